Context: an optimization exercise on an open-source flow, tuned for a short achievable clock period and few clock cycles. The choices shown serve that exercise and are no tape-out recipe.
RTL that was checked went through simulation tests only; none was proved equivalent to the original.
The runs stand in the order in which they began. Some may have run side by side, so a run need not build on the results above it, and the first need not be the original design.
The series may have gaps, and a smaller design here may also do less where the tests do not look.
Function not checked in run 1: the RTL went through the layout flow alone.

==> flow/design.v <==
module Adder (
    in1,
    in2,
    out
);
  parameter width = 32;
  input [width - 1:0] in1, in2;
  output [width - 1:0] out;
  assign out = in1 + in2;
endmodule
module MUX (
    in0,
    in1,
    sel,
    out
);
  parameter width = 32;
  input [width - 1:0] in0, in1;
  input sel;
  output [width - 1:0] out;
  assign out = sel ? in1 : in0;
endmodule
module register (
    clk,
    rst,
    en,
    in,
    out
);
  parameter width = 32;
  input clk, rst, en;
  input [width - 1:0] in;
  output reg [width - 1:0] out;
  always @(posedge clk) begin
    if (rst) out <= 0;
    else if (en) out <= in;
  end
endmodule
module status_reg (
    clk,
    rst,
    en,
    in,
    out
);
  input clk, rst, en;
  input [3:0] in;
  output reg [3:0] out;
  always @(negedge clk) begin
    if (rst) out <= 0;
    else if (en) out <= in;
  end
endmodule
module RegisterFile (
    input clk,
    rst,
    input [3:0] src1,
    src2,
    Dest_wb,
    input [31:0] Result_WB,
    input writeBackEn,
    output [31:0] reg1,
    reg2
);
  reg [31:0] reg_file[0:15];
  integer i;
  always @(negedge clk) begin
    if (rst) begin
      for (i = 0; i < 16; i = i + 1) begin
        reg_file[i] <= i;
      end
    end else if (writeBackEn) begin
      reg_file[Dest_wb] <= Result_WB;
    end
  end
  assign reg1 = reg_file[src1];
  assign reg2 = reg_file[src2];
endmodule
module Condition_Check (
    input [3:0] cond,
    SR,
    output reg flag
);
  wire N, Z, C, V;
  assign N = SR[3];
  assign Z = SR[2];
  assign C = SR[1];
  assign V = SR[0];
  parameter [3:0] EQ = 4'd0, NE = 4'd1, CS_HS = 4'd2, CC_LO = 4'd3, MI = 4'd4, 
                PL = 4'd5, VS = 4'd6, VC = 4'd7, HI = 4'd8, LS = 4'd9, 
                GE = 4'd10, LT = 4'd11, GT = 4'd12, LE = 4'd13, AL = 4'd14;
  always @(cond, SR, N, Z, C, V) begin
    flag = 1;
    case (cond)
      EQ: flag = Z;
      NE: flag = ~Z;
      CS_HS: flag = C;
      CC_LO: flag = ~C;
      MI: flag = N;
      PL: flag = ~N;
      VS: flag = V;
      VC: flag = ~V;
      HI: flag = C & (~Z);
      LS: flag = (~C) & Z;
      GE: flag = N == V;
      LT: flag = N != V;
      GT: flag = (~Z) & (N == V);
      LE: flag = Z | (N != V);
      AL: flag = 1;
      default: flag = 1;
    endcase
  end
endmodule
module ControlUnit (
    input [3:0] OP_Code,
    input [1:0] Mode,
    input S_in,
    I_in,
    output reg [3:0] EXE_CMD,
    output reg WB_EN,
    MEM_R_EN,
    MEM_W_EN,
    B_out,
    S_out
);
  parameter [3:0] NOP = 4'd0, MOV = 4'd1, MVN = 4'd2, ADD = 4'd3, ADC = 4'd4, SUB = 4'd5, SBC = 4'd6,
                    AND = 4'd7, ORR = 4'd8, EOR = 4'd9, CMP = 4'd10, TST = 4'd11, LDR = 4'd12, STR = 4'd13, B = 4'd14;
  reg [3:0] operation;
  always @(Mode, OP_Code, S_in, I_in) begin
    operation = NOP;
    S_out = 1'b0;
    case (Mode)
      2'b00: begin
        S_out = S_in;
        case (OP_Code)
          4'b1101: operation = MOV;
          4'b1111: operation = MVN;
          4'b0100: operation = ADD;
          4'b0101: operation = ADC;
          4'b0010: operation = SUB;
          4'b0110: operation = SBC;
          4'b0000: operation = AND;
          4'b1100: operation = ORR;
          4'b0001: operation = EOR;
          4'b1010: operation = CMP;
          4'b1000: operation = TST;
          default: operation = NOP;
        endcase
      end
      2'b01: begin
        case (OP_Code)
          4'b0100: begin
            if (S_in) operation = LDR;
            else operation = STR;
          end
          default: operation = NOP;
        endcase
      end
      2'b10: begin
        if (I_in) operation = B;
        else operation = NOP;
      end
      default: operation = NOP;
    endcase
  end
  always @(operation, S_in) begin
    EXE_CMD = 4'd0;
    WB_EN = 1'b0;
    MEM_R_EN = 1'b0;
    MEM_W_EN = 1'b0;
    B_out = 1'b0;
    case (operation)
      NOP: begin
        EXE_CMD = 4'b0110;
      end
      MOV: begin
        EXE_CMD = 4'b0001;
        WB_EN   = 1'b1;
      end
      MVN: begin
        EXE_CMD = 4'b1001;
        WB_EN   = 1'b1;
      end
      ADD: begin
        EXE_CMD = 4'b0010;
        WB_EN   = 1'b1;
      end
      ADC: begin
        EXE_CMD = 4'b0011;
        WB_EN   = 1'b1;
      end
      SUB: begin
        EXE_CMD = 4'b0100;
        WB_EN   = 1'b1;
      end
      SBC: begin
        EXE_CMD = 4'b0101;
        WB_EN   = 1'b1;
      end
      AND: begin
        EXE_CMD = 4'b0110;
        WB_EN   = 1'b1;
      end
      ORR: begin
        EXE_CMD = 4'b0111;
        WB_EN   = 1'b1;
      end
      EOR: begin
        EXE_CMD = 4'b1000;
        WB_EN   = 1'b1;
      end
      CMP: begin
        EXE_CMD = 4'b0100;
      end
      TST: begin
        EXE_CMD = 4'b0110;
      end
      LDR: begin
        EXE_CMD = 4'b0010;
        MEM_R_EN = 1'b1;
        WB_EN = 1'b1;
      end
      STR: begin
        EXE_CMD  = 4'b0010;
        MEM_W_EN = 1'b1;
      end
      B: begin
        B_out = 1'b1;
      end
    endcase
  end
endmodule
module IF_Stage (
    input clk,
    rst,
    freeze,
    Branch_Taken,
    input [31:0] Branch_Address,
    output [31:0] PC,
    Instruction,
    output [31:0] imem_addr,
    input [31:0] imem_data
);
  wire en;
  assign en = ~freeze;
  wire [31:0] mux_out, pc_out, adder_out, instruction_memory_out;
  register pc (
      clk,
      rst,
      en,
      mux_out,
      pc_out
  );
  MUX mux (
      adder_out,
      Branch_Address,
      Branch_Taken,
      mux_out
  );
  Adder adder (
      32'd4,
      pc_out,
      adder_out
  );
  assign PC = adder_out;
  assign imem_addr = pc_out;
  assign Instruction = imem_data;
endmodule
module IF_Stage_Reg (
    input clk,
    rst,
    freeze,
    flush,
    input [31:0] PC_in,
    Instruction_in,
    output reg [31:0] PC,
    instructions
);
  wire en;
  assign en = ~freeze;
  always @(posedge clk) begin
    if (flush) begin
      PC <= 0;
      instructions <= 0;
    end else if (rst) begin
      PC <= 0;
      instructions <= 0;
    end else if (en) begin
      PC <= PC_in;
      instructions <= Instruction_in;
    end
  end
endmodule
module ID_Stage (
    input clk,
    rst,
    input [31:0] Instruction,
    input [31:0] Result_WB,
    input writeBackEN,
    input [3:0] Dest_wb,
    input hazard,
    input [3:0] SR,
    output WB_EN,
    MEM_R_EN,
    MEM_W_EN,
    B,
    S,
    output [3:0] EXE_CMD,
    output [31:0] Val_Rn,
    Val_Rm,
    output imm,
    output [11:0] Shift_operand,
    output [23:0] Signed_imm_24,
    output [3:0] Dest,
    output [3:0] src1,
    src2,
    output Two_src
);
  wire [3:0] cond, OPCode, Rn, Rm, Rd, rotate_imm, immed_8, CU_EXE_CMD;
  wire [1:0] OPC_mode;
  wire OPC_S, CU_B, CU_S, CU_WB_EN, CU_MEM_R_EN, CU_MEM_W_EN, cond_flag, zero_sel, not_cond_flag;
  assign cond = Instruction[31:28];
  assign OPC_mode = Instruction[27:26];
  assign imm = Instruction[25];
  assign OPCode = Instruction[24:21];
  assign OPC_S = Instruction[20];
  assign Rn = Instruction[19:16];
  assign Rd = Instruction[15:12];
  assign not_cond_flag = ~cond_flag;
  assign zero_sel = not_cond_flag | hazard;
  assign Two_src = (~imm) | MEM_W_EN;
  assign src1 = Rn;
  assign src2 = Rm;
  assign Dest = Instruction[15:12];
  assign Signed_imm_24 = Instruction[23:0];
  assign Shift_operand = Instruction[11:0];
  assign Rm = MEM_W_EN ? Rd : Instruction[3:0];
  assign {EXE_CMD, WB_EN, MEM_R_EN, MEM_W_EN, B, S} = zero_sel ? 9'b0: 
         {CU_EXE_CMD, CU_WB_EN, CU_MEM_R_EN, CU_MEM_W_EN, CU_B, CU_S};
  Condition_Check condition_check (
      cond,
      SR,
      cond_flag
  );
  RegisterFile register_file (
      clk,
      rst,
      Rn,
      Rm,
      Dest_wb,
      Result_WB,
      writeBackEN,
      Val_Rn,
      Val_Rm
  );
  ControlUnit control_unit (
      OPCode,
      OPC_mode,
      OPC_S,
      imm,
      CU_EXE_CMD,
      CU_WB_EN,
      CU_MEM_R_EN,
      CU_MEM_W_EN,
      CU_B,
      CU_S
  );
endmodule
module ID_Stage_Reg (
    input clk,
    rst, freeze,
    flush,
    WB_EN_IN,
    MEM_R_EN_IN,
    MEM_W_EN_IN,
    B_IN,
    S_IN,
    input [3:0] EXE_CMD_IN,
    SR_IN,   
    input [31:0] PC_IN,
    Val_Rn_IN,
    Val_Rm_IN,
    input imm_IN,
    input [11:0] Shift_operand_IN,
    input [23:0] Signed_imm_24_IN,
    input [3:0] Dest_IN,
    Src1_IN,
    Src2_IN,
    output reg WB_EN,
    MEM_R_EN,
    MEM_W_EN,
    B,
    S,
    output reg [3:0] EXE_CMD,
    output reg [31:0] PC,
    Val_Rn,
    Val_Rm,
    output reg imm,
    output reg [11:0] Shift_operand,
    output reg [23:0] Signed_imm_24,
    output reg [3:0] Dest,
    Src1,
    Src2,
    SR_OUT   
);
  always @(posedge clk) begin
    if (flush) begin
      WB_EN <= 0;
      MEM_R_EN <= 0;
      MEM_W_EN <= 0;
      B <= 0;
      S <= 0;
      EXE_CMD <= 0;
      PC <= 0;
      Val_Rn <= 0;
      Val_Rm <= 0;
      imm <= 0;
      Shift_operand <= 0;
      Signed_imm_24 <= 0;
      Dest <= 0;
      Src1 <= 0;
      Src2 <= 0;
      SR_OUT <= 0;
    end else if (rst | flush) begin
      WB_EN <= 0;
      MEM_R_EN <= 0;
      MEM_W_EN <= 0;
      B <= 0;
      S <= 0;
      EXE_CMD <= 0;
      PC <= 0;
      Val_Rn <= 0;
      Val_Rm <= 0;
      imm <= 0;
      Shift_operand <= 0;
      Signed_imm_24 <= 0;
      Dest <= 0;
      Src1 <= 0;
      Src2 <= 0;
      SR_OUT <= 0;
    end else if (~freeze) begin
      WB_EN <= WB_EN_IN;
      MEM_R_EN <= MEM_R_EN_IN;
      MEM_W_EN <= MEM_W_EN_IN;
      B <= B_IN;
      S <= S_IN;
      EXE_CMD <= EXE_CMD_IN;
      PC <= PC_IN;
      Val_Rn <= Val_Rn_IN;
      Val_Rm <= Val_Rm_IN;
      imm <= imm_IN;
      Shift_operand <= Shift_operand_IN;
      Signed_imm_24 <= Signed_imm_24_IN;
      Dest <= Dest_IN;
      Src1 <= Src1_IN;
      Src2 <= Src2_IN;
      SR_OUT <= SR_IN;
    end
  end
endmodule
module Val2Generator (
    input I,
    bypass_rm,
    input [31:0] Val_Rm,
    input [11:0] Shift_operand,
    output reg [31:0] out
);
  parameter [1:0] LSL = 2'b00, LSR = 2'b01, ASR = 2'b10, ROR = 2'b11;
  wire [ 4:0] shift_imm;
  wire [ 1:0] shift;
  wire [ 3:0] rotate_imm;
  wire [ 7:0] immed_8;
  reg  [31:0] shift_buffer;
  assign immed_8 = Shift_operand[7:0];
  assign rotate_imm = Shift_operand[11:8];
  assign shift_imm = Shift_operand[11:7];
  assign shift = Shift_operand[6:5];
  always @(bypass_rm, I, shift, Val_Rm, shift_imm, immed_8, Shift_operand, rotate_imm) begin
    shift_buffer = 0;
    case (bypass_rm)   
      1'b0:
      case (I)
        1'b0: begin
          case (shift)
            LSL: out = Val_Rm << shift_imm;
            LSR: out = Val_Rm >> shift_imm;
            ASR: out = Val_Rm >>> shift_imm;
            ROR: out = Val_Rm << shift_imm | Val_Rm >> 5 - shift_imm;   
          endcase
        end
        1'b1: begin
          shift_buffer = {24'd0, immed_8};
          out = shift_buffer >> (rotate_imm << 1) | shift_buffer << (32 - (rotate_imm << 1));
        end
        default: out = 32'b0;
      endcase
      1'b1: out = {20'b0, Shift_operand};
    endcase
  end
endmodule
module ALU (
    input signed [31:0] in1,
    in2,
    input [3:0] EXE_CMD,
    input C,
    output [3:0] Status_bit,
    output reg signed [31:0] result
);
  parameter [3:0] MOV = 4'b001, MVN = 4'b1001, ADD_LDR_STR = 4'b0010, ADC = 4'b0011, SUB_CMP = 4'b0100, SBC = 4'b0101,
                    AND_TST = 4'b0110, ORR = 4'b0111, EOR = 4'b1000, TST = 4'b0110;
  reg N, Z, Co, V;
  assign Status_bit = {N, Z, Co, V};
  always @(in1, in2, C, EXE_CMD) begin
    N  = 1'b0;
    Z  = 1'b0;
    Co = 1'b0;
    V  = 1'b0;
    case (EXE_CMD)
      MOV:    result = in2;
      MVN:    result = ~in2;
      ADD_LDR_STR:    begin
                {Co,result} = in1 + in2;
                if(in1 > 0 & in2 > 0 & result < 0)
                    V = 1'b1;
                else if(in1 < 0 & in2 < 0 & result > 0)
                    V = 1'b1;
                else if(in1 > 0 & in2 < 0 & result > in1)
                    V = 1'b1;
                else if(in1 < 0 & in2 > 0 & result < in1)
                    V = 1'b1;
            end
      ADC:    begin
                {Co,result} = in1 + in2 + C;
                if(in1 > 0 & in2 > 0 & result < 0)
                    V = 1'b1;
                else if(in1 < 0 & in2 < 0 & result > 0)
                    V = 1'b1;
                else if(in1 > 0 & in2 < 0 & result > in1)
                    V = 1'b1;
                else if(in1 < 0 & in2 > 0 & result < in1)
                    V = 1'b1;
            end
      SUB_CMP:    begin
                result = in1 - in2;
                if(in1 > 0 & in2 < 0 & result < 0)
                    V = 1'b1;
                else if(in1 < 0 & in2 > 0 & result > 0)
                    V = 1'b1;
                else if(in1 > 0 & in2 > 0 & result > in1)
                    V = 1'b1;
                else if (in1 < 0 & in2 < 0 & result < in1)
                    V = 1'b1;
            end
      SBC:    begin
                result = in1 - in2 - (C);
                if(in1 > 0 & in2 < 0 & result < 0)
                    V = 1'b1;
                else if(in1 < 0 & in2 > 0 & result > 0)
                    V = 1'b1;
                else if(in1 > 0 & in2 > 0 & result > in1)
                    V = 1'b1;
                else if (in1 < 0 & in2 < 0 & result < in1)
                    V = 1'b1;
            end
      AND_TST:    result = in1 & in2;
      ORR:    result = in1 | in2;
      EOR:    result = in1 ^ in2;
      default: result = 32'b0;
    endcase
    if (result == 0) Z = 1'b1;
    if (result < 0) N = 1'b1;
  end
endmodule
module EXE_Stage (
    input         clk,
    input  [ 3:0] EXE_CMD,
    input         MEM_R_EN,
    MEM_W_EN,
    input  [31:0] PC,
    Val_Rn,
    Val_Rm,
    ALU_res_in,
    WB_data,   
    input         imm,
    input  [11:0] Shift_operand,
    input  [23:0] Signed_imm_24,
    input  [ 3:0] SR,
    input  [ 1:0] sel_src1,
    sel_src2,   
    output [31:0] ALU_result,
    mux2_out,   
    Br_addr,
    output [ 3:0] status
);
  wire bypass_rm;
  wire [31:0] val2, extended_imm, shifted_imm, mux1_out;
  assign extended_imm = {
    Signed_imm_24[23],
    Signed_imm_24[23],
    Signed_imm_24[23],
    Signed_imm_24[23],
    Signed_imm_24[23],
    Signed_imm_24[23],
    Signed_imm_24[23],
    Signed_imm_24[23],
    Signed_imm_24
  };
  assign shifted_imm = extended_imm << 2;
  assign bypass_rm = MEM_W_EN | MEM_R_EN;
  assign mux1_out = (sel_src1 == 2'b00) ? Val_Rn :   
      (sel_src1 == 2'b01) ? ALU_res_in : (sel_src1 == 2'b10) ? WB_data : Val_Rn;
  assign mux2_out = (sel_src2 == 2'b00) ? Val_Rm :
                    (sel_src2 == 2'b01) ? ALU_res_in :
                    (sel_src2 == 2'b10) ? WB_data :
                    Val_Rm;
  Val2Generator v2gen (
      imm,
      bypass_rm,
      mux2_out,
      Shift_operand,
      val2
  );
  ALU alu (
      mux1_out,
      val2,
      EXE_CMD,
      SR[1],
      status,
      ALU_result
  );
  Adder pc_adder (
      PC,
      shifted_imm,
      Br_addr
  );
endmodule
module EXE_Stage_Reg (
    input clk,
    rst,
    freeze,
    WB_EN_IN,
    MEM_R_EN_IN,
    MEM_W_EN_IN,
    input [31:0] ALU_result_inp,
    ST_val_in,
    input [3:0] Dest_in,
    output reg WB_EN,
    MEM_R_EN,
    MEM_W_EN,
    output reg [31:0] ALU_result,
    Val_Rm,
    output reg [3:0] Dest
);
  always @(posedge clk) begin
    if (rst) {WB_EN, MEM_R_EN, MEM_W_EN, ALU_result, Val_Rm, Dest} <= 71'b0;
    else if (~freeze) begin
      WB_EN <= WB_EN_IN;
      MEM_R_EN <= MEM_R_EN_IN;
      MEM_W_EN <= MEM_W_EN_IN;
      ALU_result <= ALU_result_inp;
      Val_Rm <= ST_val_in;
      Dest <= Dest_in;
    end
  end
endmodule
module Sram_Controller (
    input clk,
    rst,
    wr_en,
    rd_en,
    input [31:0] address,
    writeData,
    output [31:0] readData,
    output ready,
    input [15:0] SRAM_DQ_I,
    output [15:0] SRAM_DQ_O,
    output reg [17:0] SRAM_ADDR,
    output reg SRAM_WE_N
);
  parameter [3:0] idle = 0, writeState0 = 1, writeState1 = 2, readState0 = 3, readState1 = 4, readState2 = 5, readState3 = 6, readState4 = 7;
  reg [3:0] ns, ps;
  reg [15:0] readLSB;
  reg [31:0] res;
  always @* begin
    ns = idle;
    case (ps)
      idle: begin
        if (~wr_en & ~rd_en) ns = idle;
        else if (wr_en) ns = writeState0;
        else ns = readState0;
      end
      writeState0: ns = writeState1;
      writeState1: ns = idle;
      readState0: ns = readState1;
      readState1: ns = readState2;
      readState2: ns = readState3;
      readState3: ns = readState4;
      readState4: ns = idle;
      default: ns = idle;
    endcase
  end
  always @(ps, address) begin
    SRAM_ADDR = 18'b0;
    SRAM_WE_N = 1'b1;
    case (ps)
      writeState0: begin
        SRAM_ADDR = {address[18:2], 1'b0};
        SRAM_WE_N = 1'b0;
      end
      writeState1: begin
        SRAM_ADDR = {address[18:2], 1'b1};
        SRAM_WE_N = 1'b0;
      end
      readState0: begin
        SRAM_ADDR = {address[18:2], 1'b0};
      end
      readState1: begin
        SRAM_ADDR = {address[18:2], 1'b0};
      end
      readState2: begin
        SRAM_ADDR = {address[18:2], 1'b1};
      end
      readState3: begin
        SRAM_ADDR = {address[18:2], 1'b1};
      end
      default: begin
      end
    endcase
  end
  always @(posedge clk) begin
    if (ps == readState1) readLSB <= SRAM_DQ_I;
    if (ps == readState3) res <= {SRAM_DQ_I, readLSB};
  end
  always @(posedge clk) begin
    if (rst) ps <= idle;
    else ps <= ns;
  end
  assign ready = (ns == idle) ? 1'b1 : 1'b0;
  assign readData = res;
  assign SRAM_DQ_O = (ps == writeState1) ? writeData[31:16] : writeData[15:0];
endmodule
module MEM_reg (
    input clk,
    rst,
    freeze,
    WB_en_in,
    MEM_R_en_in,
    input [31:0] ALU_result_in,
    Mem_read_value_in,
    input [3:0] Dest_in,
    output reg WB_en,
    MEM_R_en,
    output reg [31:0] ALU_result,
    Mem_read_value,
    output reg [3:0] Dest
);
  always @(posedge clk) begin
    if (rst) {WB_en, MEM_R_en, ALU_result, Mem_read_value, Dest} <= 70'b0;
    else if (~freeze) begin
      Dest <= Dest_in;
      Mem_read_value <= Mem_read_value_in;
      ALU_result <= ALU_result_in;
      MEM_R_en <= MEM_R_en_in;
      WB_en <= WB_en_in;
    end
  end
endmodule
module WB_Stage (
    input [31:0] ALU_result,
    MEM_result,
    input MEM_R_en,
    output [31:0] out
);
  assign out = MEM_R_en ? MEM_result : ALU_result;
endmodule
module Hazard_Detection_Unit (
    input [3:0] src1,
    src2,
    Exe_Dest,
    input Exe_WB_EN,
    processor_mode,
    input [3:0] Mem_Dest,
    input Mem_WB_EN,
    output reg Hazard_Detected
);
  always @(src1, src2, Exe_WB_EN, Mem_Dest, Mem_WB_EN, Exe_Dest, processor_mode) begin
    Hazard_Detected = 1'b0;
    if (~processor_mode) begin
      if ((Exe_WB_EN & (src1 == Exe_Dest))|
          (Mem_WB_EN & (src1 == Mem_Dest))|
          (Exe_WB_EN & (src2 == Exe_Dest))|
          (Mem_WB_EN & (src2 == Mem_Dest)))
        Hazard_Detected = 1'b1;
    end
  end
endmodule
module Forwarding_Unit (
    input [3:0] WB_dest,
    Mem_Dest,
    src1,
    src2,
    input WB_en,
    Mem_WB_en,
    processor_mode,
    output reg [1:0] sel_src1,
    sel_src2
);
  always @(*) begin
    sel_src1 = 2'd0;
    sel_src2 = 2'd0;
    if (processor_mode) begin
      if (Mem_WB_en) begin
        if (src1 == Mem_Dest) sel_src1 = 2'd1;
        if (src2 == Mem_Dest) sel_src2 = 2'd1;
      end
      if (WB_en) begin
        if (src1 == WB_dest) sel_src1 = 2'd2;
        if (src2 == WB_dest) sel_src2 = 2'd2;
      end
    end
  end
endmodule
module ARM (
    input clk,
    input rst,
    output [31:0] imem_addr,
    input [31:0] imem_data,
    output [17:0] SRAM_ADDR,
    output [15:0] SRAM_DQ_O,
    input [15:0] SRAM_DQ_I,
    output SRAM_WE_N
);
  wire [17:0] SW;
  assign SW = {16'b0, 1'b1, rst};
  wire freeze, flush;
  wire writeBackEN_ID, hazard, WB_EN_ID_Stage,MEM_R_EN_ID_Stage, 
		MEM_W_EN_ID_Stage,B_ID_Stage,S_ID_Stage,imm_ID_Stage, 
		Two_src_ID_Stage, imm_ID_Reg, WB_EN_ID_Reg, MEM_W_EN_ID_Reg,
		MEM_R_EN_ID_Reg, B_ID_Reg, S_ID_Reg;
  wire [31:0] PC_IF_Stage, Inst_IF_Stage, Inst_IF_Reg, 
				Val_Rn_ID_Stage, Val_Rm_ID_Stage, PC_IF_Reg, 
			    PC_ID_Reg, Val_Rn_ID_Reg, Val_Rm_ID_Reg;
  wire [31:0] Result_WB, Mem_res_feedback;
  wire [3:0] Des_wb;
  wire [3:0] EXE_CMD_ID_Stage,EXE_CMD_ID_Reg, Dest_ID_Stage, src1_ID_Stage, src2_ID_Stage, dest_ID_Reg;
  wire [23:0] Signed_imm_24_ID_Stage, Signed_imm_24_ID_Reg;
  wire [11:0] Shift_operand, Shift_operand_ID_Reg;
  wire [3:0] SR, Status_bit;
  wire [31:0] ALU_result_EXE_Reg, Val_Rm_EXE_Reg;
  wire [31:0] MEM_result_MEM_Stage;
  wire [3:0] dest_EXE_Reg, src1_ID_Reg, src2_ID_Reg;
  wire WB_EN_EXE_Reg, MEM_R_EN_EXE_Reg, MEM_W_EN_EXE_Reg, processor_mode;
  wire [31:0] ALU_result_EXE_Stage, Br_addr, Val_Rm_EXE_Stage;
  wire [3:0] status, SR_ID_Reg;
  wire [1:0] fw_sel_src1, fw_sel_src2;
  assign processor_mode = SW[1];
  assign hazard = freeze;
  assign flush = 1'b0;
  assign Mem_res_feedback = MEM_R_EN_EXE_Reg ? MEM_result_MEM_Stage : ALU_result_EXE_Reg;
  wire slow_clk;
  wire Sram_Busy;
  assign slow_clk = clk;
  IF_Stage fetch (
      slow_clk,
      SW[0],
      (freeze | ~Sram_Busy),
      B_ID_Reg,
      Br_addr,
      PC_IF_Stage,
      Inst_IF_Stage,
      imem_addr,
      imem_data
  );
  IF_Stage_Reg if_reg (
      slow_clk,
      SW[0],
      (freeze | ~Sram_Busy),
      flush,
      PC_IF_Stage,
      Inst_IF_Stage,
      PC_IF_Reg,
      Inst_IF_Reg
  );
  ID_Stage decode (
      slow_clk,
      SW[0],
      Inst_IF_Reg,
      Result_WB,
      writeBackEN_ID,
      Des_wb,
      hazard,
      SR,
      WB_EN_ID_Stage,
      MEM_R_EN_ID_Stage,
      MEM_W_EN_ID_Stage,
      B_ID_Stage,
      S_ID_Stage,
      EXE_CMD_ID_Stage,
      Val_Rn_ID_Stage,
      Val_Rm_ID_Stage,
      imm_ID_Stage,
      Shift_operand,
      Signed_imm_24_ID_Stage,
      Dest_ID_Stage,
      src1_ID_Stage,
      src2_ID_Stage,
      Two_src_ID_Stage
  );
  ID_Stage_Reg id_reg (
      slow_clk,
      SW[0],
      (~Sram_Busy),
      flush,
      WB_EN_ID_Stage,
      MEM_R_EN_ID_Stage,
      MEM_W_EN_ID_Stage,
      B_ID_Stage,
      S_ID_Stage,
      EXE_CMD_ID_Stage,
      SR,
      PC_IF_Reg,
      Val_Rn_ID_Stage,
      Val_Rm_ID_Stage,
      imm_ID_Stage,
      Shift_operand,
      Signed_imm_24_ID_Stage,
      Dest_ID_Stage,
      src1_ID_Stage,
      src2_ID_Stage,
      WB_EN_ID_Reg,
      MEM_R_EN_ID_Reg,
      MEM_W_EN_ID_Reg,
      B_ID_Reg,
      S_ID_Reg,
      EXE_CMD_ID_Reg,
      PC_ID_Reg,
      Val_Rn_ID_Reg,
      Val_Rm_ID_Reg,
      imm_ID_Reg,
      Shift_operand_ID_Reg,
      Signed_imm_24_ID_Reg,
      dest_ID_Reg,
      src1_ID_Reg,
      src2_ID_Reg,
      SR_ID_Reg
  );
  status_reg Status_Register (
      slow_clk,
      SW[0],
      S_ID_Reg,
      Status_bit,
      SR
  );
  EXE_Stage execute (
      slow_clk,
      EXE_CMD_ID_Reg,
      MEM_R_EN_ID_Reg,
      MEM_W_EN_ID_Reg,
      PC_ID_Reg,
      Val_Rn_ID_Reg,
      Val_Rm_ID_Reg,
      Mem_res_feedback,
      Result_WB,
      imm_ID_Reg,
      Shift_operand_ID_Reg,
      Signed_imm_24_ID_Reg,
      SR_ID_Reg,
      fw_sel_src1,
      fw_sel_src2,
      ALU_result_EXE_Stage,
      Val_Rm_EXE_Stage,
      Br_addr,
      Status_bit
  );
  EXE_Stage_Reg EX_Reg (
      slow_clk,
      SW[0],
      (~Sram_Busy),
      WB_EN_ID_Reg,
      MEM_R_EN_ID_Reg,
      MEM_W_EN_ID_Reg,
      ALU_result_EXE_Stage,
      Val_Rm_EXE_Stage,
      dest_ID_Reg,
      WB_EN_EXE_Reg,
      MEM_R_EN_EXE_Reg,
      MEM_W_EN_EXE_Reg,
      ALU_result_EXE_Reg,
      Val_Rm_EXE_Reg,
      dest_EXE_Reg
  );
  wire MEM_R_en_MEM_Reg;
  wire [31:0] ALU_result_MEM_Reg, Mem_read_value_MEM_Reg;
  MEM_reg mem_reg (
      slow_clk,
      SW[0],
      (~Sram_Busy),
      (~Sram_Busy) ? (1'b0) : (WB_EN_EXE_Reg),
      MEM_R_EN_EXE_Reg,
      ALU_result_EXE_Reg,
      MEM_result_MEM_Stage,
      dest_EXE_Reg,
      writeBackEN_ID,
      MEM_R_en_MEM_Reg,
      ALU_result_MEM_Reg,
      Mem_read_value_MEM_Reg,
      Des_wb
  );
  WB_Stage wb_stage (
      ALU_result_MEM_Reg,
      Mem_read_value_MEM_Reg,
      MEM_R_en_MEM_Reg,
      Result_WB
  );
  Hazard_Detection_Unit hdu (
      src1_ID_Stage,
      src2_ID_Stage,
      dest_ID_Reg,
      WB_EN_ID_Reg,
      processor_mode,
      dest_EXE_Reg,
      WB_EN_EXE_Reg,
      freeze
  );
  Forwarding_Unit fwu (
      Des_wb,
      dest_EXE_Reg,
      src1_ID_Reg,
      src2_ID_Reg,
      writeBackEN_ID,
      WB_EN_EXE_Reg,
      processor_mode,
      fw_sel_src1,
      fw_sel_src2
  );
  Sram_Controller SC (
      slow_clk,
      SW[0],
      MEM_W_EN_EXE_Reg,
      MEM_R_EN_EXE_Reg,
      ALU_result_EXE_Reg,
      Val_Rm_EXE_Reg,
      MEM_result_MEM_Stage,
      Sram_Busy,
      SRAM_DQ_I,
      SRAM_DQ_O,
      SRAM_ADDR,
      SRAM_WE_N
  );
endmodule
==> flow/run.sh <==
#!/bin/bash
# synth_recipe.tcl (not shown) runs the flow's synth.tcl, then flattens the netlist and writes it again
# the make line also repeats each setting of config.mk as NAME=value (left out here)
make -C /OpenROAD-flow-scripts/flow DESIGN_CONFIG=/design/flow/config.mk WORK_HOME=/design/flow/orfs CLKGATE_MAP_FILE= SYNTH_SCRIPT=/design/flow/synth_recipe.tcl finish
==> flow/config.mk <==
export PLATFORM = sky130hd
export DESIGN_NAME = ARM
export DESIGN_NICKNAME = ARM
export VERILOG_FILES = /design/flow/design.v
export SDC_FILE = /design/flow/constraint.sdc
export NUM_CORES = 4
export LEC_CHECK = 0
export CAP_MARGIN = 20
export CORE_MARGIN = 2
export CORE_UTILIZATION = 40
export PLACE_DENSITY = 0.6
export SETUP_SLACK_MARGIN = 0.4
export SLEW_MARGIN = 20
==> flow/constraint.sdc <==
create_clock -name core_clock -period 21.0 [get_ports {clk}]
set_input_delay 4.2000 -clock core_clock [delete_from_list [all_inputs] [get_ports {clk}]]
set_output_delay 4.2000 -clock core_clock [all_outputs]
set_load 0.01 [all_outputs]
==> summary.txt, run 1 <==
worst setup path class reg -> reg; Final Hold Vio Count 0; Seq/Total Area, Yosys 0.373; std cell rows 148; Max-slew headroom 0.160; largest net degree at the start of global routing 183; R2R Path Start id_reg.Signed_imm_24[6]; Core Area 163000 um2; post-synthesis cell area 65700 um2; Clock Skew a little under 0.06 ns; cell taking the most area after synthesis edfxtp_1; Critical Path AT 10.58 ns; average vias per placed instance 6.49; commonest non-fill, non-tap cells in the layout nor2_1, nand2_1, buf_4; Post-synth top flop edfxtp_1; routed length per instance 33.9 um; Yosys top cell area share 0.256; most common cell after layout, fill and taps aside nor2_1; CTS sink cnt 943; syn nets 7463; total grt overflow 0; Most common cell on crit path buf_4; CTS tree done; vias in the first global route 64000; Tot GR Track Use 0.406; total CTS buffers about 100; Syn Inst Count slightly above 7000; Placement Setup Slack 0.557 ns; worst-case reg-to-reg path depth 34; reg-to-reg slack, setup 0.50 ns; Syn. warnings 14; DIE AREA 167000 um2; worst r2r dst Status_Register.out[0]; synth top area cells edfxtp_1, dfxtp_1, mux4_2, ha_1, nor2_1; IO Count 117; first-pass GRT wire length between 400000 and 500000 um; slowest stage delay, CP between 1 and 1.5 ns; CP Launch Type flip-flop; worst-margin pin slew 1.26 ns; starting DRC count in detailed routing between 9000 and 10000; CTS clk-pin slew, worst paths around 0.070 ns; # hold bufs at CTS 0; worst hold path type reg -> reg; Clock Path Buffers 3; dpl hpwl between 200000 and 300000 um; EDFF count, synth 560; RSZ-0062 raised after global routing no; WL final 350000 um; worst hold endpoint SC.res[5]; status no timing/DRC/antenna violations; final setup vio count 0; Max Slew Vio Count 0; FFs w/ async S/R, synth 0; hold path depth 0; synth unique cells about 110; setup slack after layout roughly 0.5 ns; Die Wd 409 um; gpl congestion 1.10; hold path start SC.readLSB[5]; antenna violations before repair 16; Pre-Repair DR Iteration Count 8; Post-route DRC 0; CP max-delay cell dfxtp_1; Starting Density 0.403; area grow syn2layout 20.7%; DRT antenna net count 0; required time worst endpoint between 10 and 15 ns; Synth Area per Inst 9.27 um2; FF+latch count, synth 943; Worst-Skew Late Latency 0.76 ns; Clock Root Buffer clkbuf_16; Max Cap Viol 0; setup TNS 0 ns; htree depth 3; DR vias 67000; ratio of cells with drive above 1 in the final layout 0.184; Die H ~410 um; crit-path max FO 14; fillcell total 15500; IO buf count 116; CP endpoint kind flip-flop; Layout Nets 8428
==> timing repair <==
item | in CTS | in global routing
buffers inserted | 0 | 4
resized for setup | 0 | 27
endpoints found under the hold margin | 0 | 0
setup endpoints to repair | 0 | 2
==> layout make-up <==
type	count	area, um2	area share
multi-input combinational	5396	38800	0.489
sequential	943	24500	0.309
timing repair buffer	892	7150	0.0902
clock buffer	124	2800	0.0353
tap	2175	2720	0.0343
clock inverter	582	2550	0.0322
inverter	200	751	0.00947
antenna	6	15.0	0.000189
==> routing by layer <==
layer,up-vias,global-route usage,share of wire
met5,-,0,0.00016
met3,931,0.116,0.12
met2,4685,0.594,0.42
li1,28300,-,-
met1,33100,0.536,0.39
met4,8,0.232,0.067
==> state kept, by name, indices dropped and copies added (netlist names), 3 cells and up, named ones only <==
signal and flops:
decode.register_file.reg_file 512, mem_reg.ALU_result 32, id_reg.Val_Rn 32, if_reg.PC 32, fetch.pc.out 32, id_reg.Val_Rm 32
id_reg.EXE_CMD 4, EX_Reg.Dest 4, if_reg.instructions 32, id_reg.Signed_imm_24 21, SC.readLSB 16, id_reg.Src2 4
SC.res 32, EX_Reg.ALU_result 32, mem_reg.Mem_read_value 32, Status_Register.out 4, id_reg.PC 32, id_reg.Src1 3
SC.ps 3, EX_Reg.Val_Rm 32, mem_reg.Dest 4
==> cells in the mapped netlist (all sizes together) (27+ instances only) <==
master and count:
a21oi 585, xnor2 147, a22oi 51, o31ai 44
ha 319, nand4 73, inv 187, mux4 334
edfxtp 560, and3 53, o21ai 217, buf 106
clkbuf 441, a211oi 175, o22ai 76, mux2 32
nand2b 58, nor4 60, a311oi 58, nand2 849
and2 75, nor2 1041, dfxtp 383, or4 30
mux2i 138, o221ai 30, xor2 40, a31o 27
o211ai 31, o21a 29, a221oi 54, o21bai 31
a21o 77, a31oi 65, nand3 130, nor2b 48
nor3 119
==> stage by stage <==
| stage | util | std cells | cell area, um2 | hold WS (ns) |
|---|---|---|---|---|
| floorplan | - | 7087 | 65700 | 0.400 |
| global placement | 0.453 | 9602 | 73700 | 0.403 |
| detailed placement | 0.453 | 9602 | 73700 | 0.405 |
| CTS | 0.485 | 10300 | 79100 | 0.423 |
| global route | 0.487 | 10300 | 79300 | 0.428 |
| finish | 0.487 | 10300 | 79300 | 0.422 |
==> how the worst max path moves through the flow <==
stage | cells past startpoint | end | start
floorplan | 39 | Status_Register.out[0] | id_reg.Signed_imm_24[8]
global placement | 40 | Status_Register.out[0] | mem_reg.Dest[0]
detailed placement | 37 | Status_Register.out[0] | mem_reg.Dest[0]
CTS | 37 | Status_Register.out[0] | mem_reg.Dest[0]
global route | 37 | Status_Register.out[0] | mem_reg.Dest[0]
finish | 34 | Status_Register.out[0] | id_reg.Signed_imm_24[6]
==> cells by family after synthesis <==
| group | share of synthesized area |
|---|---|
| AND/OR/NAND/NOR | 0.174 |
| buffers and inverters | 0.0442 |
| multiplexers | 0.141 |
| AO/OA/AOI/OAI | 0.179 |
| adder cells (fa/ha/maj) | 0.0629 |
| flip-flops | 0.373 |
| XOR/XNOR | 0.0252 |
==> critical path: cells and delay by family (launching register included) <==
| family | cells | cell delay, ns |
|---|---|---|
| buffers and inverters | 7 | 1.37 |
| flip-flops | 1 | 1.16 |
| AND/OR/NAND/NOR | 12 | 3.50 |
| XOR/XNOR | 1 | 0.17 |
| adder cells (fa/ha/maj) | 2 | 0.61 |
| AO/OA/AOI/OAI | 10 | 2.45 |
| multiplexers | 2 | 0.53 |
Power of run 1 is not shown: the default activity estimate is doubtful for this run.
==> run 2, diff against run 1 <==
==> flow/design.v (replaced) <==
module ARM (
    input clk,
    input rst,
    output [31:0] imem_addr,
    input [31:0] imem_data,
    output [17:0] SRAM_ADDR,
    output [15:0] SRAM_DQ_O,
    input [15:0] SRAM_DQ_I,
    output SRAM_WE_N
);
  wire adv;   
  reg  [31:0] pc;
  wire [31:0] pc4 = pc + 32'd4;
  wire        br_taken;
  reg  [31:0] e_target;
  always @(posedge clk)
    if (rst) pc <= 32'd0;
    else if (adv) pc <= br_taken ? e_target : pc4;
  assign imem_addr = pc;
  reg [31:0] d_inst, d_pc4;
  reg        d_valid;
  always @(posedge clk)
    if (rst) begin
      d_valid <= 1'b0;
      d_inst  <= 32'd0;
      d_pc4   <= 32'd0;
    end else if (adv) begin
      d_valid <= 1'b1;
      d_inst  <= imem_data;
      d_pc4   <= pc4;
    end
  wire [3:0] d_cond = d_inst[31:28];
  wire [1:0] d_mode = d_inst[27:26];
  wire d_I = d_inst[25];
  wire [3:0] d_opc = d_inst[24:21];
  wire d_Sb = d_inst[20];
  wire [3:0] d_rn = d_inst[19:16];
  wire [3:0] d_rd = d_inst[15:12];
  wire [11:0] d_sh = d_inst[11:0];
  wire d_dp = d_valid & (d_mode == 2'b00);
  wire d_mem = d_valid & (d_mode == 2'b01) & (d_opc == 4'b0100);
  wire d_ldr = d_mem & d_Sb;
  wire d_str = d_mem & ~d_Sb;
  wire d_b = d_valid & (d_mode == 2'b10) & d_I;
  wire o_mov = d_opc == 4'b1101, o_mvn = d_opc == 4'b1111, o_add = d_opc == 4'b0100,
       o_adc = d_opc == 4'b0101, o_sub = d_opc == 4'b0010, o_sbc = d_opc == 4'b0110,
       o_and = d_opc == 4'b0000, o_orr = d_opc == 4'b1100, o_eor = d_opc == 4'b0001,
       o_cmp = d_opc == 4'b1010;
  wire d_wb = (d_dp & (o_mov | o_mvn | o_add | o_adc | o_sub | o_sbc | o_and | o_orr | o_eor)) | d_ldr;
  wire d_S = d_dp & d_Sb;
  wire a_mov = d_dp & o_mov;
  wire a_mvn = d_dp & o_mvn;
  wire a_add = (d_dp & o_add) | d_mem;
  wire a_adc = d_dp & o_adc;
  wire a_sub = d_dp & (o_sub | o_cmp);
  wire a_sbc = d_dp & o_sbc;
  wire a_orr = d_dp & o_orr;
  wire a_eor = d_dp & o_eor;
  wire a_and = d_dp & ~(o_mov | o_mvn | o_add | o_adc | o_sub | o_cmp | o_sbc | o_orr | o_eor);
  wire [3:0] d_src1 = d_rn;
  wire [3:0] d_src2 = d_str ? d_rd : d_sh[3:0];
  wire d_use1 = d_mem | (d_dp & ~(o_mov | o_mvn));
  wire d_use2 = d_str | (d_dp & ~d_I);
  wire [3:0] rotate_imm = d_sh[11:8];
  wire [7:0] immed_8 = d_sh[7:0];
  reg [31:0] shift_buffer, rot_imm;
  always @* begin
    shift_buffer = {24'd0, immed_8};
    rot_imm = shift_buffer >> (rotate_imm << 1) | shift_buffer << (32 - (rotate_imm << 1));
  end
  wire d_selimm = d_mem | d_I;
  wire [31:0] d_imm = d_mem ? {20'b0, d_sh} : rot_imm;
  wire [4:0] shift_imm = d_sh[11:7];
  wire [1:0] shift = d_sh[6:5];
  wire d_len = (shift == 2'b00) | (shift == 2'b11);
  wire [4:0] d_lamt = shift_imm;
  wire d_ren = (shift == 2'b01) | (shift == 2'b10) | ((shift == 2'b11) & (shift_imm <= 5'd5));
  wire [4:0] d_ramt = (shift == 2'b11) ? (5'd5 - shift_imm) : shift_imm;
  wire [31:0] d_target = d_pc4 + {{6{d_inst[23]}}, d_inst[23:0], 2'b00};
  reg [31:0] rf[0:15];
  reg w2_wb_en, w2_pend, w2_tag;
  reg [3:0] w2_dest;
  reg [31:0] w2_res;
  reg ld_now, ld_now_tag;
  reg [15:0] ld_lo;
  wire w2_arrive = w2_pend & ld_now & (w2_tag == ld_now_tag);
  wire [31:0] w2_val = w2_pend ? {SRAM_DQ_I, ld_lo} : w2_res;
  integer i;
  always @(posedge clk)
    if (rst) begin
      for (i = 0; i < 16; i = i + 1) rf[i] <= i;
    end else if (adv & w2_wb_en) rf[w2_dest] <= w2_val;
  wire [31:0] d_val1 = (w2_wb_en && w2_dest == d_src1) ? w2_val : rf[d_src1];
  wire [31:0] d_val2 = (w2_wb_en && w2_dest == d_src2) ? w2_val : rf[d_src2];
  reg [3:0] e_cond, e_dest;
  reg e_wb, e_S, e_ldr, e_str, e_b, e_use1, e_use2;
  reg e_mov, e_mvn, e_add, e_adc, e_sub, e_sbc, e_and, e_orr, e_eor;
  reg [31:0] e_val1, e_val2, e_imm;
  reg e_selimm, e_len, e_ren;
  reg [4:0] e_lamt, e_ramt;
  reg [2:0] e_m1, e_m2;
  reg m_wb_en, m_pend, m_tag;
  reg [3:0] m_dest;
  reg [31:0] m_res;
  reg w_wb_en, w_pend, w_tag;
  reg [3:0] w_dest;
  reg [31:0] w_res;
  always @(posedge clk)
    if (rst) begin
      {e_wb, e_S, e_ldr, e_str, e_b, e_use1, e_use2} <= 7'b0;
      {e_mov, e_mvn, e_add, e_adc, e_sub, e_sbc, e_and, e_orr, e_eor} <= 9'b0;
      e_cond <= 4'd0;
      e_dest <= 4'd0;
      e_val1 <= 32'd0;
      e_val2 <= 32'd0;
      e_imm <= 32'd0;
      e_selimm <= 1'b0;
      e_len <= 1'b0;
      e_ren <= 1'b0;
      e_lamt <= 5'd0;
      e_ramt <= 5'd0;
      e_target <= 32'd0;
      e_m1 <= 3'd0;
      e_m2 <= 3'd0;
    end else if (adv) begin
      e_cond <= d_cond;
      e_dest <= d_rd;
      e_wb <= d_wb;
      e_S <= d_S;
      e_ldr <= d_ldr;
      e_str <= d_str;
      e_b <= d_b;
      e_use1 <= d_use1;
      e_use2 <= d_use2;
      {e_mov, e_mvn, e_add, e_adc, e_sub, e_sbc, e_and, e_orr, e_eor} <=
          {a_mov, a_mvn, a_add, a_adc, a_sub, a_sbc, a_and, a_orr, a_eor};
      e_val1 <= d_val1;
      e_val2 <= d_val2;
      e_imm <= d_imm;
      e_selimm <= d_selimm;
      e_len <= d_len;
      e_ren <= d_ren;
      e_lamt <= d_lamt;
      e_ramt <= d_ramt;
      e_target <= d_target;
      e_m1 <= {d_src1 == w_dest, d_src1 == m_dest, d_src1 == e_dest};
      e_m2 <= {d_src2 == w_dest, d_src2 == m_dest, d_src2 == e_dest};
    end
  reg [3:0] flags;   
  wire fN = flags[3], fZ = flags[2], fC = flags[1], fV = flags[0];
  reg pass;
  always @* begin
    case (e_cond)
      4'd0: pass = fZ;
      4'd1: pass = ~fZ;
      4'd2: pass = fC;
      4'd3: pass = ~fC;
      4'd4: pass = fN;
      4'd5: pass = ~fN;
      4'd6: pass = fV;
      4'd7: pass = ~fV;
      4'd8: pass = fC & ~fZ;
      4'd9: pass = ~fC & fZ;
      4'd10: pass = fN == fV;
      4'd11: pass = fN != fV;
      4'd12: pass = ~fZ & (fN == fV);
      4'd13: pass = fZ | (fN != fV);
      default: pass = 1'b1;
    endcase
  end
  wire s1_w = e_m1[1] & w_wb_en;
  wire s1_m = ~s1_w & e_m1[0] & m_wb_en;
  wire s1_2 = ~s1_w & ~s1_m & e_m1[2] & w2_wb_en;
  wire s2_w = e_m2[1] & w_wb_en;
  wire s2_m = ~s2_w & e_m2[0] & m_wb_en;
  wire s2_2 = ~s2_w & ~s2_m & e_m2[2] & w2_wb_en;
  wire [31:0] op1 = s1_w ? w_res : s1_m ? m_res : s1_2 ? w2_res : e_val1;
  wire [31:0] op2 = s2_w ? w_res : s2_m ? m_res : s2_2 ? w2_res : e_val2;
  wire pend1 = (s1_w & w_pend) | (s1_m & m_pend) | (s1_2 & w2_pend);
  wire pend2 = (s2_w & w_pend) | (s2_m & m_pend) | (s2_2 & w2_pend);
  wire [31:0] shl = e_len ? (op2 << e_lamt) : 32'd0;
  wire [31:0] shr = e_ren ? (op2 >> e_ramt) : 32'd0;
  wire [31:0] a = op1;
  wire [31:0] b = e_selimm ? e_imm : (shl | shr);
  wire inv = e_sub | e_sbc;
  wire [31:0] bb = inv ? ~b : b;
  wire cin = (e_adc & fC) | e_sub | (e_sbc & ~fC);
  wire [32:0] sum = {1'b0, a} + {1'b0, bb} + {32'd0, cin};
  wire arith = e_add | e_adc | e_sub | e_sbc;
  wire [31:0] res = ({32{arith}} & sum[31:0]) | ({32{e_mov}} & b) | ({32{e_mvn}} & ~b) |
                    ({32{e_and}} & (a & b)) | ({32{e_orr}} & (a | b)) | ({32{e_eor}} & (a ^ b));
  wire rN = res[31];
  wire rZ = res == 32'd0;
  wire a_pos = ~a[31] & (a != 32'd0);
  wire b_pos = ~b[31] & (b != 32'd0);
  wire r_pos = ~res[31] & ~rZ;
  wire rC = (e_add & (a[31] ^ b[31] ^ sum[32])) | (e_adc & sum[32]);
  wire rV = ((e_add | e_adc) & ((a_pos & b_pos & res[31]) | (a[31] & b[31] & r_pos))) |
            ((e_sub | e_sbc) & ((a_pos & b[31] & res[31]) | (a[31] & b_pos & r_pos)));
  wire e_memop = (e_ldr | e_str) & pass;
  assign br_taken = e_b & pass;
  localparam [1:0] S_IDLE = 2'd0, S_STLO = 2'd1, S_LDLO = 2'd2, S_HI = 2'd3;
  reg [1:0] sst;
  reg hi_ld, ld_tag;
  reg [17:0] sa;
  reg swe_n;
  reg [15:0] sdo, st_hi;
  wire port_busy = (sst == S_STLO) | (sst == S_LDLO);
  wire stall = (e_memop & port_busy) | (pass & ((e_use1 & pend1) | (e_use2 & pend2)));
  assign adv = ~stall;
  wire issue = adv & e_memop;
  always @(posedge clk) begin
    if ((sst == S_HI) & hi_ld) ld_lo <= SRAM_DQ_I;
    if (rst) begin
      sst <= S_IDLE;
      swe_n <= 1'b1;
      ld_now <= 1'b0;
      ld_now_tag <= 1'b0;
      ld_tag <= 1'b0;
      hi_ld <= 1'b0;
      sa <= 18'd0;
      sdo <= 16'd0;
      st_hi <= 16'd0;
    end else begin
      ld_now <= (sst == S_HI) & hi_ld;
      ld_now_tag <= ld_tag;
      if (issue) begin
        sa <= {sum[18:2], 1'b0};
        swe_n <= ~e_str;
        sdo <= op2[15:0];
        st_hi <= op2[31:16];
        sst <= e_str ? S_STLO : S_LDLO;
        if (e_ldr) ld_tag <= ~ld_tag;
      end else begin
        case (sst)
          S_STLO: begin
            sa[0] <= 1'b1;
            sdo <= st_hi;
            swe_n <= 1'b0;
            sst <= S_HI;
            hi_ld <= 1'b0;
          end
          S_LDLO: begin
            sa[0] <= 1'b1;
            swe_n <= 1'b1;
            sst <= S_HI;
            hi_ld <= 1'b1;
          end
          default: begin
            swe_n <= 1'b1;
            sst <= S_IDLE;
          end
        endcase
      end
    end
  end
  assign SRAM_ADDR = sa;
  assign SRAM_WE_N = swe_n;
  assign SRAM_DQ_O = sdo;
  always @(posedge clk)
    if (rst) flags <= 4'd0;
    else if (adv & e_S & pass) flags <= {rN, rZ, rC, rV};
  wire [31:0] ld_word = {SRAM_DQ_I, ld_lo};
  wire nm_wb_en = adv ? (e_wb & pass) : m_wb_en;
  wire nm_pend = adv ? (e_ldr & pass) : m_pend;
  wire nm_tag = adv ? ~ld_tag : m_tag;
  wire [3:0] nm_dest = adv ? e_dest : m_dest;
  wire [31:0] nm_res = adv ? res : m_res;
  wire nw_wb_en = adv ? m_wb_en : w_wb_en;
  wire nw_pend = adv ? m_pend : w_pend;
  wire nw_tag = adv ? m_tag : w_tag;
  wire [3:0] nw_dest = adv ? m_dest : w_dest;
  wire [31:0] nw_res = adv ? m_res : w_res;
  wire n2_wb_en = adv ? w_wb_en : w2_wb_en;
  wire n2_pend = adv ? w_pend : w2_pend;
  wire n2_tag = adv ? w_tag : w2_tag;
  wire [3:0] n2_dest = adv ? w_dest : w2_dest;
  wire [31:0] n2_res = adv ? w_res : w2_res;
  wire am = ld_now & nm_pend & (nm_tag == ld_now_tag);
  wire aw = ld_now & nw_pend & (nw_tag == ld_now_tag);
  wire a2 = ld_now & n2_pend & (n2_tag == ld_now_tag);
  always @(posedge clk)
    if (rst) begin
      {m_wb_en, m_pend, m_tag, w_wb_en, w_pend, w_tag, w2_wb_en, w2_pend, w2_tag} <= 9'd0;
      m_dest <= 4'd0;
      w_dest <= 4'd0;
      w2_dest <= 4'd0;
      m_res <= 32'd0;
      w_res <= 32'd0;
      w2_res <= 32'd0;
    end else begin
      m_wb_en <= nm_wb_en;
      m_tag <= nm_tag;
      m_dest <= nm_dest;
      m_pend <= nm_pend & ~am;
      m_res <= am ? ld_word : nm_res;
      w_wb_en <= nw_wb_en;
      w_tag <= nw_tag;
      w_dest <= nw_dest;
      w_pend <= nw_pend & ~aw;
      w_res <= aw ? ld_word : nw_res;
      w2_wb_en <= n2_wb_en;
      w2_tag <= n2_tag;
      w2_dest <= n2_dest;
      w2_pend <= n2_pend & ~a2;
      w2_res <= a2 ? ld_word : n2_res;
    end
endmodule
==> flow/config.mk (replaced) <==
export PLATFORM = sky130hd
export DESIGN_NAME = ARM
export DESIGN_NICKNAME = ARM
export VERILOG_FILES = /design/flow/design.v
export SDC_FILE = /design/flow/constraint.sdc
export NUM_CORES = 4
export LEC_CHECK = 0
export CAP_MARGIN = 70
export CORE_MARGIN = 2
export CORE_UTILIZATION = 55
export PLACE_DENSITY = 0.7
export SETUP_SLACK_MARGIN = 0.4
export SLEW_MARGIN = 70
==> summary.txt, run 2 <==
std cell rows roughly 120; Max Cap Viol 0; Clock Root Buffer clkbuf_16; Placement Setup Slack 13.10 ns; largest net degree at the start of global routing 78; average vias per placed instance 7.02; FFs w/ async S/R, synth 0; worst-margin pin slew 0.503 ns; Yosys top cell area share 0.270; Die Wd 331 um; Die H 331 um; synth top area cells edfxtp_1, dfxtp_1, mux4_2, nor2_1, nand2_1; Worst-Skew Late Latency about 0.74 ns; CP Launch Type flip-flop; post-synthesis cell area about 59000 um2; CTS tree done; Clock Skew 0.102 ns; Syn. warnings 1; Layout Nets roughly 6300; Setup Fix Bufs, Post-CTS 0; starting DRC count in detailed routing 7667; ratio of cells with drive above 1 in the final layout 0.182; required time worst endpoint 21.63 ns; Syn Inst Count 6129; DR vias 53200; dpl hpwl ~170000 um; # hold bufs at CTS 0; Post-CTS Resized 0; crit-path max FO 21; max reg flops a little over 500; htree depth 3; status no timing/DRC/antenna violations; worst hold path type reg -> reg; routed length per instance 31.7 um; syn nets about 6300; Max Slew Vio Count 0; worst setup path class reg -> reg; crit path buf inv count 7; commonest non-fill, non-tap cells in the layout nor2_1, nand2_1, edfxtp_1; gpl congestion 1.10; fmax 0.121 GHz; Critical Path AT a little under 9 ns; Most common cell on crit path buf_16; Top delay family on crit path simple AND/OR/NAND/NOR gates; DRT antenna net count 0; CP endpoint kind flip-flop; IO Count 117; FF+latch count, synth between 900 and 1000; DIE AREA 110000 um2; setup slack after layout between 10 and 15 ns; total CTS buffers around 100; IO buf count 116; cell taking the most area after synthesis edfxtp_1; Post-synth top flop edfxtp_1; Synth Area per Inst 9.59 um2; WL final 241000 um; CP max-delay cell clkdlybuf4s50_1; top cells by count, synth nor2_1, nand2_1, edfxtp_1, dfxtp_1, clkbuf_1; CTS sink cnt 973; Pre-Repair DR Iteration Count 7; first-pass GRT wire length 345000 um; Clock Path Buffers 3; Starting Density 0.556; antenna violations before repair 7; CTS clk-pin slew, worst paths 0.07 ns; period utilization 0.394; Core Area 106000 um2; setup TNS 0 ns; area grow syn2layout 16.6%; Tot GR Track Use 0.433; EDFF count, synth 528; RSZ-0062 raised after global routing no; Post-route DRC 0; final setup vio count 0; Most flops, register rf; top-count cell post-synth nor2_1; Final Hold Vio Count 0; vias in the first global route 49500; Seq/Total Area, Yosys 0.421; slowest stage delay, CP 0.59 ns; Max-slew headroom 0.663; most common cell after layout, fill and taps aside nor2_1; final worst path period need 8.26 ns; total grt overflow 0; synth unique cells 101
==> run 2: cell types whose count changed in the layout (fill, tap and decap cells not counted), moves of 57 or more <==
cell     previous run  this run
buf_4             762       108
inv_1             698       101
a21oi_1           577       335
ha_1              319       131
nand2_1           831       754
o21ai_0           209       140
o22ai_1            76        18
a21o_1             77        20
==> run 2: logic make-up (layout without fill, tap and decap cells) <==
logic type,after synthesis,after routing,share of synthesized area
other,0,6,0
adders and majority gates,135,135,0.0291
AOI/OAI and AO/OA,1255,1255,0.146
xor gates and xnor gates,141,141,0.0210
DFF,973,973,0.421
muxes,500,500,0.155
and+or+nand+nor,2479,2479,0.184
buffers and inverters,646,704,0.0434
==> run 2: worst min-delay path: cells and delay by family, from the launching register on <==
| family | cells | cell delay, ns |
|---|---|---|
| flip-flops | 1 | 0.31 |
| AO/OA/AOI/OAI | 1 | 0.05 |
| AND/OR/NAND/NOR | 1 | 0.05 |
==> run 2: final timing paths <==
check | startpoint | end | slack [ns] | cells past startpoint
min reg2reg | d_pc4[1] | e_target[1] | 0.45 | 2
max | w_wb_en | flags[0] | 12.74 | 29
max reg2reg | w_wb_en | flags[0] | 12.74 | 29
min | d_pc4[1] | e_target[1] | 0.45 | 2
==> run 2: cell type report <==
cell class                      instances  area (um2)
Multi-Input combinational cell       4510       33400
Clock buffer                          140        2870
Tap cell                             1391        1740
Antenna cell                            6        15.0
Timing Repair Buffer                  399        4530
Inverter                              109         419
Clock inverter                         56         732
Fill cell                            8350       37200
Sequential cell                       973       24800
==> run 2: routing by layer <==
metal	GRT usage	vias up	part of all wire	wire (um)
li1	-	22700	-	-
met1	0.559	25900	0.36	87300
met4	0.290	2	0.082	19700
met3	0.105	838	0.12	28300
met5	0.00348	-	0.00017	42
met2	0.650	3846	0.44	105000
==> run 2: through the flow <==
stage          cell area [um2]  hold slack, ns  utilization  instances
6_report                 68500           0.449        0.648       7584
5_1_grt                  68500           0.459        0.648       7580
4_1_cts                  67900           0.440        0.642       7561
3_5_place_dp             64300           0.442        0.608       7365
3_3_place_gp             61100           0.438        0.578       7270
2_1_floorplan            58800           0.427            -       6129
Testbench counts for the RTL of run 2, summed over its fixed seeds: cycles 43,177.
Power of run 2 is not shown: the default activity estimate is doubtful for this run.
==> run 3, diff against run 2 <==
==> flow/config.mk (replaced) <==
export PLATFORM = sky130hd
export DESIGN_NAME = ARM
export DESIGN_NICKNAME = ARM
export VERILOG_FILES = /design/flow/design.v
export SDC_FILE = /design/flow/constraint.sdc
export NUM_CORES = 4
export LEC_CHECK = 0
export CAP_MARGIN = 20
export CORE_MARGIN = 2
export CORE_UTILIZATION = 40
export PLACE_DENSITY = 0.6
export SETUP_SLACK_MARGIN = 0.4
export SLEW_MARGIN = 20
==> summary.txt, run 3 <==
setup slack after layout ~12 ns; Worst-Skew Late Latency ~0.77 ns; largest net degree at the start of global routing 195; post-synthesis cell area between 50000 and 60000 um2; slowest stage delay, CP 0.84 ns; DRT antenna net count 0; Tot GR Track Use 0.318; routed length per instance 30.7 um; Clock Root Buffer clkbuf_16; Yosys top cell area share 0.270; Syn. warnings 1; EDFF count, synth ~530; max reg flops 512; std cell rows between 100 and 150; IO buf count roughly 120; IO Count 117; FF+latch count, synth 973; placed cell count between 7000 and 8000; Setup Fix Bufs, Post-CTS 0; Die Wd 387 um; worst setup path class reg -> reg; CTS clk-pin slew, worst paths 0.07 ns; commonest non-fill, non-tap cells in the layout nor2_1, nand2_1, edfxtp_1; Final Util 0.449; Most flops, register rf; syn nets 6314; period utilization 0.414; setup TNS 0 ns; Starting Density 0.403; first-pass GRT wire length 351000 um; DR vias 51400; cell taking the most area after synthesis edfxtp_1; worst-case reg-to-reg path depth 22; area grow syn2layout 11.2%; fmax 0.115 GHz; hold path depth 2; RSZ-0062 raised after global routing no; Max Slew Vio Count 0; Post-synth top flop edfxtp_1; htree depth 3; average vias per placed instance 6.42; total grt overflow 0; top-count cell post-synth nor2_1; required time worst endpoint 21.63 ns; fin cells roughly 8000; Post-CTS Resized 0; gpl congestion 1.02; Post-route DRC 0; CP cell instances and2_4, nor4_1, or3_1, mux4_2, a222oi_1, a32oi_1, a2bb2oi_1, xnor2_1, ha_1, a211oi_1, o21ai_0, a2111o_1, nand2_1, o21ai_0, xor2_1, a221oi_1, nand4_1, nor4_1, nand4_1, nor4_1, nand4_1, and3b_1; Max Cap Viol 0; CP endpoint kind flip-flop; WL final 246000 um; synth top area cells edfxtp_1, dfxtp_1, mux4_2, nor2_1, nand2_1; Max-slew headroom 0.141; Core Area ~150000 um2; Layout Nets between 6000 and 7000; CP max-delay cell and2_4; vias in the first global route just under 50000; worst hold path type reg -> reg; synth unique cells 101; Die H 387 um; crit-path max FO between 70 and 80; Placement Setup Slack 12.26 ns; dpl hpwl around 170000 um; status no timing/DRC/antenna violations; final setup vio count 0; top cells by count, synth nor2_1, nand2_1, edfxtp_1, dfxtp_1, clkbuf_1; fillcell total 13900; FFs w/ async S/R, synth 0; Syn Inst Count roughly 6100; antenna violations before repair 8; starting DRC count in detailed routing 6404; CTS sink cnt just under 1000; ratio of cells with drive above 1 in the final layout 0.128; Final Hold Vio Count 0; # hold bufs at CTS 0; Synth Area per Inst roughly 9.6 um2; Clock Skew 0.0768 ns; worst-margin pin slew 1.28 ns; Clock Path Buffers 3; CP Launch Type flip-flop; DIE AREA 150000 um2; total CTS buffers 106; Critical Path AT 9.31 ns; Pre-Repair DR Iteration Count 6; most common cell after layout, fill and taps aside nor2_1; Seq/Total Area, Yosys 0.421; final worst path period need 8.69 ns; CTS tree done
## run 3: cell counts after synthesis
Identical to the previous run, type by type.
## run 3: routing by layer
| metal | global-route usage | up-vias | part of all wire |
|---|---|---|---|
| li1 | - | 22500 | - |
| met1 | 0.418 | 25700 | 0.40 |
| met2 | 0.488 | 2685 | 0.45 |
| met3 | 0.0573 | 621 | 0.085 |
| met4 | 0.192 | 12 | 0.071 |
| met5 | 0 | - | 0.00028 |
## run 3: worst paths after layout
path	endpoint	slack [ns]	start
setup / recovery	flags[0]	12.31	w_wb_en
setup reg to reg	flags[0]	12.31	w_wb_en
hold reg to reg	d_inst[30]	0.45	d_inst[30]
hold / removal	d_inst[30]	0.45	d_inst[30]
## run 3: cells by family after synthesis
logic type | after synthesis | synth area share
XOR/XNOR | 141 | 0.0210
buffers and inverters | 646 | 0.0434
flip-flops | 973 | 0.421
multiplexers | 500 | 0.155
AO/OA/AOI/OAI | 1255 | 0.146
adder cells (fa/ha/maj) | 135 | 0.0291
AND/OR/NAND/NOR | 2479 | 0.184
## run 3: metrics by stage
| stage | instance area [um2] | hold WS [ns] |
|---|---|---|
| 2_1_floorplan | 58800 | 0.427 |
| 5_1_grt | 65400 | 0.466 |
| 6_report | 65400 | 0.453 |
| 3_5_place_dp | 61800 | 0.445 |
| 3_3_place_gp | 61800 | 0.438 |
| 4_1_cts | 65400 | 0.455 |
## run 3: final cells by class
class,count,area (um2),share of cell area
Inverter,109,409,0.00626
Clock buffer,132,2820,0.0431
Multi-Input combinational cell,4510,31700,0.485
Timing Repair Buffer,298,2570,0.0393
Antenna cell,5,12.5,0.000191
Tap cell,1917,2400,0.0367
Sequential cell,973,24800,0.379
Clock inverter,67,707,0.0108
## run 3: critical path: cells and delay by family (launching register included)
family / cells / cell delay [ns]
XOR/XNOR: 2 / 0.34
flip-flops: 1 / 0.83
AND/OR/NAND/NOR: 10 / 3.26
AO/OA/AOI/OAI: 8 / 3.18
adder cells (fa/ha/maj): 1 / 0.40
multiplexers: 1 / 0.56
Power of run 3 is not shown: the default activity estimate is doubtful for this run.
==> run 4, diff against run 3 <==
--- a/flow/design.v
+++ b/flow/design.v
@@ -20,14 +20,12 @@
   reg [31:0] d_inst, d_pc4;
   reg        d_valid;
   always @(posedge clk)
-    if (rst) begin
-      d_valid <= 1'b0;
-      d_inst  <= 32'd0;
-      d_pc4   <= 32'd0;
-    end else if (adv) begin
-      d_valid <= 1'b1;
-      d_inst  <= imem_data;
-      d_pc4   <= pc4;
+    if (rst) d_valid <= 1'b0;
+    else if (adv) d_valid <= 1'b1;
+  always @(posedge clk)
+    if (adv) begin
+      d_inst <= imem_data;
+      d_pc4  <= pc4;
     end
   wire [3:0] d_cond = d_inst[31:28];
   wire [1:0] d_mode = d_inst[27:26];
@@ -85,46 +83,40 @@
   reg [15:0] ld_lo;
   wire w2_arrive = w2_pend & ld_now & (w2_tag == ld_now_tag);
   wire [31:0] w2_val = w2_pend ? {SRAM_DQ_I, ld_lo} : w2_res;
-  integer i;
+  reg [15:0] rf_wr;
   always @(posedge clk)
-    if (rst) begin
-      for (i = 0; i < 16; i = i + 1) rf[i] <= i;
-    end else if (adv & w2_wb_en) rf[w2_dest] <= w2_val;
-  wire [31:0] d_val1 = (w2_wb_en && w2_dest == d_src1) ? w2_val : rf[d_src1];
-  wire [31:0] d_val2 = (w2_wb_en && w2_dest == d_src2) ? w2_val : rf[d_src2];
+    if (rst) rf_wr <= 16'd0;
+    else if (adv & w2_wb_en) rf_wr[w2_dest] <= 1'b1;
+  always @(posedge clk)
+    if (adv & w2_wb_en) rf[w2_dest] <= w2_val;
+  wire [31:0] rf1 = rf_wr[d_src1] ? rf[d_src1] : {28'd0, d_src1};
+  wire [31:0] rf2 = rf_wr[d_src2] ? rf[d_src2] : {28'd0, d_src2};
+  wire [31:0] d_val1 = (w2_wb_en && w2_dest == d_src1) ? w2_val : rf1;
+  wire [31:0] d_val2 = (w2_wb_en && w2_dest == d_src2) ? w2_val : rf2;
   reg [3:0] e_cond, e_dest;
   reg e_wb, e_S, e_ldr, e_str, e_b, e_use1, e_use2;
   reg e_mov, e_mvn, e_add, e_adc, e_sub, e_sbc, e_and, e_orr, e_eor;
   reg [31:0] e_val1, e_val2, e_imm;
   reg e_selimm, e_len, e_ren;
   reg [4:0] e_lamt, e_ramt;
-  reg [2:0] e_m1, e_m2;
+  reg [3:0] e_s1, e_s2;
   reg m_wb_en, m_pend, m_tag;
   reg [3:0] m_dest;
   reg [31:0] m_res;
   reg w_wb_en, w_pend, w_tag;
   reg [3:0] w_dest;
   reg [31:0] w_res;
+  wire e_wb_now;   
+  wire n1_w = (d_src1 == m_dest) & m_wb_en;
+  wire n1_m = ~n1_w & (d_src1 == e_dest) & e_wb_now;
+  wire n1_2 = ~n1_w & ~n1_m & (d_src1 == w_dest) & w_wb_en;
+  wire n2_w = (d_src2 == m_dest) & m_wb_en;
+  wire n2_m = ~n2_w & (d_src2 == e_dest) & e_wb_now;
+  wire n2_2 = ~n2_w & ~n2_m & (d_src2 == w_dest) & w_wb_en;
   always @(posedge clk)
     if (rst) begin
       {e_wb, e_S, e_ldr, e_str, e_b, e_use1, e_use2} <= 7'b0;
-      {e_mov, e_mvn, e_add, e_adc, e_sub, e_sbc, e_and, e_orr, e_eor} <= 9'b0;
-      e_cond <= 4'd0;
-      e_dest <= 4'd0;
-      e_val1 <= 32'd0;
-      e_val2 <= 32'd0;
-      e_imm <= 32'd0;
-      e_selimm <= 1'b0;
-      e_len <= 1'b0;
-      e_ren <= 1'b0;
-      e_lamt <= 5'd0;
-      e_ramt <= 5'd0;
-      e_target <= 32'd0;
-      e_m1 <= 3'd0;
-      e_m2 <= 3'd0;
     end else if (adv) begin
-      e_cond <= d_cond;
-      e_dest <= d_rd;
       e_wb <= d_wb;
       e_S <= d_S;
       e_ldr <= d_ldr;
@@ -132,6 +124,11 @@
       e_b <= d_b;
       e_use1 <= d_use1;
       e_use2 <= d_use2;
+    end
+  always @(posedge clk)
+    if (adv) begin
+      e_cond <= d_cond;
+      e_dest <= d_rd;
       {e_mov, e_mvn, e_add, e_adc, e_sub, e_sbc, e_and, e_orr, e_eor} <=
           {a_mov, a_mvn, a_add, a_adc, a_sub, a_sbc, a_and, a_orr, a_eor};
       e_val1 <= d_val1;
@@ -143,8 +140,8 @@
       e_lamt <= d_lamt;
       e_ramt <= d_ramt;
       e_target <= d_target;
-      e_m1 <= {d_src1 == w_dest, d_src1 == m_dest, d_src1 == e_dest};
-      e_m2 <= {d_src2 == w_dest, d_src2 == m_dest, d_src2 == e_dest};
+      e_s1 <= {~(n1_w | n1_m | n1_2), n1_2, n1_m, n1_w};
+      e_s2 <= {~(n2_w | n2_m | n2_2), n2_2, n2_m, n2_w};
     end
   reg [3:0] flags;   
   wire fN = flags[3], fZ = flags[2], fC = flags[1], fV = flags[0];
@@ -168,14 +165,10 @@
       default: pass = 1'b1;
     endcase
   end
-  wire s1_w = e_m1[1] & w_wb_en;
-  wire s1_m = ~s1_w & e_m1[0] & m_wb_en;
-  wire s1_2 = ~s1_w & ~s1_m & e_m1[2] & w2_wb_en;
-  wire s2_w = e_m2[1] & w_wb_en;
-  wire s2_m = ~s2_w & e_m2[0] & m_wb_en;
-  wire s2_2 = ~s2_w & ~s2_m & e_m2[2] & w2_wb_en;
-  wire [31:0] op1 = s1_w ? w_res : s1_m ? m_res : s1_2 ? w2_res : e_val1;
-  wire [31:0] op2 = s2_w ? w_res : s2_m ? m_res : s2_2 ? w2_res : e_val2;
+  wire s1_w = e_s1[0], s1_m = e_s1[1], s1_2 = e_s1[2], s1_i = e_s1[3];
+  wire s2_w = e_s2[0], s2_m = e_s2[1], s2_2 = e_s2[2], s2_i = e_s2[3];
+  wire [31:0] op1 = ({32{s1_w}} & w_res) | ({32{s1_m}} & m_res) | ({32{s1_2}} & w2_res) | ({32{s1_i}} & e_val1);
+  wire [31:0] op2 = ({32{s2_w}} & w_res) | ({32{s2_m}} & m_res) | ({32{s2_2}} & w2_res) | ({32{s2_i}} & e_val2);
   wire pend1 = (s1_w & w_pend) | (s1_m & m_pend) | (s1_2 & w2_pend);
   wire pend2 = (s2_w & w_pend) | (s2_m & m_pend) | (s2_2 & w2_pend);
   wire [31:0] shl = e_len ? (op2 << e_lamt) : 32'd0;
@@ -187,10 +180,13 @@
   wire cin = (e_adc & fC) | e_sub | (e_sbc & ~fC);
   wire [32:0] sum = {1'b0, a} + {1'b0, bb} + {32'd0, cin};
   wire arith = e_add | e_adc | e_sub | e_sbc;
-  wire [31:0] res = ({32{arith}} & sum[31:0]) | ({32{e_mov}} & b) | ({32{e_mvn}} & ~b) |
-                    ({32{e_and}} & (a & b)) | ({32{e_orr}} & (a | b)) | ({32{e_eor}} & (a ^ b));
+  wire [31:0] lres = ({32{e_mov}} & b) | ({32{e_mvn}} & ~b) |
+                     ({32{e_and}} & (a & b)) | ({32{e_orr}} & (a | b)) | ({32{e_eor}} & (a ^ b));
+  wire [31:0] res = ({32{arith}} & sum[31:0]) | lres;
+  wire [31:0] zk = {a[30:0] | bb[30:0], cin};
+  wire zsum = ((a ^ bb) ^ zk) == 32'd0;
   wire rN = res[31];
-  wire rZ = res == 32'd0;
+  wire rZ = arith ? zsum : (lres == 32'd0);
   wire a_pos = ~a[31] & (a != 32'd0);
   wire b_pos = ~b[31] & (b != 32'd0);
   wire r_pos = ~res[31] & ~rZ;
@@ -198,6 +194,7 @@
   wire rV = ((e_add | e_adc) & ((a_pos & b_pos & res[31]) | (a[31] & b[31] & r_pos))) |
             ((e_sub | e_sbc) & ((a_pos & b[31] & res[31]) | (a[31] & b_pos & r_pos)));
   wire e_memop = (e_ldr | e_str) & pass;
+  assign e_wb_now = e_wb & pass;
   assign br_taken = e_b & pass;
   localparam [1:0] S_IDLE = 2'd0, S_STLO = 2'd1, S_LDLO = 2'd2, S_HI = 2'd3;
   reg [1:0] sst;
@@ -216,11 +213,7 @@
       swe_n <= 1'b1;
       ld_now <= 1'b0;
       ld_now_tag <= 1'b0;
-      ld_tag <= 1'b0;
       hi_ld <= 1'b0;
-      sa <= 18'd0;
-      sdo <= 16'd0;
-      st_hi <= 16'd0;
     end else begin
       ld_now <= (sst == S_HI) & hi_ld;
       ld_now_tag <= ld_tag;
@@ -281,28 +274,24 @@
   wire a2 = ld_now & n2_pend & (n2_tag == ld_now_tag);
   always @(posedge clk)
     if (rst) begin
-      {m_wb_en, m_pend, m_tag, w_wb_en, w_pend, w_tag, w2_wb_en, w2_pend, w2_tag} <= 9'd0;
-      m_dest <= 4'd0;
-      w_dest <= 4'd0;
-      w2_dest <= 4'd0;
-      m_res <= 32'd0;
-      w_res <= 32'd0;
-      w2_res <= 32'd0;
+      {m_wb_en, m_pend, w_wb_en, w_pend, w2_wb_en, w2_pend} <= 6'd0;
     end else begin
       m_wb_en <= nm_wb_en;
-      m_tag <= nm_tag;
-      m_dest <= nm_dest;
       m_pend <= nm_pend & ~am;
-      m_res <= am ? ld_word : nm_res;
       w_wb_en <= nw_wb_en;
-      w_tag <= nw_tag;
-      w_dest <= nw_dest;
       w_pend <= nw_pend & ~aw;
-      w_res <= aw ? ld_word : nw_res;
       w2_wb_en <= n2_wb_en;
-      w2_tag <= n2_tag;
-      w2_dest <= n2_dest;
       w2_pend <= n2_pend & ~a2;
-      w2_res <= a2 ? ld_word : n2_res;
     end
+  always @(posedge clk) begin
+    m_tag <= nm_tag;
+    m_dest <= nm_dest;
+    m_res <= am ? ld_word : nm_res;
+    w_tag <= nw_tag;
+    w_dest <= nw_dest;
+    w_res <= aw ? ld_word : nw_res;
+    w2_tag <= n2_tag;
+    w2_dest <= n2_dest;
+    w2_res <= a2 ? ld_word : n2_res;
+  end
 endmodule
==> summary.txt, run 4 <==
largest net degree at the start of global routing 126; Critical Path AT 7.96 ns; worst hold path type reg -> reg; fin cells 6471; Final Hold Vio Count 0; setup TNS 0 ns; placed cell count 6274; fmax 0.134 GHz; Core Area 140000 um2; Starting Density 0.403; crit-path max FO 41; Setup Fix Bufs, Post-CTS 0; Post-CTS Resized 0; RSZ-0062 raised after global routing no; gpl congestion 1.01; total CTS buffers 106; Syn Inst Count 4483; Hold WS 0.426 ns; Max Slew Vio Count 0; Pre-Repair DR Iteration Count 7; ratio of cells with drive above 1 in the final layout 0.168; final worst path period need 7.47 ns; commonest non-fill, non-tap cells in the layout edfxtp_1, nand2_1, mux4_2; EDFF count, synth 916; final setup vio count 0; Most flops, register rf; syn nets between 4000 and 5000; DIE AREA 144000 um2; R2R Path Start e_ramt[0]; cell taking the most area after synthesis edfxtp_1; worst setup path class reg -> reg; WL final 201000 um; Yosys top cell area share 0.489; most common cell after layout, fill and taps aside edfxtp_1; first-pass GRT wire length roughly 290000 um; Crit. Startpoint e_ramt[0]; Worst-Skew Late Latency 0.78 ns; Syn. warnings 1; Die Wd around 380 um; FF+latch count, synth 995; CP endpoint kind flip-flop; Max-slew headroom 0.225; Max Cap Viol 0; CTS clk-pin slew, worst paths 0.07 ns; DRT antenna net count 0; Layout Nets between 4000 and 5000; # hold bufs at CTS 0; Seq/Total Area, Yosys 0.517; std cell rows 137; Clock Skew approximately 0.11 ns; Clock Root Buffer clkbuf_16; CTS sink cnt 995; FFs w/ async S/R, synth 0; fillcell total 12700; status no timing/DRC/antenna violations; IO buf count 116; top-count cell post-synth edfxtp_1; CTS tree done; area grow syn2layout 12.1%; average vias per placed instance ~6.3; antenna violations before repair 6; vias in the first global route 39500; routed length per instance 31.0 um; starting DRC count in detailed routing roughly 5400; synth unique cells 100; CP Launch Type flip-flop; Post-synth top flop edfxtp_1; worst-margin pin slew approximately 1.1 ns; required time worst endpoint 21.49 ns; total grt overflow 0; IO Count 117; period utilization 0.356; Synth Area per Inst 12.6 um2; post-synthesis cell area approximately 56000 um2; Die H 379 um; top cells by count, synth edfxtp_1, nand2_1, mux4_2, nor2_1, inv_1; DR vias 40900; Clock Path Buffers 3; htree depth 3; hold path start d_pc4[0]; max reg flops 512; dpl hpwl 136000 um; synth top area cells edfxtp_1, mux4_2, ha_1, dfxtp_1, nand2_1; Post-route DRC 0; Tot GR Track Use 0.277
## run 4: cell types whose count changed after synthesis, moves of 106 or more
cell / before / now
nor2_1: 1056 / 279
edfxtp_1: 528 / 916
clkbuf_1: 436 / 180
inv_1: 106 / 212
a21oi_1: 357 / 179
dfxtp_1: 445 / 79
a22oi_1: 23 / 142
a211oi_1: 186 / 41
nand2_1: 783 / 416
## run 4: worst max-delay path, cell delays in order (launching register included)
cell	delay [ns]
edfxtp_1	0.32
buf_4	0.46
clkinv_1	0.58
buf_16	0.34
mux4_2	0.49
mux4_2	0.52
nor2_1	0.11
o32a_1	0.36
xnor2_1	0.18
fa_1	0.51
fa_1	0.51
a211oi_1	0.25
nor2_1	0.14
o21bai_1	0.23
a41oi_1	0.24
a221oi_1	0.54
a2111oi_0	0.26
nor3_1	0.42
o31ai_1	0.19
a31oi_1	0.24
xnor2_1	0.09
a21oi_1	0.15
a21oi_1	0.09
## run 4: path summary, 6_finish.rpt
| check | endpoint | slack (ns) | depth (start not counted) |
|---|---|---|---|
| worst min register to register | e_target[0] | 0.43 | 0 |
| worst max register to register | m_res[30] | 13.53 | 22 |
| worst min-delay path | e_target[0] | 0.43 | 0 |
| worst max-delay path | m_res[30] | 13.53 | 22 |
## run 4: final cells by class
class | instances | area (um2) | area share
clock buffers | 141 | 2870 | 0.0456
repair buffers | 211 | 1930 | 0.0305
flip-flops and latches | 995 | 29100 | 0.461
diodes | 1 | 2.50 | 0.0000397
clock inverters | 54 | 691 | 0.0110
well taps | 1876 | 2350 | 0.0372
inverters | 220 | 833 | 0.0132
multi-input cells | 2973 | 25300 | 0.401
## run 4: metrics by stage
| step | instance area [um2] | util | setup WS [ns] |
|---|---|---|---|
| detailed placement | 59500 | 0.426 | 13.10 |
| CTS | 63000 | 0.452 | 13.13 |
| global route | 63100 | 0.452 | 13.10 |
| global placement | 59500 | 0.426 | 13.14 |
| finish | 63100 | 0.452 | 13.53 |
| floorplan | 56300 | - | 11.38 |
## run 4: kinds of logic after synthesis
group           synth area share
flops                      0.517
compound gates             0.116
mux                        0.166
buf+inv                   0.0368
xor+xnor                  0.0290
fa+ha+maj                 0.0384
simple gates              0.0966
## run 4: metal layers
layer  global-route usage  vias up  part of all wire
met5                    0        -           0.00059
met4                0.129       10             0.050
li1                     -    17500                 -
met1                0.373    20800              0.40
met2                0.431     2150              0.46
met3               0.0548      450             0.089
Testbench counts for the RTL of run 4, summed over its fixed seeds: cycles 43,177.
Power of run 4 is not shown: the default activity estimate is doubtful for this run.
==> run 5, diff against run 4 <==
==> flow/flow/run.sh (new file) <==
#!/bin/bash
set -euo pipefail
bash standard.sh SETUP_SLACK_MARGIN=14.5 finish > standard_flow.log 2>&1
==> flow/standard.sh (new file) <==
#!/bin/bash
# synth_recipe.tcl (not shown) runs the flow's synth.tcl, then flattens the netlist and writes it again
# the make line also repeats each setting of config.mk as NAME=value (left out here)
make -C /OpenROAD-flow-scripts/flow DESIGN_CONFIG=/design/flow/config.mk WORK_HOME=/design/flow/orfs CLKGATE_MAP_FILE= SYNTH_SCRIPT=/design/flow/synth_recipe.tcl "${@:-finish}"
==> flow/config.mk (replaced) <==
export PLATFORM = sky130hd
export DESIGN_NAME = ARM
export DESIGN_NICKNAME = ARM
export VERILOG_FILES = /design/flow/design.v
export SDC_FILE = /design/flow/constraint.sdc
export NUM_CORES = 4
export LEC_CHECK = 0
export CAP_MARGIN = 70
export CORE_MARGIN = 2
export CORE_UTILIZATION = 55
export PLACE_DENSITY = 0.7
export SETUP_SLACK_MARGIN = 0.4
export SLEW_MARGIN = 70
removed: flow/run.sh
==> summary.txt, run 5 <==
final setup vio count 0; post-synthesis cell area between 50000 and 60000 um2; Critical Path AT slightly below 7 ns; syn nets 4704; Clock Root Buffer clkbuf_16; max reg flops 512; worst r2r dst m_res[30]; Core Area 102000 um2; worst hold path type reg -> reg; period utilization 0.301; CP max-delay cell ha_1; IO buf count 116; final worst path period need about 6.3 ns; required time worst endpoint 21.44 ns; worst setup path class reg -> reg; CTS sink cnt 995; antenna violations before repair 3; Pre-Repair DR Iteration Count 8; worst-case reg-to-reg path depth 25; reg-to-reg slack, setup 14.68 ns; commonest non-fill, non-tap cells in the layout edfxtp_1, nand2_1, mux4_2; CP Launch Type flip-flop; FFs w/ async S/R, synth 0; R2R Path Start e_s2[1]; Clock Path Buffers 3; Seq/Total Area, Yosys 0.517; hold path start d_inst[30]; Post-route DRC 0; Syn. warnings 1; synth unique cells 100; worst-margin pin slew between 0.5 and 0.6 ns; routed length per instance 33.2 um; IO Count 117; FF+latch count, synth 995; Post-synth top flop edfxtp_1; gpl congestion 1.09; dpl hpwl 142000 um; CTS tree done; area grow syn2layout 15.5%; Synth Area per Inst 12.6 um2; Syn Inst Count 4483; CP endpoint kind flip-flop; DIE AREA ~100000 um2; RSZ-0062 raised after global routing no; top cells by count, synth edfxtp_1, nand2_1, mux4_2, nor2_1, inv_1; largest net degree at the start of global routing 82; Max Cap Viol 0; status no timing/DRC/antenna violations; Die Wd between 300 and 400 um; Layout Nets 4846; fillcell total 7597; hold path depth 0; total CTS buffers between 100 and 150; crit-path max FO 36; starting DRC count in detailed routing 6045; slowest stage delay, CP 0.44 ns; Yosys top cell area share 0.489; Die H 324 um; worst hold endpoint e_cond[2]; Worst-Skew Late Latency between 0.7 and 0.8 ns; Most flops, register rf; WL final 202000 um; cell taking the most area after synthesis edfxtp_1; EDFF count, synth roughly 900; Clock Skew 0.0489 ns; Max-slew headroom 0.635; Tot GR Track Use 0.384; setup TNS 0 ns; most common cell after layout, fill and taps aside edfxtp_1; ratio of cells with drive above 1 in the final layout 0.229; total grt overflow 0; vias in the first global route 40500; std cell rows around 120; CTS clk-pin slew, worst paths 0.06 ns; fmax 0.158 GHz; DR vias 42700; Starting Density 0.554; first-pass GRT wire length 289000 um; Final Hold Vio Count 0; htree depth 3; average vias per placed instance 7.02; Max Slew Vio Count 0; synth top area cells edfxtp_1, mux4_2, ha_1, dfxtp_1, nand2_1; DRT antenna net count 0; top-count cell post-synth edfxtp_1
[run 5: changes by cell type in the layout (fill, tap and decap cells not counted), moves of 19 or more]
cell / previous run / this run
buf_2: 1 / 45
inv_1: 211 / 176
inv_2: 6 / 39
mux2i_1: 78 / 54
buf_12: 3 / 29
buf_4: 91 / 62
buf_8: 0 / 27
buf_6: 0 / 25
o21ai_1: 2 / 21
o21ai_0: 183 / 162
[run 5: worst max path at each step]
stage | from | end | slack [ns] | cells past startpoint
after floorplan | rst | sa[10] | 14.56 | 3
after global placement | e_s2[1] | m_res[30] | 14.07 | 22
after detailed placement | e_s2[0] | m_res[30] | 14.24 | 22
after CTS | e_s2[0] | m_res[30] | 14.50 | 22
after global routing | e_lamt[1] | flags[0] | 14.50 | 24
final | e_s2[1] | m_res[30] | 14.68 | 25
[run 5: cells by family (layout without fill, tap and decap cells)]
logic type,count (synthesis),after routing,share of synthesized area
other,0,2,0
xor gates and xnor gates,186,186,0.0290
AOI/OAI and AO/OA,945,945,0.116
and+or+nand+nor,1172,1172,0.0966
DFF,995,995,0.517
adders and majority gates,171,171,0.0384
buffers and inverters,515,741,0.0368
muxes,499,499,0.166
[run 5: per-layer routing]
metal | GRT usage | vias up | wire [um]
met5 | 0 | - | 26
met4 | 0.216 | 4 | 13500
li1 | - | 17700 | -
met2 | 0.581 | 3004 | 91000
met1 | 0.528 | 21400 | 75900
met3 | 0.0700 | 589 | 21600
[run 5: critical path, delay by kind of cell, from the launching register on]
kind | cells | cell delay, ns
AOI/OAI and AO/OA | 15 | 3.52
and+or+nand+nor | 2 | 0.23
xor gates and xnor gates | 2 | 0.31
buffers and inverters | 5 | 1.13
DFF | 1 | 0.41
adders and majority gates | 1 | 0.44
[run 5: cell type report]
cell class	instances	area (um2)	area share
clock inverters	58	636	0.00978
multi-input cells	2973	26300	0.405
repair buffers	333	3580	0.0552
well taps	1368	1710	0.0263
clock buffers	130	2740	0.0422
flip-flops and latches	995	29100	0.448
inverters	220	848	0.0131
diodes	2	5.00	0.0000770
[run 5: per-stage QoR]
stage | instance area (um2) | hold slack [ns] | setup WS [ns] | utilization | std cells
after floorplan | 56300 | 0.400 | 14.56 | - | 4483
after global placement | 58900 | 0.402 | 14.07 | 0.579 | 5772
after detailed placement | 61000 | 0.405 | 14.24 | 0.601 | 5867
after CTS | 64400 | 0.419 | 14.50 | 0.634 | 6056
after global routing | 65000 | 0.426 | 14.50 | 0.639 | 6077
final | 65000 | 0.419 | 14.68 | 0.640 | 6079
[run 5: timing repair]
action,in CTS,in global routing
endpoints found under the setup margin,6,13
hold buffers,0,0
setup buffers,1,8
pin swaps,1,2
resized for setup,6,30
Power of run 5 is not shown: the default activity estimate is doubtful for this run.
==> run 6, diff against run 5 <==
==> flow/run.sh (new file) <==
#!/bin/bash
# synth_recipe.tcl (not shown) runs the flow's synth.tcl, then flattens the netlist and writes it again
# the make line also repeats each setting of config.mk as NAME=value (left out here)
make -C /OpenROAD-flow-scripts/flow DESIGN_CONFIG=/design/flow/config.mk WORK_HOME=/design/flow/orfs CLKGATE_MAP_FILE= SYNTH_SCRIPT=/design/flow/synth_recipe.tcl finish
removed: flow/flow/run.sh
removed: flow/standard.sh
==> summary.txt, run 6 <==
total grt overflow 0; Synth Area in Simple Gates 0.0966; Layout Nets 4826; mux share of post-synthesis cell area 0.166; Syn Inst Count 4483; Post-synth top flop edfxtp_1; DRT antenna net count 0; setup slack after layout 14.33 ns; worst setup path class reg -> reg; Max Cap Viol 0; syn nets about 4700; EDFF count, synth slightly above 900; most common cell after layout, fill and taps aside edfxtp_1; Starting Density 0.554; CTS tree done; setup TNS 0 ns; GRT met1 Usage 0.506; area grow syn2layout 15.1%; Post-CTS Resized 0; Most flops, register rf; Yosys top cell area share 0.489; final worst path period need between 6 and 7 ns; Setup Fix Bufs, Post-CTS 0; crit-path max FO 36; Final Hold Vio Count 0; Die H 324 um; top cells by count, synth edfxtp_1, nand2_1, mux4_2, nor2_1, inv_1; IO Count between 100 and 150; RSZ-0062 raised after global routing no; required time worst endpoint 21.44 ns; Clock Skew 0.0453 ns; Clock Root Buffer clkbuf_16; Seq/Total Area, Yosys 0.517; CP Launch Type flip-flop; # hold bufs at CTS 0; Pre-Repair DR Iteration Count 6; top-count cell post-synth edfxtp_1; Placement Setup Slack ~14 ns; Crit. Startpoint e_s2[0]; antenna violations before repair 3; CP endpoint kind flip-flop; CTS sink cnt 995; Compound-Gate Fraction of Synth Area 0.116; final setup vio count 0; Worst-Skew Late Latency 0.72 ns; status no timing/DRC/antenna violations; std cell rows 117; fmax 0.150 GHz; routed length per instance 32.4 um; worst-margin pin slew 0.507 ns; Post-Synth Adder-Cell Area 0.0384; largest family of logic cells by synthesized area multiplexers; Core Area 102000 um2; starting DRC count in detailed routing 5990; GR Util met2 0.567; average vias per placed instance 6.97; WL final 196000 um; Max Slew Vio Count 0; period utilization 0.318; XOR/XNOR Fraction of Synth Area 0.0290; synth top area cells edfxtp_1, mux4_2, ha_1, dfxtp_1, nand2_1; Final Cell Area 64700 um2; commonest non-fill, non-tap cells in the layout edfxtp_1, nand2_1, mux4_2; R2R Path Start e_s2[0]; first-pass GRT wire length 283000 um; max reg flops a little over 500; met3 Track Usage GR 0.0750; Post-route DRC 0; ratio of cells with drive above 1 in the final layout 0.228; Most Crowded Layer GR met2; post-synthesis cell area 56300 um2; Tot GR Track Use 0.374; hold path start d_pc4[0]; Die Wd 324 um; Max-slew headroom 0.662; Clock Path Buffers 3; total CTS buffers between 100 and 150; Syn. warnings 1; FF+latch count, synth 995; worst hold path type reg -> reg; IO buf count 116; htree depth 3; dpl hpwl 137000 um; FFs w/ async S/R, synth 0; Synth Area per Inst 12.6 um2; gpl congestion 1.09; largest net degree at the start of global routing between 80 and 90; CTS clk-pin slew, worst paths 0.06 ns; DIE AREA 105000 um2; synth unique cells 100; cell taking the most area after synthesis edfxtp_1; Critical Path AT between 7 and 8 ns; vias in the first global route 40300; placed inst area 60900 um2; DR vias 42300
[run 6: cell counts after synthesis]
Identical to the previous run, type by type.
[run 6: worst paths after layout]
| path | to | slack (ns) | depth (start not counted) |
|---|---|---|---|
| worst max-delay path | m_res[30] | 14.33 | 24 |
| worst min-delay path | e_target[0] | 0.43 | 0 |
| worst max register to register | m_res[30] | 14.33 | 24 |
| worst min register to register | e_target[0] | 0.43 | 0 |
[run 6: critical path, cell delays in order, from the launching register on]
cell,delay (ns)
edfxtp_1,0.38
buf_6,0.22
a22o_1,0.25
a221oi_1,0.29
buf_4,0.32
mux4_2,0.30
mux2i_1,0.15
a221o_1,0.33
o32a_1,0.43
xnor2_1,0.20
fa_1,0.50
fa_1,0.49
a211oi_1,0.23
nor2_1,0.13
o21bai_1,0.26
a41oi_1,0.24
a221oi_2,0.26
clkbuf_2,0.20
a2111oi_4,0.10
nor3_2,0.32
o31ai_1,0.18
a31oi_1,0.25
xnor2_1,0.09
a21oi_1,0.14
a21oi_1,0.09
[run 6: cells by family after synthesis]
kind of cell               after synthesis
AOI/OAI and AO/OA                      945
xor gates and xnor gates               186
adders and majority gates              171
buffers and inverters                  515
DFF                                    995
muxes                                  499
and+or+nand+nor                       1172
[run 6: area by class of cell]
class                   instances  area (um2)
fillers                      7565       36900
flip-flops and latches        995       29100
multi-input cells            2973       26500
repair buffers                311        3210
clock buffers                 138        2840
well taps                    1368        1710
inverters                     220         853
clock inverters                57         552
diodes                          1        2.50
[run 6: per-stage QoR]
| stage | hold WS, ns | utilization | instances |
|---|---|---|---|
| finish | 0.432 | 0.637 | 6063 |
| global route | 0.446 | 0.637 | 6062 |
| CTS | 0.432 | 0.633 | 6049 |
| detailed placement | 0.417 | 0.600 | 5854 |
| global placement | 0.401 | 0.579 | 5770 |
| floorplan | 0.400 | - | 4483 |
[run 6: per-layer routing]
metal  wire length [um]  vias to the layer above
met2              88200                     3034
met3              20600                      594
met1              74000                    20900
li1                   -                    17700
met5                 13                        -
met4              13300                        2
Power of run 6 is not shown: the default activity estimate is doubtful for this run.
==> run 7, diff against run 6 <==
--- a/flow/design.v
+++ b/flow/design.v
@@ -178,7 +178,8 @@
   wire inv = e_sub | e_sbc;
   wire [31:0] bb = inv ? ~b : b;
   wire cin = (e_adc & fC) | e_sub | (e_sbc & ~fC);
-  wire [32:0] sum = {1'b0, a} + {1'b0, bb} + {32'd0, cin};
+  wire [33:0] sumc = {1'b0, a, 1'b1} + {1'b0, bb, cin};
+  wire [32:0] sum = sumc[33:1];
   wire arith = e_add | e_adc | e_sub | e_sbc;
   wire [31:0] lres = ({32{e_mov}} & b) | ({32{e_mvn}} & ~b) |
                      ({32{e_and}} & (a & b)) | ({32{e_orr}} & (a | b)) | ({32{e_eor}} & (a ^ b));
==> flow/flow/run.sh (new file) <==
#!/bin/bash
set -euo pipefail
bash standard.sh SETUP_SLACK_MARGIN=16.5 finish > standard_flow.log 2>&1
==> flow/standard.sh (new file) <==
#!/bin/bash
# synth_recipe.tcl (not shown) runs the flow's synth.tcl, then flattens the netlist and writes it again
# the make line also repeats each setting of config.mk as NAME=value (left out here)
make -C /OpenROAD-flow-scripts/flow DESIGN_CONFIG=/design/flow/config.mk WORK_HOME=/design/flow/orfs CLKGATE_MAP_FILE= SYNTH_SCRIPT=/design/flow/synth_recipe.tcl "${@:-finish}"
removed: flow/run.sh
==> summary.txt, run 7 <==
status no timing/DRC/antenna violations; fmax 0.170 GHz; slowest stage delay, CP 0.46 ns; # hold bufs at CTS 0; Seq/Total Area, Yosys 0.518; std cell rows 117; end point of the critical path m_res[31]; worst-case reg-to-reg path depth 22; Most flops, register rf; CTS sink cnt 995; mux share of post-synthesis cell area 0.167; area occupied by multi-input gates 27700 um2; Hold WS 0.414 ns; Core Area about 100000 um2; Final Cell Area 68200 um2; antenna violations before repair 4; max reg flops 512; XOR/XNOR Fraction of Synth Area 0.0281; Synth Area per Inst 12.5 um2; Synth Area in Simple Gates 0.0960; setup slack after layout 15.13 ns; FFs w/ async S/R, synth 0; DR vias 43400; dpl hpwl 145000 um; Critical Path AT 6.32 ns; total CTS buffers 105; WL final 210000 um; worst r2r dst m_res[31]; average vias per placed instance 6.95; synth unique cells between 90 and 100; Clock Path Buffers 3; CTS tree done; worst-margin pin slew 0.500 ns; DRT antenna net count 0; routed length per instance 33.7 um; CTS clk-pin slew, worst paths 0.06 ns; Post-route DRC 0; EDFF count, synth 916; Starting Density 0.553; worst setup path class reg -> reg; Yosys top cell area share 0.490; first-pass GRT wire length 300000 um; final setup vio count 0; ratio of cells with drive above 1 in the final layout 0.317; cell taking the most area after synthesis edfxtp_1; hold path depth 0; setup TNS 0 ns; Post-Synth Adder-Cell Area 0.0384; register area around 30000 um2; vias in the first global route ~42000; total grt overflow 0; final worst path period need roughly 5.9 ns; Worst path depth 22; IO buf count 116; crit path buf inv count 3; required time worst endpoint 21.46 ns; Crit. Startpoint e_s2[0]; Max Cap Viol 0; Placement Setup Slack 14.53 ns; top cells by count, synth edfxtp_1, nand2_1, mux4_2, nor2_1, o21ai_0; Clock Skew roughly 0.058 ns; RSZ-0062 raised after global routing yes; starting DRC count in detailed routing 5961; CP cell instances buf_6, buf_16, buf_6, a22oi_2, and2_4, mux4_2, mux2i_4, o311a_1, a221o_2, xnor2_2, ha_4, nand3_4, o21bai_4, a2111oi_4, a21oi_4, or3_4, a21oi_4, o2111a_1, nor2_2, mux2i_2, or2_1, mux2_2; gpl congestion roughly 1.0; area grow syn2layout 21.5%; Die Wd 324 um; Max-slew headroom 0.663; syn nets between 4000 and 5000; FF+latch count, synth 995; Syn Inst Count 4496; htree depth 3; largest family of logic cells by synthesized area multiplexers; Post-synth top flop edfxtp_1; largest net degree at the start of global routing between 80 and 90; CP max-delay cell a221o_2; Die H ~320 um; Tot GR Track Use 0.401; CP Launch Type flip-flop; Layout Nets between 5000 and 6000; Clock Root Buffer clkbuf_16; Worst-Skew Late Latency about 0.74 ns; synth top area cells edfxtp_1, mux4_2, ha_1, nand2_1, dfxtp_1; IO Count around 120; DIE AREA 105000 um2; post-synthesis cell area between 50000 and 60000 um2; Compound-Gate Fraction of Synth Area 0.116; placed inst area 61700 um2; top-count cell post-synth edfxtp_1; crit-path max FO 8; hold path start d_inst[28]; R2R Path Start e_s2[0]; ant diodes 0; worst hold path type reg -> reg; Pre-Repair DR Iteration Count 6; Final Hold Vio Count 0; Syn. warnings 1; Top delay family on crit path compound AO/OA/AOI/OAI gates; commonest non-fill, non-tap cells in the layout edfxtp_1, nand2_1, mux4_2; CP endpoint kind flip-flop; most common cell after layout, fill and taps aside edfxtp_1; reg-to-reg slack, setup 15.13 ns; Max Slew Vio Count 0; fillcell total 7166; period utilization 0.279
run 7: worst min path at each step:
stage	to	slack [ns]
6_report	e_cond[0]	0.41
5_1_grt	e_cond[0]	0.42
2_1_floorplan	e_cond[0]	0.40
4_1_cts	e_cond[0]	0.42
3_3_place_gp	e_target[0]	0.40
3_5_place_dp	e_target[1]	0.40
run 7: final cells by class:
| class | count | area share |
|---|---|---|
| timing repair buffer | 482 | 0.0736 |
| sequential | 995 | 0.428 |
| tap | 1368 | 0.0251 |
| inverter | 205 | 0.0126 |
| multi-input combinational | 2990 | 0.406 |
| clock inverter | 81 | 0.0153 |
| clock buffer | 119 | 0.0393 |
| timing repair inverter | 2 | 0.000147 |
run 7: timing repair:
| action | in CTS | in global routing |
|---|---|---|
| gates resized for setup | 525 | 97 |
| gates cloned | 2 | 6 |
| pin swaps | 66 | 64 |
| buffers inserted | 118 | 39 |
| setup endpoints to repair | 390 | 338 |
run 7: routing by layer:
metal | routed length, um | vias up | GRT usage | part of all wire
met4 | 14600 | 4 | 0.235 | 0.069
met3 | 22400 | 619 | 0.0829 | 0.11
li1 | - | 18000 | - | -
met5 | 32 | - | 0 | 0.00015
met1 | 78500 | 21600 | 0.538 | 0.37
met2 | 94900 | 3074 | 0.608 | 0.45
run 7: through the flow:
stage                     utilization  cells
after floorplan                     -   4496
after global placement          0.587   5780
after detailed placement        0.608   5868
after CTS                       0.662   6188
after global routing            0.673   6242
final                           0.673   6242
run 7: kinds of logic (layout without fill, tap and decap cells):
group,Yosys count,in the layout
AO/OA/AOI/OAI,958,958
XOR/XNOR,180,180
adder cells (fa/ha/maj),171,171
buffers and inverters,511,889
flip-flops,995,995
multiplexers,501,501
AND/OR/NAND/NOR,1180,1180
Testbench counts for the RTL of run 7, summed over its fixed seeds: cycles 43,177.
Power of run 7 is not shown: the default activity estimate is doubtful for this run.
==> run 8, diff against run 7 <==
--- a/flow/design.v
+++ b/flow/design.v
@@ -92,12 +92,16 @@
   wire [31:0] rf1 = rf_wr[d_src1] ? rf[d_src1] : {28'd0, d_src1};
   wire [31:0] rf2 = rf_wr[d_src2] ? rf[d_src2] : {28'd0, d_src2};
   wire [31:0] d_val1 = (w2_wb_en && w2_dest == d_src1) ? w2_val : rf1;
-  wire [31:0] d_val2 = (w2_wb_en && w2_dest == d_src2) ? w2_val : rf2;
+  wire d_byp2 = w2_wb_en && w2_dest == d_src2;
+  wire [31:0] d_val2 = d_byp2 ? w2_val : rf2;
+  wire [31:0] d_val2r = d_byp2 ? w2_res : rf2;   
   reg [3:0] e_cond, e_dest;
-  reg e_wb, e_S, e_ldr, e_str, e_b, e_use1, e_use2;
+  reg e_wb, e_S, e_ldr, e_str, e_isb, e_use1, e_use2;
   reg e_mov, e_mvn, e_add, e_adc, e_sub, e_sbc, e_and, e_orr, e_eor;
-  reg [31:0] e_val1, e_val2, e_imm;
-  reg e_selimm, e_len, e_ren;
+  reg [31:0] e_val1, e_val2;
+  reg e_len, e_ren;
+  reg [31:0] e_b, e_bb;
+  reg e_bok;
   reg [4:0] e_lamt, e_ramt;
   reg [3:0] e_s1, e_s2;
   reg m_wb_en, m_pend, m_tag;
@@ -113,15 +117,20 @@
   wire n2_w = (d_src2 == m_dest) & m_wb_en;
   wire n2_m = ~n2_w & (d_src2 == e_dest) & e_wb_now;
   wire n2_2 = ~n2_w & ~n2_m & (d_src2 == w_dest) & w_wb_en;
+  wire [31:0] pre_src = n2_w ? m_res : n2_2 ? w_res : d_val2r;
+  wire pre_ok = ~n2_m & ~(n2_w & m_pend) & ~(n2_2 & w_pend) & ~(~n2_w & ~n2_2 & d_byp2 & w2_pend);
+  wire [31:0] pre_sh = (d_len ? (pre_src << d_lamt) : 32'd0) | (d_ren ? (pre_src >> d_ramt) : 32'd0);
+  wire [31:0] d_bval = d_selimm ? d_imm : pre_sh;
+  wire d_inv = a_sub | a_sbc;
   always @(posedge clk)
     if (rst) begin
-      {e_wb, e_S, e_ldr, e_str, e_b, e_use1, e_use2} <= 7'b0;
+      {e_wb, e_S, e_ldr, e_str, e_isb, e_use1, e_use2} <= 7'b0;
     end else if (adv) begin
       e_wb <= d_wb;
       e_S <= d_S;
       e_ldr <= d_ldr;
       e_str <= d_str;
-      e_b <= d_b;
+      e_isb <= d_b;
       e_use1 <= d_use1;
       e_use2 <= d_use2;
     end
@@ -133,8 +142,6 @@
           {a_mov, a_mvn, a_add, a_adc, a_sub, a_sbc, a_and, a_orr, a_eor};
       e_val1 <= d_val1;
       e_val2 <= d_val2;
-      e_imm <= d_imm;
-      e_selimm <= d_selimm;
       e_len <= d_len;
       e_ren <= d_ren;
       e_lamt <= d_lamt;
@@ -171,12 +178,11 @@
   wire [31:0] op2 = ({32{s2_w}} & w_res) | ({32{s2_m}} & m_res) | ({32{s2_2}} & w2_res) | ({32{s2_i}} & e_val2);
   wire pend1 = (s1_w & w_pend) | (s1_m & m_pend) | (s1_2 & w2_pend);
   wire pend2 = (s2_w & w_pend) | (s2_m & m_pend) | (s2_2 & w2_pend);
-  wire [31:0] shl = e_len ? (op2 << e_lamt) : 32'd0;
-  wire [31:0] shr = e_ren ? (op2 >> e_ramt) : 32'd0;
-  wire [31:0] a = op1;
-  wire [31:0] b = e_selimm ? e_imm : (shl | shr);
   wire inv = e_sub | e_sbc;
-  wire [31:0] bb = inv ? ~b : b;
+  wire [31:0] ex_sh = (e_len ? (op2 << e_lamt) : 32'd0) | (e_ren ? (op2 >> e_ramt) : 32'd0);
+  wire [31:0] a = op1;
+  wire [31:0] b = e_b;
+  wire [31:0] bb = e_bb;
   wire cin = (e_adc & fC) | e_sub | (e_sbc & ~fC);
   wire [33:0] sumc = {1'b0, a, 1'b1} + {1'b0, bb, cin};
   wire [32:0] sum = sumc[33:1];
@@ -196,7 +202,7 @@
             ((e_sub | e_sbc) & ((a_pos & b[31] & res[31]) | (a[31] & b_pos & r_pos)));
   wire e_memop = (e_ldr | e_str) & pass;
   assign e_wb_now = e_wb & pass;
-  assign br_taken = e_b & pass;
+  assign br_taken = e_isb & pass;
   localparam [1:0] S_IDLE = 2'd0, S_STLO = 2'd1, S_LDLO = 2'd2, S_HI = 2'd3;
   reg [1:0] sst;
   reg hi_ld, ld_tag;
@@ -204,7 +210,7 @@
   reg swe_n;
   reg [15:0] sdo, st_hi;
   wire port_busy = (sst == S_STLO) | (sst == S_LDLO);
-  wire stall = (e_memop & port_busy) | (pass & ((e_use1 & pend1) | (e_use2 & pend2)));
+  wire stall = (e_memop & port_busy) | (pass & ((e_use1 & pend1) | (e_str & pend2) | ~e_bok));
   assign adv = ~stall;
   wire issue = adv & e_memop;
   always @(posedge clk) begin
@@ -215,6 +221,7 @@
       ld_now <= 1'b0;
       ld_now_tag <= 1'b0;
       hi_ld <= 1'b0;
+      ld_tag <= 1'b0;
     end else begin
       ld_now <= (sst == S_HI) & hi_ld;
       ld_now_tag <= ld_tag;
@@ -252,6 +259,18 @@
   assign SRAM_WE_N = swe_n;
   assign SRAM_DQ_O = sdo;
   always @(posedge clk)
+    if (adv) begin
+      e_b  <= d_bval;
+      e_bb <= d_bval ^ {32{d_inv}};
+    end else if (~e_bok) begin
+      e_b  <= ex_sh;
+      e_bb <= ex_sh ^ {32{inv}};
+    end
+  always @(posedge clk)
+    if (rst) e_bok <= 1'b1;
+    else if (adv) e_bok <= d_selimm | ~d_use2 | pre_ok;
+    else if (~e_bok) e_bok <= ~pend2;
+  always @(posedge clk)
     if (rst) flags <= 4'd0;
     else if (adv & e_S & pass) flags <= {rN, rZ, rC, rV};
   wire [31:0] ld_word = {SRAM_DQ_I, ld_lo};
--- a/flow/config.mk
+++ b/flow/config.mk
@@ -7,7 +7,7 @@
 export LEC_CHECK = 0
 export CAP_MARGIN = 70
 export CORE_MARGIN = 2
-export CORE_UTILIZATION = 55
-export PLACE_DENSITY = 0.7
+export CORE_UTILIZATION = 50
+export PLACE_DENSITY = 0.68
 export SETUP_SLACK_MARGIN = 0.4
 export SLEW_MARGIN = 70
==> summary.txt, run 8 <==
status no timing/DRC/antenna violations; RSZ-0062 raised after global routing yes; std cell rows 133; Clock Skew 0.0913 ns; final setup vio count 0; CP endpoint kind output pin; most common cell after layout, fill and taps aside edfxtp_1; worst-margin pin slew 0.555 ns; Hold WS 0.423 ns; max reg flops 512; area grow syn2layout 31.4%; Pre-Repair DR Iteration Count 20; FFs w/ async S/R, synth 0; htree depth 3; ratio of cells with drive above 1 in the final layout 0.323; Syn Inst Count between 6000 and 7000; Max-slew headroom 0.628; Clock Path Buffers 3; Critical Path AT 1.41 ns; IO Count 117; DIE AREA approximately 140000 um2; register area roughly 30000 um2; first-pass GRT wire length 433000 um; gpl congestion around 1.1; Post-route DRC 0; CTS sink cnt 1026; WL final 318000 um; CTS tree done; Layout Nets between 7000 and 8000; Max Slew Vio Count 0; Final Hold Vio Count 0; placed cell count 7976; dpl hpwl about 200000 um; CTS clk-pin slew, worst paths 0.06 ns; syn nets 6490; CP Launch Type flip-flop; commonest non-fill, non-tap cells in the layout edfxtp_1, nand2_1, nor2_1; worst hold path type reg -> reg; Syn. warnings 1; vias in the first global route 59400; top-count cell post-synth edfxtp_1; total CTS buffers roughly 110; Starting Density 0.503; Worst-Skew Late Latency 0.83 ns; area occupied by multi-input gates 38800 um2; antenna violations before repair 12; fin cells 8659; Clock Root Buffer clkbuf_16; Core Area ~130000 um2; Synth Area per Inst 10.6 um2; FF+latch count, synth ~1000; Seq/Total Area, Yosys 0.454; routed length per instance 36.7 um; starting DRC count in detailed routing 11500; synth top area cells edfxtp_1, mux4_2, mux2i_1, nand2_1, ha_1; worst setup path class reg -> out; slowest stage delay, CP 0.46 ns; Max Cap Viol 0; required time worst endpoint between 15 and 20 ns; cell taking the most area after synthesis edfxtp_1; final worst path period need roughly 5.6 ns; EDFF count, synth 946; DRT antenna net count 0; largest net degree at the start of global routing 102; total grt overflow 0; CP cell instances buf_2; fmax 0.178 GHz; IO buf count ~120; synth unique cells 114; average vias per placed instance 7.38; setup TNS 0 ns; Die Wd 368 um; Top delay family on crit path flip-flops; period utilization 0.267; fillcell total 9481; post-synthesis cell area 66200 um2; crit path buf inv count 1; Placement Setup Slack 14.67 ns; Most flops, register rf; Post-synth top flop edfxtp_1; Die H roughly 370 um; DR vias about 64000; CP max-delay cell edfxtp_1; setup slack after layout 15.39 ns; Yosys top cell area share 0.429; Tot GR Track Use 0.443; top cells by count, synth edfxtp_1, nand2_1, nor2_1, a21oi_1, o21ai_0; crit-path max FO 1
[run 8: what timing repair did]
item / 4_1_cts / 5_1_grt
gates cloned: 53 / 13
pin swaps: 188 / 147
gates resized for setup: 848 / 231
hold buffers: 0 / 0
endpoints found under the setup margin: 333 / 295
buffers inserted: 248 / 123
[run 8: layout make-up]
type                    count  area share
multi-input cells        4526       0.447
flip-flops and latches   1026       0.347
repair buffers            900       0.124
clock buffers             138      0.0348
well taps                1755      0.0253
clock inverters            76      0.0116
inverters                 227      0.0110
diodes                     10    0.000288
repair inverters            1    0.000130
[run 8: path summary, 6_finish.rpt]
kind | from | to | slack [ns] | cells past startpoint
worst max register to register | d_inst[20] | e_bb[23] | 15.41 | 24
worst max-delay path | sa[0] | SRAM_ADDR[0] | 15.39 | 1
worst min-delay path | d_pc4[0] | e_target[0] | 0.42 | 0
worst min register to register | d_pc4[0] | e_target[0] | 0.42 | 0
[run 8: per-layer routing]
metal | part of all wire | GRT usage | vias up
met4 | 0.11 | 0.354 | 14
met2 | 0.41 | 0.645 | 6002
li1 | - | - | 25300
met5 | 0.0013 | 0 | -
met1 | 0.33 | 0.539 | 30800
met3 | 0.14 | 0.144 | 1845
[run 8: kinds of logic after synthesis]
| group | count (synthesis) | synth area share |
|---|---|---|
| buffers and inverters | 719 | 0.0446 |
| and+or+nand+nor | 1801 | 0.127 |
| muxes | 592 | 0.134 |
| DFF | 1026 | 0.454 |
| adders and majority gates | 171 | 0.0326 |
| AOI/OAI and AO/OA | 1753 | 0.181 |
| xor gates and xnor gates | 207 | 0.0274 |
[run 8: stage by stage]
step	util	instance area, um2
6_report	0.661	86900
5_1_grt	0.661	86900
4_1_cts	0.639	84000
3_5_place_dp	0.562	73800
3_3_place_gp	0.531	69900
2_1_floorplan	-	67200
Testbench counts for the RTL of run 8, summed over its fixed seeds: cycles 43,485.
Power of run 8 is not shown: the default activity estimate is doubtful for this run.
==> run 9, diff against run 8 <==
==> flow/flow/run.sh (replaced) <==
#!/bin/bash
set -euo pipefail
bash standard.sh SETUP_SLACK_MARGIN=15.8 finish > standard_flow.log 2>&1
--- a/flow/config.mk
+++ b/flow/config.mk
@@ -7,7 +7,7 @@
 export LEC_CHECK = 0
 export CAP_MARGIN = 70
 export CORE_MARGIN = 2
-export CORE_UTILIZATION = 50
-export PLACE_DENSITY = 0.68
+export CORE_UTILIZATION = 45
+export PLACE_DENSITY = 0.62
 export SETUP_SLACK_MARGIN = 0.4
 export SLEW_MARGIN = 70
==> summary.txt, run 9 <==
status no timing/DRC/antenna violations; Die Wd 387 um; IO buf count 116; period utilization 0.265; Final Hold Vio Count 0; FF+latch count, synth 1026; synth top area cells edfxtp_1, mux4_2, mux2i_1, nand2_1, ha_1; Syn. warnings 1; worst-case reg-to-reg path depth 22; commonest non-fill, non-tap cells in the layout edfxtp_1, nand2_1, nor2_1; GRT met1 Usage 0.486; worst hold path type reg -> reg; syn nets 6490; CP max-delay cell edfxtp_1; Starting Density 0.454; fillcell total 12100; met3 Track Usage GR 0.100; final setup vio count 0; Seq/Total Area, Yosys 0.454; synth unique cells 114; DIE AREA 150000 um2; Max-slew headroom 0.634; Most Crowded Layer GR met2; Post-route DRC 0; slowest stage delay, CP 0.43 ns; largest net degree at the start of global routing 65; total CTS buffers 117; Worst-Skew Late Latency 0.80 ns; # hold bufs at CTS 0; hold path depth 0; worst r2r dst e_b[18]; Post-synth top flop edfxtp_1; Top delay family on crit path flip-flops; worst-margin pin slew 0.547 ns; htree depth 3; Compound-Gate Fraction of Synth Area 0.181; Clock Path Buffers 3; CP Launch Type flip-flop; IO Count 117; antenna violations before repair 7; GR Util met2 0.566; register area ~30000 um2; vias in the first global route roughly 56000; DRT antenna net count 0; Syn Inst Count 6269; routed length per instance 34.3 um; worst setup path class reg -> out; final worst path period need roughly 5.6 ns; most common cell after layout, fill and taps aside edfxtp_1; crit-path max FO 1; XOR/XNOR Fraction of Synth Area 0.0274; R2R Path Start d_inst[20]; reg-to-reg slack, setup 15.45 ns; area occupied by multi-input gates 37300 um2; Clock Skew 0.0766 ns; Die H ~390 um; CP cell instances buf_2; first-pass GRT wire length 417000 um; crit path buf inv count 1; post-synthesis cell area 66200 um2; Core Area 146000 um2; Post-Synth Adder-Cell Area 0.0326; std cell rows 140; area grow syn2layout 25.0%; cell taking the most area after synthesis edfxtp_1; CTS tree done; mux share of post-synthesis cell area 0.134; Layout Nets 6827; average vias per placed instance 6.91; largest family of logic cells by synthesized area compound AO/OA/AOI/OAI gates; worst hold endpoint e_target[0]; ratio of cells with drive above 1 in the final layout 0.276; Synth Area in Simple Gates 0.127; Most flops, register rf; placed cell count 8144; Max Slew Vio Count 0; setup TNS 0 ns; Clock Root Buffer clkbuf_16; Tot GR Track Use 0.384; CP endpoint kind output pin; Max Cap Viol 0; hold path start d_pc4[0]; dpl hpwl approximately 200000 um; RSZ-0062 raised after global routing yes; fmax 0.180 GHz; FFs w/ async S/R, synth 0; DR vias between 50000 and 60000; starting DRC count in detailed routing approximately 8900; top-count cell post-synth edfxtp_1; Yosys top cell area share 0.429; CTS clk-pin slew, worst paths 0.06 ns; WL final 296000 um; EDFF count, synth ~950; required time worst endpoint 16.80 ns; Critical Path AT 1.36 ns; Synth Area per Inst 10.6 um2; total grt overflow 0; fin cells about 8600; CTS sink cnt just over 1000; gpl congestion 1.03; top cells by count, synth edfxtp_1, nand2_1, nor2_1, a21oi_1, o21ai_0; max reg flops 512; Pre-Repair DR Iteration Count 8
run 9: cell counts after synthesis:
Identical to the previous run, type by type.
run 9: timing repair:
item / 4_1_cts / 5_1_grt
setup buffers: 150 / 62
resized for setup: 605 / 175
endpoints found under the setup margin: 133 / 133
pin swaps: 82 / 119
cloned: 29 / 1
run 9: worst max-delay path by stage:
stage              endpoint  depth (start not counted)  slack [ns]       start
2_1_floorplan        sa[10]                          3       15.61         rst
3_3_place_gp        e_b[23]                         14       13.65  d_inst[23]
3_5_place_dp       e_bb[28]                         17       14.75  d_inst[24]
4_1_cts        SRAM_ADDR[0]                          1       15.39       sa[0]
5_1_grt             e_b[18]                         22       15.39  d_inst[20]
6_report       SRAM_ADDR[0]                          1       15.44       sa[0]
run 9: cell families (layout without fill, tap and decap cells):
group,Yosys count,in the layout
AO/OA/AOI/OAI,1753,1753
XOR/XNOR,207,207
adder cells (fa/ha/maj),171,171
buffers and inverters,719,1157
flip-flops,1026,1026
multiplexers,592,592
other,0,7
AND/OR/NAND/NOR,1801,1802
run 9: cell type report:
type                    instances  share of cell area
repair buffers                709              0.0959
clock buffers                 141              0.0367
diodes                          7            0.000212
flip-flops and latches       1026               0.364
multi-input cells            4525               0.452
well taps                    1917              0.0290
clock inverters                80              0.0114
inverters                     227              0.0110
run 9: worst register-to-register path: cells and delay by family, from the launching register on:
kind                   cells  cell delay (ns)
AO/OA/AOI/OAI              9             2.24
buffers and inverters     10             1.40
AND/OR/NAND/NOR            2             0.69
multiplexers               1             0.54
flip-flops                 1             0.41
run 9: per-stage QoR:
step,util,area [um2],setup WS [ns],hold slack [ns]
6_report,0.567,82700,15.44,0.422
5_1_grt,0.567,82700,15.39,0.428
3_5_place_dp,0.505,73600,14.75,0.414
3_3_place_gp,0.475,69300,13.65,0.404
2_1_floorplan,-,66200,15.61,0.400
4_1_cts,0.555,80800,15.39,0.425
run 9: layer usage:
layer / vias to the layer above / wire length [um]
li1: 24900 / -
met1: 29300 / 108000
met2: 4438 / 127000
met3: 981 / 34800
met4: 4 / 26100
met5: - / 28
Power of run 9 is not shown: the default activity estimate is doubtful for this run.
==> run 10, diff against run 9 <==
--- a/flow/design.v
+++ b/flow/design.v
@@ -22,10 +22,13 @@
   always @(posedge clk)
     if (rst) d_valid <= 1'b0;
     else if (adv) d_valid <= 1'b1;
+  wire f_str = (imem_data[27:26] == 2'b01) & (imem_data[24:21] == 4'b0100) & ~imem_data[20];
+  reg [3:0] d_src2;
   always @(posedge clk)
     if (adv) begin
       d_inst <= imem_data;
       d_pc4  <= pc4;
+      d_src2 <= f_str ? imem_data[15:12] : imem_data[3:0];
     end
   wire [3:0] d_cond = d_inst[31:28];
   wire [1:0] d_mode = d_inst[27:26];
@@ -56,7 +59,6 @@
   wire a_eor = d_dp & o_eor;
   wire a_and = d_dp & ~(o_mov | o_mvn | o_add | o_adc | o_sub | o_cmp | o_sbc | o_orr | o_eor);
   wire [3:0] d_src1 = d_rn;
-  wire [3:0] d_src2 = d_str ? d_rd : d_sh[3:0];
   wire d_use1 = d_mem | (d_dp & ~(o_mov | o_mvn));
   wire d_use2 = d_str | (d_dp & ~d_I);
   wire [3:0] rotate_imm = d_sh[11:8];
--- a/flow/config.mk
+++ b/flow/config.mk
@@ -7,7 +7,7 @@
 export LEC_CHECK = 0
 export CAP_MARGIN = 70
 export CORE_MARGIN = 2
-export CORE_UTILIZATION = 45
-export PLACE_DENSITY = 0.62
+export CORE_UTILIZATION = 50
+export PLACE_DENSITY = 0.72
 export SETUP_SLACK_MARGIN = 0.4
 export SLEW_MARGIN = 70
==> summary.txt, run 10 <==
required time worst endpoint 16.80 ns; Layout Nets 5888; largest net degree at the start of global routing 80; FF+latch count, synth 1034; EDFF count, synth 950; most common cell after layout, fill and taps aside edfxtp_1; Clock Skew 0.0700 ns; Yosys top cell area share 0.454; routed length per instance 34.9 um; htree depth 3; status no timing/DRC/antenna violations; slowest stage delay, CP 0.42 ns; DR vias 52000; starting DRC count in detailed routing approximately 8100; CTS tree done; R2R Path Start e_s1[0]; area grow syn2layout 18.7%; IO Count ~120; Post-route DRC 0; Worst-Skew Late Latency 0.78 ns; crit path buf inv count 1; fin cells 7416; IO buf count 116; CTS sink cnt approximately 1000; first-pass GRT wire length 364000 um; CP max-delay cell edfxtp_1; gpl congestion 1.10; Clock Path Buffers 3; top-count cell post-synth edfxtp_1; synth top area cells edfxtp_1, mux4_2, ha_1, nand2_1, mux2i_1; final setup vio count 0; Final Util 0.596; Most flops, register rf; synth unique cells 95; worst hold path type reg -> reg; Max-slew headroom 0.645; syn nets around 5700; Max Cap Viol 0; top cells by count, synth edfxtp_1, nand2_1, nor2_1, a21oi_1, mux4_2; Die Wd about 360 um; Starting Density 0.502; CTS clk-pin slew, worst paths 0.06 ns; Hold WS 0.424 ns; Seq/Total Area, Yosys 0.481; CP endpoint kind output pin; final worst path period need 5.51 ns; Syn. warnings 1; hold path start d_pc4[1]; max reg flops between 500 and 600; total CTS buffers 109; placed cell count 7104; crit-path max FO 1; Post-synth top flop edfxtp_1; antenna violations before repair 11; DRT antenna net count 0; ratio of cells with drive above 1 in the final layout 0.268; total grt overflow 0; RSZ-0062 raised after global routing yes; vias in the first global route around 50000; Crit. Startpoint sa[5]; WL final about 260000 um; Syn Inst Count 5456; Final Hold Vio Count 0; DIE AREA 129000 um2; dpl hpwl 182000 um; std cell rows 130; CP Launch Type flip-flop; commonest non-fill, non-tap cells in the layout edfxtp_1, nand2_1, nor2_1; setup TNS 0 ns; Core Area 125000 um2; Critical Path AT 1.31 ns; worst-margin pin slew 0.533 ns; post-synthesis cell area 62800 um2; Clock Root Buffer clkbuf_16; Pre-Repair DR Iteration Count 9; cell taking the most area after synthesis edfxtp_1; Tot GR Track Use 0.396; Max Slew Vio Count 0; Synth Area per Inst 11.5 um2; FFs w/ async S/R, synth 0; Die H 358 um; fmax between 0.15 and 0.2 GHz; period utilization 0.262; average vias per placed instance 7.02; Top delay family on crit path flip-flops; CP cell instances buf_2; worst setup path class reg -> out
[run 10: cell count changes after synthesis, moves of 43 or more]
cell and delta:
a21oi_1 -83, mux2i_1 -67, o21ai_0 -61, clkbuf_1 -55
a211oi_1 -43, nand2_1 -56, nand3_1 -101, nor2_1 -46
mux4_2 +112
[run 10: cells by family after synthesis]
family                     synth area share
and+or+nand+nor                       0.101
AOI/OAI and AO/OA                     0.147
DFF                                   0.481
muxes                                 0.170
buffers and inverters                0.0375
xor gates and xnor gates             0.0290
adders and majority gates            0.0343
[run 10: path summary, 6_finish.rpt]
path         slack [ns]      endpoint  depth (start not counted)
max               15.49  SRAM_ADDR[5]                          1
min                0.42   e_target[1]                          0
max reg2reg       15.89      flags[1]                         20
min reg2reg        0.42   e_target[1]                          0
[run 10: metrics by stage]
step	instance area, um2	worst slack [ns]
floorplan	62900	15.47
global placement	65800	14.37
detailed placement	69100	14.90
CTS	73500	15.43
global route	74600	15.45
finish	74600	15.49
[run 10: cell type report]
class / count / area (um2)
flip-flops and latches: 1034 / 30300
clock buffers: 124 / 2840
diodes: 3 / 7.51
well taps: 1650 / 2060
repair buffers: 484 / 4800
multi-input cells: 3822 / 32700
clock inverters: 83 / 1030
inverters: 216 / 846
fillers: 9598 / 50500
[run 10: what timing repair did]
action,4_1_cts,5_1_grt
endpoints found under the setup margin,123,122
gates cloned,1,3
pin swaps,9,20
endpoints found under the hold margin,0,0
resized for setup,404,50
hold buffers,0,0
buffers inserted,46,38
[run 10: metal layers]
layer,routed length [um],share of wire,GRT usage
met5,59,0.00023,0
met4,21400,0.083,0.271
met3,29100,0.11,0.0925
met2,115000,0.45,0.600
met1,93100,0.36,0.506
Testbench counts for the RTL of run 10, summed over its fixed seeds: cycles 43,485.
Power of run 10 is not shown: the default activity estimate is doubtful for this run.
==> run 11, diff against run 10 <==
--- a/flow/design.v
+++ b/flow/design.v
@@ -228,23 +228,18 @@
       ld_now <= (sst == S_HI) & hi_ld;
       ld_now_tag <= ld_tag;
       if (issue) begin
-        sa <= {sum[18:2], 1'b0};
         swe_n <= ~e_str;
-        sdo <= op2[15:0];
         st_hi <= op2[31:16];
         sst <= e_str ? S_STLO : S_LDLO;
         if (e_ldr) ld_tag <= ~ld_tag;
       end else begin
         case (sst)
           S_STLO: begin
-            sa[0] <= 1'b1;
-            sdo <= st_hi;
             swe_n <= 1'b0;
             sst <= S_HI;
             hi_ld <= 1'b0;
           end
           S_LDLO: begin
-            sa[0] <= 1'b1;
             swe_n <= 1'b1;
             sst <= S_HI;
             hi_ld <= 1'b1;
@@ -257,6 +252,10 @@
       end
     end
   end
+  always @(posedge clk) begin
+    sa  <= issue ? {sum[18:2], 1'b0} : {m_res[18:2], 1'b1};
+    sdo <= issue ? op2[15:0] : st_hi;
+  end
   assign SRAM_ADDR = sa;
   assign SRAM_WE_N = swe_n;
   assign SRAM_DQ_O = sdo;
==> summary.txt, run 11 <==
Tot GR Track Use 0.362; post-synthesis cell area 63100 um2; Clock Path Buffers 3; synth unique cells 96; status no timing/DRC/antenna violations; CP cell instances buf_6; dpl hpwl 169000 um; cell taking the most area after synthesis edfxtp_1; Layout Nets 5784; CP max-delay cell dfxtp_2; syn nets about 5600; Critical Path AT 1.21 ns; commonest non-fill, non-tap cells in the layout edfxtp_1, nand2_1, nor2_1; first-pass GRT wire length 344000 um; placed inst area between 60000 and 70000 um2; period utilization 0.258; final worst path period need between 5 and 6 ns; CTS sink cnt slightly above 1000; setup TNS 0 ns; IO buf count 116; worst hold path type reg -> reg; most common cell after layout, fill and taps aside edfxtp_1; synth top area cells edfxtp_1, mux4_2, dfxtp_1, ha_1, mux2i_1; Pre-Repair DR Iteration Count 6; Post-route DRC 0; Max Cap Viol 0; htree depth 3; # hold bufs at CTS 0; crit-path max FO 1; Seq/Total Area, Yosys 0.473; Most flops, register rf; std cell rows 130; top-count cell post-synth edfxtp_1; max reg flops 512; RSZ-0062 raised after global routing yes; starting DRC count in detailed routing 8460; FF+latch count, synth 1034; Clock Skew 0.104 ns; antenna violations before repair 3; Max Slew Vio Count 0; CP Launch Type flip-flop; total CTS buffers 108; CP endpoint kind output pin; routed length per instance approximately 33 um; Die H ~360 um; Synth Area per Inst 11.6 um2; area grow syn2layout 16.6%; Yosys top cell area share 0.436; Die Wd 359 um; DR vias 51700; Starting Density 0.503; Clock Root Buffer clkbuf_16; DRT antenna net count 0; Top delay family on crit path flip-flops; Max-slew headroom 0.648; vias in the first global route 49100; crit path buf inv count 1; gpl congestion about 1.1; Final Hold Vio Count 0; average vias per placed instance between 7 and 8; total grt overflow 0; worst-margin pin slew approximately 0.5 ns; Syn Inst Count 5417; CTS clk-pin slew, worst paths 0.07 ns; IO Count 117; Final Cell Area 73600 um2; top cells by count, synth edfxtp_1, nand2_1, nor2_1, mux4_2, clkbuf_1; Syn. warnings 1; largest net degree at the start of global routing 65; slowest stage delay, CP between 0.3 and 0.4 ns; Core Area 125000 um2; required time worst endpoint 16.80 ns; final setup vio count 0; Post-synth top flop edfxtp_1; FFs w/ async S/R, synth 0; fmax 0.185 GHz; DIE AREA 129000 um2; CTS tree done; EDFF count, synth 916; WL final 239000 um; fillcell total 9793; Final Util 0.587; ratio of cells with drive above 1 in the final layout 0.260; Worst-Skew Late Latency 0.80 ns; worst setup path class reg -> out
-- run 11: changes by cell type in the layout (fill, tap and decap cells not counted), sizes merged, moves of 37 or more --
| cell | before | now |
|---|---|---|
| nand2 | 548 | 448 |
| a211oi | 31 | 68 |
| a21oi | 341 | 294 |
| buf | 421 | 378 |
| a22oi | 157 | 209 |
-- run 11: through the flow --
stage | hold slack [ns] | std cells | setup WS (ns)
CTS | 0.428 | 7269 | 15.56
floorplan | 0.400 | 5417 | 15.77
finish | 0.424 | 7308 | 15.59
global route | 0.439 | 7305 | 15.57
detailed placement | 0.414 | 7031 | 14.92
global placement | 0.402 | 6898 | 14.55
-- run 11: cells by family (layout without fill, tap and decap cells) --
family                   Yosys count  count (layout)  synth area share
AO/OA/AOI/OAI                   1334            1334             0.142
XOR/XNOR                         193             193            0.0268
adder cells (fa/ha/maj)          171             171            0.0342
buffers and inverters            614             849            0.0397
flip-flops                      1034            1034             0.473
multiplexers                     690             690             0.185
other                              0               5                 0
AND/OR/NAND/NOR                 1381            1382            0.0990
-- run 11: worst paths after layout --
| path | cells past startpoint | slack [ns] | end | start |
|---|---|---|---|---|
| worst max-delay path | 1 | 15.59 | SRAM_ADDR[13] | sa[13] |
| worst min-delay path | 0 | 0.42 | e_target[1] | d_pc4[1] |
| worst min register to register | 0 | 0.42 | e_target[1] | d_pc4[1] |
| worst max register to register | 16 | 15.87 | e_bb[19] | d_src2[0] |
-- run 11: cell type report --
class | count | area [um2] | area share
Clock buffer | 140 | 2940 | 0.0400
Clock inverter | 60 | 652 | 0.00886
Multi-Input combinational cell | 3770 | 32800 | 0.445
Tap cell | 1650 | 2060 | 0.0281
Sequential cell | 1034 | 30000 | 0.408
Inverter | 212 | 826 | 0.0112
Timing Repair Buffer | 437 | 4290 | 0.0583
Antenna cell | 5 | 12.5 | 0.000170
-- run 11: per-layer routing --
metal  track usage  up-vias  wire length [um]  share of wire
li1              -    21300                 -              -
met4         0.238        0             18800          0.079
met5             0        -                 0              0
met1         0.464    25400             85100           0.36
met3        0.0851      944             28600           0.12
met2         0.550     4041            107000           0.45
-- run 11: repair_timing --
action	CTS	global route
buffers inserted	38	9
endpoints found under the setup margin	79	84
hold endpoints to repair	0	0
resized for setup	397	46
cloned	0	1
pin swaps	2	13
Testbench counts for the RTL of run 11, summed over its fixed seeds: cycles 43,485.
Power of run 11 is not shown: the default activity estimate is doubtful for this run.
==> run 12, diff against run 11 <==
--- a/flow/config.mk
+++ b/flow/config.mk
@@ -7,7 +7,7 @@
 export LEC_CHECK = 0
 export CAP_MARGIN = 70
 export CORE_MARGIN = 2
-export CORE_UTILIZATION = 50
-export PLACE_DENSITY = 0.72
+export CORE_UTILIZATION = 45
+export PLACE_DENSITY = 0.85
 export SETUP_SLACK_MARGIN = 0.4
 export SLEW_MARGIN = 70
==> summary.txt, run 12 <==
status no timing/DRC/antenna violations; worst setup path class reg -> out; CP endpoint kind output pin; Pre-Repair DR Iteration Count 9; worst-margin pin slew ~0.5 ns; total CTS buffers 106; Layout Nets 5792; top routing layer in use met4; CTS sink cnt ~1000; Worst-Skew Late Latency 0.81 ns; Seq/Total Area, Yosys 0.473; Post-route DRC 0; Yosys top cell area share 0.436; synth unique cells 96; Max Cap Viol 0; top-count cell post-synth edfxtp_1; FF+latch count, synth just over 1000; total grt overflow 0; required time worst endpoint 16.80 ns; Die Wd 378 um; placed inst area 69400 um2; slowest stage delay, CP ~0.38 ns; ratio of cells with drive above 1 in the final layout 0.266; FFs w/ async S/R, synth 0; RSZ-0062 raised after global routing yes; setup TNS 0 ns; Final Cell Area around 74000 um2; CP Launch Type flip-flop; commonest non-fill, non-tap cells in the layout edfxtp_1, nand2_1, nor2_1; vias in the first global route about 51000; WL final 260000 um; Top delay family on crit path flip-flops; Die H 378 um; most common cell after layout, fill and taps aside edfxtp_1; met3 wire len 34500 um; Critical Path AT 1.22 ns; EDFF count, synth just over 900; area grow syn2layout 18.0%; Syn Inst Count 5417; syn nets 5638; largest net degree at the start of global routing 64; final worst path period need 5.42 ns; CP max-delay cell dfxtp_4; max reg flops 512; IO buf count around 120; CTS clk-pin slew, worst paths approximately 0.060 ns; antenna violations before repair 7; IO Count around 120; Final Hold Vio Count 0; Tot GR Track Use 0.355; starting DRC count in detailed routing 9735; cell taking the most area after synthesis edfxtp_1; Starting Density 0.453; Max-slew headroom 0.660; worst hold path type reg -> reg; Clock Skew 0.105 ns; dpl hpwl 178000 um; Synth Area per Inst 11.6 um2; metal2 WL 116000 um; period utilization 0.258; Syn. warnings 1; gpl congestion 1.07; DRT antenna net count 0; Hold WS ~0.42 ns; post-synthesis cell area 63100 um2; # hold bufs at CTS 0; std cell rows 137; routed length per instance 34.5 um; final setup vio count 0; Clock Root Buffer clkbuf_16; crit path buf inv count 1; average vias per placed instance approximately 7.1; Post-synth top flop edfxtp_1; crit-path max FO 6; CP cell instances buf_6; Max Slew Vio Count 0; htree depth 3; Core Area approximately 140000 um2; Most flops, register rf; first-pass GRT wire length 368000 um; DR vias 53300; Placement Setup Slack 14.89 ns; synth top area cells edfxtp_1, mux4_2, dfxtp_1, ha_1, mux2i_1; fmax 0.185 GHz; DIE AREA 143000 um2; Clock Path Buffers 3; top cells by count, synth edfxtp_1, nand2_1, nor2_1, mux4_2, clkbuf_1; setup slack after layout about 16 ns; CTS tree done; Met1 Wirelength 88600 um
[run 12: cell counts after synthesis]
No cell type changed its count.
[run 12: routing by layer]
layer / global-route usage / vias to the layer above
met2: 0.541 / 4858
met3: 0.0965 / 1075
met4: 0.238 / 0
met1: 0.443 / 26100
met5: 0 / -
li1: - / 21300
[run 12: worst paths after layout]
kind | from | end | slack (ns) | depth (start not counted)
worst max-delay path | pc[6] | imem_addr[6] | 15.58 | 1
worst min-delay path | d_pc4[1] | e_target[1] | 0.42 | 0
worst max register to register | d_src2[0] | e_b[1] | 15.89 | 16
worst min register to register | d_pc4[1] | e_target[1] | 0.42 | 0
[run 12: through the flow]
step | utilization | std cells
5_1_grt | 0.534 | 7537
4_1_cts | 0.527 | 7495
3_3_place_gp | 0.474 | 7129
6_report | 0.534 | 7540
3_5_place_dp | 0.498 | 7263
2_1_floorplan | - | 5417
[run 12: cell families (layout without fill, tap and decap cells)]
| family | count (synthesis) | after routing | share of synthesized area |
|---|---|---|---|
| DFF | 1034 | 1034 | 0.473 |
| adders and majority gates | 171 | 171 | 0.0342 |
| buffers and inverters | 614 | 857 | 0.0397 |
| xor gates and xnor gates | 193 | 193 | 0.0268 |
| and+or+nand+nor | 1381 | 1381 | 0.0990 |
| other | 0 | 4 | 0 |
| AOI/OAI and AO/OA | 1334 | 1334 | 0.142 |
| muxes | 690 | 690 | 0.185 |
[run 12: final cells by class]
class	count	area (um2)
Multi-Input combinational cell	3769	32900
Sequential cell	1034	30000
Clock buffer	123	2730
Tap cell	1876	2350
Inverter	212	821
Clock inverter	74	998
Timing Repair Buffer	448	4670
Fill cell	11100	64900
Antenna cell	4	10.0
[run 12: repair_timing]
item,CTS,global route
gates resized for setup,372,40
endpoints found under the hold margin,0,0
setup buffers,33,12
pin swaps,2,4
cloned,2,1
endpoints found under the setup margin,104,85
Power of run 12 is not shown: the default activity estimate is doubtful for this run.
==> run 13, diff against run 12 <==
--- a/flow/config.mk
+++ b/flow/config.mk
@@ -7,7 +7,7 @@
 export LEC_CHECK = 0
 export CAP_MARGIN = 70
 export CORE_MARGIN = 2
-export CORE_UTILIZATION = 45
-export PLACE_DENSITY = 0.85
+export CORE_UTILIZATION = 58
+export PLACE_DENSITY = 0.74
 export SETUP_SLACK_MARGIN = 0.4
 export SLEW_MARGIN = 70
==> summary.txt, run 13 <==
CTS sink cnt 1034; Worst-Skew Late Latency 0.75 ns; Tot GR Track Use 0.454; Critical Path AT 1.22 ns; DRT antenna net count 0; synth unique cells 96; average vias per placed instance about 7.5; FFs w/ async S/R, synth 0; max reg flops between 500 and 600; worst hold path type reg -> reg; routed length per instance around 36 um; final worst path period need 5.42 ns; required time worst endpoint 16.80 ns; XOR/XNOR Fraction of Synth Area 0.0268; fmax about 0.18 GHz; Core Area roughly 110000 um2; Post-Synth Adder-Cell Area 0.0342; Clock Skew roughly 0.054 ns; CP max-delay cell dfxtp_4; EDFF count, synth 916; Max Slew Vio Count 0; Seq/Total Area, Yosys 0.473; # hold bufs at CTS 0; area occupied by multi-input gates 33000 um2; most common cell after layout, fill and taps aside edfxtp_1; IO Count 117; commonest non-fill, non-tap cells in the layout edfxtp_1, nand2_1, nor2_1; cell taking the most area after synthesis edfxtp_1; area grow syn2layout 17.2%; worst hold endpoint e_cond[0]; Final Hold Vio Count 0; antenna violations before repair 12; starting DRC count in detailed routing slightly above 9000; top-count cell post-synth edfxtp_1; Syn Inst Count 5417; total CTS buffers ~110; worst r2r dst e_bb[10]; syn nets about 5600; R2R Path Start d_src2[0]; reg-to-reg slack, setup 15.83 ns; DR vias 53200; synth top area cells edfxtp_1, mux4_2, dfxtp_1, ha_1, mux2i_1; final setup vio count 0; CP endpoint kind output pin; Max-slew headroom 0.632; RSZ-0062 raised after global routing yes; worst-margin pin slew 0.552 ns; FF+latch count, synth 1034; IO buf count 116; hold path start d_inst[28]; total grt overflow 0; Max Cap Viol 0; Pre-Repair DR Iteration Count 6; ratio of cells with drive above 1 in the final layout 0.269; CTS tree done; Post-synth top flop edfxtp_1; Syn. warnings 1; Synth Area in Simple Gates 0.0990; register area 30000 um2; Starting Density 0.587; largest family of logic cells by synthesized area multiplexers; CP Launch Type flip-flop; post-synthesis cell area 63100 um2; first-pass GRT wire length approximately 360000 um; Layout Nets 5807; std cell rows 120; Clock Path Buffers 3; fillcell total 7450; Clock Root Buffer clkbuf_16; Yosys top cell area share 0.436; crit path buf inv count 1; top cells by count, synth edfxtp_1, nand2_1, nor2_1, mux4_2, clkbuf_1; DIE AREA 111000 um2; CP cell instances buf_6; worst setup path class reg -> out; Post-route DRC 0; slowest stage delay, CP 0.35 ns; Most flops, register rf; CTS clk-pin slew, worst paths 0.06 ns; mux share of post-synthesis cell area 0.185; largest net degree at the start of global routing 65; Top delay family on crit path flip-flops; WL final 257000 um; vias in the first global route 49900; worst-case reg-to-reg path depth 17; Die Wd 334 um; Synth Area per Inst 11.6 um2; Compound-Gate Fraction of Synth Area 0.142; hold path depth 0; dpl hpwl 175000 um; gpl congestion 1.07; setup TNS 0 ns; Die H 334 um; status no timing/DRC/antenna violations; htree depth 3; period utilization 0.258; crit-path max FO 2
run 13: layout make-up:
cell class,count,share of cell area
multi-input combinational,3770,0.446
sequential,1034,0.406
timing repair buffer,459,0.0612
clock buffer,131,0.0396
tap,1403,0.0237
clock inverter,75,0.0117
inverter,212,0.0112
antenna,10,0.000339
run 13: how the worst max path moves through the flow:
stage	from	slack, ns	end	cells after the start
floorplan	imem_data[21]	15.77	flip-flop	4
global placement	flip-flop	14.55	e_bb[12]	13
detailed placement	imem_data[26]	14.83	flip-flop	5
CTS	pc[26]	15.55	imem_addr[26]	1
global route	pc[25]	15.56	imem_addr[25]	1
finish	pc[26]	15.58	imem_addr[26]	1
run 13: cell families (layout without fill, tap and decap cells):
| family | count (synthesis) | after routing |
|---|---|---|
| compound gates | 1334 | 1334 |
| mux | 690 | 690 |
| fa+ha+maj | 171 | 171 |
| xor+xnor | 193 | 193 |
| other cells | 0 | 10 |
| simple gates | 1381 | 1382 |
| buf+inv | 614 | 877 |
| flops | 1034 | 1034 |
run 13: repair_timing:
item                                    CTS  global route
pin swaps                                 0             9
resized for setup                       408            40
cloned                                    1             2
endpoints found under the hold margin     0             0
setup buffers                            37            16
endpoints found under the setup margin  135            98
run 13: per-stage QoR:
step,hold WS [ns],setup slack [ns],instance area [um2],utilization,instances
2_1_floorplan,0.400,15.77,63100,-,5417
3_3_place_gp,0.401,14.55,65500,0.609,6657
3_5_place_dp,0.405,14.83,68600,0.639,6787
4_1_cts,0.421,15.55,72900,0.678,7031
5_1_grt,0.425,15.56,73900,0.687,7087
6_report,0.420,15.58,73900,0.688,7094
run 13: routing by layer:
layer / GRT usage / wire (um) / up-vias
met3: 0.107 / 33400 / 1042
li1: - / - / 21400
met5: 0 / 61 / -
met4: 0.290 / 21200 / 8
met2: 0.683 / 113000 / 4793
met1: 0.596 / 88900 / 26000
Power of run 13 is not shown: the default activity estimate is doubtful for this run.
==> run 14, diff against run 13 <==
==> flow/run.sh (new file) <==
#!/bin/bash
# synth_recipe.tcl (not shown) runs the flow's synth.tcl, then flattens the netlist and writes it again
# the make line also repeats each setting of config.mk as NAME=value (left out here)
make -C /OpenROAD-flow-scripts/flow DESIGN_CONFIG=/design/flow/config.mk WORK_HOME=/design/flow/orfs CLKGATE_MAP_FILE= SYNTH_SCRIPT=/design/flow/synth_recipe.tcl finish
--- a/flow/config.mk
+++ b/flow/config.mk
@@ -7,7 +7,7 @@
 export LEC_CHECK = 0
 export CAP_MARGIN = 70
 export CORE_MARGIN = 2
-export CORE_UTILIZATION = 58
-export PLACE_DENSITY = 0.74
+export CORE_UTILIZATION = 50
+export PLACE_DENSITY = 0.72
 export SETUP_SLACK_MARGIN = 0.4
 export SLEW_MARGIN = 70
removed: flow/flow/run.sh
removed: flow/standard.sh
==> summary.txt, run 14 <==
slowest stage delay, CP between 0.6 and 0.7 ns; routed length per instance 33.1 um; FFs w/ async S/R, synth 0; Most Crowded Layer GR met2; CP Launch Type flip-flop; Clock Path Buffers 3; Post-synth top flop edfxtp_1; Worst-Skew Late Latency 0.79 ns; total CTS buffers 104; hold path start d_inst[28]; DIE AREA around 130000 um2; average vias per placed instance ~7; DR vias around 51000; final worst path period need roughly 6 ns; Final Hold Vio Count 0; Post-route DRC 0; first-pass GRT wire length 345000 um; Max-slew headroom 0.665; Tot GR Track Use 0.364; Max Slew Vio Count 0; setup TNS 0 ns; GRT met1 Usage 0.457; antenna violations before repair 11; commonest non-fill, non-tap cells in the layout edfxtp_1, nand2_1, nor2_1; CP cell instances clkdlybuf4s50_1; max reg flops slightly above 500; Clock Root Buffer clkbuf_16; crit-path max FO 7; Yosys top cell area share 0.436; CP max-delay cell clkdlybuf4s50_1; EDFF count, synth 916; # hold bufs at CTS 0; worst hold path type reg -> reg; syn nets 5638; met3 Track Usage GR 0.0903; worst setup path class reg -> out; CTS clk-pin slew, worst paths 0.06 ns; GR Util met2 0.563; top cells by count, synth edfxtp_1, nand2_1, nor2_1, mux4_2, clkbuf_1; synth unique cells 96; post-synthesis cell area 63100 um2; Starting Density 0.503; RSZ-0062 raised after global routing no; Setup Fix Bufs, Post-CTS 0; ratio of cells with drive above 1 in the final layout 0.229; Post-CTS Resized 0; CP endpoint kind output pin; Seq/Total Area, Yosys 0.473; DRT antenna net count 0; final setup vio count 0; reg-to-reg slack, setup 15.37 ns; cell taking the most area after synthesis edfxtp_1; end point of the critical path imem_addr[4]; FF+latch count, synth approximately 1000; most common cell after layout, fill and taps aside edfxtp_1; gpl congestion approximately 1.1; Critical Path AT 1.83 ns; CTS sink cnt just over 1000; status no timing/DRC/antenna violations; Synth Area per Inst around 12 um2; fillcell total 9841; vias in the first global route 48400; period utilization 0.287; top-count cell post-synth edfxtp_1; Syn. warnings 1; Die Wd 359 um; starting DRC count in detailed routing 7845; WL final between 200000 and 250000 um; worst-case reg-to-reg path depth 16; crit path buf inv count 1; std cell rows 130; Core Area 125000 um2; Most flops, register rf; CTS tree done; Layout Nets 5729; Pre-Repair DR Iteration Count 6; required time worst endpoint approximately 17 ns; area grow syn2layout 15.7%; Crit. Startpoint pc[4]; Top delay family on crit path buffers and inverters; Clock Skew roughly 0.077 ns; IO buf count 116; worst r2r dst e_bb[30]; Die H between 300 and 400 um; fmax 0.166 GHz; worst-margin pin slew 0.499 ns; Syn Inst Count 5417; Max Cap Viol 0; total grt overflow 0; dpl hpwl 169000 um; htree depth 3; IO Count roughly 120; synth top area cells edfxtp_1, mux4_2, dfxtp_1, ha_1, mux2i_1; largest net degree at the start of global routing 98; Worst path depth 1
[run 14: worst min-delay path by stage]
| stage | cells after the start | to |
|---|---|---|
| after CTS | 0 | e_cond[0] |
| final | 0 | e_cond[0] |
| after global placement | 0 | e_target[1] |
| after global routing | 0 | e_target[1] |
| after floorplan | 0 | e_cond[0] |
| after detailed placement | 0 | e_cond[0] |
[run 14: cell type report]
class                           count  area (um2)  area share
Antenna cell                        4        10.0    0.000137
Clock inverter                     69         852      0.0117
Inverter                          212         830      0.0114
Multi-Input combinational cell   3769       32600       0.447
Timing Repair Buffer              387        3970      0.0545
Clock buffer                      127        2730      0.0374
Sequential cell                  1034       29900       0.410
Tap cell                         1650        2060      0.0283
[run 14: layer usage]
metal  vias to the layer above  wire (um)
met5                         -         33
met1                     25300      85600
li1                      21200          -
met2                      3757     109000
met4                         4      18300
met3                       792      27700
[run 14: logic make-up (layout without fill, tap and decap cells)]
| kind of cell | Yosys count | in the layout | share of synthesized area |
|---|---|---|---|
| and+or+nand+nor | 1381 | 1381 | 0.0990 |
| AOI/OAI and AO/OA | 1334 | 1334 | 0.142 |
| DFF | 1034 | 1034 | 0.473 |
| muxes | 690 | 690 | 0.185 |
| buffers and inverters | 614 | 795 | 0.0397 |
| xor gates and xnor gates | 193 | 193 | 0.0268 |
| adders and majority gates | 171 | 171 | 0.0342 |
| other | 0 | 4 | 0 |
[run 14: per-stage QoR]
stage	hold WS, ns	instances	instance area, um2	utilization	worst slack (ns)
after floorplan	0.400	5417	63100	-	12.00
after global placement	0.403	6891	65700	0.524	14.74
after detailed placement	0.405	7029	68800	0.548	14.97
after CTS	0.418	7225	72300	0.577	14.95
after global routing	0.435	7252	73000	0.582	14.91
final	0.418	7252	73000	0.582	14.97
Power of run 14 is not shown: the default activity estimate is doubtful for this run.

[port drivers added, routing unchanged]
How much do the figures lean on ideal ports? The routed layouts below were timed once more, with nothing changed but the port constraints. Step 1 assumes that a clkbuf_16 drives the clock port and a buf_2 every other input. Step 2 also shifts input and output timing later by t, the mid clock arrival at the registers, as if the neighbouring blocks saw the same clock. a / b / c = no drivers / after step 1 / after step 2; a / b = the first two.
run	t, ns	setup WS [ns]	hold WS [ns]	slew at the worst register clock pin (ns)	pins driven straight from the clock port
run 2	0.777	12.737 / 12.737 / 12.737	0.449 / 0.449 / 0.449	0.07 / 0.07	1
run 3	0.808	12.312 / 12.312 / 12.276	0.453 / 0.453 / 0.453	0.07 / 0.07	1
run 4	0.810	13.529 / 13.529 / 13.529	0.426 / 0.426 / 0.426	0.08 / 0.08	1
run 5	0.778	14.685 / 14.685 / 14.685	0.419 / 0.419 / 0.419	0.08 / 0.08	1
run 6	0.773	14.329 / 14.329 / 14.329	0.432 / 0.432 / 0.432	0.07 / 0.07	1
run 7	0.780	15.134 / 15.134 / 15.134	0.414 / 0.414 / 0.414	0.07 / 0.07	1
run 8	0.864	15.393 / 15.308 / 15.410	0.423 / 0.423 / 0.423	0.07 / 0.07	1
run 9	0.846	15.441 / 15.357 / 15.062	0.422 / 0.422 / 0.422	0.09 / 0.09	1
run 10	0.830	15.493 / 15.411 / 15.040	0.424 / 0.424 / 0.424	0.08 / 0.08	1
run 11	0.825	15.586 / 15.514 / 15.054	0.424 / 0.424 / 0.424	0.07 / 0.07	1
run 12	0.831	15.583 / 15.509 / 15.085	0.424 / 0.424 / 0.424	0.08 / 0.08	1
run 13	0.793	15.582 / 15.510 / 15.037	0.420 / 0.420 / 0.420	0.07 / 0.07	1
run 14	0.826	14.967 / 14.889 / 14.906	0.418 / 0.418 / 0.418	0.07 / 0.07	1
After both steps every run listed still meets setup and hold. For run 13, which loses most, drivers alone change the setup slack by -0.072 ns; drivers and shift together by -0.545 ns.
